This is an optimization exercise on Yosys and OpenROAD, whose aim is small area and a short achievable clock period, not a production implementation.
The RTL was checked by simulation tests, not by an equivalence proof against the original design.
Runs are listed by start time; runs that overlapped did not see each other's results, and the first one shown may already differ from the original design.
Some runs may be left out. An edit can pass the tests and still lose a function that they never use.
Power is estimated from default activity; no workload was simulated.

==> flow/design.v <==
`timescale 1ns / 1ps
module IF_ID(clk,rst,adder,condn_flag,imem_addr,imem_rdata,IFD_RS1_Addr_In,IFD_RS2_Addr_In,IFD_NPC,IFD_IR
   );
   input clk;
   input rst;
   input [31:0] adder;
   input condn_flag;
   output [31:0] imem_addr;
   input [31:0] imem_rdata;
   output reg [4:0] IFD_RS1_Addr_In;
   output reg [4:0] IFD_RS2_Addr_In;
   output reg [31:0] IFD_NPC,IFD_IR;
   wire [31:0] IFD_PC;
   assign IFD_PC = (condn_flag==1'b1) ? adder : IFD_NPC;
   assign imem_addr = IFD_PC;
always@(posedge clk) begin
    if(rst) begin
        IFD_NPC <= 32'd0;
        IFD_IR <= 32'hFFFFFFFF;
    end
    else begin
        IFD_IR <= imem_rdata;
        case(imem_rdata[6:2])
    5'b01100,5'b01000,5'b11000: begin  
                IFD_RS1_Addr_In<=imem_rdata[19:15];
                IFD_RS2_Addr_In<=imem_rdata[24:20];
              end
    5'b00000,5'b00100: begin  
                IFD_RS1_Addr_In<=imem_rdata[19:15];
                IFD_RS2_Addr_In<=5'b0;
              end
    default: ;
            endcase
        IFD_NPC<=IFD_PC+4;
    end
end
endmodule
`timescale 1ns / 1ps
module IFD_EX_Register(IFD_NPC,IFD_IR,IFD_RS1_Addr_In,IFD_RS2_Addr_In,IFD_EX_NPC,IFD_EX_IR,IFD_EX_RS1_Addr_In,IFD_EX_RS2_Addr_In
    );
   input [31:0] IFD_NPC;
   input [31:0] IFD_IR;
   input [4:0]  IFD_RS1_Addr_In;
   input [4:0]  IFD_RS2_Addr_In;
   output reg [31:0] IFD_EX_NPC;
   output reg [31:0] IFD_EX_IR;
   output reg [4:0] IFD_EX_RS1_Addr_In;
   output reg [4:0] IFD_EX_RS2_Addr_In;
   always@(*)
   begin
   IFD_EX_NPC = IFD_NPC;
   IFD_EX_IR = IFD_IR;
   IFD_EX_RS1_Addr_In = IFD_RS1_Addr_In;
   IFD_EX_RS2_Addr_In = IFD_RS2_Addr_In;
   end
endmodule
`timescale 1ns / 1ps
module EX(clk,rst,Bypass_Flag,RS1_Out,RS2_Out,writeflag,dest_addr,MWB_Out,IFD_EX_RS1_Addr_In,IFD_EX_RS2_Addr_In,IFD_EX_IR,IFD_EX_NPC,EX_IR,ALU_Out,condn_flag,B_reg,EX_dest_reg,adder
    );
    input clk;
    input rst;
    input writeflag;
    input [1:0] Bypass_Flag;
    input [31:0] IFD_EX_NPC;
    input [31:0] IFD_EX_IR;
    input [31:0] dest_addr;
    input [31:0] MWB_Out;
    input [31:0] RS1_Out;
    input [31:0] RS2_Out;
    input [4:0] IFD_EX_RS1_Addr_In;
    input [4:0] IFD_EX_RS2_Addr_In;
    output reg condn_flag;
    output reg [31:0] EX_IR;
    output reg [31:0] ALU_Out;
    output reg [31:0] adder;
    output [4:0] EX_dest_reg;
    reg signed [31:0] A_reg;
    output reg signed [31:0] B_reg;
    reg signed [31:0] Register[1 : 31];      
    reg signed [31:0] Imm;
    wire [31:0] A,B;
    wire signed [31:0] RS1_Data, RS2_Data;
    assign RS1_Data = (IFD_EX_RS1_Addr_In==5'd0) ? 32'sd0 : Register[IFD_EX_RS1_Addr_In];
    assign RS2_Data = (IFD_EX_RS2_Addr_In==5'd0) ? 32'sd0 : Register[IFD_EX_RS2_Addr_In];
    always@(posedge clk) begin
    case(IFD_EX_IR[6:2])
    5'b01100,5'b01000,5'b11000: begin  
                A_reg<=RS1_Data;
                B_reg<=RS2_Data;
              end
    5'b00000,5'b00100: begin  
                A_reg<=RS1_Data;
              end
    default: ;
    endcase
    end
    always@(posedge clk) begin
        if(condn_flag!=1'b1) begin
        case(IFD_EX_IR[6:2])
        5'b00100,5'b00000,5'b00010:               
                  Imm<={{20{IFD_EX_IR[31]}},IFD_EX_IR[31:20]};
        5'b01000:                          
                  Imm<={{20{IFD_EX_IR[31]}},{IFD_EX_IR[31:25],IFD_EX_IR[11:7]}};
        5'b11000:
                  Imm<={{20{IFD_EX_IR[31]}},{IFD_EX_IR[31]},{IFD_EX_IR[7]},{IFD_EX_IR[30:25]},{IFD_EX_IR[11:8]},1'b0};
        default:  Imm<=32'b0;
        endcase
        end
    end
    always@(posedge clk) begin
        if(rst)
            EX_IR<=32'hFFFFFFFF;
        else if(condn_flag==1'b1)
            EX_IR<=32'hFFFFFFFF;               
        else
            EX_IR<=IFD_EX_IR;
    end
    assign A = (Bypass_Flag[0]==1'b1)?RS1_Out:A_reg;
    assign B = (Bypass_Flag[1]==1'b1)?RS2_Out:B_reg;
    always@(*) begin
    adder = 32'd0;
    case(EX_IR[6:2])
            5'b01100: begin                  
                      condn_flag=1'b0;
                      case(EX_IR[14:12])
                                    3'b111: ALU_Out = A & B;
                                    3'b110: ALU_Out = A | B;
                                    3'b001: ALU_Out = A<< B;
                                    3'b101: ALU_Out = A >>> B;
                                    3'b010: ALU_Out = (A< B)? 1'b1 : 1'b0;
                                    3'b000: begin
                                            if(EX_IR[30])
                                                ALU_Out= A - B;
                                            else
                                                ALU_Out= A + B;
                                            end
                                    default: ALU_Out = 32'd0;
                      endcase
                      end
            5'b00000: begin                
                      condn_flag=1'b0;
                      case(EX_IR[14:12])
                                    3'b000: ALU_Out = A_reg + Imm;
                                    3'b010: ALU_Out = A_reg + Imm;
                                    default: ALU_Out = 32'd0;
                      endcase
                      end
             5'b00100:begin  
                      condn_flag=1'b0;
                      case(EX_IR[14:12])
                                    3'b000: ALU_Out = A_reg + Imm;
                                    3'b010: ALU_Out = (A_reg < Imm) ? 1'b1 : 1'b0;
                                    default: ALU_Out = 32'd0;
                      endcase
                      end
            5'b01000: begin              
                      condn_flag=1'b0;
                      case(EX_IR[14:12])
                                    3'b010:ALU_Out = A_reg + Imm;
                                    default: ALU_Out = 32'd0;
                      endcase
                      end
            5'b11000: begin              
                      ALU_Out = 32'd0;
                      case(EX_IR[14:12])
                                    3'b000:adder = IFD_EX_NPC-4 + Imm;
                                    default: adder = 32'd0;
                      endcase
                      condn_flag=(A_reg==B_reg)?1'b1:1'b0;
                      end
          default: begin
                     condn_flag=1'b0;
                     ALU_Out=32'd0;
                     end
    endcase
    end
    assign EX_dest_reg = EX_IR[11:7];
always@(posedge clk) begin
    if( writeflag==1'b1) begin
        if(dest_addr[4:0]!=5'b00000) begin
            Register[dest_addr[4:0]]<=MWB_Out;
            end
    end
end
endmodule
`timescale 1ns / 1ps
module EX_MWB_Register(clk,rst,ALU_Out,EX_IR,EX_MWB_ALU_Out,EX_MWB_IR,LMD_addr
    );
    input clk;
    input rst;
    input [31:0] ALU_Out;
    input [31:0] EX_IR;
    output reg [31:0] EX_MWB_ALU_Out;
    output reg [31:0] EX_MWB_IR;
    output reg [31:0] LMD_addr;
    always@(posedge clk)
    begin
    EX_MWB_ALU_Out<= ALU_Out;
    if (rst)
        EX_MWB_IR <= 32'hFFFFFFFF;
    else
        EX_MWB_IR <= EX_IR;
    end
    always@(*)begin
    LMD_addr = ALU_Out;
    end
endmodule
`timescale 1ns / 1ps
module MWB(clk,EX_IR,B_reg,LMD_addr,EX_MWB_ALU_Out,EX_MWB_IR,dmem_re,dmem_we,dmem_rdata,writeflag,MWB_Out,dest_addr
    );
input clk;
input [31:0] EX_MWB_ALU_Out;
input [31:0] LMD_addr;
input [31:0] EX_MWB_IR;
input [31:0] EX_IR;
input [31:0] dmem_rdata;
output dmem_re;
output dmem_we;
output reg writeflag;
output reg [31:0] MWB_Out;
output reg [31:0] dest_addr;
input [31:0] B_reg;
reg [31:0] LMD;
assign dmem_we = (EX_IR[6:2]==5'b01000);       
assign dmem_re = (EX_IR[6:2]==5'b00000);       
always@(posedge clk)
begin
LMD<=dmem_re?dmem_rdata:LMD_addr;
end
always@(*) begin
    case(EX_MWB_IR[6:2])
            5'b01100,5'b00100: begin                     
                               MWB_Out=EX_MWB_ALU_Out;
                               dest_addr={27'd0,EX_MWB_IR[11:7]};
                               writeflag=1'b1;
                               end
            5'b00000         : begin                     
                               MWB_Out=LMD;
                               dest_addr={27'd0,EX_MWB_IR[11:7]};
                               writeflag=1'b1;
                               end
            default         :  begin
                               writeflag=1'b0;
                               dest_addr=32'd0;
                               MWB_Out=32'd0;
                               end
    endcase
end
endmodule
`timescale 1ns / 1ps
module CLB(
clk,
EX_IR,
ALU_Out,
EX_dest_reg,
IFD_RS1_Addr_In,
IFD_RS2_Addr_In,
Bypass_Flag,
RS1_Out,
RS2_Out
    );
    input [31:0] EX_IR;
    input clk;
    input [31:0] ALU_Out;
    input [4:0] EX_dest_reg;
    input [4:0] IFD_RS1_Addr_In;
    input [4:0] IFD_RS2_Addr_In;
    output reg [1:0] Bypass_Flag;
    output reg [31:0] RS1_Out;
    output reg [31:0] RS2_Out;
    always@(posedge clk)
    begin
        RS1_Out <= 0;
        Bypass_Flag <= 0;
        RS2_Out <= 0;
	if(EX_IR[6:2] == 5'b00000)  begin
	end
	else begin
    if(EX_dest_reg == IFD_RS1_Addr_In)
        begin
            RS1_Out <= ALU_Out;
            Bypass_Flag[0] <= 1'b1;
        end
    if(EX_dest_reg == IFD_RS2_Addr_In)
        begin
            RS2_Out <= ALU_Out;
            Bypass_Flag[1] <= 1'b1;
        end
	end
    end
endmodule
`timescale 1ns / 1ps
module Riscv(
    input         clk,
    input         rst,
    output [31:0] imem_addr,
    input  [31:0] imem_rdata,
    output [31:0] dmem_addr,
    output        dmem_re,
    output        dmem_we,
    output [31:0] dmem_wdata,
    input  [31:0] dmem_rdata,
    output        wb_we,
    output [4:0]  wb_rd,
    output [31:0] wb_data
);
wire condn_flag;
wire [1:0] Bypass_Flag;
wire [31:0] ALU_Out;
wire [31:0] IFD_NPC;
wire [31:0] IFD_IR;
wire [4:0]  IFD_RS1_Addr_In;
wire [4:0]  IFD_RS2_Addr_In;
wire [31:0] RS1_Out;
wire [31:0] RS2_Out;
wire [4:0]  EX_dest_reg;
wire [31:0] IFD_EX_NPC;
wire [31:0] IFD_EX_IR;
wire [31:0] EX_IR;
wire [4:0]  IFD_EX_RS1_Addr_In;
wire [4:0]  IFD_EX_RS2_Addr_In;
wire [31:0] EX_MWB_ALU_Out;
wire [31:0] MWB_Out;
wire [31:0] EX_MWB_IR;
wire [31:0] B_reg;
wire        writeflag;
wire [31:0] dest_addr;
wire [31:0] LMD_addr;
wire [31:0] adder;
IF_ID if_id(.clk(clk),.rst(rst),.adder(adder),.condn_flag(condn_flag),.imem_addr(imem_addr),.imem_rdata(imem_rdata),.IFD_RS1_Addr_In(IFD_RS1_Addr_In),.IFD_RS2_Addr_In(IFD_RS2_Addr_In),.IFD_NPC(IFD_NPC),.IFD_IR(IFD_IR));
IFD_EX_Register ifd_ex(.IFD_NPC(IFD_NPC),.IFD_IR(IFD_IR),.IFD_RS1_Addr_In(IFD_RS1_Addr_In),.IFD_RS2_Addr_In(IFD_RS2_Addr_In),.IFD_EX_NPC(IFD_EX_NPC),.IFD_EX_IR(IFD_EX_IR),.IFD_EX_RS1_Addr_In(IFD_EX_RS1_Addr_In),.IFD_EX_RS2_Addr_In(IFD_EX_RS2_Addr_In));
EX  ex(.clk(clk),.rst(rst),.Bypass_Flag(Bypass_Flag),.RS1_Out(RS1_Out),.RS2_Out(RS2_Out),.writeflag(writeflag),.dest_addr(dest_addr),.MWB_Out(MWB_Out),.IFD_EX_RS1_Addr_In(IFD_EX_RS1_Addr_In),.IFD_EX_RS2_Addr_In(IFD_EX_RS2_Addr_In),.IFD_EX_IR(IFD_EX_IR),.IFD_EX_NPC(IFD_EX_NPC),.EX_IR(EX_IR),.ALU_Out(ALU_Out),.condn_flag(condn_flag),.B_reg(B_reg),.EX_dest_reg(EX_dest_reg),.adder(adder));
EX_MWB_Register ex_mwb(.clk(clk),.rst(rst),.ALU_Out(ALU_Out),.EX_IR(EX_IR),.EX_MWB_ALU_Out(EX_MWB_ALU_Out),.EX_MWB_IR(EX_MWB_IR),.LMD_addr(LMD_addr));
MWB mwb(.clk(clk),.EX_IR(EX_IR),.B_reg(B_reg),.LMD_addr(LMD_addr),.EX_MWB_ALU_Out(EX_MWB_ALU_Out),.EX_MWB_IR(EX_MWB_IR),.dmem_re(dmem_re),.dmem_we(dmem_we),.dmem_rdata(dmem_rdata),.writeflag(writeflag),.MWB_Out(MWB_Out),.dest_addr(dest_addr));
CLB clb(.clk(clk),.EX_IR(EX_IR),.ALU_Out(ALU_Out),.EX_dest_reg(EX_dest_reg),.IFD_RS1_Addr_In(IFD_RS1_Addr_In),.IFD_RS2_Addr_In(IFD_RS2_Addr_In),.Bypass_Flag(Bypass_Flag),.RS1_Out(RS1_Out),.RS2_Out(RS2_Out));
assign dmem_addr  = LMD_addr;
assign dmem_wdata = B_reg;
assign wb_we      = writeflag;
assign wb_rd      = dest_addr[4:0];
assign wb_data    = MWB_Out;
endmodule
==> flow/run.sh <==
#!/bin/bash
# synth_recipe.tcl (not shown) runs the flow's synth.tcl, then flattens the netlist and writes it again
# the make line also repeats each setting of config.mk as NAME=value (left out here)
make -C /OpenROAD-flow-scripts/flow DESIGN_CONFIG=/design/flow/config.mk WORK_HOME=/design/flow/orfs CLKGATE_MAP_FILE= SYNTH_SCRIPT=/design/flow/synth_recipe.tcl finish
==> flow/config.mk <==
export PLATFORM = sky130hd
export DESIGN_NAME = Riscv
export DESIGN_NICKNAME = Riscv
export VERILOG_FILES = /design/flow/design.v
export SDC_FILE = /design/flow/constraint.sdc
export NUM_CORES = 4
export LEC_CHECK = 0
export CAP_MARGIN = 20
export CORE_MARGIN = 2
export CORE_UTILIZATION = 40
export SLEW_MARGIN = 20
==> flow/constraint.sdc <==
create_clock -name core_clock -period 8.0 [get_ports {clk}]
set_input_delay 1.6000 -clock core_clock [delete_from_list [all_inputs] [get_ports {clk}]]
set_output_delay 1.6000 -clock core_clock [all_outputs]
set_load 0.01 [all_outputs]
==> qor_table.md, run 1 <==
| Metric | Value |
|---|---|
| Outcome | complete, no violations |
| Destination of the worst register-to-register timing path | mwb.LMD[18]$_DFF_P_ |
| Measured slew at the worst slew-check pin | 1050 ps |
| Kind of cell with the highest combined delay on the critical path | compound AO/OA/AOI/OAI gates |
| Share of layout cells above drive strength 1 | 19.9% |
| Post-DP HPWL | 158000 um |
| Number of global-route vias before repair | 48900 |
| Combined global-route utilization of all metal layers | 27.1% |
| Part of the Yosys area used for sequential elements | 52.6% |
| Overall power after layout | 14.8 mW |
| Path depth of the worst reg2reg path | 16 |
| Power per cell area | 185 mW/mm^2 |
| Number of sinks on the clock net | 1290 |
| Synthesized netlist cell count | 5248 |
| Overall die area | 0.177 sq mm |
| Sum of routed wire length over all layers | 245000 um |
| Flops & latches, synth | 1290 |
| Hold/Removal Path Class | flop to flop |
| Maximum clock skew at final layout | 45.9 ps |
| H-tree levels | 4 |
| Via/cell ratio | 6.20 |
| Drt first-iter violations | 5349 |
| Crit end category | output pin |
| Count of buffering cells on the critical path with inverters included | 6 |
| Clock tree root buffer cell | clkbuf_16 |
| Worst setup path category | flop to output pin |
| Top routing layer used | met4 |
| Cell taking the most area after synthesis | edfxtp_1 |
| Post-route DRC violation count | 0 |
| CP required | 6400 ps |
| TritonCTS buffer count | 144 |
| Count of standard-cell rows | 153 |
| Area used by sequential logic in the layout | 0.0366 sq mm |
| Die span in x | 421 um |
| Cell occurring most often along the worst timing path | buf_4 |
| Post-Synthesis Cell Area | 0.0696 sq mm |
| Reported leakage power | 25.3 nW |
| HP Start | if_id.IFD_IR[13]$_SDFF_PP1_ |
| Number of buffer cells added on primary ports | 199 |
| Most frequently used flop master after synthesis | edfxtp_1 |
| Arrival time at the worst endpoint | 6240 ps |
| Async set-reset flop share out of synthesis | 0% |
| Grt total ovfl | 0 |
| Later-pin clock latency in the skew report | 790 ps |
| Syn_area_per_cell | 13.3 sq um |
| Area grow syn2layout | 14.9% |
| Pin count of the biggest net entering global routing | 124 |
| Cell breakdown of the critical path | buf_4 -> mux2i_4 -> buf_4 -> ha_1 -> o21ai_0 -> a31oi_1 -> o41ai_1 -> buf_4 -> o31ai_1 -> buf_4 -> o221ai_1 -> xnor2_1 -> o21ai_0 -> a22oi_1 -> inv_1 -> clkdlybuf4s50_1 |
| Instance area at placement | 0.0751 sq mm |
| Net Count, Synth | 5539 |
| Ys Warns | 6 |
| Area of all placed cells without fillers | 0.0799 sq mm |
| Met2 wire len | 117000 um |
| Leading cell types in the layout, fill and taps excluded | edfxtp_1, mux4_2, mux2i_1, a21oi_1, nor2_1 |
| Kind of start point of the critical path | flop |
| Die Y | 421 um |
| Clk buf depth | 3 |
| Flip-flop count of the largest register, all copies and words added | 992 |
| Max-cap check violation count | 0 |
| Worst Hold End | ex.EX_IR[13]$_SDFF_PP1_ |
| Max Clk Rate | 128 MHz |
| Routed WL per cell | 31.0 um |
| Core area | 0.173 sq mm |
| Number of max-slew violations in the final report | 0 |
| Fraction of post-synthesis cell area in the top cell type by area | 46.6% |
| Length of the first detailed-routing pass in iterations | 6 |
| Final setup violation count | 0 |
| Setup repair after global routing missed its margin | yes |
| Multi-input gate area in the final layout | 0.0310 sq mm |
| Startpoint of the worst register-to-register path | clb.Bypass_Flag[1]$_SDFF_PP0_ |
| Time the final worst path needs with I/O delays and setup | 7840 ps |
| Number of synthesized flops with an enable pin | 1079 |
| Final number of hold-violating endpoints | 0 |
| Initial core utilization | 40.2% |
| Post-synth cell types | 98 |
| Area contributors post-synth | edfxtp_1, mux4_2, dfxtp_1 |
| Critical path's largest stage delay | 640 ps |
| Fillers | 15400 |
| Antenna Violating Nets Remaining | 0 |
| Number of antenna violations at the first check in global routing | 8 |
| Fin nets | 5738 |
| CP max stage cell | dfxtp_4 |
| Number of hold-repair buffers added at the cts stage | 0 |
| Number of cells traversed by the worst hold path | 1 |
| CP Max Fanout | 25 |
| Commonest non-fill, non-tap cell in the layout | edfxtp_1 |
| Internal reg-to-reg setup slack | 2740 ps |
| Ratio of final minimum period to clock period | 98.0% |
| Detailed-routed wire length on met3 | 20700 um |
| Met1 WL | 94600 um |
| Accumulated negative setup slack | 0 ps |
| Global-route wire length before repair | 349000 um |
| Final Wtd Congestion | 0.966 |
| Count of vias placed by the detailed router | 48900 |
| Hold_ws | 418 ps |
| Clock-pin slew reported for the worst setup and hold paths after clock tree synthesis | 60 ps |
| Worst slew margin relative to its limit | 29.7% |
| CTS tree | done |
| Peak supply drop | 0.181 mV |
| Number of placed I/O pins | 202 |
-- worst max-delay path by stage --
stage                                       start             to  depth (start not counted)  slack, ps
floorplan           clb.Bypass_Flag[1]$_SDFF_PP0_  dmem_addr[30]                         17       1860
global placement    clb.Bypass_Flag[1]$_SDFF_PP0_  dmem_addr[31]                         17        530
detailed placement  clb.Bypass_Flag[1]$_SDFF_PP0_  dmem_addr[31]                         17        560
CTS                 clb.Bypass_Flag[0]$_SDFF_PP0_  dmem_addr[30]                         17         20
global route        clb.Bypass_Flag[0]$_SDFF_PP0_  dmem_addr[31]                         15         -9
finish              clb.Bypass_Flag[1]$_SDFF_PP0_  dmem_addr[18]                         16        160
-- final cells by class --
type                    instances  share of cell area, %
diodes                          3                0.00939
clock inverters                79                   1.12
flip-flops and latches       1290                   45.8
inverters                     287                   1.35
well taps                    2325                   3.64
multi-input cells            3327                   38.8
repair buffers                397                   4.52
clock buffers                 179                   4.78
-- synthesized netlist by cell type (all sizes together) (105+ instances only) --
cell type	number
mux4	427
nand2	176
o21ai	230
ha	221
edfxtp	1079
inv	284
buf	105
clkbuf	239
nor2	341
a221oi	115
nor3	128
dfxtp	211
a21oi	334
mux2	126
mux2i	373
-- per-stage QoR --
step	setup WS [ps]	util, %	instances
3_3_place_gp	532	43.4	7626
5_1_grt	-8.96	46.1	7884
2_1_floorplan	1860	-	5248
4_1_cts	21.5	46.1	7884
6_report	164	46.1	7887
3_5_place_dp	560	43.4	7626
-- where the power goes --
| group | leakage (nW) | switching [mW] | total (mW) | internal [mW] |
|---|---|---|---|---|
| Clock | 2.29 | 2.80 | 6.63 | 3.84 |
| Combinational | 13.3 | 0.572 | 0.914 | 0.342 |
| Sequential | 9.74 | 0.0282 | 7.23 | 7.20 |
-- cells by family after synthesis --
kind of cell	after synthesis	share of synthesized area, %
buf+inv	631	3.49
mux	926	21.2
simple gates	983	6.92
fa+ha+maj	225	4.09
flops	1290	52.6
compound gates	1070	10.1
xor+xnor	123	1.55
-- per-layer routing --
layer | track usage [%] | up-vias
met5 | 0 | -
met4 | 12.1 | 0
met3 | 4.87 | 531
met2 | 44.6 | 2341
met1 | 34.9 | 25100
li1 | - | 21000
-- repair_timing --
action,CTS,global route
gates resized for setup,2,9
setup buffers,0,0
endpoints found under the setup margin,5,8
pin swaps,0,0
==> run 2, diff against run 1 <==
==> flow/design.v (replaced) <==
`timescale 1ns / 1ps
module Riscv(
    input         clk,
    input         rst,
    output [31:0] imem_addr,
    input  [31:0] imem_rdata,
    output [31:0] dmem_addr,
    output        dmem_re,
    output        dmem_we,
    output [31:0] dmem_wdata,
    input  [31:0] dmem_rdata,
    output        wb_we,
    output [4:0]  wb_rd,
    output [31:0] wb_data
);
reg  [31:1] pc;         
reg  [31:2] ir;         
reg  [31:0] xr;         
reg  [31:0] br;         
reg         bf1, bf2;   
reg         ex_r, ex_pass, ex_ld, ex_st, ex_tk, ex_we;
reg  [3:0]  ex_op;      
reg  [4:0]  ex_rd;      
reg  [31:0] wb;         
reg         wb_v;
reg  [4:0]  wb_a;
reg  [31:0] rf [1:31];
wire [31:1] fetch = ex_tk ? xr[31:1] : pc;
assign imem_addr = {fetch, 1'b0};
always @(posedge clk) begin
    pc <= rst ? 31'd0 : fetch + 31'd2;
    ir <= imem_rdata[31:2];
    if (rst) begin
        ir[2]    <= 1'b1;           
        ir[11:7] <= 5'h1f;
    end
end
wire [4:0] op  = ir[6:2];
wire [2:0] f3  = ir[14:12];
wire [4:0] rs1 = ir[19:15];
wire [4:0] rs2 = ir[24:20];
wire d_r = (op == 5'b01100);
wire d_i = (op == 5'b00100);
wire d_l = (op == 5'b00000);
wire d_s = (op == 5'b01000);
wire d_b = (op == 5'b11000);
wire [31:0] v1 = (rs1 == 5'd0) ? 32'd0 : rf[rs1];
wire [31:0] v2 = (rs2 == 5'd0) ? 32'd0 : rf[rs2];
wire [31:0] imm_i = {{20{ir[31]}}, ir[31:20]};
wire [31:0] imm_s = {{20{ir[31]}}, ir[31:25], ir[11:7]};
wire [31:0] imm_b = {{20{ir[31]}}, ir[7], ir[30:25], ir[11:8], 1'b0};
wire [31:0] sum   = v1 + (d_s ? imm_s : imm_i);
wire        slt   = (v1[31] != imm_i[31]) ? v1[31] : (v1[30:0] < imm_i[30:0]);
wire [31:0] tgt   = {pc, 1'b0} + imm_b;
reg [31:0] pre;
always @(*) begin
    pre = 32'd0;
    case (1'b1)
        d_r: pre = v1;
        d_i: if (f3 == 3'b000) pre = sum; else if (f3 == 3'b010) pre = {31'd0, slt};
        d_l: if (f3 == 3'b000 || f3 == 3'b010) pre = sum;
        d_s: if (f3 == 3'b010) pre = sum;
        d_b: if (f3 == 3'b000) pre = tgt;
        default: ;
    endcase
end
wire kill = rst | ex_tk;
always @(posedge clk) begin
    xr      <= pre;
    br      <= v2;
    bf1     <= !ex_ld && (ex_rd == rs1);
    bf2     <= !ex_ld && (ex_rd == rs2);
    ex_op   <= {ir[30], f3};
    ex_r    <= !kill && d_r;
    ex_pass <= !kill && (d_i || d_s);
    ex_ld   <= !kill && d_l;
    ex_st   <= !kill && d_s;
    ex_tk   <= !kill && d_b && (v1 == v2);
    ex_we   <= !kill && (d_r || d_i || d_l);
    ex_rd   <= kill ? 5'h1f : ir[11:7];
end
wire [31:0] a = bf1 ? wb : xr;
wire [31:0] b = bf2 ? wb : br;
wire        big = |b[31:5];
reg [31:0] alu;
always @(*) begin
    case (ex_op[2:0])
        3'b000:  alu = ex_op[3] ? a - b : a + b;
        3'b111:  alu = a & b;
        3'b110:  alu = a | b;
        3'b001:  alu = big ? 32'd0 : a << b[4:0];
        3'b101:  alu = big ? 32'd0 : a >> b[4:0];
        3'b010:  alu = {31'd0, a < b};
        default: alu = 32'd0;
    endcase
end
wire [31:0] exres = ex_r ? alu : (ex_pass ? xr : 32'd0);
assign dmem_addr  = xr;
assign dmem_re    = ex_ld;
assign dmem_we    = ex_st;
assign dmem_wdata = br;
always @(posedge clk) begin
    wb   <= ex_ld ? dmem_rdata : exres;
    wb_v <= !rst && ex_we;
    wb_a <= ex_rd;
end
always @(posedge clk)
    if (wb_v && wb_a != 5'd0)
        rf[wb_a] <= wb;
assign wb_we   = wb_v;
assign wb_rd   = wb_a;
assign wb_data = wb;
endmodule
==> run 2 against run 1 <==
Net effect: area after synthesis decreased by 7.0%; non-clock buffer count decreased by 36; die area decreased by 6.9%; final cell count decreased by 8.5%; critical endpoint is now xr[30]$_DFF_P_; register-to-register slack got worse by 1200 ps; combinational power increased by 83%.
==> qor_table.md, run 2 <==
| Metric | Value | vs previous |
|---|---|---|
| Flops & latches, synth | 1172 | -9.1% |
| Number of synthesized flops with an enable pin | 992 | -8.1% |
| Grt total ovfl | 0 | unchanged |
| Most frequently used flop master after synthesis | edfxtp_1 |  |
| Outcome | complete, no violations |  |
| Measured slew at the worst slew-check pin | 1150 ps | +100 ps |
| Number of max-slew violations in the final report | 0 | unchanged |
| Part of the Yosys area used for sequential elements | 51.6% | -1.0 points |
| Synthesized netlist cell count | 4793 | -8.7% |
| Leading cell types in the layout, fill and taps excluded | edfxtp_1, mux4_2, nand2_1, mux2i_1, nor2_1 |  |
| Cell taking the most area after synthesis | edfxtp_1 |  |
| Combinational share of power | 11.7% | +5.5 points |
| Peak supply drop | 0.226 mV | +25% |
| Die span in x | 406 um | -3.5% |
| Met2 Resource Use GR | 44.7% | +0.059 points |
| Most common cell in the netlist | edfxtp_1 |  |
| Maximum clock skew at final layout | 64.2 ps | +18.3 ps |
| Number of cells traversed by the worst hold path | 0 | -1 |
| Number of buffer cells added on primary ports | 198 | -0.50% |
| Post-synth cell types | 87 | -11% |
| Internal reg-to-reg setup slack | 1540 ps | -1200 ps |
| Time the final worst path needs with I/O delays and setup | 6460 ps | -1370 ps |
| Die Y | 406 um | -3.5% |
| Reported leakage power | 25.7 nW | +1.6% |
| Startpoint of the worst register-to-register path | ir[15]$_DFF_P_ |  |
| Number of hold-repair buffers added at the cts stage | 0 | unchanged |
| Hold/Removal Path Class | flop to flop |  |
| Clk buf depth | 3 | unchanged |
| Number of antenna violations at the first check in global routing | 21 | +13 |
| Number of global-route vias before repair | 44400 | -9.2% |
| Worst setup path category | flop to flop |  |
| Sequential group share of total power | 46.8% | -2.1 points |
| Share of layout cells above drive strength 1 | 19.1% | -0.72 points |
| Post-Synthesis Cell Area | 0.0647 sq mm | -7.0% |
| Cell breakdown of the critical path | buf_12 -> mux4_2 -> mux4_2 -> a22oi_1 -> inv_2 -> fa_1 -> a21o_1 -> a21oi_1 -> o21a_1 -> o41ai_1 -> a211oi_1 -> o21ai_1 -> a21oi_1 -> nor4_1 -> mux2i_1 -> a31oi_1 -> a221o_1 |  |
| Commonest cells in the netlist | edfxtp_1, mux4_2, nor2_1, nand2_1, mux2i_1 |  |
| CP Max Fanout | 48 | +92% |
| Setup repair after global routing missed its margin | no |  |
| Path depth of the worst reg2reg path | 17 | +1 |
| CTS tree | done |  |
| Drt first-iter violations | 5620 | +5.1% |
| Post-Route Utilization | 45.9% | -0.21 points |
| HP Start | ex_rd[0]$_SDFF_PN1_ |  |
| Async set-reset flop share out of synthesis | 0% | unchanged |
| GR met1 Demand/Resource | 38.7% | +3.7 points |
| Overall die area | 0.165 sq mm | -6.9% |
| Commonest non-fill, non-tap cell in the layout | edfxtp_1 |  |
| Routing layer with the top usage in global route | met2 |  |
| Number of placed I/O pins | 202 | unchanged |
| Sum of routed wire length over all layers | 240000 um | -1.8% |
| Clock-pin slew reported for the worst setup and hold paths after clock tree synthesis | 60 ps | about the same |
| CP required | 8670 ps | +2270 ps |
| Final setup violation count | 0 | unchanged |
| Number of sinks on the clock net | 1172 | -9.1% |
| Arrival time at the worst endpoint | 7130 ps | +890 ps |
| Area grow syn2layout | 13.9% |  |
| Final number of hold-violating endpoints | 0 | unchanged |
| GR Util met3 | 6.37% | +1.5 points |
| Switching Fraction | 26.1% | +3.1 points |
| Count of vias placed by the detailed router | 45800 | -6.4% |
| TritonCTS buffer count | 130 | -9.7% |
| Combined global-route utilization of all metal layers | 28.8% | +1.7 points |
| Area contributors post-synth | edfxtp_1, mux4_2, dfxtp_1 |  |
| H-tree levels | 4 | unchanged |
| Overall power after layout | 14.3 mW | -3.5% |
| Post-DP HPWL | 160000 um | +1.2% |
| CP max stage cell | dfxtp_4 |  |
| Fillers | 14300 | -6.9% |
| Syn_area_per_cell | 13.5 sq um | +1.8% |
| Max-cap check violation count | 0 | unchanged |
| Ratio of final minimum period to clock period | 80.8% | -17 points |
| Initial core utilization | 40.3% | +0.15 points |
| Worst Hold End | wb_a[0]$_DFF_P_ |  |
| Post-route DRC violation count | 0 | unchanged |
| Net Count, Synth | 5059 | -8.7% |
| Routed WL per cell | 33.3 um | +7.3% |
| Clock tree root buffer cell | clkbuf_16 |  |
| Count of cells resized by post-cts repair | 0 | -2 |
| Pin count of the biggest net entering global routing | 138 | +11% |
| Crit end category | flop |  |
| Power share of the clock group | 41.5% | -3.4 points |
| Ys Warns | 1 | -5 |
| Area used by sequential logic in the layout | 0.0334 sq mm | -8.7% |
| Destination of the worst register-to-register timing path | xr[30]$_DFF_P_ |  |
| Critical path's largest stage delay | 830 ps | +190 ps |
| Via/cell ratio | 6.34 | +2.3% |
| Kind of start point of the critical path | flop |  |
| Count of standard-cell rows | 147 | -3.9% |
| Later-pin clock latency in the skew report | 810 ps | +20 ps |
| Int Pwr | 10.5 mW | -7.5% |
| Max Clk Rate | 155 MHz | +21% |
| Worst slew margin relative to its limit | 23.3% | -6.3 points |
| Final Wtd Congestion | 0.995 | +3.0% |
| Fraction of post-synthesis cell area in the top cell type by area | 46.0% | -0.54 points |
| Power per cell area | 193 mW/mm^2 | +4.6% |
| Multi-input gate area in the final layout | 0.0294 sq mm | -5.1% |
| Length of the first detailed-routing pass in iterations | 6 | unchanged |
| Accumulated negative setup slack | 0 ps | unchanged |
| Fin nets | 5222 | -9.0% |
| Antenna Violating Nets Remaining | 0 | unchanged |
| Post CTS Setup Buffer Count | 0 | unchanged |
| Core area | 0.161 sq mm | -7.3% |
| Flip-flop count of the largest register, all copies and words added | 992 | unchanged |
| Switching power | 3.72 mW | +9.5% |
| Global-route wire length before repair | 335000 um | -4.2% |
==> run 2: cell families after synthesis <==
group	after synthesis	synth area share [%]
multiplexers	820	22.2
XOR/XNOR	144	1.95
adder cells (fa/ha/maj)	200	3.91
buffers and inverters	512	3.48
other	1	0.00579
AND/OR/NAND/NOR	917	6.30
AO/OA/AOI/OAI	1027	10.6
flip-flops	1172	51.6
==> run 2: final cells by class <==
type / count / share of cell area, %
sequential: 1172 / 45.3
multi-input combinational: 3109 / 39.9
clock buffer: 173 / 4.75
timing repair buffer: 361 / 4.54
tap: 2160 / 3.67
inverter: 182 / 0.937
clock inverter: 55 / 0.869
antenna: 4 / 0.0136
==> run 2: worst max-delay path by stage <==
stage | from | endpoint | slack, ps | cells past startpoint
after floorplan | ir[15]$_DFF_P_ | xr[31]$_DFF_P_ | 2970 | 23
after global placement | ir[15]$_DFF_P_ | xr[30]$_DFF_P_ | 1600 | 17
after detailed placement | ir[15]$_DFF_P_ | xr[30]$_DFF_P_ | 1590 | 17
after CTS | ir[15]$_DFF_P_ | xr[30]$_DFF_P_ | 1570 | 17
after global routing | ir[15]$_DFF_P_ | xr[31]$_DFF_P_ | 1210 | 15
final | ir[15]$_DFF_P_ | xr[30]$_DFF_P_ | 1540 | 17
==> run 2: routing by layer <==
| metal | up-vias | wire length (um) |
|---|---|---|
| li1 | 19200 | - |
| met1 | 23600 | 95000 |
| met2 | 2443 | 110000 |
| met3 | 489 | 23600 |
| met4 | 4 | 12100 |
| met5 | - | 32 |
==> run 2: stage by stage <==
| stage | std cells | cell area [sq um] | setup slack (ps) | hold slack (ps) |
|---|---|---|---|---|
| 6_report | 7216 | 73700 | 1540 | 433 |
| 3_3_place_gp | 6983 | 69500 | 1600 | 404 |
| 4_1_cts | 7212 | 73700 | 1570 | 443 |
| 2_1_floorplan | 4793 | 64700 | 2970 | 359 |
| 5_1_grt | 7213 | 73700 | 1210 | 451 |
| 3_5_place_dp | 6984 | 69600 | 1590 | 407 |
==> run 2: worst max-delay path, delay by kind of cell, from the launching register on <==
| kind | cells | cell delay (ps) |
|---|---|---|
| AO/OA/AOI/OAI | 10 | 3040 |
| multiplexers | 3 | 1270 |
| flip-flops | 1 | 830 |
| buffers and inverters | 2 | 610 |
| adder cells (fa/ha/maj) | 1 | 450 |
| AND/OR/NAND/NOR | 1 | 130 |
==> run 2: power by group through the flow <==
stage	Clock [mW]	Combinational (mW)	Sequential (mW)
floorplan	0	1.09	6.73
global placement	0	1.63	6.80
detailed placement	0	1.63	6.79
CTS	6.00	1.64	6.67
global route	6.23	1.76	6.67
finish	5.92	1.67	6.67
==> run 3, diff against run 2 <==
==> flow/design.v (replaced) <==
`timescale 1ns / 1ps
module Riscv(
    input         clk,
    input         rst,
    output [31:0] imem_addr,
    input  [31:0] imem_rdata,
    output [31:0] dmem_addr,
    output        dmem_re,
    output        dmem_we,
    output [31:0] dmem_wdata,
    input  [31:0] dmem_rdata,
    output        wb_we,
    output [4:0]  wb_rd,
    output [31:0] wb_data
);
reg  [31:1] fa;             
reg  [31:20] ir_hi;         
reg  [11:7]  ir_rd;         
reg  [31:0]  v1r, v2r;      
reg          a_fw, a_rf;    
reg          y_fw, y_rf, y_im;   
reg          c_l, c_s, c_b, c_bz, c_we, c_fw;    
reg          c_sub, c_sgn, s_sum, s_lt, s_and, s_or, s_sl, s_sr;
reg  [31:0]  xr;            
reg  [31:0]  br;            
reg          ex_ld, ex_st, ex_tk, ex_we;
reg  [4:0]   ex_rd;
reg  [31:0]  wb;
reg          wb_v;
reg  [4:0]   wb_a;
reg  [32*32-1:32] rf;       
wire kill = rst | ex_tk;
wire [31:0] f = imem_rdata;
wire [4:0]  f_op  = f[6:2];
wire [2:0]  f_f3  = f[14:12];
wire [4:0]  f_rs1 = f[19:15];
wire [4:0]  f_rs2 = f[24:20];
wire f_r = (f_op == 5'b01100);
wire f_i = (f_op == 5'b00100);
wire f_l = (f_op == 5'b00000);
wire f_s = (f_op == 5'b01000);
wire f_b = (f_op == 5'b11000);
wire [4:0] n_rd = kill ? 5'd31 : ir_rd;
wire       n_fw = !kill && c_fw;
wire       n_ld = !kill && c_l;
wire m1 = f_r && !n_ld && (n_rd == f_rs1);
wire m2 = f_r && !n_ld && (n_rd == f_rs2);
wire hit1 = wb_v && (wb_a == f_rs1) && (f_rs1 != 5'd0);
wire hit2 = wb_v && (wb_a == f_rs2) && (f_rs2 != 5'd0);
reg [31:0] rd1, rd2;
integer k;
always @(*) begin
    rd1 = {32{hit1}} & wb;
    rd2 = {32{hit2}} & wb;
    for (k = 1; k < 32; k = k + 1) begin
        rd1 = rd1 | ({32{!hit1 && f_rs1 == k}} & rf[32*k +: 32]);
        rd2 = rd2 | ({32{!hit2 && f_rs2 == k}} & rf[32*k +: 32]);
    end
end
always @(posedge clk) begin
    v1r   <= rd1;
    v2r   <= rd2;
    a_fw  <= m1 && n_fw;
    a_rf  <= !m1;
    y_fw  <= m2 && n_fw;
    y_rf  <= f_r && !m2;
    y_im  <= !f_r;
    ir_hi <= f[31:20];
    ir_rd <= rst ? 5'd31 : f[11:7];
    c_l   <= !rst && f_l;
    c_s   <= !rst && f_s;
    c_b   <= !rst && f_b;
    c_we  <= !rst && (f_r || f_i || f_l);
    c_fw  <= !rst && (f_r || f_i || f_s);
    c_bz  <= (f_f3 == 3'b000);
    c_sub <= f_r && ((f_f3 == 3'b000 && f[30]) || f_f3 == 3'b010) || f_i && f_f3 == 3'b010;
    c_sgn <= f_i;
    s_sum <= (f_r || f_i) && f_f3 == 3'b000 || f_l && (f_f3 == 3'b000 || f_f3 == 3'b010)
             || f_s && f_f3 == 3'b010;
    s_lt  <= (f_r || f_i) && f_f3 == 3'b010;
    s_and <= f_r && f_f3 == 3'b111;
    s_or  <= f_r && f_f3 == 3'b110;
    s_sl  <= f_r && f_f3 == 3'b001;
    s_sr  <= f_r && f_f3 == 3'b101;
    fa    <= rst ? 31'd0 : next_fa;
end
wire [31:0] imm_i = {{20{ir_hi[31]}}, ir_hi[31:20]};
wire [31:0] imm_s = {{20{ir_hi[31]}}, ir_hi[31:25], ir_rd};
wire [31:0] imm_b = {{20{ir_hi[31]}}, ir_rd[7], ir_hi[30:25], ir_rd[11:8], 1'b0};
wire [31:0] imm   = c_s ? imm_s : imm_i;
wire [31:0] a = ({32{a_fw}} & xr) | ({32{a_rf}} & v1r);
wire [31:0] y = ({32{y_fw}} & xr) | ({32{y_rf}} & v2r) | ({32{y_im}} & imm);
wire [31:0] sum = a + (y ^ {32{c_sub}}) + {31'd0, c_sub};
wire        lt  = (a[31] != y[31]) ? (c_sgn ? a[31] : y[31]) : sum[31];
wire        big = |y[31:5];
wire [31:0] a_rev;
genvar g;
generate for (g = 0; g < 32; g = g + 1) begin : rev_a
    assign a_rev[g] = a[31-g];
end endgenerate
wire [31:0] sh_in = s_sl ? a_rev : a;
wire [31:0] sh    = sh_in >> y[4:0];
wire [31:0] sh_rev;
generate for (g = 0; g < 32; g = g + 1) begin : rev_s
    assign sh_rev[g] = sh[31-g];
end endgenerate
wire [31:0] res = ({32{s_sum}} & sum)
                | {31'd0, s_lt & lt}
                | ({32{s_and}} & (a & y))
                | ({32{s_or}}  & (a | y))
                | ({32{s_sl && !big}} & sh_rev)
                | ({32{s_sr && !big}} & sh);
wire        tk_now = !kill && c_b && (v1r == v2r);
wire [31:1] tgt    = c_bz ? (fa + imm_b[31:1]) : 31'd0;
wire [31:1] next_fa = tk_now ? tgt : fa + 31'd2;
always @(posedge clk) begin
    xr    <= res;
    br    <= v2r;
    ex_ld <= !kill && c_l;
    ex_st <= !kill && c_s;
    ex_tk <= tk_now;
    ex_we <= !kill && c_we;
    ex_rd <= ir_rd;
end
assign imem_addr  = {fa, 1'b0};
assign dmem_addr  = xr;
assign dmem_re    = ex_ld;
assign dmem_we    = ex_st;
assign dmem_wdata = br;
always @(posedge clk) begin
    wb   <= ex_ld ? dmem_rdata : xr;
    wb_v <= !rst && ex_we;
    wb_a <= ex_rd;
end
genvar r;
generate for (r = 1; r < 32; r = r + 1) begin : regs
    always @(posedge clk)
        if (wb_v && wb_a == r)
            rf[32*r +: 32] <= wb;
end endgenerate
assign wb_we   = wb_v;
assign wb_rd   = wb_a;
assign wb_data = wb;
endmodule
==> run 3 against run 2 <==
Net effect: still clean on timing, DRC and antenna; synthesized cell count shrank 9.7%; clock power grew 6.9%; worst hold slack lost 110 ps; clock skew shrank 4.0 ps; clock-buffer cell count grew 5; global-route usage grew 4.7 points; critical path depth shrank 5; area after synthesis shrank 13%; total power grew 4.0%; highest routed layer unchanged.
==> qor_table.md, run 3 <==
| Metric | Value | vs previous |
|---|---|---|
| Outcome | complete, no violations |  |
| Via/cell ratio | 7.04 | +11% |
| Path depth of the worst reg2reg path | 13 | -4 |
| Post-synth cell types | 89 | +2.3% |
| Max-cap check violation count | 0 | unchanged |
| Leading cell types in the layout, fill and taps excluded | edfxtp_1, a22oi_1, a221oi_1, a22o_1, dfxtp_1 |  |
| Grt total ovfl | 0 | unchanged |
| Time the final worst path needs with I/O delays and setup | 5710 ps | -748 ps |
| Number of cells traversed by the worst hold path | 0 | unchanged |
| CP required | 8670 ps | about the same |
| Count of standard-cell rows | 137 | -6.8% |
| Number of max-slew violations in the final report | 0 | unchanged |
| Clock-pin slew reported for the worst setup and hold paths after clock tree synthesis | 60 ps | about the same |
| Post CTS Setup Buffer Count | 0 | unchanged |
| Switching power | 3.73 mW | +0.16% |
| TritonCTS buffer count | 133 | +2.3% |
| Area share of fa/ha/maj cells after synthesis | 1.48% | -2.4 points |
| Net Count, Synth | 4461 | -12% |
| Internal reg-to-reg setup slack | 2790 ps | +1250 ps |
| Syn_area_per_cell | 13.0 sq um | -4.0% |
| Number of antenna violations at the first check in global routing | 6 | -71% |
| Drt first-iter violations | 8873 | +58% |
| Fraction of synthesized area in multiplexers | 2.61% | -20 points |
| Combinational share of power | 9.4% | -2.3 points |
| Ys Warns | 1 | unchanged |
| Area grow syn2layout | 16.8% |  |
| Setup repair after global routing missed its margin | no |  |
| Power per cell area | 226 mW/mm^2 | +17% |
| Complex-gate fraction of the synthesized area | 20.5% | +9.9 points |
| Number of hold-repair buffers added at the cts stage | 0 | unchanged |
| Sequential group share of total power | 47.9% | +1.1 points |
| Flip-flop count of the largest register, all copies and words added | 992 | unchanged |
| Die Y | 379 um | -6.8% |
| Cell taking the most area after synthesis | edfxtp_1 |  |
| Final number of hold-violating endpoints | 0 | unchanged |
| Ratio of final minimum period to clock period | 71.4% | -9.4 points |
| Final Wtd Congestion | 0.982 | -1.3% |
| Sum of routed wire length over all layers | 246000 um | +2.2% |
| Accumulated negative setup slack | 0 ps | unchanged |
| Most frequently used flop master after synthesis | edfxtp_1 |  |
| Simple-Gate Fraction of Synth Area | 8.49% | +2.2 points |
| Overall die area | 0.143 sq mm | -13% |
| Number of synthesized flops with an enable pin | 992 | unchanged |
| Number of buffer cells added on primary ports | 198 | unchanged |
| Number of placed I/O pins | 202 | unchanged |
| Area contributors post-synth | edfxtp_1, dfxtp_1, a22oi_1 |  |
| Post-Synthesis Cell Area | 0.0561 sq mm | -13% |
| Peak supply drop | 0.230 mV | +2.0% |
| Post-DP HPWL | 152000 um | -5.3% |
| Max Clk Rate | 175 MHz | +13% |
| H-tree levels | 4 | unchanged |
| Routed WL per cell | 37.6 um | +13% |
| Length of the first detailed-routing pass in iterations | 9 | +3 |
| Later-pin clock latency in the skew report | 810 ps | about the same |
| Fin nets | 4686 | -10% |
| Global-route wire length before repair | 337000 um | +0.74% |
| CTS tree | done |  |
| Flops & latches, synth | 1234 | +5.3% |
| Xor/xnor cell area share of the yosys netlist | 2.29% | +0.35 points |
| Measured slew at the worst slew-check pin | 1230 ps | +86.9 ps |
| Final setup violation count | 0 | unchanged |
| Area used by sequential logic in the layout | 0.0346 sq mm | +3.6% |
| Part of the Yosys area used for sequential elements | 61.7% | +10 points |
| Antenna Violating Nets Remaining | 0 | unchanged |
| Count of vias placed by the detailed router | 46000 | +0.56% |
| Post-route DRC violation count | 0 | unchanged |
| CP Max Fanout | 23 | -52% |
| HP Start | ex_rd[1]$_DFF_P_ |  |
| Crit end category | flop |  |
| Worst setup path category | input port to flop |  |
| Startpoint of the worst register-to-register path | y_im$_DFF_P_ |  |
| Fraction of post-synthesis cell area in the top cell type by area | 53.1% | +7.1 points |
| Clock tree root buffer cell | clkbuf_16 |  |
| Reported leakage power | 21.0 nW | -18% |
| Synthesized netlist cell count | 4330 | -9.7% |
| Core area | 0.139 sq mm | -13% |
| Initial core utilization | 40.3% | -0.042 points |
| Die span in x | 379 um | -6.8% |
| Destination of the worst register-to-register timing path | xr[28]$_DFF_P_ |  |
| Clk buf depth | 3 | unchanged |
| Async set-reset flop share out of synthesis | 0% | unchanged |
| Number of sinks on the clock net | 1234 | +5.3% |
| Post-Route Utilization | 47.0% | +1.1 points |
| Kind of start point of the critical path | input port |  |
| Hold_ws | 325 ps | -108 ps |
| Worst slew margin relative to its limit | 17.7% | -5.6 points |
| Combinational family with the most area after synthesis | compound AO/OA/AOI/OAI gates |  |
| Worst Hold End | wb_a[1]$_DFF_P_ |  |
| Commonest cells in the netlist | edfxtp_1, a22oi_1, a221oi_1, a22o_1, dfxtp_1 |  |
| Number of global-route vias before repair | 43400 | -2.2% |
| Most common cell in the netlist | edfxtp_1 |  |
| Maximum clock skew at final layout | 60.2 ps | -3.98 ps |
| Int Pwr | 11.1 mW | +5.3% |
| Power share of the clock group | 42.7% | +1.2 points |
| Commonest non-fill, non-tap cell in the layout | edfxtp_1 |  |
| Switching Fraction | 25.1% | -0.96 points |
| Fillers | 12300 | -14% |
| Combined global-route utilization of all metal layers | 33.5% | +4.7 points |
| Share of layout cells above drive strength 1 | 12.5% | -6.6 points |
| Pin count of the biggest net entering global routing | 46 | -67% |
| Multi-input gate area in the final layout | 0.0205 sq mm | -30% |
| Hold/Removal Path Class | flop to flop |  |
| Arrival time at the worst endpoint | 6390 ps | -740 ps |
| Count of cells resized by post-cts repair | 0 | unchanged |
run 3: changes by cell type in the layout (fill, tap and decap cells not counted), moves of 193 or more:
cell	delta
a21oi_1	-193
mux2i_1	-253
a221oi_1	+251
a22oi_1	+524
a22o_1	+240
mux4_2	-478
run 3: power by group through the flow:
stage                     clock network (mW)  registers (mW)  logic [mW]
after floorplan                            0            7.17       0.729
after global placement                     0            7.22        1.32
after detailed placement                   0            7.23        1.33
after CTS                               6.34            7.09        1.33
after global routing                    6.61            7.09        1.44
final                                   6.33            7.10        1.39
run 3: kinds of logic (layout without fill, tap and decap cells):
logic type	Yosys count	in the layout
other	1	3
AOI/OAI and AO/OA	1482	1482
muxes	118	118
xor gates and xnor gates	147	147
buffers and inverters	348	676
and+or+nand+nor	935	935
adders and majority gates	65	65
DFF	1234	1234
run 3: through the flow:
| stage | total power [mW] | cells | setup WS (ps) | area (sq um) |
|---|---|---|---|---|
| after floorplan | 7.90 | 4330 | 3950 | 56100 |
| after global placement | 8.55 | 6295 | 1700 | 61100 |
| after detailed placement | 8.55 | 6295 | 1660 | 61100 |
| after CTS | 14.8 | 6533 | 2450 | 65500 |
| after global routing | 15.1 | 6536 | 2210 | 65500 |
| final | 14.8 | 6536 | 2290 | 65500 |
run 3: final cells by class:
class | count | area share, %
Antenna cell | 2 | 0.00764
Clock buffer | 178 | 5.50
Clock inverter | 60 | 1.25
Inverter | 56 | 0.321
Multi-Input combinational cell | 2748 | 31.3
Sequential cell | 1234 | 52.9
Tap cell | 1876 | 3.58
Timing Repair Buffer | 382 | 5.16
run 3: critical path, stage by stage:
cell             delay, ps
clkdlybuf4s50_1       1060
nor4_1                 150
nor3_1                 170
a21oi_1                 90
nor3_4                 590
nand3b_2               500
nor2_4                 200
buf_4                  360
a22o_1                 300
a221oi_1               230
nand4_1                540
or3_1                  530
run 3: how the worst max path moves through the flow:
stage | slack, ps | start | to | cells past startpoint
3_5_place_dp | 1660 | imem_rdata[15] | v1r[7]$_DFF_P_ | 12
5_1_grt | 2210 | imem_rdata[15] | v1r[7]$_DFF_P_ | 12
4_1_cts | 2450 | imem_rdata[15] | v1r[22]$_DFF_P_ | 12
3_3_place_gp | 1700 | imem_rdata[15] | v1r[7]$_DFF_P_ | 12
6_report | 2290 | imem_rdata[15] | v1r[7]$_DFF_P_ | 12
2_1_floorplan | 3950 | y_fw$_DFF_P_ | xr[25]$_DFF_P_ | 18
run 3: routing by layer:
metal / up-vias / global-route usage, % / share of wire, %
li1: 18300 / - / -
met1: 22600 / 42.9 / 36
met2: 4142 / 47.9 / 41
met3: 926 / 10.0 / 14
met4: 7 / 23.7 / 8.4
met5: - / 2.68 / 0.16
==> run 4, diff against run 3 <==
--- a/flow/design.v
+++ b/flow/design.v
@@ -1,3 +1,28 @@
+`timescale 1ns / 1ps
+module add32(a, b, ci, s);
+    input  [31:0] a, b;
+    input         ci;
+    output [31:0] s;
+    wire [31:0] p = a ^ b;
+    wire [31:0] g0 = a & b;
+    wire [31:0] gl [0:5];
+    wire [31:0] pl [0:5];
+    assign gl[0] = {g0[31:1], g0[0] | (p[0] & ci)};
+    assign pl[0] = p;
+    genvar l, i;
+    generate for (l = 0; l < 5; l = l + 1) begin : lvl
+        for (i = 0; i < 32; i = i + 1) begin : bit_
+            if (i >= (1 << l)) begin : op
+                assign gl[l+1][i] = gl[l][i] | (pl[l][i] & gl[l][i - (1 << l)]);
+                assign pl[l+1][i] = pl[l][i] & pl[l][i - (1 << l)];
+            end else begin : pass
+                assign gl[l+1][i] = gl[l][i];
+                assign pl[l+1][i] = pl[l][i];
+            end
+        end
+    end endgenerate
+    assign s = p ^ {gl[5][30:0], ci};
+endmodule
 `timescale 1ns / 1ps
 module Riscv(
     input         clk,
@@ -50,22 +75,22 @@
 reg [31:0] rd1, rd2;
 integer k;
 always @(*) begin
-    rd1 = {32{hit1}} & wb;
-    rd2 = {32{hit2}} & wb;
+    rd1 = 32'd0;
+    rd2 = 32'd0;
     for (k = 1; k < 32; k = k + 1) begin
-        rd1 = rd1 | ({32{!hit1 && f_rs1 == k}} & rf[32*k +: 32]);
-        rd2 = rd2 | ({32{!hit2 && f_rs2 == k}} & rf[32*k +: 32]);
+        rd1 = rd1 | ({32{f_rs1 == k}} & rf[32*k +: 32]);
+        rd2 = rd2 | ({32{f_rs2 == k}} & rf[32*k +: 32]);
     end
 end
 always @(posedge clk) begin
-    v1r   <= rd1;
-    v2r   <= rd2;
+    v1r   <= hit1 ? wb : rd1;
+    v2r   <= hit2 ? wb : rd2;
     a_fw  <= m1 && n_fw;
     a_rf  <= !m1;
     y_fw  <= m2 && n_fw;
     y_rf  <= f_r && !m2;
     y_im  <= !f_r;
-    ir_hi <= f[31:20];
+    ir_hi <= {f[31:25], f_s ? f[11:7] : f[24:20]};
     ir_rd <= rst ? 5'd31 : f[11:7];
     c_l   <= !rst && f_l;
     c_s   <= !rst && f_s;
@@ -84,13 +109,12 @@
     s_sr  <= f_r && f_f3 == 3'b101;
     fa    <= rst ? 31'd0 : next_fa;
 end
-wire [31:0] imm_i = {{20{ir_hi[31]}}, ir_hi[31:20]};
-wire [31:0] imm_s = {{20{ir_hi[31]}}, ir_hi[31:25], ir_rd};
+wire [31:0] imm   = {{20{ir_hi[31]}}, ir_hi[31:20]};
 wire [31:0] imm_b = {{20{ir_hi[31]}}, ir_rd[7], ir_hi[30:25], ir_rd[11:8], 1'b0};
-wire [31:0] imm   = c_s ? imm_s : imm_i;
 wire [31:0] a = ({32{a_fw}} & xr) | ({32{a_rf}} & v1r);
 wire [31:0] y = ({32{y_fw}} & xr) | ({32{y_rf}} & v2r) | ({32{y_im}} & imm);
-wire [31:0] sum = a + (y ^ {32{c_sub}}) + {31'd0, c_sub};
+wire [31:0] sum;
+add32 alu_add(.a(a), .b(y ^ {32{c_sub}}), .ci(c_sub), .s(sum));
 wire        lt  = (a[31] != y[31]) ? (c_sgn ? a[31] : y[31]) : sum[31];
 wire        big = |y[31:5];
 wire [31:0] a_rev;
--- a/flow/config.mk
+++ b/flow/config.mk
@@ -8,4 +8,5 @@
 export CAP_MARGIN = 20
 export CORE_MARGIN = 2
 export CORE_UTILIZATION = 40
+export SETUP_SLACK_MARGIN = 4
 export SLEW_MARGIN = 20
==> run 4 against run 3 <==
Net effect: global-route usage rose by 5.2 points; non-clock buffer count rose by 151; fmax grew 36%; sequential cell count unchanged; wire length rose by 16%; area after synthesis down 0.70%; critical path depth down 5; via count rose by 9.1%; die area shrank 0.69%; total power increased by 0.22%; highest routed layer unchanged.
==> qor_table.md, run 4 <==
| Metric | Value | vs previous |
|---|---|---|
| Outcome | complete, no violations |  |
| Ratio of final minimum period to clock period | 52.6% | -19 points |
| Final setup violation count | 0 | unchanged |
| Number of synthesized flops with an enable pin | 992 | unchanged |
| Cell breakdown of the critical path | a222oi_1 -> nand3_1 -> nor3_1 -> nand3_1 -> nor2_1 -> a221oi_1 -> o2111ai_1 |  |
| Fillers | 11900 | -3.0% |
| Syn_area_per_cell | 12.8 sq um | -0.97% |
| Clock-pin slew reported for the worst setup and hold paths after clock tree synthesis | 60 ps | about the same |
| CP max stage cell | a222oi_1 |  |
| Number of max-slew violations in the final report | 0 | unchanged |
| Grt total ovfl | 0 | unchanged |
| Die Y | 377 um | -0.35% |
| Number of buffer cells added on primary ports | 198 | unchanged |
| Peak supply drop | 0.265 mV | +15% |
| Startpoint of the worst register-to-register path | v2r[7]$_DFF_P_ |  |
| Worst setup startpoint | v2r[7]$_DFF_P_ |  |
| Most frequently used flop master after synthesis | edfxtp_1 |  |
| Switching Fraction | 25.8% | +0.66 points |
| Clk buf depth | 3 | unchanged |
| Time the final worst path needs with I/O delays and setup | 4210 ps | -1500 ps |
| Critical path's largest stage delay | 810 ps | -250 ps |
| Cell occurring most often along the worst timing path | nand3_1 |  |
| Ys Warns | 2 | +1 |
| Async set-reset flop share out of synthesis | 0% | unchanged |
| Post-route DRC violation count | 0 | unchanged |
| Final Wtd Congestion | 1.01 | +2.5% |
| Count of buffering cells on the critical path with inverters included | 0 | -2 |
| Clock tree root buffer cell | clkbuf_16 |  |
| Fin nets | 4838 | +3.2% |
| Number of sinks on the clock net | 1234 | unchanged |
| Antenna Violating Nets Remaining | 0 | unchanged |
| Count of vias placed by the detailed router | 50200 | +9.1% |
| Worst Hold End | wb_a[1]$_DFF_P_ |  |
| Maximum clock skew at final layout | 31.3 ps | -28.9 ps |
| Area grow syn2layout | 20.4% |  |
| Part of the Yosys area used for sequential elements | 62.2% | +0.44 points |
| Measured slew at the worst slew-check pin | 1160 ps | -74.5 ps |
| Commonest non-fill, non-tap cell in the layout | edfxtp_1 |  |
| Flops & latches, synth | 1234 | unchanged |
| Max Clk Rate | 238 MHz | +36% |
| Post-synth cell types | 87 | -2.2% |
| CP Max Fanout | 8 | -65% |
| Number of global-route vias before repair | 46100 | +6.0% |
| Final number of hold-violating endpoints | 0 | unchanged |
| Reported leakage power | 21.9 nW | +4.3% |
| Fraction of post-synthesis cell area in the top cell type by area | 53.5% | +0.37 points |
| Max-cap check violation count | 0 | unchanged |
| Number of placed I/O pins | 202 | unchanged |
| HP Start | ex_rd[1]$_DFF_P_ |  |
| Kind of start point of the critical path | flop |  |
| Share of layout cells above drive strength 1 | 16.7% | +4.2 points |
| Post-DP HPWL | 160000 um | +5.3% |
| Most common cell in the netlist | edfxtp_1 |  |
| Sum of routed wire length over all layers | 284000 um | +16% |
| Combinational share of power | 9.9% | +0.5 points |
| CTS tree | done |  |
| Pin count of the biggest net entering global routing | 39 | -15% |
| Later-pin clock latency in the skew report | 800 ps | about the same |
| Hold_ws | 328 ps | +2.20 ps |
| Switching power | 3.83 mW | +2.9% |
| Overall die area | 0.142 sq mm | -0.69% |
| Path depth of the worst reg2reg path | 7 | -6 |
| Flip-flop count of the largest register, all copies and words added | 992 | unchanged |
| Number of cells traversed by the worst hold path | 0 | unchanged |
| Post-Synthesis Cell Area | 0.0557 sq mm | -0.70% |
| Area contributors post-synth | edfxtp_1, dfxtp_1, a22oi_1 |  |
| Kind of cell with the highest combined delay on the critical path | simple AND/OR/NAND/NOR gates |  |
| Power share of the clock group | 42.2% | -0.5 points |
| Initial core utilization | 40.4% | +0.16 points |
| TritonCTS buffer count | 134 | +0.75% |
| Length of the first detailed-routing pass in iterations | 17 | +8 |
| Hold/Removal Path Class | flop to flop |  |
| Sequential group share of total power | 47.9% | about the same |
| Accumulated negative setup slack | 0 ps | unchanged |
| Die span in x | 377 um | -0.35% |
| Leading cell types in the layout, fill and taps excluded | edfxtp_1, a22oi_1, buf_4, a221oi_1, a22o_1 |  |
| Worst slew margin relative to its limit | 22.7% | +5.0 points |
| Drt first-iter violations | 12200 | +37% |
| Global-route wire length before repair | 378000 um | +12% |
| Post-Route Utilization | 48.7% | +1.7 points |
| Combined global-route utilization of all metal layers | 38.6% | +5.2 points |
| Cell taking the most area after synthesis | edfxtp_1 |  |
| Number of antenna violations at the first check in global routing | 19 | +13 |
| Worst setup path category | flop to flop |  |
| Int Pwr | 11.0 mW | -0.67% |
| H-tree levels | 4 | unchanged |
| Synthesized netlist cell count | 4342 | +0.28% |
| Core area | 0.138 sq mm | -1.1% |
| Power per cell area | 221 mW/mm^2 | -2.1% |
| Count of standard-cell rows | 136 | -0.73% |
| Setup repair after global routing missed its margin | yes |  |
| Destination of the worst register-to-register timing path | xr[19]$_DFF_P_ |  |
| Arrival time at the worst endpoint | 4890 ps | -1500 ps |
| Routed WL per cell | 43.0 um | +14% |
| CP required | 8680 ps | about the same |
| Net Count, Synth | 4473 | +0.27% |
| Internal reg-to-reg setup slack | 3790 ps | +1000 ps |
| Commonest cells in the netlist | edfxtp_1, a22oi_1, nor2_1, a221oi_1, a22o_1 |  |
| Crit end category | flop |  |
| Via/cell ratio | 7.59 | +7.8% |
[run 4: changes by cell type in the layout (fill, tap and decap cells not counted), moves of 23 or more]
cell	delta
nor2_1	+52
a21oi_1	+59
or3_1	-40
a222oi_1	+76
a22oi_1	-111
buf_12	+23
nand3_1	-31
buf_4	+114
[run 4: layout make-up]
class	count	area (sq um)	share of cell area, %
Clock buffer	178	3620	5.39
Inverter	54	203	0.302
Sequential cell	1234	34700	51.7
Antenna cell	8	20.0	0.0298
Clock inverter	66	741	1.10
Multi-Input combinational cell	2750	20700	30.9
Tap cell	1794	2240	3.35
Timing Repair Buffer	533	4870	7.27
[run 4: cell families after synthesis]
kind of cell,count (synthesis),share of synthesized area [%]
AOI/OAI and AO/OA,1472,20.6
buffers and inverters,361,2.56
DFF,1234,62.2
and+or+nand+nor,961,8.32
other,1,0.00673
adders and majority gates,65,1.49
xor gates and xnor gates,150,2.36
muxes,98,2.52
[run 4: worst max-delay path by stage]
stage	to	slack [ps]	cells after the start
2_1_floorplan	xr[20]$_DFF_P_	4090	17
3_3_place_gp	v1r[4]$_DFF_P_	2430	9
3_5_place_dp	v1r[4]$_DFF_P_	2440	9
4_1_cts	wb_we	3710	1
5_1_grt	fa[22]$_SDFF_PP0_	3950	12
6_report	xr[19]$_DFF_P_	3790	7
[run 4: per-layer routing]
| metal | vias to the layer above | GRT usage (%) | wire length [um] |
|---|---|---|---|
| li1 | 18600 | - | - |
| met1 | 24100 | 45.1 | 91300 |
| met2 | 5719 | 54.2 | 113000 |
| met3 | 1718 | 19.8 | 51700 |
| met4 | 38 | 27.3 | 27100 |
| met5 | - | 3.22 | 754 |
[run 4: through the flow]
step,total power [mW],instance area [sq um],instances,setup slack [ps]
final,14.9,67100,6617,3790
after global routing,15.1,67100,6612,3950
after CTS,14.7,66600,6579,3710
after detailed placement,8.54,61000,6225,2440
after global placement,8.54,61000,6225,2430
after floorplan,7.93,55700,4342,4090
[run 4: power by group through the flow]
stage | clock [mW] | sequential, mW | combinational (mW)
floorplan | 0 | 7.17 | 0.753
global placement | 0 | 7.23 | 1.31
detailed placement | 0 | 7.23 | 1.31
CTS | 6.25 | 7.09 | 1.37
global route | 6.49 | 7.10 | 1.51
finish | 6.27 | 7.11 | 1.47
[run 4: repair_timing]
item / 4_1_cts / 5_1_grt
gates cloned: 4 / 1
buffers inserted: 106 / 27
setup endpoints to repair: 95 / 62
resized for setup: 57 / 50
pin swaps: 48 / 19
hold buffers: 0 / 0
==> run 5, diff against run 4 <==
--- a/flow/config.mk
+++ b/flow/config.mk
@@ -8,5 +8,5 @@
 export CAP_MARGIN = 20
 export CORE_MARGIN = 2
 export CORE_UTILIZATION = 40
-export SETUP_SLACK_MARGIN = 4
+export SETUP_SLACK_MARGIN = 5
 export SLEW_MARGIN = 20
==> run 5 against run 4 <==
Net effect: still clean on timing, DRC and antenna; register-to-register slack improved by 260 ps; global-route usage rose by 2.3 points; combinational power rose by 34%; sequential cell count did not move; core utilization rose by 5.0 points; worst hold slack got worse by 1.6 ps; synthesized cell count did not move; via count rose by 6.7%; fmax rose by 6.6%; cell area rose by 10%; clock-buffer cell count fell by 6.
==> qor_table.md, run 5 <==
| Metric | Value | vs previous |
|---|---|---|
| Outcome | complete, no violations |  |
| Most common cell in the netlist | edfxtp_1 |  |
| TritonCTS buffer count | 133 | -0.75% |
| Die Y | 377 um | unchanged |
| Number of synthesized flops with an enable pin | 992 | unchanged |
| Leading cell types in the layout, fill and taps excluded | edfxtp_1, buf_4, a22oi_1, a22o_1, a221oi_1 |  |
| Worst setup path category | flop to flop |  |
| Final number of hold-violating endpoints | 0 | unchanged |
| Fraction of post-synthesis cell area in the top cell type by area | 53.5% | unchanged |
| Sequential group share of total power | 46.2% | -1.7 points |
| CP required | 8610 ps | -70 ps |
| Peak supply drop | 0.194 mV | -27% |
| Clock-pin slew reported for the worst setup and hold paths after clock tree synthesis | 60 ps | about the same |
| Max Clk Rate | 253 MHz | +6.6% |
| Flops & latches, synth | 1234 | unchanged |
| CP Max Fanout | 3 | -5 |
| Post-route DRC violation count | 0 | unchanged |
| Net Count, Synth | 4473 | unchanged |
| Area contributors post-synth | edfxtp_1, dfxtp_1, a22oi_1 |  |
| Count of vias placed by the detailed router | 53600 | +6.7% |
| Initial core utilization | 40.4% | unchanged |
| Clk buf depth | 3 | unchanged |
| CP max stage cell | a222oi_1 |  |
| Reported leakage power | 25.1 nW | +15% |
| Final Wtd Congestion | 1.01 | +0.44% |
| Number of global-route vias before repair | 48800 | +6.0% |
| Area grow syn2layout | 32.9% |  |
| Count of standard-cell rows | 136 | unchanged |
| Number of placed I/O pins | 202 | unchanged |
| Maximum clock skew at final layout | 36.2 ps | +4.82 ps |
| H-tree levels | 4 | unchanged |
| Antenna Violating Nets Remaining | 0 | unchanged |
| Number of hold-repair buffers added at the cts stage | 0 | unchanged |
| Combined global-route utilization of all metal layers | 40.9% | +2.3 points |
| Worst slew margin relative to its limit | 23.1% | +0.40 points |
| Post-DP HPWL | 163000 um | +2.1% |
| Commonest cells in the netlist | edfxtp_1, a22oi_1, nor2_1, a221oi_1, a22o_1 |  |
| Via/cell ratio | 7.68 | +1.1% |
| Pre-CTS WS | 2550 ps | +115 ps |
| Length of the first detailed-routing pass in iterations | 15 | -2 |
| Power share of the clock group | 40.9% | -1.3 points |
| Fillers | 11200 | -6.1% |
| Final setup violation count | 0 | unchanged |
| Arrival time at the worst endpoint | 4560 ps | -330 ps |
| Hold/Removal Path Class | flop to flop |  |
| Power per cell area | 207 mW/mm^2 | -6.6% |
| Fin nets | 5195 | +7.4% |
| Switching Fraction | 26.1% | +0.29 points |
| Crit end category | flop |  |
| Number of buffer cells added on primary ports | 198 | unchanged |
| Critical path's largest stage delay | 440 ps | -370 ps |
| Later-pin clock latency in the skew report | 780 ps | -20 ps |
| Int Pwr | 11.3 mW | +2.6% |
| Global-route wire length before repair | 399000 um | +5.6% |
| Clock tree root buffer cell | clkbuf_16 |  |
| Overall power after layout | 15.3 mW | +3.0% |
| Share of layout cells above drive strength 1 | 31.9% | +15 points |
| Post-Synthesis Cell Area | 0.0557 sq mm | unchanged |
| Accumulated negative setup slack | 0 ps | unchanged |
| Switching power | 4.00 mW | +4.2% |
| Hold_ws | 326 ps | -1.58 ps |
| Measured slew at the worst slew-check pin | 1150 ps | -8.67 ps |
| Cell taking the most area after synthesis | edfxtp_1 |  |
| Part of the Yosys area used for sequential elements | 62.2% | unchanged |
| Commonest non-fill, non-tap cell in the layout | edfxtp_1 |  |
| Ratio of final minimum period to clock period | 49.3% | -3.3 points |
| Setup repair after global routing missed its margin | yes |  |
| Cell breakdown of the critical path | a222oi_1 -> bufbuf_16 -> mux2_4 -> fa_2 -> a21oi_2 -> o21ai_1 -> a21o_1 -> a31o_4 -> a21o_1 -> and3_4 -> o311ai_4 -> mux2i_2 -> o221ai_4 |  |
| Number of antenna violations at the first check in global routing | 25 | +6 |
| Grt total ovfl | 0 | unchanged |
| Max-cap check violation count | 0 | unchanged |
| Async set-reset flop share out of synthesis | 0% | unchanged |
| Die span in x | 377 um | unchanged |
| Worst setup slack after layout | 4050 ps | +262 ps |
| CTS tree | done |  |
| Post-synth cell types | 87 | unchanged |
| Synthesized netlist cell count | 4342 | unchanged |
| Drt first-iter violations | 12800 | +4.9% |
| Number of sinks on the clock net | 1234 | unchanged |
| Ys Warns | 2 | unchanged |
| Flip-flop count of the largest register, all copies and words added | 992 | unchanged |
| Combinational share of power | 12.9% | +3.0 points |
| Core area | 0.138 sq mm | unchanged |
| Overall die area | 0.142 sq mm | unchanged |
| Kind of start point of the critical path | flop |  |
| Time the final worst path needs with I/O delays and setup | 3950 ps | -262 ps |
| Routed WL per cell | 43.5 um | +1.2% |
| Most frequently used flop master after synthesis | edfxtp_1 |  |
| Number of max-slew violations in the final report | 0 | unchanged |
| Cell occurring most often along the worst timing path | a21o_1 |  |
| Syn_area_per_cell | 12.8 sq um | unchanged |
| Sum of routed wire length over all layers | 304000 um | +6.7% |
| Pin count of the biggest net entering global routing | 47 | +21% |
==> run 5: cell counts after synthesis <==
No cell type changed its count.
==> run 5: repair_timing <==
item	in CTS	in global routing
endpoints found under the setup margin	265	152
pin swaps	171	145
resized for setup	1139	230
gates cloned	33	1
buffers inserted	401	68
==> run 5: final cells by class <==
type                       count  area, sq um  share of cell area, %
inverter                      54          203                  0.274
sequential                  1234        35000                   47.3
clock inverter                70          666                  0.899
timing repair buffer         892         9490                   12.8
antenna                       16         40.0                 0.0541
multi-input combinational   2749        22700                   30.6
tap                         1794         2240                   3.03
clock buffer                 172         3720                   5.03
==> run 5: layer usage <==
| layer | track usage (%) | part of all wire (%) |
|---|---|---|
| met1 | 46.3 | 31 |
| met2 | 56.8 | 39 |
| met3 | 22.7 | 19 |
| met4 | 31.5 | 10 |
| met5 | 2.44 | 0.23 |
==> run 5: path summary, 6_finish.rpt <==
check	from	endpoint	slack [ps]	depth (start not counted)
setup / recovery	xr[0]$_DFF_P_	xr[20]$_DFF_P_	4050	13
hold / removal	ex_rd[1]$_DFF_P_	wb_a[1]$_DFF_P_	330	0
setup reg to reg	xr[0]$_DFF_P_	xr[20]$_DFF_P_	4050	13
hold reg to reg	ex_rd[1]$_DFF_P_	wb_a[1]$_DFF_P_	330	0
==> run 5: worst max-delay path, delay by kind of cell (launching register included) <==
family	cells	cell delay, ps
compound gates	8	1860
fa+ha+maj	1	360
buf+inv	1	340
flops	1	350
mux	2	680
simple gates	1	180
==> run 5: kinds of logic after synthesis <==
group           count (synthesis)  share of synthesized area (%)
mux                            98                           2.52
buf+inv                       361                           2.56
fa+ha+maj                      65                           1.49
other cells                     1                        0.00673
compound gates               1472                           20.6
simple gates                  961                           8.32
xor+xnor                      150                           2.36
flops                        1234                           62.2
==> run 5: power by group through the flow <==
stage	Sequential [mW]	Combinational, mW	Clock [mW]
floorplan	7.17	0.807	0
global placement	7.22	1.36	0
detailed placement	7.22	1.35	0
CTS	7.05	1.73	6.23
global route	7.06	2.00	6.49
finish	7.06	1.97	6.27
==> run 5: per-stage QoR <==
step / instance area, sq um / util, % / instances
3_3_place_gp: 61300 / 44.5 / 6219
3_5_place_dp: 61400 / 44.5 / 6220
2_1_floorplan: 57100 / - / 4342
4_1_cts: 72300 / 52.5 / 6896
5_1_grt: 74000 / 53.7 / 6966
6_report: 74000 / 53.7 / 6981
==> run 6, diff against run 5 <==
--- a/flow/design.v
+++ b/flow/design.v
@@ -39,11 +39,11 @@
     output [31:0] wb_data
 );
 reg  [31:1] fa;             
-reg  [31:20] ir_hi;         
+reg  [31:25] ir_hi;         
 reg  [11:7]  ir_rd;         
-reg  [31:0]  v1r, v2r;      
-reg          a_fw, a_rf;    
-reg          y_fw, y_rf, y_im;   
+reg  [31:0]  ar;            
+reg  [31:0]  yr;            
+reg  [31:0]  v2r;           
 reg          c_l, c_s, c_b, c_bz, c_we, c_fw;    
 reg          c_sub, c_sgn, s_sum, s_lt, s_and, s_or, s_sl, s_sr;
 reg  [31:0]  xr;            
@@ -55,6 +55,7 @@
 reg  [4:0]   wb_a;
 reg  [32*32-1:32] rf;       
 wire kill = rst | ex_tk;
+wire [31:0] res;
 wire [31:0] f = imem_rdata;
 wire [4:0]  f_op  = f[6:2];
 wire [2:0]  f_f3  = f[14:12];
@@ -65,6 +66,7 @@
 wire f_l = (f_op == 5'b00000);
 wire f_s = (f_op == 5'b01000);
 wire f_b = (f_op == 5'b11000);
+wire f_sub = f_r && ((f_f3 == 3'b000 && f[30]) || f_f3 == 3'b010) || f_i && f_f3 == 3'b010;
 wire [4:0] n_rd = kill ? 5'd31 : ir_rd;
 wire       n_fw = !kill && c_fw;
 wire       n_ld = !kill && c_l;
@@ -82,15 +84,21 @@
         rd2 = rd2 | ({32{f_rs2 == k}} & rf[32*k +: 32]);
     end
 end
+wire [31:0] v1 = hit1 ? wb : rd1;
+wire [31:0] v2 = hit2 ? wb : rd2;
+wire [31:0] f_imm = {{20{f[31]}}, f[31:25], f_s ? f[11:7] : f[24:20]};
+wire a_res = m1 && n_fw;
+wire a_reg = !m1;
+wire y_res = m2 && n_fw;
+wire y_reg = f_r && !m2;
+wire y_imm = !f_r;
+wire [31:0] a_nx = ({32{a_res}} & res) | ({32{a_reg}} & v1);
+wire [31:0] y_nx = ({32{y_res}} & res) | ({32{y_reg}} & v2) | ({32{y_imm}} & f_imm);
 always @(posedge clk) begin
-    v1r   <= hit1 ? wb : rd1;
-    v2r   <= hit2 ? wb : rd2;
-    a_fw  <= m1 && n_fw;
-    a_rf  <= !m1;
-    y_fw  <= m2 && n_fw;
-    y_rf  <= f_r && !m2;
-    y_im  <= !f_r;
-    ir_hi <= {f[31:25], f_s ? f[11:7] : f[24:20]};
+    ar    <= a_nx;
+    yr    <= y_nx ^ {32{f_sub}};
+    v2r   <= v2;
+    ir_hi <= f[31:25];
     ir_rd <= rst ? 5'd31 : f[11:7];
     c_l   <= !rst && f_l;
     c_s   <= !rst && f_s;
@@ -98,7 +106,7 @@
     c_we  <= !rst && (f_r || f_i || f_l);
     c_fw  <= !rst && (f_r || f_i || f_s);
     c_bz  <= (f_f3 == 3'b000);
-    c_sub <= f_r && ((f_f3 == 3'b000 && f[30]) || f_f3 == 3'b010) || f_i && f_f3 == 3'b010;
+    c_sub <= f_sub;
     c_sgn <= f_i;
     s_sum <= (f_r || f_i) && f_f3 == 3'b000 || f_l && (f_f3 == 3'b000 || f_f3 == 3'b010)
              || f_s && f_f3 == 3'b010;
@@ -109,13 +117,13 @@
     s_sr  <= f_r && f_f3 == 3'b101;
     fa    <= rst ? 31'd0 : next_fa;
 end
-wire [31:0] imm   = {{20{ir_hi[31]}}, ir_hi[31:20]};
 wire [31:0] imm_b = {{20{ir_hi[31]}}, ir_rd[7], ir_hi[30:25], ir_rd[11:8], 1'b0};
-wire [31:0] a = ({32{a_fw}} & xr) | ({32{a_rf}} & v1r);
-wire [31:0] y = ({32{y_fw}} & xr) | ({32{y_rf}} & v2r) | ({32{y_im}} & imm);
+wire [31:0] a = ar;
+wire [31:0] y = yr;         
 wire [31:0] sum;
-add32 alu_add(.a(a), .b(y ^ {32{c_sub}}), .ci(c_sub), .s(sum));
-wire        lt  = (a[31] != y[31]) ? (c_sgn ? a[31] : y[31]) : sum[31];
+add32 alu_add(.a(a), .b(y), .ci(c_sub), .s(sum));
+wire        y31 = y[31] ^ c_sub;
+wire        lt  = (a[31] != y31) ? (c_sgn ? a[31] : y31) : sum[31];
 wire        big = |y[31:5];
 wire [31:0] a_rev;
 genvar g;
@@ -128,13 +136,13 @@
 generate for (g = 0; g < 32; g = g + 1) begin : rev_s
     assign sh_rev[g] = sh[31-g];
 end endgenerate
-wire [31:0] res = ({32{s_sum}} & sum)
-                | {31'd0, s_lt & lt}
-                | ({32{s_and}} & (a & y))
-                | ({32{s_or}}  & (a | y))
-                | ({32{s_sl && !big}} & sh_rev)
-                | ({32{s_sr && !big}} & sh);
-wire        tk_now = !kill && c_b && (v1r == v2r);
+assign res = ({32{s_sum}} & sum)
+           | {31'd0, s_lt & lt}
+           | ({32{s_and}} & (a & y))
+           | ({32{s_or}}  & (a | y))
+           | ({32{s_sl && !big}} & sh_rev)
+           | ({32{s_sr && !big}} & sh);
+wire        tk_now = !kill && c_b && (ar == v2r);
 wire [31:1] tgt    = c_bz ? (fa + imm_b[31:1]) : 31'd0;
 wire [31:1] next_fa = tk_now ? tgt : fa + 31'd2;
 always @(posedge clk) begin
--- a/flow/config.mk
+++ b/flow/config.mk
@@ -10,3 +10,4 @@
 export CORE_UTILIZATION = 40
 export SETUP_SLACK_MARGIN = 5
 export SLEW_MARGIN = 20
+export TNS_END_PERCENT = 0
==> run 6 against run 5 <==
Net effect: still clean on timing, DRC and antenna; sequential share of layout area rose by 2.4 points; area after synthesis rose by 2.8%; worst hold slack barely moved; final cell count rose by 0.80%; die area rose by 2.8%; clock power barely moved; sequential cell count rose by 22; fmax rose by 8.9%; core utilization fell by 3.9 points; combinational power fell by 12%; first-iteration DRC count fell by 4.0%; non-clock buffer count fell by 301; critical endpoint is now ar[3]$_DFF_P_; largest cell class unchanged.
==> qor_table.md, run 6 <==
| Metric | Value | vs previous |
|---|---|---|
| Outcome | complete, no violations |  |
| Flip-flop count of the largest register, all copies and words added | 992 | unchanged |
| Final Wtd Congestion | 0.991 | -2.0% |
| Setup repair after global routing missed its margin | yes |  |
| Worst Hold End | wb_a[1]$_DFF_P_ |  |
| Worst setup path category | input port to flop |  |
| CTS tree | done |  |
| Number of global-route vias before repair | 47700 | -2.4% |
| H-tree levels | 4 | unchanged |
| Hold/Removal Path Class | flop to flop |  |
| Async set-reset flop share out of synthesis | 0% | unchanged |
| CP max stage cell | nor3_2 |  |
| Critical path's largest stage delay | 520 ps | +80 ps |
| Commonest cells in the netlist | edfxtp_1, a22oi_1, nand2_1, nor2_1, clkbuf_1 |  |
| Peak supply drop | 0.245 mV | +26% |
| Fin nets | 5207 | +0.23% |
| CP required | 8680 ps | +70 ps |
| Ratio of final minimum period to clock period | 45.3% | -4.0 points |
| Post-Synthesis Cell Area | 0.0573 sq mm | +2.8% |
| Measured slew at the worst slew-check pin | 1240 ps | +89.3 ps |
| Power per cell area | 215 mW/mm^2 | +4.1% |
| Drt first-iter violations | 12300 | -4.0% |
| Kind of cell with the highest combined delay on the critical path | simple AND/OR/NAND/NOR gates |  |
| Post-DP HPWL | 162000 um | -0.26% |
| Clock-pin slew reported for the worst setup and hold paths after clock tree synthesis | 60 ps | about the same |
| Number of buffer cells added on primary ports | 198 | unchanged |
| Die span in x | 382 um | +1.4% |
| Die Y | 382 um | +1.4% |
| Length of the first detailed-routing pass in iterations | 14 | -1 |
| Via/cell ratio | 7.27 | -5.3% |
| Initial core utilization | 40.4% | -0.055 points |
| Post-Route Utilization | 49.9% | -3.9 points |
| Fraction of post-synthesis cell area in the top cell type by area | 52.0% | -1.5 points |
| Most common cell in the netlist | edfxtp_1 |  |
| Syn_area_per_cell | 12.4 sq um | -3.4% |
| Combined global-route utilization of all metal layers | 37.8% | -3.1 points |
| Path depth of the worst reg2reg path | 8 | -5 |
| Destination of the worst register-to-register timing path | xr[15]$_DFF_P_ |  |
| Number of sinks on the clock net | 1256 | +1.8% |
| Net Count, Synth | 4784 | +7.0% |
| Kind of start point of the critical path | input port |  |
| Startpoint of the worst register-to-register path | s_sl$_DFF_P_ |  |
| Routed WL per cell | 40.8 um | -6.2% |
| Core area | 0.142 sq mm | +3.0% |
| Area contributors post-synth | edfxtp_1, dfxtp_1, a22oi_1 |  |
| Max-cap check violation count | 0 | unchanged |
| Cell occurring most often along the worst timing path | a22o_1 |  |
| Number of synthesized flops with an enable pin | 992 | unchanged |
| Sum of routed wire length over all layers | 287000 um | -5.4% |
| Internal reg-to-reg setup slack | 4480 ps | +430 ps |
| Count of vias placed by the detailed router | 51200 | -4.5% |
| Count of standard-cell rows | 138 | +1.5% |
| Area grow syn2layout | 23.5% |  |
| Reported leakage power | 24.1 nW | -3.9% |
| Number of antenna violations at the first check in global routing | 14 | -44% |
| Final setup violation count | 0 | unchanged |
| HP Start | ex_rd[1]$_DFF_P_ |  |
| Arrival time at the worst endpoint | 4300 ps | -260 ps |
| Overall die area | 0.146 sq mm | +2.8% |
| Most frequently used flop master after synthesis | edfxtp_1 |  |
| Maximum clock skew at final layout | 31.5 ps | -4.66 ps |
| Clock tree root buffer cell | clkbuf_16 |  |
| Final number of hold-violating endpoints | 0 | unchanged |
| Share of layout cells above drive strength 1 | 19.8% | -12 points |
| Cell breakdown of the critical path | clkbuf_4 -> or3b_4 -> nor2_4 -> buf_4 -> buf_12 -> a22o_1 -> a221oi_1 -> nand4_1 -> nor3_2 -> a21oi_1 -> a22o_1 |  |
| Number of cells traversed by the worst hold path | 0 | unchanged |
| Cell taking the most area after synthesis | edfxtp_1 |  |
| Time the final worst path needs with I/O delays and setup | 3620 ps | -322 ps |
| Flops & latches, synth | 1256 | +1.8% |
| Worst slew margin relative to its limit | 17.1% | -6.0 points |
| Post-synth cell types | 89 | +2.3% |
| Count of buffering cells on the critical path with inverters included | 3 | +2 |
| Ys Warns | 2 | unchanged |
| Max Clk Rate | 276 MHz | +8.9% |
| Clk buf depth | 3 | unchanged |
| TritonCTS buffer count | 132 | -0.75% |
| CP Max Fanout | 18 | +15 |
| Later-pin clock latency in the skew report | 810 ps | +30 ps |
| Grt total ovfl | 0 | unchanged |
| Number of max-slew violations in the final report | 0 | unchanged |
| Leading cell types in the layout, fill and taps excluded | edfxtp_1, a22oi_1, nand2_1, buf_4, dfxtp_1 |  |
| Part of the Yosys area used for sequential elements | 61.2% | -0.94 points |
| Accumulated negative setup slack | 0 ps | unchanged |
| Number of placed I/O pins | 202 | unchanged |
| Pin count of the biggest net entering global routing | 40 | -15% |
| Synthesized netlist cell count | 4620 | +6.4% |
| Crit end category | flop |  |
| Global-route wire length before repair | 383000 um | -4.0% |
| Commonest non-fill, non-tap cell in the layout | edfxtp_1 |  |
| Antenna Violating Nets Remaining | 0 | unchanged |
| Post-route DRC violation count | 0 | unchanged |
-- run 6: cell count changes after synthesis, moves of 32 or more --
| cell | delta |
|---|---|
| a221oi_1 | -131 |
| a22o_1 | -117 |
| a22oi_1 | +205 |
| a31oi_1 | +39 |
| ha_1 | +32 |
| inv_1 | +49 |
| nand2_1 | +93 |
| nand4_1 | -45 |
| o21ai_1 | +48 |
| xnor2_1 | -39 |
| xor2_1 | +42 |
-- run 6: metrics by stage --
| step | worst slack [ps] | hold WS (ps) | power, mW | area (sq um) | std cells |
|---|---|---|---|---|---|
| 6_report | 4380 | 326 | 15.2 | 70800 | 7037 |
| 3_5_place_dp | 1990 | 313 | 8.77 | 62800 | 6605 |
| 5_1_grt | 4430 | 329 | 15.5 | 70800 | 7031 |
| 4_1_cts | 4380 | 319 | 15.0 | 69300 | 6973 |
| 3_3_place_gp | 2030 | 312 | 8.77 | 62800 | 6605 |
| 2_1_floorplan | 4120 | 310 | 8.10 | 57300 | 4620 |
-- run 6: layout make-up --
class / count / area, sq um
clock buffer: 174 / 3650
antenna: 6 / 15.0
timing repair buffer: 591 / 6000
sequential: 1256 / 35100
multi-input combinational: 2955 / 22500
tap: 1890 / 2360
fill: 12300 / 71200
clock inverter: 58 / 667
inverter: 107 / 410
-- run 6: where the power goes --
part | internal [mW] | total [mW] | switching (mW)
Clock | 3.59 | 6.28 | 2.69
Combinational | 0.642 | 1.74 | 1.10
Sequential | 7.07 | 7.21 | 0.138
-- run 6: kinds of logic (layout without fill, tap and decap cells) --
group / Yosys count / after routing / share of synthesized area, %
buffers and inverters: 411 / 930 / 2.84
flip-flops: 1256 / 1256 / 61.2
other: 1 / 7 / 0.00655
multiplexers: 117 / 117 / 2.71
AO/OA/AOI/OAI: 1506 / 1506 / 19.7
adder cells (fa/ha/maj): 98 / 98 / 2.18
AND/OR/NAND/NOR: 1078 / 1080 / 8.96
XOR/XNOR: 153 / 153 / 2.34
-- run 6: worst max-delay path by stage --
stage / from / end / slack, ps / cells past startpoint
after floorplan: rst / yr[3]$_DFF_P_ / 4120 / 12
after global placement: imem_rdata[21] / yr[30]$_DFF_P_ / 2030 / 11
after detailed placement: imem_rdata[20] / yr[30]$_DFF_P_ / 1990 / 11
after CTS: yr[0]$_DFF_P_ / yr[16]$_DFF_P_ / 4380 / 14
after global routing: imem_rdata[15] / ar[0]$_DFF_P_ / 4430 / 12
final: imem_rdata[17] / ar[3]$_DFF_P_ / 4380 / 11
-- run 6: layer usage --
metal	vias to the layer above	part of all wire (%)	GRT usage, %
met3	1717	17	17.8
met4	18	9.8	27.6
li1	19400	-	-
met2	5507	40	53.7
met5	-	0.15	0.132
met1	24500	33	44.4
-- run 6: what timing repair did --
item,in CTS,in global routing
setup buffers,133,50
endpoints found under the setup margin,297,293
gates resized for setup,262,217
pin swaps,55,41
cloned,3,8
hold buffers,0,0
==> run 7, diff against run 6 <==
--- a/flow/design.v
+++ b/flow/design.v
@@ -72,8 +72,6 @@
 wire       n_ld = !kill && c_l;
 wire m1 = f_r && !n_ld && (n_rd == f_rs1);
 wire m2 = f_r && !n_ld && (n_rd == f_rs2);
-wire hit1 = wb_v && (wb_a == f_rs1) && (f_rs1 != 5'd0);
-wire hit2 = wb_v && (wb_a == f_rs2) && (f_rs2 != 5'd0);
 reg [31:0] rd1, rd2;
 integer k;
 always @(*) begin
@@ -84,8 +82,8 @@
         rd2 = rd2 | ({32{f_rs2 == k}} & rf[32*k +: 32]);
     end
 end
-wire [31:0] v1 = hit1 ? wb : rd1;
-wire [31:0] v2 = hit2 ? wb : rd2;
+wire [31:0] v1 = rd1;
+wire [31:0] v2 = rd2;
 wire [31:0] f_imm = {{20{f[31]}}, f[31:25], f_s ? f[11:7] : f[24:20]};
 wire a_res = m1 && n_fw;
 wire a_reg = !m1;
@@ -159,16 +157,18 @@
 assign dmem_re    = ex_ld;
 assign dmem_we    = ex_st;
 assign dmem_wdata = br;
+wire [31:0] wdata = ex_ld ? dmem_rdata : xr;
+wire        wen   = !rst && ex_we;
 always @(posedge clk) begin
-    wb   <= ex_ld ? dmem_rdata : xr;
-    wb_v <= !rst && ex_we;
+    wb   <= wdata;
+    wb_v <= wen;
     wb_a <= ex_rd;
 end
 genvar r;
 generate for (r = 1; r < 32; r = r + 1) begin : regs
     always @(posedge clk)
-        if (wb_v && wb_a == r)
-            rf[32*r +: 32] <= wb;
+        if (wen && ex_rd == r)
+            rf[32*r +: 32] <= wdata;
 end endgenerate
 assign wb_we   = wb_v;
 assign wb_rd   = wb_a;
--- a/flow/config.mk
+++ b/flow/config.mk
@@ -8,6 +8,10 @@
 export CAP_MARGIN = 20
 export CORE_MARGIN = 2
 export CORE_UTILIZATION = 40
+export CTS_BUF_LIST = sky130_fd_sc_hd__clkbuf_16
+export CTS_CLUSTER_DIAMETER = 100
+export CTS_CLUSTER_SIZE = 24
 export SETUP_SLACK_MARGIN = 5
 export SLEW_MARGIN = 20
+export SYNTH_HIERARCHICAL = 1
 export TNS_END_PERCENT = 0
==> run 7 against run 6 <==
Net effect: sequential power up 0.7%; final cell count down 5.9%; clock skew increased by 16 ps; fmax down 11%; wire length is 0.40% lower; critical endpoint is now yr[0]$_DFF_P_; still clean on timing, DRC and antenna; core utilization fell by 2.7 points; critical path depth shrank 1; sequential cell count is the same.
==> qor_table.md, run 7 <==
| Metric | Value | vs previous |
|---|---|---|
| Routed WL per cell | 43.2 um | +5.9% |
| Most common cell in the netlist | edfxtp_1 |  |
| Number of max-slew violations in the final report | 0 | unchanged |
| Post-synth cell types | 98 | +10% |
| Leading cell types in the layout, fill and taps excluded | edfxtp_1, a22oi_1, buf_4, nand2_1, dfxtp_1 |  |
| Length of the first detailed-routing pass in iterations | 11 | -3 |
| Clock-pin slew reported for the worst setup and hold paths after clock tree synthesis | 100 ps | +40 ps |
| Overall die area | 0.144 sq mm | -1.5% |
| Final Wtd Congestion | 1.00 | +1.2% |
| Arrival time at the worst endpoint | 4720 ps | +420 ps |
| Count of vias placed by the detailed router | 49200 | -3.8% |
| Setup repair after global routing missed its margin | yes |  |
| Antenna Violating Nets Remaining | 0 | unchanged |
| Accumulated negative setup slack | 0 ps | unchanged |
| Worst setup path category | input port to flop |  |
| Area grow syn2layout | 16.8% |  |
| Combinational share of power | 14.5% | +3.1 points |
| Post-Synthesis Cell Area | 0.0564 sq mm | -1.5% |
| Combined global-route utilization of all metal layers | 38.2% | +0.41 points |
| Flops & latches, synth | 1256 | unchanged |
| Power per cell area | 199 mW/mm^2 | -7.5% |
| Hold/Removal Path Class | flop to flop |  |
| Ratio of final minimum period to clock period | 50.9% | +5.6 points |
| Flip-flop count of the largest register, all copies and words added | 992 | unchanged |
| Measured slew at the worst slew-check pin | 1150 ps | -90.4 ps |
| Count of standard-cell rows | 137 | -0.72% |
| Worst slew margin relative to its limit | 23.4% | +6.2 points |
| Switching power | 3.72 mW | -5.4% |
| Part of the Yosys area used for sequential elements | 62.1% | +0.92 points |
| Grt total ovfl | 0 | unchanged |
| Clk buf depth | 3 | unchanged |
| Area contributors post-synth | edfxtp_1, dfxtp_1, a22oi_1 |  |
| CTS tree | done |  |
| Outcome | complete, no violations |  |
| Switching Fraction | 28.3% | +2.5 points |
| Fillers | 12300 | -0.47% |
| Post-DP HPWL | 167000 um | +2.6% |
| Int Pwr | 9.41 mW | -17% |
| Ys Warns | 8 | +6 |
| Die span in x | 380 um | -0.74% |
| Number of buffer cells added on primary ports | 198 | unchanged |
| Reported leakage power | 21.8 nW | -9.7% |
| Syn_area_per_cell | 12.9 sq um | +3.7% |
| Number of global-route vias before repair | 45200 | -5.3% |
| Sequential group share of total power | 55.3% | +8.0 points |
| Drt first-iter violations | 11700 | -4.7% |
| TritonCTS buffer count | 68 | -48% |
| Peak supply drop | 0.163 mV | -34% |
| Post-route DRC violation count | 0 | unchanged |
| Placed cell count | 6338 | -4.0% |
| H-tree levels | 3 | -1 |
| Die Y | 380 um | -0.74% |
| Global-route wire length before repair | 381000 um | -0.68% |
| Final setup violation count | 0 | unchanged |
| Commonest non-fill, non-tap cell in the layout | edfxtp_1 |  |
| Initial core utilization | 40.4% | about the same |
| Final Non-Filler Cells | 6620 | -5.9% |
| Number of antenna violations at the first check in global routing | 30 | +16 |
| Number of hold-repair buffers added at the cts stage | 0 | unchanged |
| Commonest cells in the netlist | edfxtp_1, a22oi_1, dfxtp_1, nand2_1, nor2_1 |  |
| Synthesized netlist cell count | 4391 | -5.0% |
| Power share of the clock group | 30.2% | -11 points |
| Later-pin clock latency in the skew report | 740 ps | -70 ps |
| Time the final worst path needs with I/O delays and setup | 4070 ps | +444 ps |
| Fraction of post-synthesis cell area in the top cell type by area | 52.8% | +0.78 points |
| Async set-reset flop share out of synthesis | 0% | unchanged |
| Most frequently used flop master after synthesis | edfxtp_1 |  |
| Share of layout cells above drive strength 1 | 15.4% | -4.4 points |
| Pin count of the biggest net entering global routing | 65 | +63% |
| Number of sinks on the clock net | 1256 | unchanged |
| Core area | 0.140 sq mm | -1.6% |
| Crit end category | flop |  |
| CP required | 8650 ps | -30 ps |
| Fin nets | 4805 | -7.7% |
| CP Max Fanout | 15 | -3 |
| Final number of hold-violating endpoints | 0 | unchanged |
| Number of placed I/O pins | 202 | unchanged |
| Number of synthesized flops with an enable pin | 992 | unchanged |
| Kind of start point of the critical path | input port |  |
| Net Count, Synth | 4521 | -5.5% |
| Clock tree root buffer cell | clkbuf_16 |  |
| Maximum clock skew at final layout | 47.4 ps | +15.9 ps |
| Cell taking the most area after synthesis | edfxtp_1 |  |
| Via/cell ratio | 7.44 | +2.3% |
| Max-cap check violation count | 0 | unchanged |
| Sum of routed wire length over all layers | 286000 um | -0.40% |
| Max Clk Rate | 246 MHz | -11% |
## run 7: changes by cell type after synthesis, moves of 42 or more
| cell | before | now |
|---|---|---|
| o21ai_1 | 59 | 7 |
| nand3_1 | 111 | 170 |
| buf_2 | 7 | 68 |
| clkbuf_1 | 268 | 159 |
| a21oi_1 | 139 | 96 |
| nand2_1 | 305 | 255 |
| nor2_1 | 273 | 231 |
| o21ai_0 | 55 | 98 |
| inv_1 | 101 | 28 |
## run 7: per-layer routing
metal / GRT usage (%) / up-vias / share of wire (%)
li1: - / 18500 / -
met1: 45.9 / 23700 / 33
met2: 54.1 / 5402 / 41
met3: 17.9 / 1586 / 18
met4: 25.9 / 36 / 9.1
met5: 1.42 / - / 0.19
## run 7: path summary, 6_finish.rpt
| check | startpoint | endpoint | slack (ps) | depth (start not counted) |
|---|---|---|---|---|
| max | imem_rdata[21] | yr[0]$_DFF_P_ | 3930 | 10 |
| min | v2r[10]$_DFF_P_ | br[10]$_DFF_P_ | 370 | 0 |
| max reg2reg | yr[0]$_DFF_P_ | ar[6]$_DFF_P_ | 4140 | 11 |
| min reg2reg | v2r[10]$_DFF_P_ | br[10]$_DFF_P_ | 370 | 0 |
## run 7: Yosys stat by module (local to each module, per instance)
module / cell area (sq um) / times used / cells / flops+latches
add32: 1940 / 1 / 271 / 0
Riscv: 54500 / 1 / 4120 / 1256
## run 7: final cells by class
| cell class | instances | area, sq um | share of cell area, % |
|---|---|---|---|
| antenna | 30 | 75.1 | 0.114 |
| sequential | 1256 | 35100 | 53.2 |
| clock buffer | 69 | 1730 | 2.62 |
| multi-input combinational | 2817 | 21500 | 32.5 |
| inverter | 30 | 113 | 0.171 |
| clock inverter | 40 | 334 | 0.507 |
| tap | 1876 | 2350 | 3.56 |
| timing repair buffer | 502 | 4770 | 7.24 |
## run 7: power by group through the flow
stage / Clock, mW / Combinational [mW] / Sequential, mW
detailed placement: 0 / 1.65 / 7.40
floorplan: 0 / 0.970 / 7.32
finish: 3.96 / 1.90 / 7.26
CTS: 3.95 / 1.78 / 7.25
global route: 4.16 / 1.96 / 7.27
global placement: 0 / 1.65 / 7.40
## run 7: timing repair
action,CTS,global route
resized for setup,202,19
setup endpoints to repair,1286,1286
gates cloned,9,0
buffers inserted,126,8
pin swaps,70,5
## run 7: kinds of logic after synthesis
kind of cell               count (synthesis)  share of synthesized area (%)
DFF                                     1256                           62.1
adders and majority gates                 64                           1.46
other                                      1                        0.00664
xor gates and xnor gates                 147                           2.28
and+or+nand+nor                         1010                           8.61
muxes                                    121                           3.16
AOI/OAI and AO/OA                       1468                           19.9
buffers and inverters                    324                           2.42
## run 7: worst max-delay path: stages
cell	delay (ps)
buf_2	350
nor2b_4	480
and2_2	920
a22oi_1	250
nand4_1	150
nor3_1	50
nand2_1	440
nand2_1	130
o211ai_1	140
xor2_1	160
## run 7: stage by stage
step | setup WS (ps) | util, % | total power, mW | area, sq um | hold slack [ps]
6_report | 3930 | 47.2 | 13.1 | 65900 | 372
5_1_grt | 4130 | 47.2 | 13.4 | 65900 | 381
4_1_cts | 4310 | 47.1 | 13.0 | 65700 | 374
3_5_place_dp | 2230 | 44.1 | 9.05 | 61600 | 360
3_3_place_gp | 2260 | 44.1 | 9.05 | 61600 | 360
2_1_floorplan | 4490 | - | 8.29 | 56700 | 344
==> run 8, diff against run 7 <==
--- a/flow/design.v
+++ b/flow/design.v
@@ -4,10 +4,9 @@
     input         ci;
     output [31:0] s;
     wire [31:0] p = a ^ b;
-    wire [31:0] g0 = a & b;
     wire [31:0] gl [0:5];
     wire [31:0] pl [0:5];
-    assign gl[0] = {g0[31:1], g0[0] | (p[0] & ci)};
+    assign gl[0] = a & b;
     assign pl[0] = p;
     genvar l, i;
     generate for (l = 0; l < 5; l = l + 1) begin : lvl
@@ -21,7 +20,8 @@
             end
         end
     end endgenerate
-    assign s = p ^ {gl[5][30:0], ci};
+    wire [31:0] c = gl[5] | (pl[5] & {32{ci}});
+    assign s = p ^ {c[30:0], ci};
 endmodule
 `timescale 1ns / 1ps
 module Riscv(
==> run 8 against run 7 <==
Net effect: worst hold slack got worse by 6.2 ps; wire length shrank 1.1%; clock power barely moved; combinational power is essentially flat; sequential cell count did not move; global-route usage rose by 0.31 points; largest cell class unchanged; highest routed layer unchanged.
==> qor_table.md, run 8 <==
| Metric | Value | vs previous |
|---|---|---|
| Internal reg-to-reg setup slack | 4270 ps | +130 ps |
| Number of hold-repair buffers added at the cts stage | 0 | unchanged |
| Reported leakage power | 21.8 nW | about the same |
| Clock-pin slew reported for the worst setup and hold paths after clock tree synthesis | 110 ps | about the same |
| Cell breakdown of the critical path | buf_4 -> nor3b_4 -> and2_2 -> a22oi_1 -> nand4_1 -> nor3_1 -> nand2_1 -> nand2_1 -> o211ai_1 -> xor2_1 |  |
| Startpoint of the worst register-to-register path | yr[11]$_DFF_P_ |  |
| Power per cell area | 199 mW/mm^2 | about the same |
| Overall die area | 0.143 sq mm | -0.62% |
| Commonest non-fill, non-tap cell in the layout | edfxtp_1 |  |
| Number of buffer cells added on primary ports | 198 | unchanged |
| Part of the Yosys area used for sequential elements | 62.5% | +0.39 points |
| Core area | 0.139 sq mm | -0.25% |
| Most frequently used flop master after synthesis | edfxtp_1 |  |
| Combined global-route utilization of all metal layers | 38.5% | +0.31 points |
| Worst slew margin relative to its limit | 12.0% | -11 points |
| Sum of routed wire length over all layers | 283000 um | -1.1% |
| Worst Hold End | wb_a[1]$_DFF_P_ |  |
| Post-route DRC violation count | 0 | unchanged |
| Hold/Removal Path Class | flop to flop |  |
| Net Count, Synth | 4461 | -1.3% |
| Routed WL per cell | 43.0 um | -0.36% |
| Flops & latches, synth | 1256 | unchanged |
| Count of standard-cell rows | 137 | unchanged |
| Final Wtd Congestion | 1.00 | about the same |
| Accumulated negative setup slack | 0 ps | unchanged |
| Drt first-iter violations | 12300 | +5.0% |
| Number of cells traversed by the worst hold path | 0 | unchanged |
| Final number of hold-violating endpoints | 0 | unchanged |
| Arrival time at the worst endpoint | 4690 ps | -30 ps |
| Global-route wire length before repair | 377000 um | -0.90% |
| Number of global-route vias before repair | 45000 | -0.28% |
| Measured slew at the worst slew-check pin | 1320 ps | +169 ps |
| Clock tree root buffer cell | clkbuf_16 |  |
| Maximum clock skew at final layout | 63.2 ps | +15.8 ps |
| Commonest cells in the netlist | edfxtp_1, a22oi_1, dfxtp_1, nand2_1, nor2_1 |  |
| Max-cap check violation count | 0 | unchanged |
| Pin count of the biggest net entering global routing | 65 | unchanged |
| Area grow syn2layout | 17.4% |  |
| Path depth of the worst reg2reg path | 9 | -2 |
| CP max stage cell | and2_2 |  |
| Ys Warns | 8 | unchanged |
| Via/cell ratio | 7.42 | -0.25% |
| Ratio of final minimum period to clock period | 50.3% | -0.59 points |
| Leading cell types in the layout, fill and taps excluded | edfxtp_1, a22oi_1, nand2_1, dfxtp_1, buf_4 |  |
| Peak supply drop | 0.147 mV | -10% |
| Post-synth cell types | 90 | -8.2% |
| Synthesized netlist cell count | 4331 | -1.4% |
| Async set-reset flop share out of synthesis | 0% | unchanged |
| Count of buffering cells on the critical path with inverters included | 1 | unchanged |
| Fraction of post-synthesis cell area in the top cell type by area | 53.1% | +0.33 points |
| Share of layout cells above drive strength 1 | 16.0% | +0.57 points |
| Final setup violation count | 0 | unchanged |
| Max Clk Rate | 249 MHz | +1.2% |
| Initial core utilization | 40.2% | -0.15 points |
| TritonCTS buffer count | 68 | unchanged |
| Die Y | 378 um | -0.31% |
| Kind of start point of the critical path | input port |  |
| Setup repair after global routing missed its margin | yes |  |
| Number of sinks on the clock net | 1256 | unchanged |
| Post-DP HPWL | 164000 um | -1.6% |
| Cell taking the most area after synthesis | edfxtp_1 |  |
| H-tree levels | 3 | unchanged |
| Overall power after layout | 13.1 mW | -0.12% |
| Time the final worst path needs with I/O delays and setup | 4020 ps | -47.1 ps |
| Area contributors post-synth | edfxtp_1, dfxtp_1, a22oi_1 |  |
| Crit end category | flop |  |
| Number of placed I/O pins | 202 | unchanged |
| CTS tree | done |  |
| Fin nets | 4741 | -1.3% |
| Outcome | complete, no violations |  |
| Post-Route Utilization | 47.3% | +0.061 points |
| Later-pin clock latency in the skew report | 740 ps | about the same |
| CP Max Fanout | 17 | +2 |
| Cell occurring most often along the worst timing path | nand2_1 |  |
| Grt total ovfl | 0 | unchanged |
| Number of synthesized flops with an enable pin | 992 | unchanged |
| Destination of the worst register-to-register timing path | ar[12]$_DFF_P_ |  |
| Clk buf depth | 3 | unchanged |
| Number of max-slew violations in the final report | 0 | unchanged |
| Worst setup path category | input port to flop |  |
| Die span in x | 378 um | -0.31% |
| Count of vias placed by the detailed router | 48700 | -0.97% |
| Number of antenna violations at the first check in global routing | 24 | -20% |
| HP Start | ex_rd[1]$_DFF_P_ |  |
| Antenna Violating Nets Remaining | 0 | unchanged |
| Kind of cell with the highest combined delay on the critical path | simple AND/OR/NAND/NOR gates |  |
| CP required | 8670 ps | +20 ps |
| Critical path's largest stage delay | 980 ps | +60 ps |
| Syn_area_per_cell | 13.0 sq um | +0.75% |
| Length of the first detailed-routing pass in iterations | 13 | +2 |
| Flip-flop count of the largest register, all copies and words added | 992 | unchanged |
| Most common cell in the netlist | edfxtp_1 |  |
| Post-Synthesis Cell Area | 0.0561 sq mm | -0.62% |
run 8: cells by family (layout without fill, tap and decap cells):
group | count (synthesis) | after routing | synth area share, %
AOI/OAI and AO/OA | 1445 | 1445 | 19.8
muxes | 118 | 118 | 3.13
other | 1 | 33 | 0.00669
buffers and inverters | 315 | 640 | 2.36
and+or+nand+nor | 980 | 988 | 8.38
xor gates and xnor gates | 152 | 152 | 2.37
DFF | 1256 | 1256 | 62.5
adders and majority gates | 64 | 64 | 1.45
run 8: how the worst max path moves through the flow:
stage / from / slack (ps) / to / cells after the start
floorplan: imem_rdata[21] / 4490 / yr[22]$_DFF_P_ / 11
global placement: imem_rdata[23] / 2100 / yr[8]$_DFF_P_ / 11
detailed placement: imem_rdata[23] / 2030 / yr[8]$_DFF_P_ / 11
CTS: yr[2]$_DFF_P_ / 4370 / yr[0]$_DFF_P_ / 18
global route: yr[1]$_DFF_P_ / 4180 / yr[0]$_DFF_P_ / 18
finish: imem_rdata[23] / 3980 / yr[0]$_DFF_P_ / 10
run 8: per-module statistics from Yosys, one instance, submodules excluded:
module / flops+latches / cell area (sq um) / cells inside
Riscv: 1256 / 54500 / 4120
add32: 0 / 1590 / 211
run 8: timing repair:
| action | in CTS | in global routing |
|---|---|---|
| gates cloned | 12 | 0 |
| endpoints found under the setup margin | 1286 | 1286 |
| setup buffers | 125 | 5 |
| gates resized for setup | 294 | 12 |
| pin swaps | 85 | 7 |
run 8: report_power, final:
group / switching (mW) / internal [mW]
Combinational: 1.17 / 0.701
Sequential: 0.187 / 7.09
Clock: 2.32 / 1.65
run 8: layout make-up:
class / instances / area, sq um
repair buffers: 488 / 4770
diodes: 32 / 80.1
clock inverters: 53 / 344
well taps: 1876 / 2350
clock buffers: 70 / 1750
fillers: 12400 / 73500
flip-flops and latches: 1256 / 35100
inverters: 29 / 109
multi-input cells: 2768 / 21300
run 8: layer usage:
| metal | share of wire, % | global-route usage, % | vias to the layer above |
|---|---|---|---|
| met3 | 18 | 18.6 | 1492 |
| met2 | 41 | 54.2 | 5297 |
| met4 | 8.3 | 24.9 | 28 |
| met1 | 33 | 46.6 | 23600 |
| met5 | 0.16 | 0.789 | - |
| li1 | - | - | 18300 |
run 8: metrics by stage:
step	cell area (sq um)	hold slack, ps	cells	setup WS (ps)
final	65900	366	6572	3980
after global routing	65800	380	6543	4180
after CTS	65700	367	6535	4370
after detailed placement	61300	356	6275	2030
after global placement	61200	362	6272	2100
after floorplan	56400	344	4331	4490
run 8: worst reg2reg max path: stages, from the launching register on:
cell and delay (ps):
dfxtp_1 380, nor4_1 620, nand4_1 160, nor2_1 430, nand2_1 580, nor2_2 570, a21boi_0 230, o21ai_0 470
nand2_1 130, o21ai_0 110
==> run 9, diff against run 8 <==
--- a/flow/design.v
+++ b/flow/design.v
@@ -94,7 +94,7 @@
 wire [31:0] y_nx = ({32{y_res}} & res) | ({32{y_reg}} & v2) | ({32{y_imm}} & f_imm);
 always @(posedge clk) begin
     ar    <= a_nx;
-    yr    <= y_nx ^ {32{f_sub}};
+    yr    <= y_nx;
     v2r   <= v2;
     ir_hi <= f[31:25];
     ir_rd <= rst ? 5'd31 : f[11:7];
@@ -117,11 +117,10 @@
 end
 wire [31:0] imm_b = {{20{ir_hi[31]}}, ir_rd[7], ir_hi[30:25], ir_rd[11:8], 1'b0};
 wire [31:0] a = ar;
-wire [31:0] y = yr;         
+wire [31:0] y = yr;
 wire [31:0] sum;
-add32 alu_add(.a(a), .b(y), .ci(c_sub), .s(sum));
-wire        y31 = y[31] ^ c_sub;
-wire        lt  = (a[31] != y31) ? (c_sgn ? a[31] : y31) : sum[31];
+add32 alu_add(.a(a), .b(y ^ {32{c_sub}}), .ci(c_sub), .s(sum));
+wire        lt  = (a[31] != y[31]) ? (c_sgn ? a[31] : y[31]) : sum[31];
 wire        big = |y[31:5];
 wire [31:0] a_rev;
 genvar g;
==> run 9 against run 8 <==
Net effect: global-route usage down 0.55 points; die area decreased by 0.60%; largest cell class unchanged; worst setup slack worse by 18 ps; combinational power hardly changed; via count shrank 1.8%; first-iteration DRC count shrank 6.5%; highest routed layer unchanged; core utilization about the same; still clean; wire length shrank 1.4%; sequential cell count unchanged.
==> qor_table.md, run 9 <==
| Metric | Value | vs previous |
|---|---|---|
| Outcome | complete, no violations |  |
| Worst setup path category | input port to flop |  |
| Worst Hold End | br[14]$_DFF_P_ |  |
| Flip-flop count of the largest register, all copies and words added | 992 | unchanged |
| Routed WL per cell | 43.9 um | +2.1% |
| Clock tree root buffer cell | clkbuf_16 |  |
| Grt total ovfl | 0 | unchanged |
| Area contributors post-synth | edfxtp_1, dfxtp_1, a22oi_1 |  |
| Post-route DRC violation count | 0 | unchanged |
| Async set-reset flop share out of synthesis | 0% | unchanged |
| Startpoint of the worst register-to-register path | yr[9]$_DFF_P_ |  |
| Final setup violation count | 0 | unchanged |
| Destination of the worst register-to-register timing path | ar[8]$_DFF_P_ |  |
| Placed cell count | 6093 | -2.9% |
| Final number of hold-violating endpoints | 0 | unchanged |
| Accumulated negative setup slack | 0 ps | unchanged |
| Crit end category | flop |  |
| Final Non-Filler Cells | 6351 | -3.4% |
| Global-route wire length before repair | 370000 um | -1.9% |
| Die Y | 377 um | -0.30% |
| CP required | 8630 ps | -40 ps |
| Core area | 0.138 sq mm | -1.1% |
| CTS tree | done |  |
| Antenna Violating Nets Remaining | 0 | unchanged |
| Via/cell ratio | 7.54 | +1.6% |
| Initial core utilization | 40.4% | +0.20 points |
| Syn_area_per_cell | 13.2 sq um | +1.8% |
| Max-cap check violation count | 0 | unchanged |
| Number of placed I/O pins | 202 | unchanged |
| Measured slew at the worst slew-check pin | 1160 ps | -162 ps |
| Die span in x | 377 um | -0.30% |
| Flops & latches, synth | 1256 | unchanged |
| Max Clk Rate | 248 MHz | -0.45% |
| Post-DP HPWL | 163000 um | -0.71% |
| Hold/Removal Path Class | flop to flop |  |
| Most frequently used flop master after synthesis | edfxtp_1 |  |
| Leading cell types in the layout, fill and taps excluded | edfxtp_1, a22oi_1, dfxtp_1, a22o_1, a221oi_1 |  |
| Count of vias placed by the detailed router | 47900 | -1.8% |
| Hold_ws | 359 ps | -6.74 ps |
| Part of the Yosys area used for sequential elements | 62.9% | +0.38 points |
| Commonest cells in the netlist | edfxtp_1, a22oi_1, dfxtp_1, a221oi_1, clkbuf_1 |  |
| Worst setup slack after layout | 3960 ps | -18.0 ps |
| Post-Route Utilization | 47.3% | about the same |
| Number of synthesized flops with an enable pin | 992 | unchanged |
| Clock-pin slew reported for the worst setup and hold paths after clock tree synthesis | 100 ps | about the same |
| CP Max Fanout | 16 | -1 |
| Sum of routed wire length over all layers | 279000 um | -1.4% |
| Count of standard-cell rows | 136 | -0.73% |
| Arrival time at the worst endpoint | 4670 ps | -20 ps |
| Cell taking the most area after synthesis | edfxtp_1 |  |
| Number of max-slew violations in the final report | 0 | unchanged |
| Drt first-iter violations | 11500 | -6.5% |
| Reported leakage power | 21.2 nW | -3.0% |
| Length of the first detailed-routing pass in iterations | 13 | unchanged |
| Number of sinks on the clock net | 1256 | unchanged |
| Commonest non-fill, non-tap cell in the layout | edfxtp_1 |  |
| Combined global-route utilization of all metal layers | 37.9% | -0.55 points |
| Worst slew margin relative to its limit | 22.9% | +11 points |
| Number of cells traversed by the worst hold path | 0 | unchanged |
| Net Count, Synth | 4359 | -2.3% |
| Overall die area | 0.142 sq mm | -0.60% |
| Post-synth cell types | 83 | -7.8% |
| Internal reg-to-reg setup slack | 3990 ps | -280 ps |
| Number of buffer cells added on primary ports | 198 | unchanged |
| Path depth of the worst reg2reg path | 7 | -2 |
| Time the final worst path needs with I/O delays and setup | 4040 ps | +18.0 ps |
| Most common cell in the netlist | edfxtp_1 |  |
| Fraction of post-synthesis cell area in the top cell type by area | 53.4% | +0.33 points |
| HP Start | v2r[14]$_DFF_P_ |  |
| Final Wtd Congestion | 0.992 | -1.1% |
| Ratio of final minimum period to clock period | 50.5% | +0.22 points |
| Power per cell area | 199 mW/mm^2 | +0.22% |
| Setup repair after global routing missed its margin | yes |  |
| Later-pin clock latency in the skew report | 710 ps | -30 ps |
| Worst setup startpoint | imem_rdata[21] |  |
| Maximum clock skew at final layout | 52.3 ps | -10.9 ps |
| Synthesized netlist cell count | 4227 | -2.4% |
| Ys Warns | 8 | unchanged |
| TritonCTS buffer count | 67 | -1.5% |
| Share of layout cells above drive strength 1 | 15.8% | -0.18 points |
| Area grow syn2layout | 16.9% |  |
| H-tree levels | 3 | unchanged |
| Peak supply drop | 0.152 mV | +3.4% |
| Fin nets | 4628 | -2.4% |
| Number of antenna violations at the first check in global routing | 20 | -17% |
| Post-Synthesis Cell Area | 0.0557 sq mm | -0.61% |
| Clk buf depth | 3 | unchanged |
| Kind of start point of the critical path | input port |  |
| Pin count of the biggest net entering global routing | 41 | -37% |
| Number of global-route vias before repair | 43900 | -2.6% |
| Pre-CTS WS | 2030 ps | +0.830 ps |
[run 9: cells by family (layout without fill, tap and decap cells)]
| family | Yosys count | in the layout | share of synthesized area, % |
|---|---|---|---|
| DFF | 1256 | 1256 | 62.9 |
| and+or+nand+nor | 916 | 918 | 8.19 |
| adders and majority gates | 66 | 66 | 1.51 |
| buffers and inverters | 322 | 632 | 2.30 |
| AOI/OAI and AO/OA | 1391 | 1391 | 19.4 |
| other | 1 | 19 | 0.00673 |
| xor gates and xnor gates | 149 | 149 | 2.34 |
| muxes | 126 | 126 | 3.36 |
[run 9: stage by stage]
stage	power, mW	cell area, sq um
floorplan	8.26	56100
global placement	9.04	60900
detailed placement	9.04	60900
CTS	12.8	64400
global route	13.3	65100
finish	13.0	65200
[run 9: worst max-delay path, stage by stage]
cell             delay, ps
clkdlybuf4s50_1        440
buf_12                 170
nand2b_4               200
buf_4                  200
nor2_4                 790
buf_8                  360
a22o_1                 190
a221oi_1                50
nand4_1                150
or3_4                  230
a21oi_1                100
nand2_1                110
[run 9: Yosys stat by module, one instance, submodules excluded]
module  cells  flip-flops and latches
Riscv    3954                    1256
add32     273                       0
[run 9: how the worst max path moves through the flow]
stage / depth (start not counted) / end
after floorplan: 12 / yr[22]$_DFF_P_
after global placement: 10 / yr[10]$_DFF_P_
after detailed placement: 10 / yr[10]$_DFF_P_
after CTS: 14 / yr[19]$_DFF_P_
after global routing: 13 / ar[27]$_DFF_P_
final: 12 / yr[17]$_DFF_P_
[run 9: metal layers]
| layer | vias to the layer above | global-route usage, % | wire length (um) |
|---|---|---|---|
| met5 | - | 0.137 | 138 |
| met1 | 23100 | 45.7 | 91700 |
| met4 | 12 | 27.5 | 26200 |
| met2 | 5333 | 54.0 | 113000 |
| li1 | 18000 | - | - |
| met3 | 1447 | 16.4 | 48200 |
[run 9: final cells by class]
class | instances | area (sq um)
diodes | 18 | 45.0
clock buffers | 69 | 1730
flip-flops and latches | 1256 | 35100
fillers | 12100 | 72700
repair buffers | 487 | 4830
inverters | 33 | 124
multi-input cells | 2651 | 20800
well taps | 1794 | 2240
clock inverters | 43 | 290
[run 9: power by group]
group          switching, mW  internal (mW)  leakage, nW
Sequential             0.202           7.08         10.6
Clock                   2.26           1.62         1.09
Combinational           1.15          0.694         9.43
[run 9: what timing repair did]
item,4_1_cts,5_1_grt
hold endpoints to repair,0,0
cloned,3,1
hold buffers,0,0
pin swaps,52,37
gates resized for setup,115,102
setup endpoints to repair,1287,1287
setup buffers,99,24
==> run 10, diff against run 9 <==
--- a/flow/config.mk
+++ b/flow/config.mk
@@ -14,4 +14,4 @@
 export SETUP_SLACK_MARGIN = 5
 export SLEW_MARGIN = 20
 export SYNTH_HIERARCHICAL = 1
-export TNS_END_PERCENT = 0
+export TNS_END_PERCENT = 20
==> run 10 against run 9 <==
Net effect: worst setup slack improved by 190 ps; sequential share of layout area decreased by 3.5 points; critical path depth unchanged; clock skew increased by 14 ps; combinational power increased by 22%; via count increased by 5.5%; cell area increased by 7.1%; critical path type is now flop to flop; critical endpoint is now xr[24]$_DFF_P_.
==> qor_table.md, run 10 <==
| Metric | Value | vs previous |
|---|---|---|
| Async set-reset flop share out of synthesis | 0% | unchanged |
| Post-synth cell types | 83 | unchanged |
| Number of cells traversed by the worst hold path | 0 | unchanged |
| Met1 WL | 94800 um | +3.5% |
| Number of hold-repair buffers added at the cts stage | 0 | unchanged |
| Top routing layer used | met5 |  |
| Pin count of the biggest net entering global routing | 41 | unchanged |
| Count of standard-cell rows | 136 | unchanged |
| Peak supply drop | 0.187 mV | +23% |
| Worst setup slack after layout | 4150 ps | +191 ps |
| Grt total ovfl | 0 | unchanged |
| CTS tree | done |  |
| Kind of start point of the critical path | flop |  |
| Crit end category | flop |  |
| Leading cell types in the layout, fill and taps excluded | edfxtp_1, a22oi_1, buf_4, dfxtp_1, a22o_1 |  |
| Ratio of final minimum period to clock period | 48.1% | -2.4 points |
| TritonCTS buffer count | 61 | -9.0% |
| Antenna Violating Nets Remaining | 0 | unchanged |
| Area contributors post-synth | edfxtp_1, dfxtp_1, a22oi_1 |  |
| Post-route DRC violation count | 0 | unchanged |
| Fraction of post-synthesis cell area in the top cell type by area | 53.4% | unchanged |
| Area grow syn2layout | 25.2% |  |
| Final setup violation count | 0 | unchanged |
| Part of the Yosys area used for sequential elements | 62.9% | unchanged |
| HP Start | v2r[16]$_DFF_P_ |  |
| Commonest cells in the netlist | edfxtp_1, a22oi_1, dfxtp_1, a221oi_1, clkbuf_1 |  |
| Hold/Removal Path Class | flop to flop |  |
| Arrival time at the worst endpoint | 4530 ps | -140 ps |
| Time the final worst path needs with I/O delays and setup | 3850 ps | -191 ps |
| Commonest non-fill, non-tap cell in the layout | edfxtp_1 |  |
| Fin nets | 4876 | +5.4% |
| Flops & latches, synth | 1256 | unchanged |
| Worst Hold End | br[16]$_DFF_P_ |  |
| Ys Warns | 8 | unchanged |
| H-tree levels | 2 | -1 |
| Core area | 0.138 sq mm | unchanged |
| Worst setup path category | flop to flop |  |
| CP required | 8680 ps | +50 ps |
| Routed WL per cell | 44.4 um | +1.1% |
| Share of layout cells above drive strength 1 | 24.6% | +8.8 points |
| Post-DP HPWL | 163000 um | about the same |
| Max Clk Rate | 260 MHz | +5.0% |
| Internal reg-to-reg setup slack | 4150 ps | +160 ps |
| Drt first-iter violations | 12700 | +11% |
| Number of sinks on the clock net | 1256 | unchanged |
| Max-cap check violation count | 0 | unchanged |
| Most frequently used flop master after synthesis | edfxtp_1 |  |
| Clk buf depth | 3 | unchanged |
| Final Wtd Congestion | 0.994 | +0.16% |
| Accumulated negative setup slack | 0 ps | unchanged |
| Later-pin clock latency in the skew report | 800 ps | +90 ps |
| Met2 wire len | 116000 um | +2.8% |
| Combined global-route utilization of all metal layers | 39.5% | +1.5 points |
| Global-route wire length before repair | 384000 um | +3.8% |
| CP Max Fanout | 7 | -9 |
| Clock tree root buffer cell | clkbuf_16 |  |
| Number of placed I/O pins | 202 | unchanged |
| Post-Synthesis Cell Area | 0.0557 sq mm | unchanged |
| Sum of routed wire length over all layers | 294000 um | +5.4% |
| Cell taking the most area after synthesis | edfxtp_1 |  |
| Count of vias placed by the detailed router | 50500 | +5.5% |
| Initial core utilization | 40.4% | unchanged |
| Clock-pin slew reported for the worst setup and hold paths after clock tree synthesis | 100 ps | about the same |
| Reported leakage power | 23.5 nW | +11% |
| Number of antenna violations at the first check in global routing | 31 | +55% |
| Destination of the worst register-to-register timing path | xr[24]$_DFF_P_ |  |
| Final number of hold-violating endpoints | 0 | unchanged |
| Pre-CTS WS | 2260 ps | +237 ps |
| Die span in x | 377 um | unchanged |
| Via/cell ratio | 7.63 | +1.2% |
| Flip-flop count of the largest register, all copies and words added | 992 | unchanged |
| Maximum clock skew at final layout | 66.2 ps | +13.9 ps |
| Startpoint of the worst register-to-register path | ar[9]$_DFF_P_ |  |
| Number of buffer cells added on primary ports | 198 | unchanged |
| Syn_area_per_cell | 13.2 sq um | unchanged |
| Worst slew margin relative to its limit | 21.8% | -1.1 points |
| Path depth of the worst reg2reg path | 12 | +5 |
| Measured slew at the worst slew-check pin | 1170 ps | +16.5 ps |
| Die Y | 377 um | unchanged |
| Number of max-slew violations in the final report | 0 | unchanged |
| Most common cell in the netlist | edfxtp_1 |  |
| Setup repair after global routing missed its margin | yes |  |
| Overall die area | 0.142 sq mm | unchanged |
| Outcome | complete, no violations |  |
| Number of synthesized flops with an enable pin | 992 | unchanged |
| Detailed-routed wire length on met3 | 52000 um | +7.8% |
| Net Count, Synth | 4359 | unchanged |
| Power per cell area | 190 mW/mm^2 | -4.8% |
| Synthesized netlist cell count | 4227 | unchanged |
| Number of global-route vias before repair | 45800 | +4.4% |
| Length of the first detailed-routing pass in iterations | 17 | +4 |
[run 10: cell counts after synthesis]
Identical to the previous run, type by type.
[run 10: worst max-delay path: stages, from the launching register on]
cell and delay, ps:
dfxtp_1 740, ha_2 460, inv_1 270, o21bai_2 200, a221oi_4 330, a21oi_4 120, nor4_4 230, a311oi_2 90
a222oi_1 580, o21ai_1 190, a21oi_2 240, nand2_4 120, buf_12 150
[run 10: kinds of logic after synthesis]
| group | after synthesis | share of synthesized area, % |
|---|---|---|
| AO/OA/AOI/OAI | 1391 | 19.4 |
| adder cells (fa/ha/maj) | 66 | 1.51 |
| AND/OR/NAND/NOR | 916 | 8.19 |
| multiplexers | 126 | 3.36 |
| flip-flops | 1256 | 62.9 |
| buffers and inverters | 322 | 2.30 |
| other | 1 | 0.00673 |
| XOR/XNOR | 149 | 2.34 |
[run 10: repair_timing]
item                                    in CTS  in global routing
resized for setup                          477                296
endpoints found under the setup margin    1286               1209
endpoints found under the hold margin        0                  0
pin swaps                                  177                 80
gates cloned                                25                  6
setup buffers                              283                 66
[run 10: per-module statistics from Yosys, one instance, submodules excluded]
module	copies in the design	flip-flops and latches	cells inside	area, sq um
Riscv	1	1256	3954	53800
add32	1	0	273	1900
[run 10: worst max-delay path by stage]
stage | from | endpoint | slack, ps | depth (start not counted)
finish | ar[9]$_DFF_P_ | xr[24]$_DFF_P_ | 4150 | 12
global route | c_sub$_DFF_P_ | ar[26]$_DFF_P_ | 4140 | 16
CTS | c_sub$_DFF_P_ | yr[19]$_DFF_P_ | 3980 | 15
detailed placement | imem_rdata[23] | yr[10]$_DFF_P_ | 2260 | 12
global placement | imem_rdata[23] | yr[10]$_DFF_P_ | 2300 | 12
floorplan | rst | yr[22]$_DFF_P_ | 4510 | 12
[run 10: layer usage]
layer	up-vias	track usage (%)
li1	18500	-
met1	24300	46.2
met2	5751	54.9
met3	1884	19.8
met4	30	29.6
met5	-	2.78
[run 10: cell type report]
| type | count | area [sq um] |
|---|---|---|
| Inverter | 33 | 124 |
| Tap cell | 1794 | 2240 |
| Multi-Input combinational cell | 2652 | 22100 |
| Sequential cell | 1256 | 35200 |
| Clock buffer | 63 | 1580 |
| Clock inverter | 52 | 318 |
| Fill cell | 11600 | 68000 |
| Timing Repair Buffer | 739 | 8190 |
| Timing Repair inverter | 1 | 7.51 |
| Antenna cell | 29 | 72.6 |
[run 10: through the flow]
step | utilization, % | hold slack (ps) | area [sq um] | cells | power (mW)
global route | 50.6 | 385 | 69700 | 6596 | 13.5
detailed placement | 44.3 | 362 | 61000 | 6094 | 9.03
finish | 50.6 | 369 | 69800 | 6619 | 13.3
CTS | 49.4 | 375 | 68000 | 6517 | 12.9
floorplan | - | 349 | 56200 | 4227 | 8.26
global placement | 44.2 | 362 | 60900 | 6090 | 9.04
[run 10: report_power, final]
part / total, mW / internal (mW) / switching (mW)
Clock: 3.73 / 1.47 / 2.26
Combinational: 2.24 / 0.920 / 1.32
Sequential: 7.28 / 7.08 / 0.204
==> run 11, diff against run 10 <==
--- a/flow/design.v
+++ b/flow/design.v
@@ -4,9 +4,10 @@
     input         ci;
     output [31:0] s;
     wire [31:0] p = a ^ b;
+    wire [31:0] g0 = a & b;
     wire [31:0] gl [0:5];
     wire [31:0] pl [0:5];
-    assign gl[0] = a & b;
+    assign gl[0] = {g0[31:1], g0[0] | (p[0] & ci)};
     assign pl[0] = p;
     genvar l, i;
     generate for (l = 0; l < 5; l = l + 1) begin : lvl
@@ -20,8 +21,7 @@
             end
         end
     end endgenerate
-    wire [31:0] c = gl[5] | (pl[5] & {32{ci}});
-    assign s = p ^ {c[30:0], ci};
+    assign s = p ^ {gl[5][30:0], ci};
 endmodule
 `timescale 1ns / 1ps
 module Riscv(
@@ -94,7 +94,7 @@
 wire [31:0] y_nx = ({32{y_res}} & res) | ({32{y_reg}} & v2) | ({32{y_imm}} & f_imm);
 always @(posedge clk) begin
     ar    <= a_nx;
-    yr    <= y_nx;
+    yr    <= y_nx ^ {32{f_sub}};
     v2r   <= v2;
     ir_hi <= f[31:25];
     ir_rd <= rst ? 5'd31 : f[11:7];
@@ -117,10 +117,11 @@
 end
 wire [31:0] imm_b = {{20{ir_hi[31]}}, ir_rd[7], ir_hi[30:25], ir_rd[11:8], 1'b0};
 wire [31:0] a = ar;
-wire [31:0] y = yr;
+wire [31:0] y = yr;         
 wire [31:0] sum;
-add32 alu_add(.a(a), .b(y ^ {32{c_sub}}), .ci(c_sub), .s(sum));
-wire        lt  = (a[31] != y[31]) ? (c_sgn ? a[31] : y[31]) : sum[31];
+add32 alu_add(.a(a), .b(y), .ci(c_sub), .s(sum));
+wire        y31 = y[31] ^ c_sub;
+wire        lt  = (a[31] != y31) ? (c_sgn ? a[31] : y31) : sum[31];
 wire        big = |y[31:5];
 wire [31:0] a_rev;
 genvar g;
--- a/flow/config.mk
+++ b/flow/config.mk
@@ -13,5 +13,4 @@
 export CTS_CLUSTER_SIZE = 24
 export SETUP_SLACK_MARGIN = 5
 export SLEW_MARGIN = 20
-export SYNTH_HIERARCHICAL = 1
-export TNS_END_PERCENT = 20
+export TNS_END_PERCENT = 0
==> run 11 against run 10 <==
Net effect: still clean; cell area decreased by 4.1%; total power decreased by 1.6%; final cell count increased by 1.4%; clock-buffer cell count increased by 7; non-clock buffer count decreased by 206; sequential cell count unchanged; wire length decreased by 5.6%; register-to-register slack improved by 430 ps; via count decreased by 3.5%; die area increased by 1.6%; first-iteration DRC count decreased by 12%.
==> qor_table.md, run 11 <==
| Metric | Value | vs previous |
|---|---|---|
| Number of buffer cells added on primary ports | 198 | unchanged |
| Most common cell in the netlist | edfxtp_1 |  |
| Post-Synthesis Cell Area | 0.0566 sq mm | +1.6% |
| Number of synthesized flops with an enable pin | 992 | unchanged |
| Kind of start point of the critical path | input port |  |
| Clock-pin slew reported for the worst setup and hold paths after clock tree synthesis | 100 ps | about the same |
| Synthesized netlist cell count | 4449 | +5.3% |
| Fillers | 12400 | +7.0% |
| CTS tree | done |  |
| Post-DP HPWL | 164000 um | +0.95% |
| Number of global-route vias before repair | 44600 | -2.7% |
| Count of vias placed by the detailed router | 48700 | -3.5% |
| Die Y | 380 um | +0.79% |
| Routed WL per cell | 41.4 um | -6.9% |
| Later-pin clock latency in the skew report | 710 ps | -90 ps |
| Sequential group share of total power | 55.7% | +0.8 points |
| Number of hold-repair buffers added at the cts stage | 0 | unchanged |
| Via/cell ratio | 7.26 | -4.8% |
| Clock tree root buffer cell | clkbuf_16 |  |
| Switching power | 3.65 mW | -3.8% |
| Commonest non-fill, non-tap cell in the layout | edfxtp_1 |  |
| Async set-reset flop share out of synthesis | 0% | unchanged |
| Number of antenna violations at the first check in global routing | 19 | -39% |
| Number of sinks on the clock net | 1256 | unchanged |
| Max Clk Rate | 275 MHz | +5.8% |
| Overall die area | 0.145 sq mm | +1.6% |
| Power share of the clock group | 30.2% | +2.0 points |
| Setup repair after global routing missed its margin | yes |  |
| Combined global-route utilization of all metal layers | 36.6% | -2.9 points |
| Initial core utilization | 40.1% | -0.30 points |
| Time the final worst path needs with I/O delays and setup | 3640 ps | -211 ps |
| Number of max-slew violations in the final report | 0 | unchanged |
| Post-synth cell types | 97 | +17% |
| Area contributors post-synth | edfxtp_1, dfxtp_1, a22oi_1 |  |
| Antenna Violating Nets Remaining | 0 | unchanged |
| Syn_area_per_cell | 12.7 sq um | -3.5% |
| Flip-flop count of the largest register, all copies and words added | 992 | unchanged |
| Count of standard-cell rows | 138 | +1.5% |
| Cell occurring most often along the worst timing path | buf_4 |  |
| Fin nets | 4930 | +1.1% |
| Flops & latches, synth | 1256 | unchanged |
| Ratio of final minimum period to clock period | 45.5% | -2.6 points |
| Length of the first detailed-routing pass in iterations | 15 | -2 |
| Die span in x | 380 um | +0.79% |
| TritonCTS buffer count | 67 | +9.8% |
| Leading cell types in the layout, fill and taps excluded | edfxtp_1, a22oi_1, nand2_1, dfxtp_1, buf_4 |  |
| CP Max Fanout | 24 | +17 |
| Worst slew margin relative to its limit | 23.9% | +2.0 points |
| Sum of routed wire length over all layers | 278000 um | -5.6% |
| Core area | 0.141 sq mm | +2.3% |
| Combinational share of power | 14.1% | -2.8 points |
| Clk buf depth | 3 | unchanged |
| CP required | 8630 ps | -50 ps |
| Reported leakage power | 22.2 nW | -5.3% |
| Arrival time at the worst endpoint | 4270 ps | -260 ps |
| Most frequently used flop master after synthesis | edfxtp_1 |  |
| Post-route DRC violation count | 0 | unchanged |
| Measured slew at the worst slew-check pin | 1140 ps | -30.6 ps |
| Power per cell area | 195 mW/mm^2 | +2.7% |
| Final setup violation count | 0 | unchanged |
| Hold/Removal Path Class | flop to flop |  |
| Number of placed I/O pins | 202 | unchanged |
| Fraction of post-synthesis cell area in the top cell type by area | 52.6% | -0.84 points |
| Grt total ovfl | 0 | unchanged |
| Ys Warns | 2 | -6 |
| Drt first-iter violations | 11200 | -12% |
| Critical path's largest stage delay | 670 ps | -70 ps |
| Kind of cell with the highest combined delay on the critical path | simple AND/OR/NAND/NOR gates |  |
| Final number of hold-violating endpoints | 0 | unchanged |
| Cell breakdown of the critical path | clkbuf_4 -> nand3b_1 -> buf_4 -> nor2_4 -> buf_4 -> a22o_1 -> a221oi_1 -> nand4_1 -> nor3_4 -> o21ai_0 |  |
| CP max stage cell | buf_4 |  |
| H-tree levels | 3 | +1 |
| Worst setup path category | input port to flop |  |
| Final Wtd Congestion | 0.999 | +0.50% |
| Pin count of the biggest net entering global routing | 46 | +12% |
| Part of the Yosys area used for sequential elements | 61.9% | -0.99 points |
| Accumulated negative setup slack | 0 ps | unchanged |
| Cell taking the most area after synthesis | edfxtp_1 |  |
| Max-cap check violation count | 0 | unchanged |
| Hold_ws | 375 ps | +5.96 ps |
| Area grow syn2layout | 18.1% |  |
| Peak supply drop | 0.139 mV | -26% |
| Int Pwr | 9.40 mW | -0.68% |
| Crit end category | flop |  |
| Count of buffering cells on the critical path with inverters included | 3 | +1 |
| Share of layout cells above drive strength 1 | 17.2% | -7.3 points |
| Switching Fraction | 27.9% | -0.64 points |
| Maximum clock skew at final layout | 38.1 ps | -28.1 ps |
| Net Count, Synth | 4613 | +5.8% |
| Outcome | complete, no violations |  |
| Global-route wire length before repair | 369000 um | -4.1% |
| Commonest cells in the netlist | edfxtp_1, a22oi_1, nand2_1, dfxtp_1, nor2_1 |  |
[run 11: cell types whose count changed in the layout (fill, tap and decap cells not counted), sizes merged, moves of 25 or more]
| cell | before | now |
|---|---|---|
| buf | 538 | 335 |
| a22oi | 458 | 602 |
| nand2 | 204 | 288 |
| a221oi | 234 | 154 |
| nand3 | 172 | 101 |
| a22o | 225 | 156 |
| o21ai | 95 | 146 |
| inv | 79 | 129 |
| nor2 | 191 | 226 |
| ha | 64 | 95 |
| a21oi | 113 | 142 |
| a222oi | 89 | 64 |
[run 11: path summary, 6_finish.rpt]
kind	slack [ps]	cells past startpoint	to	start
worst max-delay path	4360	10	ar[4]$_DFF_P_	imem_rdata[18]
worst min-delay path	380	0	br[18]$_DFF_P_	v2r[18]$_DFF_P_
worst max register to register	4580	12	yr[28]$_DFF_P_	ar[7]$_DFF_P_
worst min register to register	380	0	br[18]$_DFF_P_	v2r[18]$_DFF_P_
[run 11: through the flow]
step	instance area (sq um)	setup slack (ps)	power (mW)	cells	util [%]
floorplan	56700	4330	8.25	4449	-
global placement	61700	2110	8.96	6401	43.7
detailed placement	61800	2220	8.97	6407	43.8
CTS	65300	4310	12.8	6623	46.3
global route	66900	4480	13.3	6703	47.4
finish	66900	4360	13.0	6711	47.4
[run 11: layer usage]
| layer | wire length (um) | GRT usage, % | part of all wire (%) | vias to the layer above |
|---|---|---|---|---|
| met5 | 246 | 0 | 0.089 | - |
| met4 | 24700 | 23.8 | 8.9 | 18 |
| met3 | 47500 | 16.6 | 17 | 1466 |
| met2 | 114000 | 52.6 | 41 | 5241 |
| met1 | 91200 | 44.3 | 33 | 23500 |
| li1 | - | - | - | 18600 |
[run 11: cell type report]
class                   instances  area, sq um  area share (%)
diodes                         10         25.0          0.0374
clock buffers                  70         1750            2.62
clock inverters                44          293           0.438
inverters                      96          377           0.563
multi-input cells            2812        21600            32.3
flip-flops and latches       1256        35100            52.5
well taps                    1890         2360            3.53
repair buffers                533         5380            8.04
[run 11: power by group through the flow]
stage	sequential (mW)	combinational [mW]	clock, mW
floorplan	7.32	0.924	0
global placement	7.41	1.56	0
detailed placement	7.40	1.56	0
CTS	7.26	1.64	3.93
global route	7.27	1.90	4.16
finish	7.27	1.84	3.94
[run 11: what timing repair did]
item / in CTS / in global routing
setup endpoints to repair: 1288 / 1202
cloned: 1 / 8
setup buffers: 101 / 70
endpoints found under the hold margin: 0 / 0
resized for setup: 160 / 247
pin swaps: 52 / 78
[run 11: cell families (layout without fill, tap and decap cells)]
| logic type | after synthesis | count (layout) | synth area share (%) |
|---|---|---|---|
| flops | 1256 | 1256 | 61.9 |
| xor+xnor | 142 | 142 | 2.20 |
| simple gates | 1002 | 1005 | 8.68 |
| mux | 118 | 118 | 2.89 |
| compound gates | 1448 | 1448 | 19.2 |
| other cells | 1 | 11 | 0.00662 |
| buf+inv | 384 | 743 | 2.84 |
| fa+ha+maj | 98 | 98 | 2.20 |
==> run 12, diff against run 11 <==
--- a/flow/design.v
+++ b/flow/design.v
@@ -94,7 +94,7 @@
 wire [31:0] y_nx = ({32{y_res}} & res) | ({32{y_reg}} & v2) | ({32{y_imm}} & f_imm);
 always @(posedge clk) begin
     ar    <= a_nx;
-    yr    <= y_nx ^ {32{f_sub}};
+    yr    <= y_nx;
     v2r   <= v2;
     ir_hi <= f[31:25];
     ir_rd <= rst ? 5'd31 : f[11:7];
@@ -117,11 +117,10 @@
 end
 wire [31:0] imm_b = {{20{ir_hi[31]}}, ir_rd[7], ir_hi[30:25], ir_rd[11:8], 1'b0};
 wire [31:0] a = ar;
-wire [31:0] y = yr;         
+wire [31:0] y = yr;
 wire [31:0] sum;
-add32 alu_add(.a(a), .b(y), .ci(c_sub), .s(sum));
-wire        y31 = y[31] ^ c_sub;
-wire        lt  = (a[31] != y31) ? (c_sgn ? a[31] : y31) : sum[31];
+add32 alu_add(.a(a), .b(y ^ {32{c_sub}}), .ci(c_sub), .s(sum));
+wire        lt  = (a[31] != y[31]) ? (c_sgn ? a[31] : y[31]) : sum[31];
 wire        big = |y[31:5];
 wire [31:0] a_rev;
 genvar g;
==> run 12 against run 11 <==
Net effect: wire length is 0.51% higher; final cell count is 5.6% lower; area after synthesis is 1.8% lower; worst setup slack worse by 51 ps; clock skew is 8.9 ps lower; sequential power hardly changed; non-clock buffer count is 44 lower; critical endpoint is now ar[21]$_DFF_P_; highest routed layer unchanged.
==> qor_table.md, run 12 <==
| Metric | Value | vs previous |
|---|---|---|
| Measured slew at the worst slew-check pin | 1250 ps | +110 ps |
| Fraction of synthesized area in multiplexers | 2.74% | -0.15 points |
| Worst setup path category | input port to flop |  |
| Most frequently used flop master after synthesis | edfxtp_1 |  |
| Antenna Violating Nets Remaining | 0 | unchanged |
| H-tree levels | 2 | -1 |
| Maximum clock skew at final layout | 29.1 ps | -8.95 ps |
| Power per cell area | 198 mW/mm^2 | +1.4% |
| Commonest cells in the netlist | edfxtp_1, a22oi_1, dfxtp_1, clkbuf_1, a221oi_1 |  |
| Die Y | 377 um | -0.88% |
| Clock-pin slew reported for the worst setup and hold paths after clock tree synthesis | 100 ps | about the same |
| Clk buf depth | 3 | unchanged |
| Accumulated negative setup slack | 0 ps | unchanged |
| Placed cell count | 6046 | -5.6% |
| Fillers | 12200 | -1.9% |
| Async set-reset flop share out of synthesis | 0% | unchanged |
| Sum of routed wire length over all layers | 279000 um | +0.51% |
| Critical path's largest stage delay | 520 ps | -150 ps |
| Number of global-route vias before repair | 44000 | -1.4% |
| Commonest non-fill, non-tap cell in the layout | edfxtp_1 |  |
| CP required | 8670 ps | +40 ps |
| Time the final worst path needs with I/O delays and setup | 3690 ps | +50.9 ps |
| Later-pin clock latency in the skew report | 760 ps | +50 ps |
| Outcome | complete, no violations |  |
| Syn_area_per_cell | 13.2 sq um | +3.8% |
| TritonCTS buffer count | 61 | -9.0% |
| Count of standard-cell rows | 136 | -1.4% |
| Part of the Yosys area used for sequential elements | 63.0% | +1.1 points |
| Number of synthesized flops with an enable pin | 992 | unchanged |
| Post-synth cell types | 91 | -6.2% |
| Post-route DRC violation count | 0 | unchanged |
| Xor/xnor cell area share of the yosys netlist | 2.33% | +0.13 points |
| CTS tree | done |  |
| Post-Synthesis Cell Area | 0.0556 sq mm | -1.8% |
| Flops & latches, synth | 1256 | unchanged |
| Length of the first detailed-routing pass in iterations | 14 | -1 |
| Count of vias placed by the detailed router | 47300 | -3.1% |
| Fraction of post-synthesis cell area in the top cell type by area | 53.5% | +0.95 points |
| Final Non-Filler Cells | 6332 | -5.6% |
| CP Max Fanout | 23 | -4.2% |
| Number of max-slew violations in the final report | 0 | unchanged |
| Peak supply drop | 0.202 mV | +46% |
| Simple-Gate Fraction of Synth Area | 7.59% | -1.1 points |
| Core area | 0.138 sq mm | -2.3% |
| Overall die area | 0.142 sq mm | -1.7% |
| Max-cap check violation count | 0 | unchanged |
| Number of antenna violations at the first check in global routing | 20 | +1 |
| Complex-gate fraction of the synthesized area | 20.5% | +1.2 points |
| Number of placed I/O pins | 202 | unchanged |
| Number of buffer cells added on primary ports | 198 | unchanged |
| Max Clk Rate | 271 MHz | -1.4% |
| Via/cell ratio | 7.46 | +2.7% |
| Final number of hold-violating endpoints | 0 | unchanged |
| Leading cell types in the layout, fill and taps excluded | edfxtp_1, a22oi_1, dfxtp_1, a22o_1, a221oi_1 |  |
| Area grow syn2layout | 16.9% |  |
| Number of hold-repair buffers added at the cts stage | 0 | unchanged |
| Ratio of final minimum period to clock period | 46.1% | +0.64 points |
| Arrival time at the worst endpoint | 4350 ps | +80 ps |
| Area used by sequential logic in the layout | 0.0351 sq mm | about the same |
| Initial core utilization | 40.4% | +0.22 points |
| Ys Warns | 2 | unchanged |
| Multi-input gate area in the final layout | 0.0209 sq mm | -3.4% |
| Hold/Removal Path Class | flop to flop |  |
| Grt total ovfl | 0 | unchanged |
| Final setup violation count | 0 | unchanged |
| Pin count of the biggest net entering global routing | 63 | +37% |
| Synthesized netlist cell count | 4211 | -5.3% |
| Drt first-iter violations | 10900 | -2.9% |
| Reported leakage power | 21.3 nW | -4.4% |
| Area share of fa/ha/maj cells after synthesis | 1.53% | -0.67 points |
| Area contributors post-synth | edfxtp_1, dfxtp_1, a22oi_1 |  |
| Combined global-route utilization of all metal layers | 38.0% | +1.4 points |
| Share of layout cells above drive strength 1 | 15.8% | -1.4 points |
| Worst slew margin relative to its limit | 16.4% | -7.4 points |
| Flip-flop count of the largest register, all copies and words added | 992 | unchanged |
| Net Count, Synth | 4344 | -5.8% |
| Clock tree root buffer cell | clkbuf_16 |  |
| Most common cell in the netlist | edfxtp_1 |  |
| Cell breakdown of the critical path | clkdlybuf4s15_2 -> or2_4 -> buf_4 -> nor2_4 -> buf_6 -> a22o_1 -> a221oi_1 -> nand4_1 -> o21ai_0 -> buf_4 -> o21ai_0 |  |
| Combinational family with the most area after synthesis | compound AO/OA/AOI/OAI gates |  |
| Cell taking the most area after synthesis | edfxtp_1 |  |
| Die span in x | 377 um | -0.88% |
| Kind of start point of the critical path | input port |  |
| Fin nets | 4612 | -6.5% |
| Post-DP HPWL | 158000 um | -4.1% |
| Global-route wire length before repair | 370000 um | +0.41% |
| Final Wtd Congestion | 0.997 | -0.13% |
| Routed WL per cell | 44.1 um | +6.5% |
| Crit end category | flop |  |
| Number of sinks on the clock net | 1256 | unchanged |
| Setup repair after global routing missed its margin | yes |  |
| CP max stage cell | nor2_4 |  |
-- run 12: per-stage QoR --
stage	utilization [%]	power, mW	area [sq um]	setup WS, ps	hold WS (ps)
after global placement	43.9	8.95	60500	2360	359
after floorplan	-	8.21	56000	4490	344
after detailed placement	43.9	8.95	60500	2280	356
after global routing	47.2	13.1	65000	4330	380
final	47.2	12.9	65100	4310	370
after CTS	46.9	12.7	64600	4490	371
-- run 12: cells by family after synthesis --
kind of cell               Yosys count
xor gates and xnor gates           148
AOI/OAI and AO/OA                 1465
other                                1
and+or+nand+nor                    834
buffers and inverters              331
DFF                               1256
adders and majority gates           67
muxes                              109
-- run 12: final timing paths --
kind                                      start              to  slack, ps  cells past startpoint
worst min-delay path            v2r[27]$_DFF_P_  br[27]$_DFF_P_        370                      0
worst min register to register  v2r[27]$_DFF_P_  br[27]$_DFF_P_        370                      0
worst max-delay path             imem_rdata[15]  ar[21]$_DFF_P_       4310                     11
worst max register to register    ar[4]$_DFF_P_  yr[29]$_DFF_P_       4380                     11
-- run 12: metal layers --
| metal | GRT usage (%) | routed length, um | vias up |
|---|---|---|---|
| met1 | 44.3 | 90000 | 22800 |
| met3 | 16.1 | 45400 | 1533 |
| met2 | 55.6 | 116000 | 4992 |
| li1 | - | - | 17900 |
| met5 | 0.823 | 221 | - |
| met4 | 28.2 | 27400 | 26 |
-- run 12: area by class of cell --
class / instances / share of cell area, %
diodes: 10 / 0.0385
clock buffers: 62 / 2.38
clock inverters: 50 / 0.510
inverters: 46 / 0.265
multi-input cells: 2625 / 32.1
flip-flops and latches: 1256 / 53.9
well taps: 1794 / 3.45
repair buffers: 489 / 7.35
-- run 12: worst max-delay path, delay by kind of cell --
kind                   cells  cell delay [ps]
buffers and inverters      4             1240
and+or+nand+nor            3             1030
AOI/OAI and AO/OA          4              430
-- run 12: power by group --
| part | internal (mW) | switching (mW) | leakage, nW |
|---|---|---|---|
| clock network | 1.51 | 2.23 | 1.06 |
| logic | 0.708 | 1.15 | 9.54 |
| registers | 7.08 | 0.201 | 10.7 |
-- run 12: what timing repair did --
action | CTS | global route
setup buffers | 137 | 23
pin swaps | 81 | 28
setup endpoints to repair | 1287 | 1286
cloned | 3 | 1
gates resized for setup | 264 | 50
hold endpoints to repair | 0 | 0

## port drivers added, routing unchanged
How much do the figures lean on ideal ports? The routed layouts below were timed once more, with nothing changed but the port constraints.
Step 1 (the two cells are an assumption about what drives the block):
set clk [get_ports {clk}]
set_driving_cell -lib_cell sky130_fd_sc_hd__clkbuf_16 $clk
set_driving_cell -lib_cell sky130_fd_sc_hd__buf_2 [delete_from_list [all_inputs] $clk]
Step 2 moves the port delays by t, midway between the first and last clock arrival at a register: inputs arrive t later, outputs are due t later. That takes back most of the time a late clock gives input paths.
a / b / c = no drivers / after step 1 / after step 2; a / b = the first two.
run	t, ns	setup WS [ns]	hold WS [ns]	worst setup path after step 2
run 1	0.851	0.164 / 0.077 / 0.929	0.418 / 0.418 / 0.418	register to output
run 2	0.856	1.538 / 1.538 / 1.538	0.433 / 0.433 / 0.433	register to register
run 3	0.853	2.287 / 2.276 / 1.423	0.325 / 0.325 / 0.325	input to register
run 4	0.875	3.792 / 3.792 / 3.000	0.328 / 0.328 / 0.328	input to register
run 5	0.847	4.053 / 4.053 / 3.912	0.326 / 0.326 / 0.326	input to register
run 6	0.872	4.376 / 4.378 / 3.506	0.326 / 0.326 / 0.326	input to register
run 7	0.793	3.931 / 3.942 / 3.149	0.372 / 0.372 / 0.372	input to register
run 8	0.786	3.979 / 3.959 / 3.173	0.366 / 0.366 / 0.366	input to register
run 9	0.762	3.961 / 3.989 / 3.243	0.359 / 0.359 / 0.359	input to register
run 10	0.847	4.151 / 4.151 / 3.674	0.369 / 0.369 / 0.369	input to register
run 11	0.776	4.362 / 4.364 / 3.588	0.375 / 0.375 / 0.375	input to register
run 12	0.825	4.311 / 4.293 / 3.468	0.370 / 0.370 / 0.370	input to register
After both steps setup and hold are still met in every run listed. The setup slack of run 6, which loses most, moves by +0.002 ns with the drivers and by -0.870 ns with both steps.
